Context: an optimization exercise on an open-source flow, tuned for small area. The choices shown serve that exercise and are no tape-out recipe. At most, simulation tests tie the RTL to the original design; equivalence was not proved. Runs are listed by start time; runs that overlapped did not see each other's results, and the first one shown may already differ from the original design. Some runs may be left out. An edit can pass the tests and still lose a function that they never use. For runs 3, 7, 17, 21 and 23, only the layout was checked, not whether the RTL still works. The clock port is modelled as an ideal driver; clocking choices that lean on that would not hold on a real chip. No activity file was given, so power comes from the tool's default toggle rates.

===== run.sh =====
#!/bin/bash
# synth_recipe.tcl (not shown) runs the flow's synth.tcl, then flattens the netlist and writes it again
# the make line also repeats each setting of config.mk as NAME=value (left out here)
make -C /OpenROAD-flow-scripts/flow DESIGN_CONFIG=/design/flow/config.mk WORK_HOME=/design/flow/orfs CLKGATE_MAP_FILE= SYNTH_SCRIPT=/design/flow/synth_recipe.tcl finish

===== config.mk =====
export PLATFORM = sky130hd
export DESIGN_NAME = Allocator
export DESIGN_NICKNAME = Allocator
export VERILOG_FILES = /design/flow/design.v
export SDC_FILE = /design/flow/constraint.sdc
export NUM_CORES = 4
export LEC_CHECK = 0
export CAP_MARGIN = 20
export CORE_MARGIN = 2
export CORE_UTILIZATION = 40
export SLEW_MARGIN = 20

===== constraint.sdc =====
create_clock -name core_clock -period 5.0 [get_ports {clk_11MHz}]
set_input_delay 1.0000 -clock core_clock [delete_from_list [all_inputs] [get_ports {clk_11MHz}]]
set_output_delay 1.0000 -clock core_clock [all_outputs]
set_load 0.01 [all_outputs]

===== design.v =====
`timescale 1ns / 1ps
module Allocator
	#(parameter MODEL_ADDR_WIDTH=10, MODEL_DATA_WIDTH=18, MODEL_LOC_SIZE=1024,
					WEIGHT_ADDR_WIDTH=11, WEIGHT_DATA_WIDTH=9, WEIGHT_LOC_SIZE=2048,
					TENSOR_ADDR_WIDTH=9, TENSOR_DATA_WIDTH=36, TENSOR_LOC_SIZE=512)
	(input clk_11MHz, input resetn,
	output reg [7:0] N,
	output reg [7:0] M,
	output reg mm_ena,
	output reg mm_wea,
	output reg [MODEL_ADDR_WIDTH-1:0] mm_addra,
	output reg [MODEL_DATA_WIDTH-1:0] mm_dla,
	output wm_ena_0, wm_ena_1, wm_ena_2, wm_ena_3, wm_ena_4, wm_ena_5, wm_ena_6, wm_ena_7,
	output wm_wea_0, wm_wea_1, wm_wea_2, wm_wea_3, wm_wea_4, wm_wea_5, wm_wea_6, wm_wea_7,
	output [WEIGHT_ADDR_WIDTH-1:0] wm_addra_0,
	output [WEIGHT_ADDR_WIDTH-1:0] wm_addra_1,
	output [WEIGHT_ADDR_WIDTH-1:0] wm_addra_2,
	output [WEIGHT_ADDR_WIDTH-1:0] wm_addra_3,
	output [WEIGHT_ADDR_WIDTH-1:0] wm_addra_4,
	output [WEIGHT_ADDR_WIDTH-1:0] wm_addra_5,
	output [WEIGHT_ADDR_WIDTH-1:0] wm_addra_6,
	output [WEIGHT_ADDR_WIDTH-1:0] wm_addra_7,
	output [WEIGHT_DATA_WIDTH-1:0] wm_dla_0,
	output [WEIGHT_DATA_WIDTH-1:0] wm_dla_1,
	output [WEIGHT_DATA_WIDTH-1:0] wm_dla_2,
	output [WEIGHT_DATA_WIDTH-1:0] wm_dla_3,
	output [WEIGHT_DATA_WIDTH-1:0] wm_dla_4,
	output [WEIGHT_DATA_WIDTH-1:0] wm_dla_5,
	output [WEIGHT_DATA_WIDTH-1:0] wm_dla_6,
	output [WEIGHT_DATA_WIDTH-1:0] wm_dla_7,
	output reg tm_ena, tm_wea,
	output reg [TENSOR_ADDR_WIDTH-1:0] tm_addra,
	output [TENSOR_DATA_WIDTH-1:0] tm_dla,
	input [7:0] RxData,
	input valid,
	output reg start_sig,
	output reg [3:0] StateLED
	);
	parameter	IMG_SIZE=10'd784;
	parameter 	Waiting=4'h0,
					FType=4'h1,
					Nnum=4'h2,
					S1=4'h3,
					S2=4'h4,
					WN=4'h5,
					Mnum=4'h6,
					MS1=4'h7,
					MS2=4'h8,
					ReadW=4'h9,
					ReadS=4'hA,
					ReadImage=4'hB,
					Last=4'hC,
					Error=4'hD;
	reg wm_ena[7:0];
	reg wm_wea[7:0];
	reg [WEIGHT_ADDR_WIDTH-1:0] wm_addra[7:0];
	reg [WEIGHT_DATA_WIDTH-1:0] wm_dla[7:0];
	assign wm_ena_0=wm_ena[0];  
	assign wm_ena_1=wm_ena[1];
	assign wm_ena_2=wm_ena[2];
	assign wm_ena_3=wm_ena[3];
	assign wm_ena_4=wm_ena[4];
	assign wm_ena_5=wm_ena[5];
	assign wm_ena_6=wm_ena[6];
	assign wm_ena_7=wm_ena[7];
	assign wm_wea_0=wm_wea[0];  
	assign wm_wea_1=wm_wea[1];
	assign wm_wea_2=wm_wea[2];
	assign wm_wea_3=wm_wea[3];
	assign wm_wea_4=wm_wea[4];
	assign wm_wea_5=wm_wea[5];
	assign wm_wea_6=wm_wea[6];
	assign wm_wea_7=wm_wea[7];
	assign wm_addra_0=wm_addra[0];  
	assign wm_addra_1=wm_addra[1];
	assign wm_addra_2=wm_addra[2];
	assign wm_addra_3=wm_addra[3];
	assign wm_addra_4=wm_addra[4];
	assign wm_addra_5=wm_addra[5];
	assign wm_addra_6=wm_addra[6];
	assign wm_addra_7=wm_addra[7];
	assign wm_dla_0=wm_dla[0];  
	assign wm_dla_1=wm_dla[1];
	assign wm_dla_2=wm_dla[2];
	assign wm_dla_3=wm_dla[3];
	assign wm_dla_4=wm_dla[4];
	assign wm_dla_5=wm_dla[5];
	assign wm_dla_6=wm_dla[6];
	assign wm_dla_7=wm_dla[7];
	reg [3:0] state;
	reg [3:0] next_state;
	reg [0:0] ncnt;
	reg [15:0] i;
	reg [15:0] cnt;
	reg [15:0] line;
	reg [15:0] acline;
	reg [15:0] L;
	reg [15:0] COL;
	reg [15:0] ROW;
	reg [7:0] buffer;
	reg [31:0] img_buffer;
	integer iter;
	assign tm_dla=img_buffer;
	always @(posedge clk_11MHz)
	begin
		if(~resetn)
		begin
			N<=0; M<=0; ROW<=0; COL<=0; 
			mm_ena<=0; mm_wea<=0; buffer<=0;
			mm_addra<=0; mm_dla<=0;
			for(iter=0;iter<8;iter=iter+1)
			begin
				wm_ena[iter]<=0; wm_wea[iter]<=0;
				wm_addra[iter]<=0; wm_dla[iter]<=0;
			end
			tm_ena<=0; tm_wea<=0;
			tm_addra<=0;
			img_buffer<=0;
		end
		else if(valid)
		begin
			case(state)
			Nnum:
			begin
				N<=RxData;
			end
			S1:
			begin
				if(ncnt==0)
				begin
					mm_ena<=0; mm_wea<=0;
					buffer<=RxData;
				end
				else
				begin
					mm_ena<=1; mm_wea<=1;
					mm_addra<=i*4; mm_dla<={1'b0, 1'b0, buffer, RxData};
				end
			end
			S2:
			begin
				if(ncnt==0)
				begin
					mm_ena<=0; mm_wea<=0;
					buffer<=RxData;
				end
				else
				begin
					mm_ena<=1; mm_wea<=1;
					mm_addra<=i*4+1; mm_dla<={1'b0, 1'b0, buffer, RxData};
				end
			end
			WN:
			begin
				if(ncnt==0)
				begin
					mm_ena<=0; mm_wea<=0;
					buffer<=RxData;
				end
				else
				begin
					mm_ena<=1; mm_wea<=1;
					mm_addra<=i*4+2; mm_dla<={1'b0, 1'b0, buffer, RxData};
				end
			end
			Mnum:
			begin
				M<=RxData;
			end
			MS1:
			begin
				if(ncnt==0) begin buffer<=RxData; end
				else begin ROW<={buffer, RxData}; end
			end
			MS2:
			begin
				if(ncnt==0) begin buffer<=RxData; end
				else begin COL<={buffer, RxData}; end
			end
			ReadW:
			begin
				for(iter=0;iter<8;iter=iter+1)
				begin
					if(iter==L[2:0]) begin
						wm_ena[iter]<=1; wm_wea[iter]<=1;
						wm_addra[iter]<=acline[WEIGHT_ADDR_WIDTH-1:0]; wm_dla[iter]<={1'b0, RxData};
					end
					else begin
						wm_ena[iter]<=0; wm_wea[iter]<=0;
					end
				end
			end
			ReadImage:
			begin
				tm_ena<=(i[1:0]==3)?(1):(0); tm_wea<=(i[1:0]==3)?(1):(0); tm_addra<=i/4;
				img_buffer<={RxData[7:0], img_buffer[31:8]};
			end
			Last:
			begin
				mm_ena<=0; mm_wea<=0;
				for(iter=0;iter<8;iter=iter+1)
				begin
					wm_ena[iter]<=0; wm_wea[iter]<=0;
				end
				tm_ena<=0; tm_wea<=0;
			end
			default:
			begin
				mm_ena<=0; mm_wea<=0;
				end
			endcase
		end
		else
		begin
			mm_ena<=0; mm_wea<=0;
			for(iter=0;iter<8;iter=iter+1)
			begin
				wm_ena[iter]<=0; wm_wea[iter]<=0;
			end
			tm_ena<=0; tm_wea<=0;
		end
	end
	always @(posedge clk_11MHz)
	begin
		if(~resetn)
		begin
			cnt <= 0; ncnt <= 0;
			L<=0;
			line<=0; acline<=0;
			start_sig<=0;
		end
		else if(valid)
		begin
			case(state)
			Waiting:
			begin
				cnt <= 0; ncnt <= 0;
				start_sig <= 0;
			end
			FType:
			begin
				cnt <= (RxData==8'h03)?(IMG_SIZE-1):(0); ncnt <= 0;
				i<=0;
				end
			Nnum:
			begin
				cnt <= RxData-1; ncnt <= 0;
				i<=0;
			end
			S1:
			begin
				cnt <= cnt; ncnt <= (ncnt==0)?(1):(0);
			end
			S2:
			begin
				cnt <= cnt; ncnt <= (ncnt==0)?(1):(0);
			end
			WN:
			begin
				cnt <= (ncnt==1 && cnt>0)?(cnt-1):(cnt);
				ncnt <= (ncnt==0)?(1):(0);
				i<=(ncnt==1 && cnt>0)?(i+1):(i);
			end
			Mnum:
			begin
				cnt <= RxData-1; ncnt <= 0;
				i<=0;
				acline <= 0;
			end
			MS1:
			begin
				cnt <= cnt; ncnt <= (ncnt==0)?(1):(0);
			end
			MS2:
			begin
				cnt <= cnt; ncnt <= (ncnt==0)?(1):(0);
				L <= 0;
				line <= 0;
			end
			ReadW:
			begin
				cnt <= (L==COL-1 && line==ROW-1 && cnt>0)?(cnt-1):(cnt);
				ncnt <= 0;
				L <= (L==COL-1)?(0):(L+1);
				line <= (L==COL-1)?(line+1):(line);
				acline <= (L[2:0]==3'h7 || L==COL-1)?(acline+1):(acline);
			end
			ReadImage:
			begin
				cnt <= cnt-1; ncnt <= 0;
				i<=i+1;
				start_sig <= (cnt==0)?(1):(0);
			end
			Last:
			begin
				cnt <= 0; ncnt <= 0;
				start_sig<=0;
			end
			default:
			begin
				cnt <= cnt; ncnt <= ncnt;
				start_sig<=0;
			end
			endcase
		end
		else
		begin
			cnt <= cnt; ncnt <= ncnt;
			start_sig <= 0;
		end
	end
	always @(*) begin
		case(state)
		Waiting: next_state = (RxData==8'hFF) ? (FType) : (Waiting);
		FType: next_state = (RxData==8'h01) ? (Nnum) : ((RxData==8'h02) ? (Mnum) : ((RxData==8'h03) ? (ReadImage) : (Error)));
		Nnum: next_state = S1;
		S1: next_state = (ncnt==0)?(S1):(S2);
		S2: next_state = (ncnt==0)?(S2):(WN);
		WN: next_state = (ncnt==0)?(WN):((cnt>0) ? (S1) : (Last));
		Mnum: next_state = MS1;
		MS1: next_state = (ncnt==0)?(MS1):(MS2);
		MS2: next_state = (ncnt==0)?(MS2):(ReadW);
		ReadW: next_state = (L!=COL-1 || line!=ROW-1)?(ReadW):((cnt>0)?(MS1):(Last));
		ReadImage: next_state = (cnt>0) ? (ReadImage) : (Last);
		Last: next_state = (RxData==8'hFF) ? (Waiting) : (Error);
		default: next_state = Waiting;
		endcase
	end
	always @(posedge clk_11MHz) begin
		if(~resetn) begin state <= Waiting; end
		else if(valid) begin state <= next_state; end
		else begin state <= state; end
	end
	reg [2:0] instage;
	always @(posedge clk_11MHz) begin
		if(~resetn) begin instage<=0; StateLED <= 0; end
		else if(valid) begin
			case(state)
			FType: begin
				instage<=(next_state==Nnum)?(1):((next_state==Mnum)?(2):((next_state==ReadImage)?(3):(0)));
				StateLED[3]<=0;
			end
			Nnum: StateLED[0]<=1;
			Mnum: StateLED[1]<=1;
			ReadImage: StateLED[2]<=1;
			Last: begin
					StateLED[3]<=(next_state!=Error && instage==3)?(1):(StateLED[3]);
					StateLED[2]<=(next_state!=Error && instage==3)?(0):(StateLED[2]);
					StateLED[1]<=(next_state!=Error && instage==2)?(0):(StateLED[1]);
					StateLED[0]<=(next_state!=Error && instage==1)?(0):(StateLED[0]);
			end
			endcase
		end
	end
endmodule

==> summary.txt, run 1 <==
WL met3=~4300 µm; outcome=finished clean; Slew Viols, Final=0; CP Data Required Time=~5400 ps; PwrDens=308.6 mW/mm²; met2 wire len=between 20000 and 30000 µm; synthesis-to-layout area growth=25.22%; Root Driver=clkbuf_16; Top FF cell, synth=dfxtp_1; drt drc=0; Critical path buffers and inverters=1; CTS H-tree lvls=2; Crit. End Element=flop; family with the most delay on the worst path=simple AND/OR/NAND/NOR gates; Fin Setup TNS=0 ps; number of synthesized flops with an enable pin=11; number of global-route vias before repair=between 10000 and 15000; largest net degree at the start of global routing=approximately 180; CP max FO=15; Clock Sinks=367; Clk Latency, worst-skew pair=about 560 ps; minimum clock period=about 3700 ps; layout cells sized above 1=about 5.7%; Hold Fails Final Rpt=0; slowest stage delay, CP=about 620 ps; startpoint types=flop; Setup Viol. Count Final=0; ANT cells=0; gr usage total=about a quarter; PortBufs=between 200 and 300; DRT Pass-1 Iters=5; Max-cap violations=0; Power, Total=~6300 µW; sequential share of the synthesized area=a little under half; slowest CP cell=or4b_1; dpl hpwl=37290 µm; Std-Cell Core Area=around 0.041 mm²; YS warnings=5; gr ovfl total=0; TritonCTS clock tree=built; Nets=around 2300; Critical Setup Path Class=flop to flop; Tcrit/Tclk final=about three quarters; RSZ-0062 raised after global routing=no; non-filler cells, final=2834; Avg Inst Size Synth=between 7 and 8 µm²; Initial DRC Count=1273; Post-CTS Setup Bufs=0; Unique masters post-synth=81; Inst Count DP=between 2000 and 3000; Worst-Margin Slew=about 1100 ps; VDD IR-drop max=~270 µV; CP cell instances=inv_1 -> ha_1 -> or4b_1 -> nor4_1 -> o22ai_1 -> nor4_1 -> o2111a_1 -> nand4_1 -> a21boi_0 -> o22ai_1; Die Area=approximately 0.043 mm²; die width=206.3 µm; Post-Route WL=~56000 µm; Initial Util=40.28%; top sig layer=met4; Synth Register Bits=~370; Cells after Synth=around 2100; Die Y=206.3 µm; post-synthesis async set-or-reset flop share=0%; M1 WL=between 20000 and 25000 µm; CTS resizes=0; routability cong.=~0.90; Rows=74; Setup Skew=about 13 ps; crit path DAT=slightly above 4000 ps; IO Count=285; antenna violations before repair=1; CTS Buf Count=41; antenna-violating nets left=0; CTS clock-pin slew for the worst setup and hold paths=about 60 ps; Hold Crit Class=flop to flop; number of hold buffers added after cts=0; standby leakage power=around 0.007 µW; area of the mapped netlist=~0.016 mm²; Worst slew margin=27.50%; detailed-route via count=between 15000 and 20000; Via density=approximately 5.5; drt wl/cell=between 15 and 20 µm; CTS Buffer Depth=3; fmax=around 270 MHz; global-route wire length before repair=between 80000 and 90000 µm
## cell families (layout without fill, tap and decap cells)
kind of cell	Yosys count	in the layout	synth area share [%]
simple gates	938	938	25.19
compound gates	481	481	17.31
flops	367	367	45.54
buf+inv	215	394	5.548
xor+xnor	62	62	3.317
mux	30	30	1.849
fa+ha+maj	16	16	1.223
other cells	1	14	0.02290
## layout by cell type (no fill, tap or decap), types with 20 or more instances in the layout
cell type and n:
a21oi_1 318, nor2_1 104, nand3_1 51, clkbuf_16 41, nor3_1 38, dfxtp_1 356, buf_4 26, clkdlybuf4s50_1 269
or3_1 20, o21ai_0 35, xnor2_1 35, xor2_1 27, and3_1 22, mux2i_1 28, inv_1 28, nand2_1 594
## where the power goes
group          internal (µW)  switching [µW]
clock network           1720            1230
registers               2960            40.9
logic                    115             261
total                   4790            1540
## per-layer routing
layer  GRT usage [%]  vias up
met3           6.465      104
met1           33.34     7481
met4           9.949        0
met5               0        -
li1                -     7500
met2           40.09      507
## registers in the layout, summed over array words and instances, names as in the netlist, 9 cells and up
| register | cells |
|---|---|
| L | 16 |
| acline | 11 |
| tm_addra | 9 |
| cnt | 16 |
| line | 16 |
| wm_dla | 64 |
| i | 11 |
| COL | 16 |
| ROW | 16 |
| mm_dla | 16 |
| img_buffer | 32 |
| wm_addra | 88 |
| mm_addra | 10 |
## worst paths after layout
path	start	endpoint	slack, ps	cells past startpoint
worst min register to register	wm_dla[7][6]	wm_dla[7][6]	450	2
worst min-delay path	wm_dla[7][6]	wm_dla[7][6]	450	2
worst max-delay path	ROW[0]	cnt[11]	1310	10
worst max register to register	ROW[0]	cnt[11]	1310	10
## per-stage QoR
stage / hold slack [ps] / area (µm²) / setup WS (ps) / utilization, %
6_report: 453.9 / 20500 / 1314 / 50.44
5_1_grt: 470.2 / 20500 / 1022 / 50.44
4_1_cts: 453.9 / 20500 / 1336 / 50.43
3_5_place_dp: 447.3 / 19210 / 1188 / 47.26
3_3_place_gp: 441.8 / 19210 / 1205 / 47.25
2_1_floorplan: 440.9 / 16420 / 1766 / -
## cells in the mapped netlist (9+ instances only)
library cell	n	area share, %
nand3_1	51	1.6
xor2_1	27	1.4
and2_1	10	0.38
and3_1	22	0.84
nand2_1	595	14
xnor2_1	35	1.9
clkbuf_1	145	3.3
buf_4	25	1.1
a21oi_1	319	9.8
o31ai_1	11	0.50
nor3_1	40	1.2
mux2i_1	28	1.7
or4_1	17	0.78
o22ai_1	13	0.50
o21ai_0	36	1.1
or2_2	10	0.38
ha_1	16	1.2
edfxtp_1	11	2.0
inv_1	29	0.66
a31oi_1	11	0.42
nor2_1	104	2.4
o21a_1	13	0.60
nand4_1	12	0.46
dfxtp_1	356	44
nor4_1	14	0.53
buf_1	9	0.21
or3_1	20	0.76
## worst register-to-register path, stage by stage (launching register included)
cell	delay (ps)
dfxtp_1	370
inv_1	80
ha_1	290
or4b_1	620
nor4_1	370
o22ai_1	130
nor4_1	230
o2111a_1	360
nand4_1	590
a21boi_0	400
o22ai_1	100
## cell type report
cell class	count	area, µm²
clock buffers	58	1200
repair buffers	296	2893
inverters	30	120.1
clock inverters	10	88.84
multi-input cells	1541	8078
well taps	532	665.6
fillers	3889	20140
flip-flops and latches	367	7457
==> inputs of run 2 (changes only) <==
==> design.v (replaced) <==
`timescale 1ns / 1ps
module Allocator
	#(parameter MODEL_ADDR_WIDTH=10, MODEL_DATA_WIDTH=18, MODEL_LOC_SIZE=1024,
					WEIGHT_ADDR_WIDTH=11, WEIGHT_DATA_WIDTH=9, WEIGHT_LOC_SIZE=2048,
					TENSOR_ADDR_WIDTH=9, TENSOR_DATA_WIDTH=36, TENSOR_LOC_SIZE=512)
	(input clk_11MHz, input resetn,
	output reg [7:0] N,
	output reg [7:0] M,
	output reg mm_ena,
	output mm_wea,
	output [MODEL_ADDR_WIDTH-1:0] mm_addra,
	output [MODEL_DATA_WIDTH-1:0] mm_dla,
	output wm_ena_0, wm_ena_1, wm_ena_2, wm_ena_3, wm_ena_4, wm_ena_5, wm_ena_6, wm_ena_7,
	output wm_wea_0, wm_wea_1, wm_wea_2, wm_wea_3, wm_wea_4, wm_wea_5, wm_wea_6, wm_wea_7,
	output [WEIGHT_ADDR_WIDTH-1:0] wm_addra_0,
	output [WEIGHT_ADDR_WIDTH-1:0] wm_addra_1,
	output [WEIGHT_ADDR_WIDTH-1:0] wm_addra_2,
	output [WEIGHT_ADDR_WIDTH-1:0] wm_addra_3,
	output [WEIGHT_ADDR_WIDTH-1:0] wm_addra_4,
	output [WEIGHT_ADDR_WIDTH-1:0] wm_addra_5,
	output [WEIGHT_ADDR_WIDTH-1:0] wm_addra_6,
	output [WEIGHT_ADDR_WIDTH-1:0] wm_addra_7,
	output [WEIGHT_DATA_WIDTH-1:0] wm_dla_0,
	output [WEIGHT_DATA_WIDTH-1:0] wm_dla_1,
	output [WEIGHT_DATA_WIDTH-1:0] wm_dla_2,
	output [WEIGHT_DATA_WIDTH-1:0] wm_dla_3,
	output [WEIGHT_DATA_WIDTH-1:0] wm_dla_4,
	output [WEIGHT_DATA_WIDTH-1:0] wm_dla_5,
	output [WEIGHT_DATA_WIDTH-1:0] wm_dla_6,
	output [WEIGHT_DATA_WIDTH-1:0] wm_dla_7,
	output reg tm_ena,
	output tm_wea,
	output [TENSOR_ADDR_WIDTH-1:0] tm_addra,
	output [TENSOR_DATA_WIDTH-1:0] tm_dla,
	input [7:0] RxData,
	input valid,
	output reg start_sig,
	output reg [3:0] StateLED
	);
	localparam [4:0]
		Waiting = 5'd0,  FType = 5'd1,  Nnum = 5'd2,  Error = 5'd3,
		S1a  = 5'd8,  S1b  = 5'd9,  S2a  = 5'd10, S2b  = 5'd11,
		WNa  = 5'd12, WNb  = 5'd13, LastM = 5'd14,
		Mnum = 5'd16, ReadW = 5'd17, LastW = 5'd18,
		MS1a = 5'd20, MS1b = 5'd21, MS2a = 5'd22, MS2b = 5'd23,
		ReadImage = 5'd24, LastI = 5'd25;
	reg [4:0] state, next_state;
	reg [15:0] C;        
	reg [7:0]  D;        
	reg [23:0] img;      
	reg [15:0] L;        
	reg [15:0] rowcnt;   
	reg [10:0] acline;   
	reg [2:0]  lane;     
	reg        we;       
	wire ms    = (state[4:2] == 3'b101);
	wire [15:0] Cinc = C + 16'd1;
	wire [16:0] Linc = {1'b0, L} + 17'd1;
	wire [15:0] COL  = {img[15:8], img[23:16]};
	wire rowend  = (Linc == {1'b0, COL});
	wire lastrow = (rowcnt == 16'd1);
	wire mend    = (&C);
	wire nend    = (Cinc == {8'd0, N});
	wire iend    = (C[9:0] == 10'd782);
	assign mm_wea = mm_ena;
	assign mm_addra = {C[7:0], state == S1a || state == LastM, state == WNa};
	assign mm_dla = {2'b00, img[23:16], D};
	wire [7:0] wsel = {8{we}} & (8'd1 << lane);
	assign {wm_ena_7, wm_ena_6, wm_ena_5, wm_ena_4, wm_ena_3, wm_ena_2, wm_ena_1, wm_ena_0} = wsel;
	assign {wm_wea_7, wm_wea_6, wm_wea_5, wm_wea_4, wm_wea_3, wm_wea_2, wm_wea_1, wm_wea_0} = wsel;
	assign wm_addra_0 = acline; assign wm_addra_1 = acline;
	assign wm_addra_2 = acline; assign wm_addra_3 = acline;
	assign wm_addra_4 = acline; assign wm_addra_5 = acline;
	assign wm_addra_6 = acline; assign wm_addra_7 = acline;
	assign wm_dla_0 = {1'b0, D}; assign wm_dla_1 = {1'b0, D};
	assign wm_dla_2 = {1'b0, D}; assign wm_dla_3 = {1'b0, D};
	assign wm_dla_4 = {1'b0, D}; assign wm_dla_5 = {1'b0, D};
	assign wm_dla_6 = {1'b0, D}; assign wm_dla_7 = {1'b0, D};
	assign tm_wea = tm_ena;
	assign tm_addra = {1'b0, C[9:2]};
	assign tm_dla = {4'b0000, D, img};
	always @(*) begin
		case (state)
		Waiting:   next_state = (RxData == 8'hFF) ? FType : Waiting;
		FType:     next_state = (RxData == 8'h01) ? Nnum : (RxData == 8'h02) ? Mnum :
		                        (RxData == 8'h03) ? ReadImage : Error;
		Nnum:      next_state = S1a;
		S1a:       next_state = S1b;
		S1b:       next_state = S2a;
		S2a:       next_state = S2b;
		S2b:       next_state = WNa;
		WNa:       next_state = WNb;
		WNb:       next_state = nend ? LastM : S1a;
		Mnum:      next_state = MS1a;
		MS1a:      next_state = MS1b;
		MS1b:      next_state = MS2a;
		MS2a:      next_state = MS2b;
		MS2b:      next_state = ReadW;
		ReadW:     next_state = (rowend && lastrow) ? (mend ? LastW : MS1a) : ReadW;
		ReadImage: next_state = iend ? LastI : ReadImage;
		LastM, LastW, LastI: next_state = (RxData == 8'hFF) ? Waiting : Error;
		default:   next_state = Waiting;
		endcase
	end
	always @(posedge clk_11MHz) begin
		if (~resetn) begin
			state <= Waiting;
			N <= 0; M <= 0; StateLED <= 0;
			mm_ena <= 0; we <= 0; tm_ena <= 0; start_sig <= 0;
		end else begin
			mm_ena <= valid && (state == S1b || state == S2b || state == WNb);
			we <= valid && (state == ReadW || (we && ms));
			tm_ena <= valid && state == ReadImage && C[1:0] == 2'd2;
			start_sig <= valid && state == ReadImage && iend;
			if (valid) begin
				state <= next_state;
				case (state)
				FType: StateLED[3] <= 0;
				Nnum: begin N <= RxData; StateLED[0] <= 1; end
				Mnum: begin M <= RxData; StateLED[1] <= 1; end
				ReadImage: StateLED[2] <= 1;
				LastM: if (RxData == 8'hFF) StateLED[0] <= 0;
				LastW: if (RxData == 8'hFF) StateLED[1] <= 0;
				LastI: if (RxData == 8'hFF) begin StateLED[2] <= 0; StateLED[3] <= 1; end
				default: ;
				endcase
			end
		end
	end
	always @(posedge clk_11MHz) begin
		if (state == ReadW) lane <= L[2:0];
		if (valid) begin
			if (!ms) D <= RxData;
			if (state != ReadW) img <= {ms ? RxData : D, img[23:8]};
			case (state)
			FType: C <= 16'hFFFF;
			Mnum: begin
				C[7:0] <= ~RxData;
				L <= 0;
				acline <= 11'h7FF;
			end
			S1a, MS1a, ReadImage: C <= Cinc;
			MS2b: rowcnt <= {img[7:0], img[15:8]};
			ReadW: begin
				L <= rowend ? 16'd0 : Linc[15:0];
				acline <= acline + {10'd0, L[2:0] == 3'd0};
				if (rowend && rowcnt != 16'd0) rowcnt <= rowcnt - 16'd1;
			end
			default: ;
			endcase
		end
	end
endmodule
--- a/config.mk
+++ b/config.mk
@@ -5,7 +5,8 @@
 export SDC_FILE = /design/flow/constraint.sdc
 export NUM_CORES = 4
 export LEC_CHECK = 0
+export ABC_AREA = 1
 export CAP_MARGIN = 20
 export CORE_MARGIN = 2
-export CORE_UTILIZATION = 40
+export CORE_UTILIZATION = 70
 export SLEW_MARGIN = 20
==> summary.txt, run 2 <==
startpoint types=flop; hold path endpoint=StateLED[0]; crit path DAT=about 3600 ps; cell mode on critical path=inv_2; Rows=39; Slew Viols, Final=0; Hold Crit Start=StateLED[0]; detailed-route via count=about 7100; Max-cap violations=0; Die Area=about 0.013 mm²; VDD IR-drop max=roughly 290 µV; post-synthesis async set-or-reset flop share=0%; CP cell instances=inv_2 -> nor3_2 -> inv_2 -> o21ai_1 -> inv_1 -> o21ai_0; gr usage total=33.72%; antenna violations before repair=0; gr ovfl total=0; drt wl/cell=roughly 17 µm; Cells after Synth=1010; Die Y=112.4 µm; YS warnings=1; minimum clock period=3541 ps; DRT Pass-1 Iters=7; Setup Skew=between 7 and 8 ps; most frequent cells in the layout=clkdlybuf4s50_1 (269), nand2_1 (213), inv_1 (98); worst r2r dst=C[11]; CTS H-tree lvls=4; CTS Buffer Depth=2; Via density=5.654; area of the mapped netlist=0.008230 mm²; commonest non-fill, non-tap cell in the layout=clkdlybuf4s50_1; Worst Hold Path Cells=2; Hold Fails Final Rpt=0; Std-Cell Core Area=around 0.011 mm²; Fin Setup TNS=0 ps; drt drc=0; slowest stage delay, CP=just over 900 ps; reg-to-reg startpoint=state[4]; CTS Buf Count=17; outcome=finished clean; flop-to-flop setup slack=1460 ps; Post-CTS Setup Bufs=0; Crit. End Element=flop; IO Count=285; cell with the most instances after synthesis=nand2_1; Root Driver=clkbuf_16; number of global-route vias before repair=between 6000 and 7000; largest net degree at the start of global routing=36; Tcrit/Tclk final=a little over 70%; standby leakage power=just over 0.004 µW; CP max FO=18; slowest CP cell=o21ai_0; Avg Inst Size Synth=8.149 µm²; ANT cells=0; Post-Route WL=21670 µm; Critical Setup Path Class=flop to flop; Clock Sinks=~120; antenna-violating nets left=0; max reg flops=24; Initial DRC Count=around 850; fmax=around 280 MHz; sequential share of the synthesized area=41.35%; Worst Reg2Reg Path Length in Cells=6; top post-synthesis cells by area=edfxtp_1 (34%), buf_4 (18%), nand2_1 (9.7%); number of synthesized flops with an enable pin=94; TritonCTS clock tree=built; largest area contributor in the netlist=edfxtp_1; PortBufs=269; PwrDens=~260 mW/mm²; Top FF cell, synth=edfxtp_1; Unique masters post-synth=47; number of hold buffers added after cts=0; Worst-Margin Slew=roughly 1100 ps; Synth top cells by count=nand2_1 (213), buf_4 (199), inv_1 (98); RSZ-0062 raised after global routing=no; most flop-heavy register=img; Synth Register Bits=about 120; routability cong.=0.9923; Power, Total=approximately 2600 µW; Nets=1122; global-route wire length before repair=33580 µm; CTS resizes=0; CP Data Required Time=slightly above 5000 ps; die width=around 110 µm; Synth top area share=about a third; synthesis-to-layout area growth=23.97%; CTS clock-pin slew for the worst setup and hold paths=roughly 60 ps; Clk Latency, worst-skew pair=430 ps; layout cells sized above 1=7.079%; Initial Util=a little under three quarters; Hold Crit Class=flop to flop; dpl hpwl=~15000 µm; Setup Viol. Count Final=0; Worst slew margin=between 20% and 30%
==> run 2: cell count changes in the layout (fill, tap and decap cells not counted), moves of 24 or more <==
cell	before	now
inv_1	28	98
xnor2_1	35	10
edfxtp_1	11	94
nor2_1	104	71
clkbuf_16	41	17
nand2_1	594	213
buf_4	26	2
mux2i_1	28	0
dfxtp_1	356	29
nor3_1	38	12
a21oi_1	318	37
==> run 2: cells by family (layout without fill, tap and decap cells) <==
group	count (synthesis)	count (layout)	synth area share [%]
compound gates	113	113	7.677
simple gates	425	425	23.40
other cells	1	15	0.04556
buf+inv	317	409	23.69
xor+xnor	23	23	2.630
flops	123	123	41.35
fa+ha+maj	8	8	1.216
==> run 2: through the flow <==
step / setup slack, ps / utilization (%) / cells / instance area [µm²] / hold slack [ps]
5_1_grt: 1213 / 88.98 / 1259 / 10200 / 507.2
3_5_place_dp: 1546 / 83.97 / 1227 / 9629 / 467.6
2_1_floorplan: 1879 / - / 1024 / 8283 / 456.8
3_3_place_gp: 1706 / 83.97 / 1227 / 9629 / 467.3
6_report: 1459 / 88.98 / 1259 / 10200 / 490.9
4_1_cts: 1520 / 88.93 / 1259 / 10200 / 485.3
==> run 2: layout make-up <==
| class | instances | area (µm²) |
|---|---|---|
| clock buffers | 17 | 425.4 |
| clock inverters | 15 | 142.6 |
| fillers | 539 | 1264 |
| inverters | 106 | 400.4 |
| multi-input cells | 584 | 2945 |
| flip-flops and latches | 123 | 3403 |
| well taps | 143 | 178.9 |
| repair buffers | 271 | 2708 |
==> run 2: power breakdown <==
group,internal (µW),leakage (µW),switching [µW]
Combinational,146,0.00272,120
Clock,691,0.000269,496
Sequential,1130,0.00109,41.6
Total,1960,0.00407,658
==> run 2: how the worst max path moves through the flow <==
stage	cells past startpoint	from	end	slack (ps)
3_3_place_gp	6	state[4]	C[10]	1710
4_1_cts	6	state[4]	C[11]	1520
3_5_place_dp	6	state[4]	C[10]	1550
6_report	6	state[4]	C[11]	1460
2_1_floorplan	11	L[0]	rowcnt[0]	1880
5_1_grt	6	state[4]	C[11]	1210
==> run 2: critical path: cells and delay by family (launching register included) <==
kind                   cells  cell delay (ps)
buffers and inverters      3              680
flip-flops                 1              420
AND/OR/NAND/NOR            1              330
AO/OA/AOI/OAI              2             1720
==> run 2: per-layer routing <==
layer / track usage [%] / part of all wire, %
met5: 0 / 0
met4: 14.39 / 3.5
met2: 56.99 / 50
met1: 40.75 / 36
met3: 9.287 / 9.8
==> inputs of run 3 (changes only) <==
--- a/design.v
+++ b/design.v
@@ -129,6 +129,7 @@
 	end
 	always @(posedge clk_11MHz) begin
 		if (state == ReadW) lane <= L[2:0];
+		if (valid || state != ReadW) L <= (state == ReadW && !rowend) ? Linc[15:0] : 16'd0;
 		if (valid) begin
 			if (!ms) D <= RxData;
 			if (state != ReadW) img <= {ms ? RxData : D, img[23:8]};
@@ -136,13 +137,11 @@
 			FType: C <= 16'hFFFF;
 			Mnum: begin
 				C[7:0] <= ~RxData;
-				L <= 0;
 				acline <= 11'h7FF;
 			end
 			S1a, MS1a, ReadImage: C <= Cinc;
 			MS2b: rowcnt <= {img[7:0], img[15:8]};
 			ReadW: begin
-				L <= rowend ? 16'd0 : Linc[15:0];
 				acline <= acline + {10'd0, L[2:0] == 3'd0};
 				if (rowend && rowcnt != 16'd0) rowcnt <= rowcnt - 16'd1;
 			end
==> flow/run.sh (new file) <==
#!/bin/bash
# Standard layout, with each port's buffer the smallest buffer cell.
export BUFFER_PORTS_ARGS="-buffer_cell sky130_fd_sc_hd__buf_1"
bash standard.sh > standard_flow.log 2>&1
==> standard.sh (new file) <==
#!/bin/bash
# synth_recipe.tcl (not shown) runs the flow's synth.tcl, then flattens the netlist and writes it again
# the make line also repeats each setting of config.mk as NAME=value (left out here)
make -C /OpenROAD-flow-scripts/flow DESIGN_CONFIG=/design/flow/config.mk WORK_HOME=/design/flow/orfs CLKGATE_MAP_FILE= SYNTH_SCRIPT=/design/flow/synth_recipe.tcl "${@:-finish}"
--- a/config.mk
+++ b/config.mk
@@ -9,4 +9,5 @@
 export CAP_MARGIN = 20
 export CORE_MARGIN = 2
 export CORE_UTILIZATION = 70
+export CTS_BUF_LIST = sky130_fd_sc_hd__clkbuf_4
 export SLEW_MARGIN = 20
removed: run.sh
==> summary.txt, run 3 <==
outcome=finished clean; CTS H-tree lvls=4; RSZ-0062 raised after global routing=no; Setup Skew=17.82 ps; Cells after Synth=about 1000; drt drc=0; number of synthesized flops with an enable pin=between 90 and 100; Worst Hold Path Cells=2; gr ovfl total=0; CTS resizes=0; drt wl/cell=roughly 15 µm; Setup Viol. Count Final=0; largest net degree at the start of global routing=29; Worst Reg2Reg Path Length in Cells=12; final instance area=0.008137 mm²; dpl hpwl=around 14000 µm; layout cells sized above 1=just over 5%; CTS Buf Count=17; CP Data Required Time=roughly 4000 ps; Hold Crit Start=N[5]; Std-Cell Core Area=~0.011 mm²; CP max FO=6; DRT Pass-1 Iters=5; routability cong.=just under 0.9; non-filler cells, final=1255; ANT cells=0; post-synthesis async set-or-reset flop share=0%; WHS=between 400 and 500 ps; area of the mapped netlist=about 0.008 mm²; PortBufs=about 270; Synth top cells by count=nand2_1 (211), buf_4 (199), inv_1 (100); placed inst area=approximately 0.008 mm²; synthesis-to-layout area growth=0.5411%; die width=approximately 110 µm; Root Driver=clkbuf_4; IO Count=285; Initial Util=71.18%; fmax=about 320 MHz; Final WS setup=1916 ps; largest area contributor in the netlist=edfxtp_1; hold path endpoint=N[5]; Clk Latency, worst-skew pair=about 540 ps; flop-to-flop setup slack=2250 ps; standby leakage power=0.003133 µW; commonest non-fill, non-tap cell in the layout=buf_1; gr usage total=around 29%; YS warnings=1; Slew Viols, Final=0; Via density=5.230; worst r2r dst=rowcnt[10]; Worst-Margin Slew=974.1 ps; CTS clock-pin slew for the worst setup and hold paths=roughly 110 ps; number of global-route vias before repair=between 5000 and 6000; PwrDens=~250 mW/mm²; startpoint types=flop; Initial DRC Count=563; Worst slew margin=a little over a third; detailed-route via count=between 6000 and 7000; top post-synthesis cells by area=edfxtp_1 (35%), buf_4 (18%), nand2_1 (9.8%); crit path DAT=2080 ps; sequential share of the synthesized area=42.05%; TritonCTS clock tree=built; most frequent cells in the layout=buf_1 (269), nand2_1 (211), inv_1 (100); Critical Setup Path Class=flop to primary output; Post-Route WL=18330 µm; pre-CTS setup slack=about 1900 ps; antenna violations before repair=0; most flop-heavy register=img; antenna-violating nets left=0; Fin Setup TNS=0 ps; Inst Count DP=1223; Nets=1118; CTS Buffer Depth=2; minimum clock period=just over 3000 ps; Clock Sinks=123; Post-CTS Setup Bufs=0; Synth Register Bits=around 120; global-route wire length before repair=28460 µm; Rows=39; Hold Fails Final Rpt=0; Die Area=roughly 0.012 mm²; Top FF cell, synth=edfxtp_1; Max-cap violations=0; Synth top area share=34.88%; Crit. End Element=primary output; Tcrit/Tclk final=roughly three fifths; VDD IR-drop max=around 220 µV; max reg flops=24; Hold Crit Class=flop to flop; number of hold buffers added after cts=0; cell with the most instances after synthesis=nand2_1; Unique masters post-synth=42; reg-to-reg startpoint=L[0]; Avg Inst Size Synth=around 8 µm²; Die Y=between 100 and 150 µm
==> run 3: cell types whose count changed in the layout (fill, tap and decap cells not counted), sizes merged, moves of 3 or more <==
cell	delta
inv	-4
nand3b	-3
clkbuf	+4
nor3	+3
a31oi	+5
nand2	-7
buf	+269
clkinvlp	-3
bufinv	+3
clkdlybuf4s50	-269
nor2	+3
==> run 3: critical path, cell delays in order, from the launching register on <==
cell and delay [ps]:
dfxtp_1 470, nand2_1 160, nor2_1 280, inv_1 140
o21ai_0 310, buf_1 190
==> run 3: kinds of logic (layout without fill, tap and decap cells) <==
kind of cell | after synthesis | count (layout) | synth area share [%]
flip-flops | 123 | 123 | 42.05
other | 1 | 15 | 0.04634
adder cells (fa/ha/maj) | 8 | 8 | 1.237
XOR/XNOR | 21 | 21 | 2.458
buffers and inverters | 316 | 410 | 24.00
AO/OA/AOI/OAI | 113 | 113 | 7.669
AND/OR/NAND/NOR | 422 | 422 | 22.54
==> run 3: cell type report <==
cell class                 instances  area, µm²
clock buffer                      21      157.7
clock inverter                    11      152.6
fill                             966       3233
inverter                         107      401.6
multi-input combinational        579       2818
sequential                       123       3403
tap                              143      178.9
timing repair buffer             271       1025
==> run 3: per-stage QoR <==
stage | utilization [%] | total power (µW)
floorplan | - | 1264
global route | 71.56 | 2068
global placement | 68.79 | 1266
finish | 71.56 | 2009
detailed placement | 68.79 | 1267
CTS | 71.52 | 2017
==> run 3: routing by layer <==
| layer | vias to the layer above | wire length (µm) | GRT usage, % |
|---|---|---|---|
| met5 | - | 0 | 0 |
| met4 | 0 | 331 | 9.136 |
| met3 | 20 | 1219 | 5.661 |
| met2 | 294 | 8989 | 48.29 |
| met1 | 2978 | 7788 | 39.07 |
| li1 | 3272 | - | - |
==> run 3: worst max-delay path by stage <==
stage | endpoint | startpoint | cells past startpoint | slack, ps
5_1_grt | mm_addra[1] | state[3] | 5 | 1810
2_1_floorplan | rowcnt[0] | L[0] | 13 | 1840
4_1_cts | mm_addra[1] | state[3] | 5 | 1970
3_5_place_dp | img[3] | valid | 3 | 1910
6_report | mm_addra[1] | state[3] | 5 | 1920
3_3_place_gp | img[3] | valid | 3 | 1910
==> run 3: report_power, final <==
part	internal, µW	switching (µW)	total, µW
logic	31.8	80.3	112
clock network	411	354	765
registers	1110	23.5	1130
total	1550	458	2010
==> inputs of run 4 (changes only) <==
==> design.v (replaced) <==
`timescale 1ns / 1ps
module Allocator
	#(parameter MODEL_ADDR_WIDTH=10, MODEL_DATA_WIDTH=18, MODEL_LOC_SIZE=1024,
					WEIGHT_ADDR_WIDTH=11, WEIGHT_DATA_WIDTH=9, WEIGHT_LOC_SIZE=2048,
					TENSOR_ADDR_WIDTH=9, TENSOR_DATA_WIDTH=36, TENSOR_LOC_SIZE=512)
	(input clk_11MHz, input resetn,
	output reg [7:0] N,
	output reg [7:0] M,
	output reg mm_ena,
	output mm_wea,
	output [MODEL_ADDR_WIDTH-1:0] mm_addra,
	output [MODEL_DATA_WIDTH-1:0] mm_dla,
	output wm_ena_0, wm_ena_1, wm_ena_2, wm_ena_3, wm_ena_4, wm_ena_5, wm_ena_6, wm_ena_7,
	output wm_wea_0, wm_wea_1, wm_wea_2, wm_wea_3, wm_wea_4, wm_wea_5, wm_wea_6, wm_wea_7,
	output [WEIGHT_ADDR_WIDTH-1:0] wm_addra_0,
	output [WEIGHT_ADDR_WIDTH-1:0] wm_addra_1,
	output [WEIGHT_ADDR_WIDTH-1:0] wm_addra_2,
	output [WEIGHT_ADDR_WIDTH-1:0] wm_addra_3,
	output [WEIGHT_ADDR_WIDTH-1:0] wm_addra_4,
	output [WEIGHT_ADDR_WIDTH-1:0] wm_addra_5,
	output [WEIGHT_ADDR_WIDTH-1:0] wm_addra_6,
	output [WEIGHT_ADDR_WIDTH-1:0] wm_addra_7,
	output [WEIGHT_DATA_WIDTH-1:0] wm_dla_0,
	output [WEIGHT_DATA_WIDTH-1:0] wm_dla_1,
	output [WEIGHT_DATA_WIDTH-1:0] wm_dla_2,
	output [WEIGHT_DATA_WIDTH-1:0] wm_dla_3,
	output [WEIGHT_DATA_WIDTH-1:0] wm_dla_4,
	output [WEIGHT_DATA_WIDTH-1:0] wm_dla_5,
	output [WEIGHT_DATA_WIDTH-1:0] wm_dla_6,
	output [WEIGHT_DATA_WIDTH-1:0] wm_dla_7,
	output reg tm_ena,
	output tm_wea,
	output [TENSOR_ADDR_WIDTH-1:0] tm_addra,
	output [TENSOR_DATA_WIDTH-1:0] tm_dla,
	input [7:0] RxData,
	input valid,
	output reg start_sig,
	output reg [3:0] StateLED
	);
	reg [1:0] t;
	reg [2:0] p;
	reg [15:0] C;        
	reg [7:0]  D;        
	reg [23:0] img;      
	reg [15:0] L;        
	reg [15:0] rowcnt;   
	reg [10:0] acline;   
	reg [2:0]  lane;     
	reg        we;       
	wire ctrl   = (t == 2'b00);
	wire model  = (t == 2'b01);
	wire wgt    = (t == 2'b10);
	wire image  = (t == 2'b11);
	wire plast  = (p == 3'd7);
	wire FF     = (RxData == 8'hFF);
	wire Waiting = ctrl & ~p[0] & ~p[1];
	wire FType   = ctrl & p[0];
	wire Nnum    = model & (p == 3'd0);
	wire Mnum    = wgt & (p == 3'd0);
	wire MS2b    = wgt & (p == 3'd4);
	wire ReadW   = wgt & (p == 3'd5);
	wire ReadImg = image & ~p[1];
	function [16:0] inc16(input [15:0] x);
		integer k;
		reg c;
		begin
			c = 1'b1;
			for (k = 0; k < 16; k = k + 1) begin
				inc16[k] = x[k] ^ c;
				c = c & x[k];
			end
			inc16[16] = c;
		end
	endfunction
	function [15:0] dec16(input [15:0] x);
		integer k;
		reg b;
		begin
			b = 1'b1;
			for (k = 0; k < 16; k = k + 1) begin
				dec16[k] = x[k] ^ b;
				b = b & ~x[k];
			end
		end
	endfunction
	function [10:0] inc11(input [10:0] x, input ci);
		integer k;
		reg c;
		begin
			c = ci;
			for (k = 0; k < 11; k = k + 1) begin
				inc11[k] = x[k] ^ c;
				c = c & x[k];
			end
		end
	endfunction
	wire [16:0] Cinc17 = inc16(C);
	wire [15:0] Cinc = Cinc17[15:0];
	wire [16:0] Linc = inc16(L);
	wire [15:0] COL  = {img[15:8], img[23:16]};
	wire rowend  = (Linc == {1'b0, COL});
	wire lastrow = (rowcnt == 16'd1);
	wire mend    = (&C);
	wire nend    = (Cinc == {8'd0, N});
	wire iend    = (C[9:0] == 10'd782);
	assign mm_wea = mm_ena;
	assign mm_addra = {C[7:0], ~(p[2] ^ p[1]), p[2] & ~p[1]};
	assign mm_dla = {2'b00, img[23:16], D};
	wire [7:0] wsel = {8{we}} & (8'd1 << lane);
	assign {wm_ena_7, wm_ena_6, wm_ena_5, wm_ena_4, wm_ena_3, wm_ena_2, wm_ena_1, wm_ena_0} = wsel;
	assign {wm_wea_7, wm_wea_6, wm_wea_5, wm_wea_4, wm_wea_3, wm_wea_2, wm_wea_1, wm_wea_0} = wsel;
	assign wm_addra_0 = acline; assign wm_addra_1 = acline;
	assign wm_addra_2 = acline; assign wm_addra_3 = acline;
	assign wm_addra_4 = acline; assign wm_addra_5 = acline;
	assign wm_addra_6 = acline; assign wm_addra_7 = acline;
	assign wm_dla_0 = {1'b0, D}; assign wm_dla_1 = {1'b0, D};
	assign wm_dla_2 = {1'b0, D}; assign wm_dla_3 = {1'b0, D};
	assign wm_dla_4 = {1'b0, D}; assign wm_dla_5 = {1'b0, D};
	assign wm_dla_6 = {1'b0, D}; assign wm_dla_7 = {1'b0, D};
	assign tm_wea = tm_ena;
	assign tm_addra = {1'b0, C[9:2]};
	assign tm_dla = {4'b0000, D, img};
	reg [1:0] nt;
	reg [2:0] np;
	always @(*) begin
		nt = t; np = p + 3'd1;
		if (plast) begin
			nt = 2'b00; np = FF ? 3'd0 : 3'd2;
		end else case (t)
		2'b00: begin
			if (p[1]) np = 3'd0;
			else if (p[0]) begin
				if (RxData == 8'h01) begin nt = 2'b01; np = 3'd0; end
				else if (RxData == 8'h02) begin nt = 2'b10; np = 3'd0; end
				else if (RxData == 8'h03) begin nt = 2'b11; np = 3'd1; end
				else np = 3'd2;
			end else np = FF ? 3'd1 : 3'd0;
		end
		2'b01: if (p == 3'd6) np = nend ? 3'd7 : 3'd1;
		2'b10: if (p == 3'd5) np = (rowend && lastrow) ? (mend ? 3'd7 : 3'd1) : 3'd5;
		2'b11: np = iend ? 3'd7 : 3'd1;
		endcase
	end
	always @(posedge clk_11MHz) begin
		if (~resetn) begin
			t <= 2'b00; p <= 3'd0;
			N <= 0; M <= 0; StateLED <= 0;
			mm_ena <= 0; we <= 0; tm_ena <= 0; start_sig <= 0;
		end else begin
			mm_ena <= valid && model && !p[0] && p != 3'd0;
			we <= valid && (ReadW || (we && !plast));
			tm_ena <= valid && ReadImg && C[1:0] == 2'd2;
			start_sig <= valid && ReadImg && iend;
			if (valid) begin
				t <= nt; p <= np;
				if (Nnum) N <= RxData;
				if (Mnum) M <= RxData;
				if (FType) StateLED[3] <= 0;
				if (image && plast && FF) StateLED[3] <= 1;
				if (model) StateLED[0] <= !(plast && FF);
				if (wgt) StateLED[1] <= !(plast && FF);
				if (image) StateLED[2] <= !(plast && FF);
			end
		end
	end
	always @(posedge clk_11MHz) begin
		if (ReadW) lane <= L[2:0];
		if (valid || !ReadW) L <= (ReadW && !rowend) ? Linc[15:0] : 16'd0;
		if (valid) begin
			if (ReadW || !we) D <= RxData;
			if (!ReadW) img <= {wgt ? RxData : D, img[23:8]};
			if (FType) C <= 16'hFFFF;
			else if (Mnum) C[7:0] <= ~RxData;
			else if (p == 3'd1 && !ctrl) C <= Cinc;
			if (Mnum) acline <= 11'h7FF;
			else if (ReadW) acline <= inc11(acline, L[2:0] == 3'd0);
			if (MS2b) rowcnt <= {img[7:0], img[15:8]};
			else if (ReadW && rowend && rowcnt != 16'd0) rowcnt <= dec16(rowcnt);
		end
	end
endmodule
==> summary.txt, run 4 <==
Critical Setup Path Class=flop to flop; top post-synthesis cells by area=edfxtp_1 (36%), buf_4 (19%), ha_1 (9.9%); area of the mapped netlist=between 0.007 and 0.008 mm²; Avg Inst Size Synth=9.147 µm²; clock power share=between 30% and 40%; DRT Pass-1 Iters=5; cell-internal power=1542 µW; Slew Viols, Final=0; pre-CTS setup slack=240.4 ps; Inst Count DP=1071; largest area contributor in the netlist=edfxtp_1; Die Area=between 0.01 and 0.015 mm²; mux cell area share after synthesis=0%; Final WS setup=approximately 300 ps; CTS Buf Count=17; crit path DAT=slightly below 5000 ps; IO Count=285; minimum clock period=between 4000 and 5000 ps; VDD IR-drop max=approximately 230 µV; Post-Route WL=about 16000 µm; fmax=between 200 and 250 MHz; CP Data Required Time=between 5000 and 6000 ps; largest family of logic cells by synthesized area=buffers and inverters; Synth Register Bits=roughly 120; Std-Cell Core Area=0.01089 mm²; Setup Viol. Count Final=0; PortBufs=~270; CP cell instances=ha_1 -> ha_1 -> ha_1 -> ha_1 -> ha_1 -> ha_1 -> ha_1 -> ha_1 -> ha_1 -> ha_1 -> ha_1 -> ha_1 -> ha_1 -> ha_1 -> ha_1 -> inv_1 -> nor2_1 -> nor2_1 -> nand3_1 -> nor2_1 -> and2_2 -> nand4_1 -> a21oi_1 -> buf_6; cell with the most instances after synthesis=buf_4; Via density=5.100; startpoint types=flop; Simple-Gate Fraction of Synth Area=approximately 15%; drt drc=0; standby leakage power=approximately 0.0033 µW; Die Y=109.8 µm; sequential share of the synthesized area=a little over two fifths; YS warnings=1; Initial DRC Count=~320; antenna-violating nets left=0; Initial Util=between 70% and 80%; Max-cap violations=0; antenna violations before repair=0; CTS Buffer Depth=2; slowest stage delay, CP=around 440 ps; gr ovfl total=0; Tcrit/Tclk final=93.91%; Seq pwr share=between 50% and 60%; Worst-Margin Slew=816.5 ps; PwrDens=around 260 mW/mm²; sw frac=between 20% and 30%; detailed-route via count=about 5600; Clk Latency, worst-skew pair=between 500 and 600 ps; CTS H-tree lvls=4; Root Driver=clkbuf_4; post-synthesis async set-or-reset flop share=0%; outcome=finished clean; slowest CP cell=edfxtp_1; Worst slew margin=between 40 and 50%; largest net degree at the start of global routing=34; Hold Crit Class=flop to flop; layout cells sized above 1=7.484%; combinational share of power=6.4%; drt wl/cell=14.78 µm; max reg flops=24; adder-cell area share of the yosys netlist=9.896%; Rows=38; CP max FO=16; Nets=1024; gr usage total=between 20 and 30%; ANT cells=0; cell mode on critical path=ha_1; Power, Total=between 2000 and 2500 µW; die width=approximately 110 µm; Unique masters post-synth=37; Top FF cell, synth=edfxtp_1; TritonCTS clock tree=built; flip-flop and latch area=roughly 0.0034 mm²; Cells after Synth=857; number of global-route vias before repair=just under 5000; routability cong.=a little over 0.9; commonest non-fill, non-tap cell in the layout=buf_1; number of synthesized flops with an enable pin=94; Clock Sinks=roughly 120; dpl hpwl=around 13000 µm; global-route wire length before repair=24510 µm; Fillers=~850; Synth Area in XOR/XNOR=under 10%; most flop-heavy register=img; Crit. End Element=flop; post-synthesis compound-gate area fraction=around 5.9%; Hold Fails Final Rpt=0; Net Sw Power=between 400 and 500 µW; CTS clock-pin slew for the worst setup and hold paths=around 100 ps; Synth top cells by count=buf_4 (199), nand2_1 (111), edfxtp_1 (94); synthesis-to-layout area growth=-0.04794%; non-filler cells, final=1102; multi-input logic area=0.002554 mm²; Synth top area share=a little over a third; Setup Skew=17.32 ps; most frequent cells in the layout=buf_1 (269), nand2_1 (111), edfxtp_1 (94)
run 4: cell types whose count changed in the layout (fill, tap and decap cells not counted), sizes merged, moves of 4 or more:
cell	change
o21ai	-21
nor3	-12
nand2	-97
o211ai	-7
a31oi	-4
ha	+54
xor2	-9
nand4	-11
or2	+10
nand3	-46
nor2	+4
a21oi	+10
inv	-9
run 4: timing repair:
item | CTS | global route
hold buffers | 0 | 0
buffers inserted | 0 | 1
setup endpoints to repair | 0 | 16
gates resized for setup | 0 | 1
run 4: layout make-up:
type                            count  share of cell area (%)
Clock buffer                       19                   1.821
Clock inverter                     11                   1.948
Inverter                           97                   4.647
Multi-Input combinational cell    439                   32.59
Sequential cell                   123                   43.44
Tap cell                          140                   2.236
Timing Repair Buffer              273                   13.32
run 4: logic make-up (layout without fill, tap and decap cells):
family                   count (synthesis)  after routing
buffers and inverters                  309            400
AND/OR/NAND/NOR                        264            264
flip-flops                             123            123
AO/OA/AOI/OAI                           87             87
adder cells (fa/ha/maj)                 62             62
XOR/XNOR                                11             11
other                                    1             15
run 4: layer usage:
metal  GRT usage [%]  vias up  share of wire [%]
met5               0        -                  0
met4           12.66        0                3.1
met3           5.691       32                6.2
met2           47.41      232                 51
met1           32.38     2605                 40
li1                -     2751                  -
run 4: path summary, 6_finish.rpt:
kind,startpoint,to,slack [ps],cells past startpoint
setup / recovery,L[0],rowcnt[2],300,24
hold / removal,L[1],lane[1],500,0
setup reg to reg,L[0],rowcnt[2],300,24
hold reg to reg,L[1],lane[1],500,0
run 4: power groups by stage:
| stage | Sequential [µW] | Clock, µW | Combinational, µW |
|---|---|---|---|
| finish | 1140 | 753 | 130 |
| global route | 1140 | 805 | 142 |
| CTS | 1140 | 759 | 131 |
| detailed placement | 1160 | 0 | 131 |
| global placement | 1160 | 0 | 130 |
| floorplan | 1160 | 0 | 134 |
run 4: metrics by stage:
stage	area [µm²]	util, %	setup TNS [ps]	hold slack (ps)
5_1_grt	7835	71.96	-6.545	517.6
4_1_cts	7824	71.86	0	497.0
3_5_place_dp	7528	69.15	0	478.9
2_1_floorplan	7891	-	0	454.3
3_3_place_gp	7528	69.15	0	464.6
6_report	7835	71.96	0	501.5
run 4: worst max-delay path, delay by kind of cell, from the launching register on:
kind                       cells  cell delay, ps
adders and majority gates     15            2850
and+or+nand+nor                6             640
DFF                            1             440
buffers and inverters          2             330
AOI/OAI and AO/OA              1             170
==> inputs of run 5 (changes only) <==
==> flow/run.sh (replaced) <==
#!/bin/bash
# Standard layout, with each port's buffer the smallest buffer cell and a
# clock tree of small buffers without dummy loads.
export BUFFER_PORTS_ARGS="-buffer_cell sky130_fd_sc_hd__buf_1"
export CTS_ARGS="-sink_clustering_enable -repair_clock_nets -buf_list sky130_fd_sc_hd__clkbuf_4 -dont_use_dummy_load"
bash standard.sh > standard_flow.log 2>&1
==> summary.txt, run 5 <==
Std-Cell Core Area=0.01089 mm²; Initial DRC Count=313; Max-cap violations=0; cell mode on critical path=ha_1; DRT Pass-1 Iters=5; gr ovfl total=0; number of hold buffers added after cts=0; Synth top area share=a little over a third; Worst-Margin Slew=about 810 ps; drt wl/cell=about 15 µm; top sig layer=met4; slowest stage delay, CP=between 400 and 500 ps; post-synthesis async set-or-reset flop share=0%; most flop-heavy register=img; Slew Viols, Final=0; most frequent cells in the layout=buf_1 (269), nand2_1 (111), edfxtp_1 (94); top post-synthesis cells by area=edfxtp_1 (36%), buf_4 (19%), ha_1 (9.9%); Avg Inst Size Synth=slightly above 9 µm²; flop-to-flop setup slack=approximately 300 ps; number of global-route vias before repair=slightly below 5000; VDD IR-drop max=approximately 180 µV; startpoint types=flop; synthesis-to-layout area growth=-2.187%; IO Count=approximately 290; outcome=finished clean; slowest CP cell=edfxtp_1; Die Y=between 100 and 150 µm; CTS clock-pin slew for the worst setup and hold paths=80 ps; global-route wire length before repair=about 24000 µm; sequential share of the synthesized area=a little over two fifths; Crit. End Element=flop; Initial Util=71.99%; dpl hpwl=12980 µm; drt drc=0; WL met3=1036 µm; Post-Route WL=between 15000 and 20000 µm; PwrDens=~220 mW/mm²; Setup Skew=34.12 ps; YS warnings=1; fmax=213.1 MHz; antenna violations before repair=0; antenna-violating nets left=0; Top FF cell, synth=edfxtp_1; CTS Buffer Depth=2; largest area contributor in the netlist=edfxtp_1; Rows=38; ANT cells=0; max reg flops=24; routability cong.=around 0.93; Nets=between 1000 and 1500; Worst slew margin=45.62%; CTS H-tree lvls=4; Hold Fails Final Rpt=0; pre-CTS setup slack=approximately 240 ps; Root Driver=clkbuf_4; Synth Register Bits=123; placed inst area=0.007528 mm²; Synth top cells by count=buf_4 (199), nand2_1 (111), edfxtp_1 (94); CTS Buf Count=17; Final WS setup=around 310 ps; Via density=5.175; Clock Sinks=123; Unique masters post-synth=37; Setup Viol. Count Final=0; Power, Total=1724 µW; CP cell instances=ha_1 -> ha_1 -> ha_1 -> ha_1 -> ha_1 -> ha_1 -> ha_1 -> ha_1 -> ha_1 -> ha_1 -> ha_1 -> ha_1 -> ha_1 -> ha_1 -> ha_1 -> inv_1 -> nor2_1 -> nor2_1 -> nand3_1 -> nor2_1 -> and2_2 -> nand4_1 -> a21oi_1 -> buf_6; CP max FO=16; cell with the most instances after synthesis=buf_4; area of the mapped netlist=between 0.007 and 0.008 mm²; Critical Setup Path Class=flop to flop; CP Data Required Time=~5200 ps; Clk Latency, worst-skew pair=520 ps; final instance area=around 0.0077 mm²; standby leakage power=0.003195 µW; M1 WL=between 6000 and 7000 µm; crit path DAT=approximately 4900 ps; Hold Crit Class=flop to flop; layout cells sized above 1=between 6 and 7%; met2 wire len=between 8000 and 9000 µm; detailed-route via count=approximately 5600; Tcrit/Tclk final=93.87%; Cells after Synth=roughly 860; minimum clock period=about 4700 ps; Critical path buffers and inverters=2; Die Area=about 0.012 mm²; PortBufs=269; largest net degree at the start of global routing=34; family with the most delay on the worst path=adder cells; gr usage total=27.02%; number of synthesized flops with an enable pin=94; commonest non-fill, non-tap cell in the layout=buf_1; TritonCTS clock tree=built; die width=around 110 µm
run 5: cell counts after synthesis:
No cell type changed its count.
run 5: layout make-up:
cell class | count | area [µm²]
sequential | 123 | 3403
inverter | 97 | 364.1
clock buffer | 17 | 127.6
tap | 140 | 175.2
timing repair buffer | 273 | 1044
fill | 870 | 3221
multi-input combinational | 439 | 2554
run 5: logic make-up (layout without fill, tap and decap cells):
logic type,Yosys count,after routing,synth area share [%]
fa+ha+maj,62,62,9.896
buf+inv,309,387,24.71
compound gates,87,87,5.890
xor+xnor,11,11,1.229
other cells,1,15,0.04784
simple gates,264,264,14.81
flops,123,123,43.42
run 5: path summary, 6_finish.rpt:
path              from  depth (start not counted)   endpoint
hold reg to reg   L[1]                          0    lane[1]
setup reg to reg  L[0]                         24  rowcnt[2]
hold / removal    L[1]                          0    lane[1]
setup / recovery  L[0]                         24  rowcnt[2]
run 5: through the flow:
stage               setup TNS (ps)  hold slack, ps  utilization, %  std cells
finish                           0           493.0           70.42       1089
global placement                 0           464.6           69.15       1071
detailed placement               0           478.9           69.15       1071
floorplan                        0           454.3               -        871
global route                -41.87           522.3           70.42       1089
CTS                              0           494.8           70.32       1088
run 5: power by group:
group	internal [µW]	switching (µW)
clock	155	301
sequential	1110	28.7
combinational	36.6	93.4
run 5: repair_timing:
| action | in CTS | in global routing |
|---|---|---|
| resized for setup | 0 | 1 |
| setup buffers | 0 | 1 |
| endpoints found under the setup margin | 0 | 16 |
| endpoints found under the hold margin | 0 | 0 |
run 5: routing by layer:
metal	up-vias	global-route usage, %
met3	33	6.224
li1	2742	-
met5	-	0
met1	2613	32.26
met4	0	11.57
met2	248	46.58
==> inputs of run 6 (changes only) <==
==> flow/run.sh (replaced) <==
#!/bin/bash
# Standard layout, with each port's buffer the smallest buffer cell and a
# clock tree of few larger buffers without dummy loads.
export BUFFER_PORTS_ARGS="-buffer_cell sky130_fd_sc_hd__buf_1"
export CTS_ARGS="-sink_clustering_enable -repair_clock_nets -buf_list sky130_fd_sc_hd__clkbuf_8 -dont_use_dummy_load -sink_clustering_size 40 -sink_clustering_max_diameter 150"
bash standard.sh > standard_flow.log 2>&1
==> summary.txt, run 6 <==
global-route wire length before repair=~25000 µm; Hold Fails Final Rpt=0; Clk Latency, worst-skew pair=approximately 440 ps; Std-Cell Core Area=about 0.011 mm²; CTS Buffer Depth=2; max reg flops=24; Die Area=roughly 0.012 mm²; top post-synthesis cells by area=edfxtp_1 (36%), buf_4 (19%), ha_1 (9.9%); Initial DRC Count=about 310; VDD IR-drop max=159.4 µV; PwrDens=around 240 mW/mm²; IO Count=between 200 and 300; Synth top cells by count=buf_4 (199), nand2_1 (111), edfxtp_1 (94); ANT cells=0; largest area contributor in the netlist=edfxtp_1; Die Y=around 110 µm; outcome=finished clean; Final Util=a little over 70%; Tcrit/Tclk final=94.02%; detailed-route via count=around 5600; YS warnings=1; Avg Inst Size Synth=9.147 µm²; layout cells sized above 1=6.428%; Synth top area share=36.01%; Worst slew margin=between 40% and 50%; Post-Route WL=between 15000 and 20000 µm; slowest stage delay, CP=roughly 440 ps; most flop-heavy register=img; pre-CTS setup slack=around 240 ps; fmax=212.7 MHz; startpoint types=flop; Max-cap violations=0; CTS clock-pin slew for the worst setup and hold paths=about 60 ps; gr ovfl total=0; cell with the most instances after synthesis=buf_4; Crit. End Element=flop; CTS Buf Count=17; gr usage total=between 20 and 30%; crit path DAT=~4800 ps; Top FF cell, synth=edfxtp_1; antenna-violating nets left=0; largest net degree at the start of global routing=34; Root Driver=clkbuf_8; Synth Register Bits=about 120; Setup Skew=roughly 23 ps; Via density=about 5.2; WHS=just under 500 ps; drt drc=0; antenna violations before repair=0; dpl hpwl=12980 µm; minimum clock period=roughly 4700 ps; post-synthesis async set-or-reset flop share=0%; sequential share of the synthesized area=a little over two fifths; Rows=38; Clock Sinks=123; PortBufs=around 270; DRT Pass-1 Iters=5; routability cong.=approximately 0.93; Nets=approximately 1000; CTS H-tree lvls=4; RSZ-0062 raised after global routing=no; slowest CP cell=edfxtp_1; Cells after Synth=approximately 860; CP cell instances=ha_1 -> ha_1 -> ha_1 -> ha_1 -> ha_1 -> ha_1 -> ha_1 -> ha_1 -> ha_1 -> ha_1 -> ha_1 -> ha_1 -> ha_1 -> ha_1 -> ha_1 -> inv_1 -> nor2_1 -> nor2_1 -> nand3_1 -> nor2_1 -> and2_2 -> nand4_1 -> a21oi_1 -> buf_6; die width=109.8 µm; Fin Setup TNS=0 ps; CP Data Required Time=5130 ps; synthesis-to-layout area growth=-0.8300%; number of synthesized flops with an enable pin=94; standby leakage power=around 0.0032 µW; CP max FO=16; commonest non-fill, non-tap cell in the layout=buf_1; TritonCTS clock tree=built; Hold Crit Class=flop to flop; Slew Viols, Final=0; Unique masters post-synth=37; drt wl/cell=14.96 µm; Final WS setup=298.9 ps; number of global-route vias before repair=slightly below 5000; Setup Viol. Count Final=0; area of the mapped netlist=about 0.008 mm²; Critical Setup Path Class=flop to flop; Initial Util=71.99%; cell mode on critical path=ha_1; most frequent cells in the layout=buf_1 (269), nand2_1 (111), edfxtp_1 (94); Worst-Margin Slew=798.3 ps
[run 6: changes by cell type in the layout (fill, tap and decap cells not counted)]
cell      previous run  this run
clkbuf_4            17         0
clkbuf_8             0        17
[run 6: power breakdown]
group | internal [µW] | total, µW | switching, µW
combinational | 36.6 | 130 | 93.4
clock | 298 | 624 | 326
sequential | 1110 | 1140 | 28.5
total | 1450 | 1890 | 448
[run 6: routing by layer]
layer | share of wire (%) | up-vias | track usage (%)
met2 | 51 | 268 | 47.55
met5 | 0 | - | 0
met1 | 39 | 2609 | 32.34
met4 | 3.2 | 0 | 13.11
li1 | - | 2733 | -
met3 | 6.5 | 37 | 4.979
[run 6: path summary, 6_finish.rpt]
kind	startpoint	endpoint	slack, ps	cells after the start
max	L[0]	rowcnt[2]	300	24
min	L[1]	lane[1]	490	0
max reg2reg	L[0]	rowcnt[2]	300	24
min reg2reg	L[1]	lane[1]	490	0
[run 6: metrics by stage]
step | instances | instance area, µm² | power, µW
2_1_floorplan | 871 | 7891 | 1297
3_3_place_gp | 1071 | 7528 | 1291
3_5_place_dp | 1071 | 7528 | 1293
4_1_cts | 1088 | 7762 | 1904
5_1_grt | 1089 | 7774 | 1960
6_report | 1089 | 7774 | 1895
[run 6: timing repair]
action                     CTS  global route
hold buffers                 0             0
resized for setup            0             1
buffers inserted             0             1
setup endpoints to repair    0            16
[run 6: cell type report]
type | instances | area (µm²)
sequential | 123 | 3403
fill | 857 | 3114
clock buffer | 17 | 234.0
timing repair buffer | 273 | 1044
tap | 140 | 175.2
multi-input combinational | 439 | 2554
inverter | 97 | 364.1
[run 6: kinds of logic after synthesis]
| family | Yosys count | share of synthesized area (%) |
|---|---|---|
| buf+inv | 309 | 24.71 |
| simple gates | 264 | 14.81 |
| flops | 123 | 43.42 |
| compound gates | 87 | 5.890 |
| fa+ha+maj | 62 | 9.896 |
| xor+xnor | 11 | 1.229 |
| other cells | 1 | 0.04784 |
[run 6: critical path: cells and delay by family (launching register included)]
family                     cells  cell delay, ps
AOI/OAI and AO/OA              1             170
adders and majority gates     15            2840
buffers and inverters          2             320
DFF                            1             440
and+or+nand+nor                6             650
==> inputs of run 7 (changes only) <==
--- a/design.v
+++ b/design.v
@@ -39,7 +39,7 @@
 	);
 	reg [1:0] t;
 	reg [2:0] p;
-	reg [15:0] C;        
+	reg [9:0]  C;        
 	reg [7:0]  D;        
 	reg [23:0] img;      
 	reg [15:0] L;        
@@ -57,7 +57,6 @@
 	wire FType   = ctrl & p[0];
 	wire Nnum    = model & (p == 3'd0);
 	wire Mnum    = wgt & (p == 3'd0);
-	wire MS2b    = wgt & (p == 3'd4);
 	wire ReadW   = wgt & (p == 3'd5);
 	wire ReadImg = image & ~p[1];
 	function [16:0] inc16(input [15:0] x);
@@ -94,14 +93,15 @@
 			end
 		end
 	endfunction
-	wire [16:0] Cinc17 = inc16(C);
-	wire [15:0] Cinc = Cinc17[15:0];
+	wire [16:0] Cinc17 = inc16({6'd0, C});
+	wire [9:0]  Cinc = Cinc17[9:0];
+	wire [16:0] Hinc17 = inc16({8'd0, img[7:0]});
+	wire [7:0]  Hinc = Hinc17[7:0];
 	wire [16:0] Linc = inc16(L);
 	wire [15:0] COL  = {img[15:8], img[23:16]};
 	wire rowend  = (Linc == {1'b0, COL});
 	wire lastrow = (rowcnt == 16'd1);
-	wire mend    = (&C);
-	wire nend    = (Cinc == {8'd0, N});
+	wire mend    = (&C[7:0]) & (&img[7:0]);
 	wire iend    = (C[9:0] == 10'd782);
 	assign mm_wea = mm_ena;
 	assign mm_addra = {C[7:0], ~(p[2] ^ p[1]), p[2] & ~p[1]};
@@ -136,7 +136,7 @@
 				else np = 3'd2;
 			end else np = FF ? 3'd1 : 3'd0;
 		end
-		2'b01: if (p == 3'd6) np = nend ? 3'd7 : 3'd1;
+		2'b01: if (p == 3'd6) np = lastrow ? 3'd7 : 3'd1;
 		2'b10: if (p == 3'd5) np = (rowend && lastrow) ? (mend ? 3'd7 : 3'd1) : 3'd5;
 		2'b11: np = iend ? 3'd7 : 3'd1;
 		endcase
@@ -168,14 +168,20 @@
 		if (valid || !ReadW) L <= (ReadW && !rowend) ? Linc[15:0] : 16'd0;
 		if (valid) begin
 			if (ReadW || !we) D <= RxData;
-			if (!ReadW) img <= {wgt ? RxData : D, img[23:8]};
-			if (FType) C <= 16'hFFFF;
+			if (!ReadW) img[23:8] <= {wgt ? RxData : D, img[23:16]};
+			if (wgt) begin
+				if (Mnum) img[7:0] <= 8'hFF;
+				else if (p == 3'd1 && (&C[7:0])) img[7:0] <= Hinc;
+			end else img[7:0] <= img[15:8];
+			if (FType) C <= 10'h3FF;
 			else if (Mnum) C[7:0] <= ~RxData;
 			else if (p == 3'd1 && !ctrl) C <= Cinc;
 			if (Mnum) acline <= 11'h7FF;
 			else if (ReadW) acline <= inc11(acline, L[2:0] == 3'd0);
-			if (MS2b) rowcnt <= {img[7:0], img[15:8]};
-			else if (ReadW && rowend && rowcnt != 16'd0) rowcnt <= dec16(rowcnt);
+			if (wgt && p == 3'd1) rowcnt[15:8] <= RxData;
+			else if (Nnum) rowcnt <= {8'd0, RxData};
+			else if (wgt && p == 3'd2) rowcnt[7:0] <= RxData;
+			else if ((ReadW && rowend && rowcnt != 16'd0) || (model && p == 3'd6)) rowcnt <= dec16(rowcnt);
 		end
 	end
 endmodule
==> flow/run.sh (replaced) <==
#!/bin/bash
# Standard layout, with each port's buffer the smallest buffer cell and a
# clock tree of small buffers without dummy loads.
export BUFFER_PORTS_ARGS="-buffer_cell sky130_fd_sc_hd__buf_1"
export CTS_ARGS="-sink_clustering_enable -repair_clock_nets -buf_list {sky130_fd_sc_hd__clkbuf_1 sky130_fd_sc_hd__clkbuf_2 sky130_fd_sc_hd__clkbuf_4} -dont_use_dummy_load"
bash standard.sh > standard_flow.log 2>&1
==> summary.txt, run 7 <==
crit path from=L[0]; CTS Buf Count=17; multi-input logic area=about 0.0025 mm²; largest area contributor in the netlist=edfxtp_1; post-synthesis async set-or-reset flop share=0%; Clk Latency, worst-skew pair=about 520 ps; die width=roughly 110 µm; CTS Buffer Depth=2; CTS H-tree lvls=4; cell mode on critical path=ha_1; detailed-route via count=~5400; minimum clock period=4720 ps; standby leakage power=roughly 0.0031 µW; most flop-heavy register=img; most frequent cells in the layout=buf_1 (269), nand2_1 (105), edfxtp_1 (88); gr ovfl total=0; reg-to-reg startpoint=L[0]; ANT cells=0; area of the mapped netlist=0.007500 mm²; Die Area=around 0.012 mm²; Power, Total=1678 µW; Hold Fails Final Rpt=0; routability cong.=between 0.9 and 1; gr usage total=about 28%; Post-Route WL=around 16000 µm; Std-Cell Core Area=0.01037 mm²; Worst-Margin Slew=a little over 800 ps; final instance area=0.007426 mm²; VDD IR-drop max=154.6 µV; placed inst area=0.007263 mm²; global-route wire length before repair=approximately 24000 µm; cell with the most instances after synthesis=buf_4; Nets=990; flip-flop and latch area=approximately 0.0032 mm²; largest registers=img (24), L (16), rowcnt (16); outcome=finished clean; Critical Setup Path Class=flop to flop; Avg Inst Size Synth=slightly above 9 µm²; dpl hpwl=about 13000 µm; Setup Skew=between 30 and 40 ps; pre-CTS setup slack=93.01 ps; Rows=37; Worst Reg2Reg Path Length in Cells=25; Final WS setup=between 200 and 300 ps; Final Util=between 70% and 80%; sequential share of the synthesized area=between 40 and 50%; Unique masters post-synth=38; IO Count=between 200 and 300; Synth top area share=between 30% and 40%; TritonCTS clock tree=built; number of global-route vias before repair=approximately 4800; Worst slew margin=45.32%; layout cells sized above 1=about 6.6%; fmax=211.9 MHz; CP max FO=8; YS warnings=1; drt drc=0; slowest CP cell=edfxtp_1; Hold Crit Class=flop to flop; DRT Pass-1 Iters=5; flop-to-flop setup slack=around 280 ps; Via density=approximately 5.2; commonest non-fill, non-tap cell in the layout=buf_1; Tcrit/Tclk final=between 90% and 100%; largest net degree at the start of global routing=24; Slew Viols, Final=0; max reg flops=24; slowest stage delay, CP=about 440 ps; Root Driver=clkbuf_4; CP Data Required Time=5210 ps; synthesis-to-layout area growth=-0.9843%; antenna violations before repair=0; crit path capture=rowcnt[7]; Initial DRC Count=between 300 and 400; Max-cap violations=0; Fillers=between 800 and 900; startpoint types=flop; Initial Util=72.32%; Fin Setup TNS=0 ps; Synth Register Bits=around 120; drt wl/cell=15.29 µm; Setup Viol. Count Final=0; top post-synthesis cells by area=edfxtp_1 (35%), buf_4 (19%), ha_1 (10%); PortBufs=between 200 and 300; Clock Sinks=~120; antenna-violating nets left=0; PwrDens=around 230 mW/mm²; crit path DAT=~4900 ps; number of hold buffers added after cts=0; Crit. End Element=flop; number of synthesized flops with an enable pin=approximately 90; Synth top cells by count=buf_4 (190), nand2_1 (105), edfxtp_1 (88), inv_1 (88); Cells after Synth=813; worst r2r dst=rowcnt[7]; Top FF cell, synth=edfxtp_1; Die Y=~110 µm; CTS clock-pin slew for the worst setup and hold paths=around 80 ps
## run 7: cell count changes after synthesis, moves of 4 or more
cell	before	now
o211ai_1	3	7
a21oi_1	47	30
nand2_1	111	105
o21ai_0	29	44
edfxtp_1	94	88
buf_4	199	190
nor2_2	11	3
inv_1	92	88
nor2_1	89	62
o22ai_1	0	15
## run 7: power breakdown
part           internal (µW)  switching, µW  leakage, µW
sequential              1060           28.5      0.00110
combinational           42.9            106      0.00193
clock                    155            290    0.0000782
total                   1250            424      0.00311
## run 7: worst max-delay path, delay by kind of cell (launching register included)
| kind | cells | cell delay, ps |
|---|---|---|
| flip-flops | 1 | 440 |
| AND/OR/NAND/NOR | 8 | 860 |
| buffers and inverters | 1 | 140 |
| adder cells (fa/ha/maj) | 15 | 2840 |
| AO/OA/AOI/OAI | 1 | 140 |
## run 7: cell families (layout without fill, tap and decap cells)
| family | after synthesis | after routing | share of synthesized area [%] |
|---|---|---|---|
| other cells | 1 | 15 | 0.05000 |
| flops | 117 | 117 | 42.98 |
| fa+ha+maj | 62 | 62 | 10.34 |
| xor+xnor | 7 | 7 | 0.8175 |
| simple gates | 218 | 218 | 12.76 |
| compound gates | 110 | 110 | 8.358 |
| buf+inv | 298 | 386 | 24.69 |
## run 7: stage by stage
step	instances	hold slack (ps)
3_3_place_gp	1032	461.9
6_report	1051	490.2
5_1_grt	1051	525.3
4_1_cts	1049	488.4
3_5_place_dp	1032	468.6
2_1_floorplan	827	454.3
## run 7: worst min-delay path by stage
stage / start / to / slack (ps) / cells past startpoint
floorplan: L[1] / lane[1] / 450 / 0
global placement: L[1] / lane[1] / 460 / 0
detailed placement: L[1] / lane[1] / 470 / 0
CTS: L[1] / lane[1] / 490 / 0
global route: L[1] / lane[1] / 530 / 0
finish: L[1] / lane[1] / 490 / 0
## run 7: layout make-up
type                    instances  share of cell area, %
inverters                      94                  4.819
flip-flops and latches        117                  43.40
repair buffers                275                  14.20
multi-input cells             412                  33.56
well taps                     136                  2.291
clock buffers                  17                  1.719
## run 7: what timing repair did
item                                    in CTS  in global routing
resized for setup                            0                  8
endpoints found under the setup margin       0                 16
setup buffers                                0                  2
## run 7: layer usage
layer	global-route usage [%]	share of wire [%]
met4	9.249	2.0
met5	0	0
met2	45.28	50
met3	6.295	7.0
met1	36.14	41
==> inputs of run 8 (changes only) <==
--- a/design.v
+++ b/design.v
@@ -43,7 +43,7 @@
 	reg [7:0]  D;        
 	reg [23:0] img;      
 	reg [15:0] L;        
-	reg [15:0] rowcnt;   
+	reg [15:0] nrow;     
 	reg [10:0] acline;   
 	reg [2:0]  lane;     
 	reg        we;       
@@ -71,17 +71,6 @@
 			inc16[16] = c;
 		end
 	endfunction
-	function [15:0] dec16(input [15:0] x);
-		integer k;
-		reg b;
-		begin
-			b = 1'b1;
-			for (k = 0; k < 16; k = k + 1) begin
-				dec16[k] = x[k] ^ b;
-				b = b & ~x[k];
-			end
-		end
-	endfunction
 	function [10:0] inc11(input [10:0] x, input ci);
 		integer k;
 		reg c;
@@ -97,10 +86,12 @@
 	wire [9:0]  Cinc = Cinc17[9:0];
 	wire [16:0] Hinc17 = inc16({8'd0, img[7:0]});
 	wire [7:0]  Hinc = Hinc17[7:0];
+	wire [16:0] Rinc17 = inc16(nrow);
+	wire [15:0] Rinc = Rinc17[15:0];
 	wire [16:0] Linc = inc16(L);
 	wire [15:0] COL  = {img[15:8], img[23:16]};
 	wire rowend  = (Linc == {1'b0, COL});
-	wire lastrow = (rowcnt == 16'd1);
+	wire lastrow = (nrow == 16'hFFFE);
 	wire mend    = (&C[7:0]) & (&img[7:0]);
 	wire iend    = (C[9:0] == 10'd782);
 	assign mm_wea = mm_ena;
@@ -178,10 +169,10 @@
 			else if (p == 3'd1 && !ctrl) C <= Cinc;
 			if (Mnum) acline <= 11'h7FF;
 			else if (ReadW) acline <= inc11(acline, L[2:0] == 3'd0);
-			if (wgt && p == 3'd1) rowcnt[15:8] <= RxData;
-			else if (Nnum) rowcnt <= {8'd0, RxData};
-			else if (wgt && p == 3'd2) rowcnt[7:0] <= RxData;
-			else if ((ReadW && rowend && rowcnt != 16'd0) || (model && p == 3'd6)) rowcnt <= dec16(rowcnt);
+			if (wgt && p == 3'd1) nrow[15:8] <= ~RxData;
+			else if (Nnum) nrow <= {8'hFF, ~RxData};
+			else if (wgt && p == 3'd2) nrow[7:0] <= ~RxData;
+			else if ((ReadW && rowend && !(&nrow)) || (model && p == 3'd6)) nrow <= Rinc;
 		end
 	end
 endmodule
==> flow/run.sh (replaced) <==
#!/bin/bash
# Standard layout, with each port's buffer the smallest buffer cell and a
# clock tree of small buffers without dummy loads.
export BUFFER_PORTS_ARGS="-buffer_cell sky130_fd_sc_hd__buf_1"
export CTS_ARGS="-sink_clustering_enable -repair_clock_nets -buf_list sky130_fd_sc_hd__clkbuf_4 -dont_use_dummy_load"
bash standard.sh > standard_flow.log 2>&1
==> summary.txt, run 8 <==
area of the mapped netlist=approximately 0.0075 mm²; most frequent cells in the layout=buf_1 (269), nand2_1 (99), edfxtp_1 (88); gr ovfl total=0; most flop-heavy register=img; dpl hpwl=about 13000 µm; Root Driver=clkbuf_4; PortBufs=about 270; Synth top cells by count=buf_4 (191), nand2_1 (99), edfxtp_1 (88); Fillers=between 800 and 900; multi-input logic area=approximately 0.0025 mm²; Clk Latency, worst-skew pair=roughly 520 ps; gr usage total=roughly 28%; drt drc=0; largest net degree at the start of global routing=24; Slew Viols, Final=0; IO Count=~290; global-route wire length before repair=between 20000 and 25000 µm; placed inst area=between 0.007 and 0.008 mm²; routability cong.=0.8933; Setup Viol. Count Final=0; flop-to-flop setup slack=roughly 260 ps; antenna-violating nets left=0; layout cells sized above 1=7.229%; Worst Reg2Reg Path Length in Cells=22; fmax=roughly 210 MHz; CP Data Required Time=5240 ps; CP cell instances=ha_1 -> ha_1 -> ha_1 -> ha_1 -> ha_1 -> ha_1 -> ha_1 -> ha_1 -> ha_1 -> ha_1 -> ha_1 -> ha_1 -> ha_1 -> ha_1 -> ha_1 -> inv_1 -> a21oi_1 -> nand3b_1 -> nor2_1 -> nand3_1 -> nand2_1 -> nor2_1; met2 wire len=8221 µm; number of global-route vias before repair=between 4000 and 5000; Die Y=around 110 µm; Hold Crit Class=flop to flop; number of synthesized flops with an enable pin=about 90; CP max FO=16; crit path DAT=~5000 ps; minimum clock period=~4700 ps; standby leakage power=around 0.0031 µW; post-synthesis async set-or-reset flop share=0%; hold path endpoint=StateLED[3]; die width=about 110 µm; CTS H-tree lvls=4; CTS Buffer Depth=2; reg-to-reg startpoint=L[0]; Critical Setup Path Class=flop to flop; Initial Util=72.36%; largest registers=img (24), L (16), nrow (16); Cells after Synth=813; Fin Setup TNS=0 ps; slowest CP cell=edfxtp_1; commonest non-fill, non-tap cell in the layout=buf_1; slowest stage delay, CP=around 460 ps; Hold Fails Final Rpt=0; CTS clock-pin slew for the worst setup and hold paths=around 90 ps; Post-Route WL=between 15000 and 20000 µm; top sig layer=met4; VDD IR-drop max=approximately 160 µV; TritonCTS clock tree=built; Setup Skew=between 30 and 40 ps; final instance area=0.007390 mm²; worst r2r dst=L[4]; top post-synthesis cells by area=edfxtp_1 (35%), buf_4 (19%), ha_1 (10%); Nets=just under 1000; PwrDens=~230 mW/mm²; YS warnings=1; DRT Pass-1 Iters=5; ANT cells=0; cell with the most instances after synthesis=buf_4; Worst slew margin=53.30%; Crit. End Element=flop; Synth Register Bits=117; synthesis-to-layout area growth=-1.517%; Worst-Margin Slew=698.8 ps; Rows=37; Worst Hold Path Cells=2; startpoint types=flop; Initial DRC Count=approximately 250; Max-cap violations=0; M1 WL=~6300 µm; drt wl/cell=15.47 µm; detailed-route via count=about 5400; largest area contributor in the netlist=edfxtp_1; Avg Inst Size Synth=a little over 9 µm²; max reg flops=24; outcome=finished clean; antenna violations before repair=0; sequential share of the synthesized area=a little over two fifths; Unique masters post-synth=37; Via density=roughly 5.2; RSZ-0062 raised after global routing=no; cell mode on critical path=ha_1; Die Area=0.01156 mm²; Std-Cell Core Area=roughly 0.010 mm²; flip-flop and latch area=approximately 0.0032 mm²; Tcrit/Tclk final=approximately 95%; CTS Buf Count=17; Synth top area share=35.22%; Top FF cell, synth=edfxtp_1; Clock Sinks=117; Hold Crit Start=StateLED[3]; WL met3=1306 µm; Post-CTS Setup Bufs=0
==> run 8: metrics by stage <==
stage	setup WS, ps	power, µW	util, %	cells	hold slack [ps]
after floorplan	716.7	1252	-	827	454.3
after global placement	423.0	1253	70.03	1032	462.9
after detailed placement	244.8	1255	70.03	1032	477.3
after CTS	211.9	1694	71.26	1049	492.9
after global routing	6.072	1747	71.26	1049	493.6
final	260.8	1680	71.26	1049	489.7
==> run 8: layer usage <==
metal,up-vias,track usage (%)
met5,-,0
met4,0,9.799
met3,28,6.053
met2,268,46.32
met1,2477,35.15
li1,2655,-
==> run 8: layout make-up <==
cell class | instances | area share, %
sequential | 117 | 43.62
inverter | 80 | 4.098
clock buffer | 17 | 1.727
tap | 136 | 2.303
multi-input combinational | 428 | 34.39
timing repair buffer | 271 | 13.87
==> run 8: what timing repair did <==
item	in CTS	in global routing
endpoints found under the setup margin	0	16
hold buffers	0	0
resized for setup	0	2
==> run 8: worst max path at each step <==
stage               start  endpoint  slack (ps)  cells after the start
global route         L[0]      L[4]           6                     22
global placement     L[0]   nrow[8]         420                     23
CTS                  L[0]  nrow[12]         210                     23
finish               L[0]      L[4]         260                     22
floorplan            L[0]  nrow[10]         720                     23
detailed placement   L[0]  nrow[11]         240                     23
==> run 8: worst max-delay path: cells and delay by family, from the launching register on <==
kind            cells  cell delay (ps)
compound gates      1              140
fa+ha+maj          15             2900
buf+inv             1               60
flops               1              460
simple gates        5              930
==> run 8: cell families (layout without fill, tap and decap cells) <==
kind of cell    Yosys count  after routing  share of synthesized area [%]
buf+inv                 282            368                          23.88
simple gates            242            242                          14.51
flops                   117            117                          42.95
compound gates          100            100                          7.220
fa+ha+maj                62             62                          10.34
xor+xnor                  9              9                          1.051
other cells               1             15                        0.04998
==> run 8: power by group <==
part,internal (µW),switching [µW]
logic,42.6,107
clock network,155,292
registers,1060,27.4
total,1250,427
==> inputs of run 9 (changes only) <==
==> flow/run.sh (replaced) <==
#!/bin/bash
# The standard layout (standard.sh) with three changes:
#  - synthesis maps the logic with ABC's area mapper (flow/abc_area_map.script)
#    and without Yosys's half/full-adder extraction; registers, the synth
#    options and the flatten/rename steps are the standard flow's own (synth_recipe.tcl)
#  - each port's buffer is the smallest buffer cell
#  - the clock tree uses clkbuf_4 and no dummy loads
set -euo pipefail
here=$PWD
export AREA_ABC_SCRIPT=$here/flow/abc_area_map.script
{
  cat <<'TCL'
# use the area script for the technology mapping call of synth.tcl
proc abc {args} {
  set i [lsearch -exact $args -script]
  if {$i >= 0} { lset args [expr {$i + 1}] $::env(AREA_ABC_SCRIPT) }
  yosys abc {*}$args
}
TCL
  cat synth_recipe.tcl
} > area_synth.tcl
sed -e "s#SYNTH_SCRIPT=[^ ]*#SYNTH_SCRIPT=$here/area_synth.tcl ADDER_MAP_FILE=#" standard.sh > area_standard.sh
grep -q "SYNTH_SCRIPT=$here/area_synth.tcl" area_standard.sh
export BUFFER_PORTS_ARGS="-buffer_cell sky130_fd_sc_hd__buf_1"
export CTS_ARGS="-sink_clustering_enable -repair_clock_nets -buf_list sky130_fd_sc_hd__clkbuf_4 -dont_use_dummy_load"
bash area_standard.sh > standard_flow.log 2>&1
==> flow/abc_area_map.script (new file) <==
strash
balance
rewrite
refactor
balance
rewrite
rewrite -z
balance
refactor -z
rewrite -z
balance
dch -f
amap
topo
==> summary.txt, run 9 <==
outcome=finished clean; sequential share of the synthesized area=between 40% and 50%; Fillers=between 700 and 800; worst r2r dst=p[2]; Clock Sinks=117; Crit. End Element=flop; Clk Latency, worst-skew pair=510 ps; global-route wire length before repair=24260 µm; synthesis-to-layout area growth=1.021%; Fin Setup TNS=0 ps; crit path DAT=~4800 ps; gr usage total=a little under a third; number of global-route vias before repair=between 4000 and 5000; area of the mapped netlist=a little under 0.007 mm²; die width=about 100 µm; reg-to-reg startpoint=L[1]; max reg flops=24; standby leakage power=around 0.0024 µW; crit path from=L[1]; VDD IR-drop max=165.7 µV; Final WS setup=roughly 590 ps; dpl hpwl=~12000 µm; Net Sw Power=roughly 390 µW; PwrDens=between 200 and 250 mW/mm²; flop-to-flop setup slack=~590 ps; drt wl/cell=about 16 µm; Via density=about 5.5; layout cells sized above 1=~4.2%; drt drc=0; clock power share=approximately 27%; Worst Hold Path Cells=2; CTS clock-pin slew for the worst setup and hold paths=~90 ps; Cells after Synth=between 700 and 800; detailed-route via count=between 5000 and 6000; number of synthesized flops with an enable pin=88; cell-internal power=1236 µW; flip-flop and latch area=between 0.003 and 0.004 mm²; antenna-violating nets left=0; routability cong.=around 0.93; Final Util=a little under three quarters; CP Data Required Time=approximately 5400 ps; Die Area=between 0.01 and 0.015 mm²; CP max FO=4; most frequent cells in the layout=buf_1 (269), nor2_1 (122), edfxtp_1 (88); CTS Buf Count=17; crit path capture=p[2]; CTS H-tree lvls=4; combinational share of power=between 6 and 7%; Tcrit/Tclk final=between 80 and 90%; Top FF cell, synth=edfxtp_1; Unique masters post-synth=37; cell with the most instances after synthesis=buf_4; multi-input logic area=between 0.002 and 0.0025 mm²; Hold Fails Final Rpt=0; startpoint types=flop; Worst Reg2Reg Path Length in Cells=22; Critical Setup Path Class=flop to flop; placed inst area=between 0.006 and 0.007 mm²; Setup Skew=37.27 ps; top post-synthesis cells by area=edfxtp_1 (38%), buf_4 (21%), dfxtp_1 (8.5%); Worst-Margin Slew=1036 ps; ANT cells=0; Slew Viols, Final=0; CTS Buffer Depth=2; Initial DRC Count=between 300 and 400; largest net degree at the start of global routing=25; Hold Crit Class=flop to flop; DRT Pass-1 Iters=6; commonest non-fill, non-tap cell in the layout=buf_1; Avg Inst Size Synth=between 8 and 9 µm²; final instance area=roughly 0.007 mm²; gr ovfl total=0; RSZ-0062 raised after global routing=no; post-synthesis async set-or-reset flop share=0%; TritonCTS clock tree=built; largest area contributor in the netlist=edfxtp_1; Max-cap violations=0; sw frac=roughly a quarter; Die Y=103.0 µm; Nets=between 900 and 1000; minimum clock period=4405 ps; most flop-heavy register=img; Synth top area share=between 30% and 40%; fmax=approximately 230 MHz; IO Count=285; Worst slew margin=30.69%; Std-Cell Core Area=slightly below 0.01 mm²; largest registers=img (24), L (16), nrow (16); Setup Viol. Count Final=0; Synth top cells by count=buf_4 (188), nor2_1 (122), edfxtp_1 (88); pre-CTS setup slack=553.9 ps; YS warnings=1; Seq pwr share=approximately 66%; Rows=36; Synth Register Bits=between 100 and 150; PortBufs=around 270; Root Driver=clkbuf_4; Post-Route WL=16210 µm; Initial Util=71.21%; antenna violations before repair=0
-- run 9: layer usage --
metal / global-route usage (%) / vias up / routed length (µm)
met4: 11.34 / 0 / 397
met3: 6.102 / 35 / 1263
met5: 0 / - / 0
met1: 38.64 / 2593 / 6452
met2: 51.50 / 308 / 8094
li1: - / 2718 / -
-- run 9: layout make-up --
type / instances / area share, %
Clock buffer: 17 / 1.840
Inverter: 57 / 3.086
Multi-Input combinational cell: 422 / 30.22
Sequential cell: 117 / 46.48
Tap cell: 133 / 2.400
Timing Repair Buffer: 282 / 15.97
-- run 9: cells by family (layout without fill, tap and decap cells) --
logic type	Yosys count	count (layout)	synth area share, %
AND/OR/NAND/NOR	246	246	15.33
buffers and inverters	245	356	23.68
AO/OA/AOI/OAI	161	161	13.98
flip-flops	117	117	46.96
other	1	15	0.05463
-- run 9: timing repair --
action	4_1_cts	5_1_grt
endpoints found under the hold margin	0	0
hold buffers	0	0
gates resized for setup	0	10
setup buffers	0	4
endpoints found under the setup margin	0	18
-- run 9: worst max-delay path, cell delays in order (launching register included) --
cell and delay [ps]:
edfxtp_1 430, buf_4 160, o21ai_1 240, o21ai_0 160, a2111oi_1 330, o211ai_1 140, a2111oi_0 380, o211ai_1 150
a211oi_1 200, o211ai_1 120, a211oi_1 180, o211a_1 170, o211ai_1 80, nor2_1 90, o211a_1 150, o211ai_1 80
nor2_1 100, o211ai_1 200, nor4_2 310, nor3_1 90, o311ai_1 310, o21a_1 170, nor2_1 30
-- run 9: worst min-delay path by stage --
stage               slack [ps]        start           to
detailed placement         490         L[1]      lane[1]
global placement           480         L[1]      lane[1]
CTS                        520         L[1]      lane[1]
finish                     520  StateLED[0]  StateLED[0]
floorplan                  470         L[2]      lane[2]
global route               520  StateLED[0]  StateLED[0]
-- run 9: power by group through the flow --
stage          logic, µW  clock network, µW  registers [µW]
2_1_floorplan        103                  0            1100
3_3_place_gp         109                  0            1090
3_5_place_dp         109                  0            1100
4_1_cts              110                447            1070
5_1_grt              124                483            1080
6_report             110                441            1070
-- run 9: per-stage QoR --
| stage | hold WS, ps | total power, µW | instances |
|---|---|---|---|
| 3_3_place_gp | 478.0 | 1203 | 1007 |
| 2_1_floorplan | 468.7 | 1199 | 784 |
| 4_1_cts | 516.9 | 1630 | 1024 |
| 3_5_place_dp | 494.9 | 1205 | 1007 |
| 5_1_grt | 522.9 | 1683 | 1028 |
| 6_report | 515.0 | 1625 | 1028 |
==> inputs of run 10 (changes only) <==
--- a/design.v
+++ b/design.v
@@ -43,9 +43,9 @@
 	reg [7:0]  D;        
 	reg [23:0] img;      
 	reg [15:0] L;        
-	reg [15:0] nrow;     
+	reg        rowdone;  
+	reg [15:0] rowcnt;   
 	reg [10:0] acline;   
-	reg [2:0]  lane;     
 	reg        we;       
 	wire ctrl   = (t == 2'b00);
 	wire model  = (t == 2'b01);
@@ -71,6 +71,17 @@
 			inc16[16] = c;
 		end
 	endfunction
+	function [15:0] dec16(input [15:0] x);
+		integer k;
+		reg b;
+		begin
+			b = 1'b1;
+			for (k = 0; k < 16; k = k + 1) begin
+				dec16[k] = x[k] ^ b;
+				b = b & ~x[k];
+			end
+		end
+	endfunction
 	function [10:0] inc11(input [10:0] x, input ci);
 		integer k;
 		reg c;
@@ -86,17 +97,17 @@
 	wire [9:0]  Cinc = Cinc17[9:0];
 	wire [16:0] Hinc17 = inc16({8'd0, img[7:0]});
 	wire [7:0]  Hinc = Hinc17[7:0];
-	wire [16:0] Rinc17 = inc16(nrow);
-	wire [15:0] Rinc = Rinc17[15:0];
 	wire [16:0] Linc = inc16(L);
+	wire [16:0] Lnext = rowdone ? 17'd1 : Linc;    
 	wire [15:0] COL  = {img[15:8], img[23:16]};
-	wire rowend  = (Linc == {1'b0, COL});
-	wire lastrow = (nrow == 16'hFFFE);
+	wire rowend  = (Lnext == {1'b0, COL});
+	wire lastrow = (rowcnt == 16'd1);
 	wire mend    = (&C[7:0]) & (&img[7:0]);
 	wire iend    = (C[9:0] == 10'd782);
 	assign mm_wea = mm_ena;
 	assign mm_addra = {C[7:0], ~(p[2] ^ p[1]), p[2] & ~p[1]};
 	assign mm_dla = {2'b00, img[23:16], D};
+	wire [2:0] lane = L[2:0] - 3'd1;
 	wire [7:0] wsel = {8{we}} & (8'd1 << lane);
 	assign {wm_ena_7, wm_ena_6, wm_ena_5, wm_ena_4, wm_ena_3, wm_ena_2, wm_ena_1, wm_ena_0} = wsel;
 	assign {wm_wea_7, wm_wea_6, wm_wea_5, wm_wea_4, wm_wea_3, wm_wea_2, wm_wea_1, wm_wea_0} = wsel;
@@ -155,8 +166,6 @@
 		end
 	end
 	always @(posedge clk_11MHz) begin
-		if (ReadW) lane <= L[2:0];
-		if (valid || !ReadW) L <= (ReadW && !rowend) ? Linc[15:0] : 16'd0;
 		if (valid) begin
 			if (ReadW || !we) D <= RxData;
 			if (!ReadW) img[23:8] <= {wgt ? RxData : D, img[23:16]};
@@ -168,11 +177,13 @@
 			else if (Mnum) C[7:0] <= ~RxData;
 			else if (p == 3'd1 && !ctrl) C <= Cinc;
 			if (Mnum) acline <= 11'h7FF;
-			else if (ReadW) acline <= inc11(acline, L[2:0] == 3'd0);
-			if (wgt && p == 3'd1) nrow[15:8] <= ~RxData;
-			else if (Nnum) nrow <= {8'hFF, ~RxData};
-			else if (wgt && p == 3'd2) nrow[7:0] <= ~RxData;
-			else if ((ReadW && rowend && !(&nrow)) || (model && p == 3'd6)) nrow <= Rinc;
+			else if (ReadW) acline <= inc11(acline, rowdone || L[2:0] == 3'd0);
+			if (ReadW) L <= Lnext[15:0];
+			rowdone <= !ReadW || rowend;
+			if (wgt && p == 3'd1) rowcnt[15:8] <= RxData;
+			else if (Nnum) rowcnt <= {8'd0, RxData};
+			else if (wgt && p == 3'd2) rowcnt[7:0] <= RxData;
+			else if ((ReadW && rowend && rowcnt != 16'd0) || (model && p == 3'd6)) rowcnt <= dec16(rowcnt);
 		end
 	end
 endmodule
==> summary.txt, run 10 <==
Hold Fails Final Rpt=0; drt drc=0; multi-input logic area=between 0.002 and 0.0025 mm²; pre-CTS setup slack=76.67 ps; antenna violations before repair=0; Final Util=between 70 and 80%; VDD IR-drop max=between 150 and 200 µV; Final WS setup=between 300 and 400 ps; flip-flop and latch area=roughly 0.0032 mm²; gr usage total=between 30 and 40%; CP max FO=4; Net Sw Power=approximately 400 µW; Setup Viol. Count Final=0; Cells after Synth=between 700 and 800; Fillers=roughly 770; largest net degree at the start of global routing=25; dpl hpwl=about 12000 µm; layout cells sized above 1=about 3.8%; number of synthesized flops with an enable pin=86; combinational share of power=between 7 and 8%; Initial Util=roughly 73%; crit path DAT=a little over 5000 ps; Nets=roughly 900; IO Count=about 290; Synth top area share=around two fifths; PortBufs=269; placed inst area=between 0.006 and 0.007 mm²; outcome=finished clean; minimum clock period=approximately 4600 ps; Tcrit/Tclk final=92.28%; cell with the most instances after synthesis=buf_4; CTS Buffer Depth=2; Synth Register Bits=around 120; most flop-heavy register=img; sw frac=between 20% and 30%; Clk Latency, worst-skew pair=510 ps; Die Area=0.01050 mm²; detailed-route via count=about 5500; most frequent cells in the layout=buf_1 (269), nor2_1 (113), edfxtp_1 (86); Std-Cell Core Area=0.009328 mm²; Fin Setup TNS=0 ps; Rows=35; Critical Setup Path Class=flop to flop; commonest non-fill, non-tap cell in the layout=buf_1; top post-synthesis cells by area=edfxtp_1 (38%), buf_4 (21%), dfxtp_1 (8.6%); final instance area=just under 0.007 mm²; Hold Crit Class=flop to flop; post-synthesis async set-or-reset flop share=0%; Worst slew margin=27.65%; Synth top cells by count=buf_4 (188), nor2_1 (115), edfxtp_1 (86); PwrDens=roughly 240 mW/mm²; Max-cap violations=0; sequential share of the synthesized area=between 40% and 50%; die width=102.5 µm; Die Y=slightly above 100 µm; Initial DRC Count=between 400 and 500; largest registers=img (24), L (16), rowcnt (16); Post-CTS Setup Bufs=0; Post-Route WL=16360 µm; CTS clock-pin slew for the worst setup and hold paths=about 110 ps; routability cong.=~0.92; Setup Skew=38.49 ps; clock power share=approximately 28%; startpoint types=flop; ANT cells=0; standby leakage power=between 0.002 and 0.0025 µW; Avg Inst Size Synth=9.049 µm²; DRT Pass-1 Iters=5; CP Data Required Time=roughly 5400 ps; Clock Sinks=115; YS warnings=1; Worst-Margin Slew=1085 ps; number of hold buffers added after cts=0; max reg flops=24; number of global-route vias before repair=about 4900; Unique masters post-synth=42; Seq pwr share=65.1%; largest area contributor in the netlist=edfxtp_1; antenna-violating nets left=0; Via density=about 5.5; Slew Viols, Final=0; global-route wire length before repair=roughly 24000 µm; drt wl/cell=16.37 µm; Top FF cell, synth=edfxtp_1; fmax=216.7 MHz; CTS Buf Count=17; Crit. End Element=flop; Root Driver=clkbuf_4; CTS H-tree lvls=4; cell-internal power=1222 µW; WHS=between 500 and 600 ps; area of the mapped netlist=roughly 0.0068 mm²; gr ovfl total=0; synthesis-to-layout area growth=0.4057%; TritonCTS clock tree=built
==> run 10: cell types whose count changed after synthesis, sizes merged, moves of 3 or more <==
cell	change
o31ai	+4
a211oi	-5
o21ai	-14
a31oi	+4
nand2	-29
nor2	-7
or4	+7
nand4	-3
o211ai	-4
o22ai	+7
a21oi	+17
and3	+5
==> run 10: area by class of cell <==
type	instances	share of cell area, %
Tap cell	129	2.369
Timing Repair Buffer	277	15.70
Multi-Input combinational cell	404	30.50
Clock buffer	17	1.873
Inverter	57	3.140
Sequential cell	115	46.42
==> run 10: timing repair <==
| action | CTS | global route |
|---|---|---|
| resized for setup | 1 | 10 |
| setup endpoints to repair | 1 | 18 |
| pin swaps | 0 | 1 |
| endpoints found under the hold margin | 0 | 0 |
==> run 10: cell families (layout without fill, tap and decap cells) <==
kind of cell,count (synthesis),in the layout,synth area share (%)
AOI/OAI and AO/OA,167,167,14.47
xor gates and xnor gates,1,1,0.1291
buffers and inverters,245,351,23.95
DFF,115,115,46.61
other,1,15,0.05526
and+or+nand+nor,221,221,14.79
==> run 10: worst paths after layout <==
kind	from	endpoint	slack, ps	cells past startpoint
setup reg to reg	L[0]	p[1]	390	19
hold / removal	img[19]	img[11]	530	0
setup / recovery	L[0]	p[1]	390	19
hold reg to reg	img[19]	img[11]	530	0
==> run 10: stage by stage <==
stage | std cells | power (µW)
5_1_grt | 999 | 1674
3_3_place_gp | 982 | 1192
3_5_place_dp | 982 | 1195
2_1_floorplan | 764 | 1185
6_report | 999 | 1624
4_1_cts | 999 | 1625
==> run 10: layer usage <==
layer / track usage [%] / vias to the layer above / part of all wire, %
li1: - / 2657 / -
met1: 41.31 / 2556 / 42
met2: 47.61 / 288 / 48
met3: 7.045 / 24 / 8.4
met4: 11.49 / 0 / 1.7
met5: 0 / - / 0
==> run 10: power by group through the flow <==
stage	combinational, µW	sequential [µW]	clock (µW)
2_1_floorplan	106	1080	0
3_3_place_gp	115	1080	0
3_5_place_dp	116	1080	0
4_1_cts	116	1060	452
5_1_grt	128	1060	485
6_report	117	1060	449
==> run 10: worst max-delay path, cell delays in order (launching register included) <==
cell and delay (ps):
edfxtp_1 460, clkinv_1 100, nor2_2 50, and3_1 210, and2_0 200, and2_1 200, and2_0 180, nor3_1 310
a21oi_1 120, or4_1 420, or4_1 540, a2111oi_2 280, o2111ai_1 170, nor3_2 190, clkinv_1 140, o31a_1 310
o311ai_1 270, o311ai_0 150, o21a_1 130, nor2_1 70
==> inputs of run 11 (changes only) <==
--- a/flow/run.sh
+++ b/flow/run.sh
@@ -22,5 +22,5 @@
 sed -e "s#SYNTH_SCRIPT=[^ ]*#SYNTH_SCRIPT=$here/area_synth.tcl ADDER_MAP_FILE=#" standard.sh > area_standard.sh
 grep -q "SYNTH_SCRIPT=$here/area_synth.tcl" area_standard.sh
 export BUFFER_PORTS_ARGS="-buffer_cell sky130_fd_sc_hd__buf_1"
-export CTS_ARGS="-sink_clustering_enable -repair_clock_nets -buf_list sky130_fd_sc_hd__clkbuf_4 -dont_use_dummy_load"
+export CTS_ARGS="-repair_clock_nets -buf_list sky130_fd_sc_hd__clkbuf_4 -dont_use_dummy_load"
 bash area_standard.sh > standard_flow.log 2>&1
==> summary.txt, run 11 <==
outcome=finished clean; Net Sw Power=401.9 µW; Clock Sinks=around 120; Std-Cell Core Area=approximately 0.0093 mm²; antenna violations before repair=0; Die Y=roughly 100 µm; non-filler cells, final=999; top post-synthesis cells by area=edfxtp_1 (38%), buf_4 (21%), dfxtp_1 (8.6%); Post-Route WL=approximately 16000 µm; YS warnings=1; Max-cap violations=0; worst r2r dst=p[1]; Inst Count DP=slightly below 1000; Final WS setup=386.0 ps; Avg Inst Size Synth=about 9.0 µm²; gr usage total=around 30%; sw frac=between 20 and 25%; CTS H-tree lvls=4; max reg flops=24; PwrDens=between 200 and 250 mW/mm²; most frequent cells in the layout=buf_1 (269), nor2_1 (113), edfxtp_1 (86); WHS=529.6 ps; Hold Fails Final Rpt=0; Hold Crit Start=img[19]; startpoint types=flop; gr ovfl total=0; Worst Reg2Reg Path Length in Cells=19; Root Driver=clkbuf_4; Crit. End Element=flop; Power, Total=between 1500 and 2000 µW; fmax=216.7 MHz; CTS Buffer Depth=2; Via density=~5.5; Tcrit/Tclk final=between 90% and 100%; number of global-route vias before repair=roughly 4900; IO Count=about 290; Die Area=roughly 0.010 mm²; Initial Util=just over 70%; global-route wire length before repair=between 20000 and 25000 µm; Initial DRC Count=437; largest area contributor in the netlist=edfxtp_1; largest registers=img (24), L (16), rowcnt (16); post-synthesis async set-or-reset flop share=0%; die width=just over 100 µm; crit path from=L[0]; Setup Skew=around 38 ps; most flop-heavy register=img; slowest stage delay, CP=roughly 540 ps; multi-input logic area=~0.0021 mm²; clock power share=between 20 and 30%; PortBufs=269; Synth top area share=38.05%; reg-to-reg startpoint=L[0]; ANT cells=0; Worst Hold Path Cells=0; DRT Pass-1 Iters=5; hold path endpoint=img[11]; Slew Viols, Final=0; CTS clock-pin slew for the worst setup and hold paths=about 110 ps; Post-CTS Setup Bufs=0; Unique masters post-synth=between 40 and 50; area of the mapped netlist=0.006787 mm²; cell with the most instances after synthesis=buf_4; crit path DAT=about 5000 ps; largest net degree at the start of global routing=25; commonest non-fill, non-tap cell in the layout=buf_1; combinational share of power=a little over 7%; Synth top cells by count=buf_4 (188), nor2_1 (115), edfxtp_1 (86); Nets=883; layout cells sized above 1=~3.8%; routability cong.=between 0.9 and 1; Worst-Margin Slew=roughly 1100 ps; Fillers=roughly 770; Top FF cell, synth=edfxtp_1; number of synthesized flops with an enable pin=86; Critical path buffers and inverters=2; Rows=35; dpl hpwl=around 12000 µm; Worst slew margin=27.65%; family with the most delay on the worst path=simple AND/OR/NAND/NOR gates; Seq pwr share=65.1%; drt drc=0; Hold Crit Class=flop to flop; CTS Buf Count=17; slowest CP cell=or4_1; Clk Latency, worst-skew pair=510 ps; synthesis-to-layout area growth=0.4057%; drt wl/cell=16.37 µm; CP cell instances=clkinv_1 -> nor2_2 -> and3_1 -> and2_0 -> and2_1 -> and2_0 -> nor3_1 -> a21oi_1 -> or4_1 -> or4_1 -> a2111oi_2 -> o2111ai_1 -> nor3_2 -> clkinv_1 -> o31a_1 -> o311ai_1 -> o311ai_0 -> o21a_1 -> nor2_1; detailed-route via count=between 5000 and 6000; standby leakage power=between 0.002 and 0.0025 µW; antenna-violating nets left=0; pre-CTS setup slack=76.67 ps; VDD IR-drop max=between 150 and 200 µV; Cells after Synth=750; CP Data Required Time=5420 ps; Setup Viol. Count Final=0; flip-flop and latch area=0.003163 mm²; cell-internal power=1222 µW; Synth Register Bits=approximately 120; Critical Setup Path Class=flop to flop; sequential share of the synthesized area=between 40% and 50%; number of hold buffers added after cts=0; minimum clock period=approximately 4600 ps; TritonCTS clock tree=built; flop-to-flop setup slack=~390 ps; CP max FO=4
## run 11: cell counts after synthesis
No cell type changed its count.
## run 11: worst max-delay path by stage
stage,endpoint,depth (start not counted)
finish,p[1],19
global route,p[1],22
CTS,p[1],19
detailed placement,p[1],19
global placement,p[1],17
floorplan,rowcnt[0],15
## run 11: kinds of logic (layout without fill, tap and decap cells)
group	count (synthesis)	after routing	synth area share, %
buffers and inverters	245	351	23.95
and+or+nand+nor	221	221	14.79
xor gates and xnor gates	1	1	0.1291
other	1	15	0.05526
AOI/OAI and AO/OA	167	167	14.47
DFF	115	115	46.61
## run 11: power by group through the flow
| stage | logic (µW) | clock network [µW] | registers [µW] |
|---|---|---|---|
| 2_1_floorplan | 106 | 0 | 1080 |
| 4_1_cts | 116 | 452 | 1060 |
| 3_5_place_dp | 116 | 0 | 1080 |
| 3_3_place_gp | 115 | 0 | 1080 |
| 6_report | 117 | 449 | 1060 |
| 5_1_grt | 128 | 485 | 1060 |
## run 11: area by class of cell
cell class                 instances  area share (%)
clock buffer                      17           1.873
inverter                          57           3.140
multi-input combinational        404           30.50
timing repair buffer             277           15.70
sequential                       115           46.42
tap                              129           2.369
## run 11: stage by stage
| stage | util [%] | area [µm²] | TNS, ps |
|---|---|---|---|
| floorplan | - | 6839 | 0 |
| global placement | 71.39 | 6659 | 0 |
| detailed placement | 71.39 | 6659 | 0 |
| CTS | 72.81 | 6792 | 0 |
| global route | 73.05 | 6814 | -1.691 |
| finish | 73.05 | 6814 | 0 |
## run 11: timing repair
action | 4_1_cts | 5_1_grt
endpoints found under the setup margin | 1 | 18
pin swaps | 0 | 1
gates resized for setup | 1 | 10
## run 11: routing by layer
layer  share of wire [%]  up-vias  track usage [%]
met2                  48      288            47.61
met3                 8.4       24            7.045
met1                  42     2556            41.31
met4                 1.7        0            11.49
li1                    -     2657                -
met5                   0        -                0
==> inputs of run 12 (changes only) <==
--- a/design.v
+++ b/design.v
@@ -28,13 +28,13 @@
 	output [WEIGHT_DATA_WIDTH-1:0] wm_dla_5,
 	output [WEIGHT_DATA_WIDTH-1:0] wm_dla_6,
 	output [WEIGHT_DATA_WIDTH-1:0] wm_dla_7,
-	output reg tm_ena,
+	output tm_ena,
 	output tm_wea,
 	output [TENSOR_ADDR_WIDTH-1:0] tm_addra,
 	output [TENSOR_DATA_WIDTH-1:0] tm_dla,
 	input [7:0] RxData,
 	input valid,
-	output reg start_sig,
+	output start_sig,
 	output reg [3:0] StateLED
 	);
 	reg [1:0] t;
@@ -47,6 +47,7 @@
 	reg [15:0] rowcnt;   
 	reg [10:0] acline;   
 	reg        we;       
+	reg        lv;       
 	wire ctrl   = (t == 2'b00);
 	wire model  = (t == 2'b01);
 	wire wgt    = (t == 2'b10);
@@ -119,7 +120,9 @@
 	assign wm_dla_2 = {1'b0, D}; assign wm_dla_3 = {1'b0, D};
 	assign wm_dla_4 = {1'b0, D}; assign wm_dla_5 = {1'b0, D};
 	assign wm_dla_6 = {1'b0, D}; assign wm_dla_7 = {1'b0, D};
+	assign tm_ena = lv & image & C[1] & C[0] & ~(C[9] & C[8] & C[4]);
 	assign tm_wea = tm_ena;
+	assign start_sig = lv & image & p[1];
 	assign tm_addra = {1'b0, C[9:2]};
 	assign tm_dla = {4'b0000, D, img};
 	reg [1:0] nt;
@@ -147,12 +150,10 @@
 		if (~resetn) begin
 			t <= 2'b00; p <= 3'd0;
 			N <= 0; M <= 0; StateLED <= 0;
-			mm_ena <= 0; we <= 0; tm_ena <= 0; start_sig <= 0;
+			mm_ena <= 0; we <= 0;
 		end else begin
 			mm_ena <= valid && model && !p[0] && p != 3'd0;
 			we <= valid && (ReadW || (we && !plast));
-			tm_ena <= valid && ReadImg && C[1:0] == 2'd2;
-			start_sig <= valid && ReadImg && iend;
 			if (valid) begin
 				t <= nt; p <= np;
 				if (Nnum) N <= RxData;
@@ -166,6 +167,7 @@
 		end
 	end
 	always @(posedge clk_11MHz) begin
+		lv <= valid;
 		if (valid) begin
 			if (ReadW || !we) D <= RxData;
 			if (!ReadW) img[23:8] <= {wgt ? RxData : D, img[23:16]};
--- a/flow/run.sh
+++ b/flow/run.sh
@@ -22,5 +22,5 @@
 sed -e "s#SYNTH_SCRIPT=[^ ]*#SYNTH_SCRIPT=$here/area_synth.tcl ADDER_MAP_FILE=#" standard.sh > area_standard.sh
 grep -q "SYNTH_SCRIPT=$here/area_synth.tcl" area_standard.sh
 export BUFFER_PORTS_ARGS="-buffer_cell sky130_fd_sc_hd__buf_1"
-export CTS_ARGS="-repair_clock_nets -buf_list sky130_fd_sc_hd__clkbuf_4 -dont_use_dummy_load"
+export CTS_ARGS="-sink_clustering_enable -repair_clock_nets -buf_list sky130_fd_sc_hd__clkbuf_4 -dont_use_dummy_load"
 bash area_standard.sh > standard_flow.log 2>&1
==> summary.txt, run 12 <==
max reg flops=24; crit path DAT=between 5000 and 6000 ps; fmax=around 220 MHz; PwrDens=237.3 mW/mm²; CP Data Required Time=approximately 5400 ps; Clock Sinks=around 110; synthesis-to-layout area growth=0.7598%; Die Area=about 0.010 mm²; global-route wire length before repair=23600 µm; drt drc=0; Cells after Synth=about 750; gr ovfl total=0; outcome=finished clean; placed inst area=about 0.0066 mm²; Setup Viol. Count Final=0; routability cong.=around 0.95; die width=about 100 µm; area of the mapped netlist=0.006751 mm²; non-filler cells, final=1003; Critical Setup Path Class=flop to flop; Crit. End Element=flop; antenna violations before repair=0; Worst slew margin=a little over a quarter; most flop-heavy register=img; Hold Crit Class=flop to flop; YS warnings=1; Root Driver=clkbuf_4; most frequent cells in the layout=buf_1 (269), nor2_1 (123), edfxtp_1 (86); Top FF cell, synth=edfxtp_1; detailed-route via count=5527; gr usage total=~30%; Tcrit/Tclk final=around 92%; largest net degree at the start of global routing=22; CTS Buffer Depth=2; Synth top area share=a little under two fifths; Initial DRC Count=378; flip-flop and latch area=between 0.003 and 0.004 mm²; Hold Fails Final Rpt=0; Clk Latency, worst-skew pair=520 ps; number of global-route vias before repair=between 4000 and 5000; VDD IR-drop max=about 180 µV; Die Y=~100 µm; CP max FO=4; Via density=roughly 5.5; number of synthesized flops with an enable pin=86; Std-Cell Core Area=0.009284 mm²; PortBufs=between 200 and 300; CTS H-tree lvls=4; post-synthesis async set-or-reset flop share=0%; standby leakage power=between 0.002 and 0.0025 µW; layout cells sized above 1=4.119%; Setup Skew=~48 ps; IO Count=~290; Initial Util=a little over 70%; Inst Count DP=984; startpoint types=flop; Slew Viols, Final=0; Post-Route WL=between 15000 and 20000 µm; Nets=887; Worst-Margin Slew=around 1100 ps; drt wl/cell=16.01 µm; sequential share of the synthesized area=a little under half; Synth Register Bits=between 100 and 150; CTS Buf Count=17; minimum clock period=about 4600 ps; dpl hpwl=roughly 12000 µm; WHS=509.8 ps; top post-synthesis cells by area=edfxtp_1 (38%), buf_4 (21%), dfxtp_1 (8.3%); largest registers=img (24), L (16), rowcnt (16); Rows=35; pre-CTS setup slack=between 200 and 250 ps; final instance area=just under 0.007 mm²; Max-cap violations=0; Unique masters post-synth=between 40 and 50; Avg Inst Size Synth=8.990 µm²; CTS clock-pin slew for the worst setup and hold paths=around 100 ps; cell with the most instances after synthesis=buf_4; Fillers=747; Synth top cells by count=buf_4 (188), nor2_1 (124), edfxtp_1 (86); commonest non-fill, non-tap cell in the layout=buf_1; antenna-violating nets left=0; multi-input logic area=roughly 0.0021 mm²; largest area contributor in the netlist=edfxtp_1; DRT Pass-1 Iters=6; ANT cells=0; TritonCTS clock tree=built; Final WS setup=398.8 ps
## run 12: cell types whose count changed after synthesis, sizes merged, moves of 3 or more
cell / change
nor2: +9
o32ai: -4
o22ai: +6
nand2: -4
a21oi: +4
and2: +4
a211oi: +3
nor3: -3
nand3: +3
nor4: -3
clkinv: -3
## run 12: path summary, 6_finish.rpt
kind / endpoint / slack [ps] / from / cells after the start
hold reg to reg: M[4] / 510 / M[4] / 2
hold / removal: M[4] / 510 / M[4] / 2
setup / recovery: p[1] / 400 / L[0] / 22
setup reg to reg: p[1] / 400 / L[0] / 22
## run 12: per-stage QoR
step	utilization [%]	power (µW)	TNS, ps
CTS	72.80	1620	0
detailed placement	71.43	1193	0
floorplan	-	1181	0
global route	73.27	1669	-45.78
finish	73.27	1615	0
global placement	71.43	1190	0
## run 12: cell type report
cell class                 instances  share of cell area, %
clock buffer                      17                  1.876
inverter                          54                  2.980
multi-input combinational        409                  30.51
sequential                       114                  46.20
tap                              129                  2.373
timing repair buffer             280                  16.06
## run 12: critical path, cell delays in order, from the launching register on
cell and delay, ps:
edfxtp_1 410, clkinv_1 110, nor2_2 150, clkinv_1 150, nor2_1 200, nor2_1 90
nor3_2 180, a21oi_1 90, or4_1 420, or4_1 510, nor3_1 200, o221ai_1 160
a2111oi_2 310, o2111ai_1 160, nor2_1 100, nor2b_2 160, clkinv_1 100, o31a_1 300
nor3_1 150, a211oi_1 80, a311oi_1 300, a21oi_1 70, nor2_1 90
## run 12: cell families (layout without fill, tap and decap cells)
kind of cell    after synthesis  count (layout)  share of synthesized area [%]
simple gates                225             225                          15.07
flops                       114             114                          46.55
buf+inv                     242             351                          23.91
other cells                   1              15                        0.05554
compound gates              168             168                          14.29
xor+xnor                      1               1                         0.1297
## run 12: what timing repair did
| action | CTS | global route |
|---|---|---|
| gates resized for setup | 0 | 11 |
| hold buffers | 0 | 0 |
| setup buffers | 0 | 2 |
| setup endpoints to repair | 0 | 18 |
## run 12: power by group
part	internal [µW]	switching, µW
clock network	155	287
registers	1030	24.3
logic	33.6	87.5
## run 12: routing by layer
metal,wire length [µm],track usage [%],vias to the layer above
met4,395,10.67,0
met3,1255,6.703,35
li1,-,-,2651
met5,0,0,-
met2,8161,49.29,288
met1,6241,38.38,2553
==> inputs of run 13 (changes only) <==
--- a/flow/run.sh
+++ b/flow/run.sh
@@ -4,7 +4,8 @@
 #    and without Yosys's half/full-adder extraction; registers, the synth
 #    options and the flatten/rename steps are the standard flow's own (synth_recipe.tcl)
 #  - each port's buffer is the smallest buffer cell
-#  - the clock tree uses clkbuf_4 and no dummy loads
+#  - the clock tree is four clkbuf_16, each driving a quarter of the
+#    flip-flops (flow/clock_tree.tcl, run as ORFS's PRE_CTS_TCL hook)
 set -euo pipefail
 here=$PWD
 export AREA_ABC_SCRIPT=$here/flow/abc_area_map.script
@@ -23,4 +24,5 @@
 grep -q "SYNTH_SCRIPT=$here/area_synth.tcl" area_standard.sh
 export BUFFER_PORTS_ARGS="-buffer_cell sky130_fd_sc_hd__buf_1"
 export CTS_ARGS="-sink_clustering_enable -repair_clock_nets -buf_list sky130_fd_sc_hd__clkbuf_4 -dont_use_dummy_load"
+export PRE_CTS_TCL=$here/flow/clock_tree.tcl
 bash area_standard.sh > standard_flow.log 2>&1
==> flow/clock_tree.tcl (new file) <==
# PRE_CTS_TCL hook: a clock tree built by hand, in place of TritonCTS's.
# The clock port drives CLK_LEAVES (default 4) clock buffers (CLK_LEAF_BUF,
# default clkbuf_16), through a root buffer CLK_ROOT_BUF if one is named
# (default none). Each leaf sits at the centre of a group of flip-flops
# (split by position into equal groups) and drives that group's clock pins.
# The cts step's detailed placement then legalizes the buffers.
proc build_clock_tree {} {
  set nleaf [expr {[info exists ::env(CLK_LEAVES)] ? $::env(CLK_LEAVES) : 4}]
  set master_name [expr {[info exists ::env(CLK_LEAF_BUF)] ? $::env(CLK_LEAF_BUF) : "sky130_fd_sc_hd__clkbuf_16"}]
  set db [ord::get_db]
  set block [ord::get_db_block]
  set master [$db findMaster $master_name]
  set root_name [expr {[info exists ::env(CLK_ROOT_BUF)] ? $::env(CLK_ROOT_BUF) : "none"}]
  set clk_port [sta::get_property [lindex [all_clocks] 0] sources]
  set clk_name [get_full_name $clk_port]
  set clk_net [$block findNet $clk_name]
  set sinks {}
  foreach it [$clk_net getITerms] {
    lappend sinks [list $it {*}[[$it getInst] getLocation]]
  }
  # split into groups of close flip-flops: sort by x, cut into columns,
  # then sort each column by y and cut into rows
  set ncol [expr {$nleaf >= 4 ? 2 : 1}]
  if {$nleaf >= 8} { set ncol [expr {$nleaf / 4}] }
  set nrow [expr {$nleaf / $ncol}]
  set sinks [lsort -integer -index 1 $sinks]
  set n [llength $sinks]
  set groups {}
  for {set c 0} {$c < $ncol} {incr c} {
    set col [lrange $sinks [expr {$c * $n / $ncol}] [expr {($c + 1) * $n / $ncol - 1}]]
    set col [lsort -integer -index 2 $col]
    set m [llength $col]
    for {set r 0} {$r < $nrow} {incr r} {
      lappend groups [lrange $col [expr {$r * $m / $nrow}] [expr {($r + 1) * $m / $nrow - 1}]]
    }
  }
  # root buffer at the centre of all flip-flops (none: the port drives the leaves)
  if {$root_name eq "none"} {
    set root_net $clk_net
  } else {
  set sx 0; set sy 0
  foreach s $sinks { incr sx [lindex $s 1]; incr sy [lindex $s 2] }
  set root [odb::dbInst_create $block [$db findMaster $root_name] "clkroot"]
  set root_net [odb::dbNet_create $block "clknet_root"]
  $root_net setSigType CLOCK
  [$root findITerm A] connect $clk_net
  [$root findITerm X] connect $root_net
  $root setLocation [expr {$sx / $n}] [expr {$sy / $n}]
  $root setPlacementStatus PLACED
  }
  set i 0
  foreach g $groups {
    set sx 0; set sy 0
    foreach s $g { incr sx [lindex $s 1]; incr sy [lindex $s 2] }
    set cx [expr {$sx / [llength $g]}]
    set cy [expr {$sy / [llength $g]}]
    set inst [odb::dbInst_create $block $master "clkleaf_$i"]
    set net [odb::dbNet_create $block "clknet_leaf_$i"]
    $net setSigType CLOCK
    [$inst findITerm A] connect $root_net
    [$inst findITerm X] connect $net
    foreach s $g {
      set it [lindex $s 0]
      $it disconnect
      $it connect $net
    }
    $inst setLocation $cx $cy
    $inst setPlacementStatus PLACED
    incr i
  }
  puts "build_clock_tree: [llength $groups] leaf buffers ($master_name) for $n clock pins"
}
build_clock_tree
# the tree is complete: keep clock_tree_synthesis from adding to it
set skip {}
foreach n [[ord::get_db_block] getNets] { if {[$n getSigType] eq "CLOCK"} { lappend skip [$n getName] } }
set_cts_config -skip_nets $skip
puts "clock nets left to clock_tree_synthesis: none ([llength $skip] skipped)"
==> summary.txt, run 13 <==
sequential share of the synthesized area=between 40% and 50%; commonest non-fill, non-tap cell in the layout=buf_1; routability cong.=~0.95; antenna violations before repair=0; Top FF cell, synth=edfxtp_1; most flop-heavy register=img; flop-to-flop setup slack=430 ps; VDD IR-drop max=roughly 260 µV; cell with the most instances after synthesis=buf_4; YS warnings=1; gr usage total=27.99%; CP Data Required Time=just over 5000 ps; startpoint types=flop; Die Area=roughly 0.010 mm²; met3 Track Usage GR=3.283%; Worst-Margin Slew=roughly 1100 ps; Worst slew margin=between 20% and 30%; reg-to-reg startpoint=L[0]; standby leakage power=between 0.002 and 0.0025 µW; Unique masters post-synth=between 40 and 50; Slew Viols, Final=0; antenna-violating nets left=0; met2 Track Usage GR=a little under half; Power, Total=around 1600 µW; grt met1 use=about two fifths; outcome=finished clean; Synth Register Bits=about 110; crit path capture=p[1]; most frequent cells in the layout=buf_1 (269), nor2_1 (123), edfxtp_1 (86); detailed-route via count=about 5500; Initial DRC Count=481; Avg Inst Size Synth=around 9 µm²; placed inst area=between 0.006 and 0.007 mm²; DRT Pass-1 Iters=5; worst r2r dst=p[1]; largest registers=img (24), L (16), rowcnt (16); Top Usage Layer GRT=met2; Worst Reg2Reg Path Length in Cells=22; number of synthesized flops with an enable pin=86; Initial Util=72.72%; Hold Crit Class=flop to flop; max reg flops=24; Setup Viol. Count Final=0; Tcrit/Tclk final=between 90% and 100%; largest net degree at the start of global routing=30; Synth top cells by count=buf_4 (188), nor2_1 (124), edfxtp_1 (86); Rows=35; WHS=between 500 and 600 ps; Cells after Synth=between 700 and 800; dpl hpwl=12080 µm; fmax=between 200 and 250 MHz; Std-Cell Core Area=between 0.009 and 0.01 mm²; global-route wire length before repair=approximately 23000 µm; ANT cells=0; Via density=~5.5; Die Y=approximately 100 µm; PwrDens=228.9 mW/mm²; crit path DAT=roughly 4700 ps; crit path from=L[0]; top post-synthesis cells by area=edfxtp_1 (38%), buf_4 (21%), dfxtp_1 (8.3%); gr ovfl total=0; Synth top area share=38.25%; IO Count=285; CP max FO=4; number of global-route vias before repair=approximately 4600; drt wl/cell=between 15 and 20 µm; Setup Skew=a little under 10 ps; layout cells sized above 1=about 2.7%; synthesis-to-layout area growth=0.3521%; largest area contributor in the netlist=edfxtp_1; Clk Latency, worst-skew pair=170 ps; final instance area=slightly below 0.007 mm²; post-synthesis async set-or-reset flop share=0%; Nets=between 800 and 900; Hold Fails Final Rpt=0; die width=just over 100 µm; minimum clock period=4570 ps; Max-cap violations=0; Critical Setup Path Class=flop to flop; CTS clock-pin slew for the worst setup and hold paths=around 110 ps; area of the mapped netlist=between 0.006 and 0.007 mm²; Crit. End Element=flop; PortBufs=269; drt drc=0; Post-Route WL=15810 µm
-- run 13: worst max-delay path, cell delays in order (launching register included) --
cell,delay [ps]
edfxtp_1,410
clkinv_1,110
nor2_2,150
clkinv_1,150
nor2_1,210
nor2_1,90
nor3_2,180
a21oi_1,90
or4_1,420
or4_1,510
nor3_1,210
o221ai_1,160
a2111oi_2,310
o2111ai_1,160
nor2_1,100
nor2b_2,160
clkinv_1,110
o31a_1,300
nor3_1,150
a211oi_1,80
a311oi_1,290
a21oi_1,70
nor2_1,90
-- run 13: metal layers --
| metal | wire [µm] | vias up |
|---|---|---|
| li1 | - | 2642 |
| met1 | 6350 | 2540 |
| met2 | 7885 | 253 |
| met5 | 0 | - |
| met4 | 469 | 0 |
| met3 | 1109 | 32 |
-- run 13: per-stage QoR --
step	utilization (%)	TNS, ps	instances	setup WS [ps]
global route	72.98	-30.33	990	-30.33
CTS	72.51	0	988	217.2
global placement	71.43	0	984	550.2
floorplan	-	0	765	857.3
detailed placement	71.43	0	984	228.5
finish	72.98	0	990	429.9
-- run 13: timing repair --
item | CTS | global route
hold buffers | 0 | 0
buffers inserted | 0 | 2
setup endpoints to repair | 0 | 18
gates resized for setup | 0 | 11
-- run 13: area by class of cell --
| cell class | instances | area, µm² |
|---|---|---|
| Buffer | 4 | 100.1 |
| Fill cell | 739 | 2509 |
| Inverter | 54 | 202.7 |
| Multi-Input combinational cell | 409 | 2076 |
| Sequential cell | 114 | 3143 |
| Tap cell | 129 | 161.4 |
| Timing Repair Buffer | 280 | 1092 |
-- run 13: worst min path at each step --
stage / start / end / slack (ps) / cells past startpoint
floorplan: M[4] / M[4] / 510 / 2
global placement: M[4] / M[4] / 480 / 2
detailed placement: M[4] / M[4] / 490 / 2
CTS: M[4] / M[4] / 500 / 2
global route: M[4] / M[4] / 520 / 2
finish: M[4] / M[4] / 510 / 2
-- run 13: cells by family after synthesis --
family	after synthesis	share of synthesized area (%)
flip-flops	114	46.55
other	1	0.05554
AND/OR/NAND/NOR	225	15.07
buffers and inverters	242	23.91
XOR/XNOR	1	0.1297
AO/OA/AOI/OAI	168	14.29
-- run 13: where the power goes --
group          switching (µW)  total, µW  internal [µW]  leakage (µW)
Clock                     230        379            149     0.0000493
Combinational            87.3        121           33.6       0.00117
Sequential               24.3       1050           1030       0.00103
==> inputs of run 14 (changes only) <==
--- a/design.v
+++ b/design.v
@@ -39,7 +39,7 @@
 	);
 	reg [1:0] t;
 	reg [2:0] p;
-	reg [9:0]  C;        
+	reg [7:0]  C;        
 	reg [7:0]  D;        
 	reg [23:0] img;      
 	reg [15:0] L;        
@@ -94,8 +94,9 @@
 			end
 		end
 	endfunction
-	wire [16:0] Cinc17 = inc16({6'd0, C});
-	wire [9:0]  Cinc = Cinc17[9:0];
+	wire [16:0] Cinc17 = inc16({8'd0, C});
+	wire [7:0]  Cinc = Cinc17[7:0];
+	wire [9:0]  ibyte = {acline[1:0], C};    
 	wire [16:0] Hinc17 = inc16({8'd0, img[7:0]});
 	wire [7:0]  Hinc = Hinc17[7:0];
 	wire [16:0] Linc = inc16(L);
@@ -104,7 +105,7 @@
 	wire rowend  = (Lnext == {1'b0, COL});
 	wire lastrow = (rowcnt == 16'd1);
 	wire mend    = (&C[7:0]) & (&img[7:0]);
-	wire iend    = (C[9:0] == 10'd782);
+	wire iend    = (ibyte == 10'd782);
 	assign mm_wea = mm_ena;
 	assign mm_addra = {C[7:0], ~(p[2] ^ p[1]), p[2] & ~p[1]};
 	assign mm_dla = {2'b00, img[23:16], D};
@@ -120,10 +121,10 @@
 	assign wm_dla_2 = {1'b0, D}; assign wm_dla_3 = {1'b0, D};
 	assign wm_dla_4 = {1'b0, D}; assign wm_dla_5 = {1'b0, D};
 	assign wm_dla_6 = {1'b0, D}; assign wm_dla_7 = {1'b0, D};
-	assign tm_ena = lv & image & C[1] & C[0] & ~(C[9] & C[8] & C[4]);
+	assign tm_ena = lv & image & ibyte[1] & ibyte[0] & ~(ibyte[9] & ibyte[8] & ibyte[4]);
 	assign tm_wea = tm_ena;
 	assign start_sig = lv & image & p[1];
-	assign tm_addra = {1'b0, C[9:2]};
+	assign tm_addra = {1'b0, ibyte[9:2]};
 	assign tm_dla = {4'b0000, D, img};
 	reg [1:0] nt;
 	reg [2:0] np;
@@ -175,11 +176,12 @@
 				if (Mnum) img[7:0] <= 8'hFF;
 				else if (p == 3'd1 && (&C[7:0])) img[7:0] <= Hinc;
 			end else img[7:0] <= img[15:8];
-			if (FType) C <= 10'h3FF;
-			else if (Mnum) C[7:0] <= ~RxData;
+			if (FType) C <= 8'hFF;
+			else if (Mnum) C <= ~RxData;
 			else if (p == 3'd1 && !ctrl) C <= Cinc;
-			if (Mnum) acline <= 11'h7FF;
+			if (FType) acline <= 11'h7FF;
 			else if (ReadW) acline <= inc11(acline, rowdone || L[2:0] == 3'd0);
+			else if (ReadImg && (&C)) acline <= inc11(acline, 1'b1);
 			if (ReadW) L <= Lnext[15:0];
 			rowdone <= !ReadW || rowend;
 			if (wgt && p == 3'd1) rowcnt[15:8] <= RxData;
==> summary.txt, run 14 <==
outcome=finished clean; RSZ-0062 raised after global routing=no; Slew Viols, Final=0; CP max FO=4; YS warnings=1; Post-Route WL=between 15000 and 20000 µm; Setup Viol. Count Final=0; area of the mapped netlist=0.006706 mm²; Synth Area in XOR/XNOR=less than 1%; Clk Latency, worst-skew pair=170 ps; standby leakage power=roughly 0.0023 µW; largest family of logic cells by synthesized area=buffers and inverters; gr usage total=a little over a quarter; dpl hpwl=about 12000 µm; drt wl/cell=approximately 16 µm; antenna-violating nets left=0; commonest non-fill, non-tap cell in the layout=buf_1; sw frac=between 20% and 30%; Rows=35; cell with the most instances after synthesis=buf_4; drt drc=0; CTS clock-pin slew for the worst setup and hold paths=110 ps; Top FF cell, synth=edfxtp_1; adder-cell area share of the yosys netlist=0%; layout cells sized above 1=roughly 2.8%; Worst-Margin Slew=slightly above 1000 ps; post-synthesis async set-or-reset flop share=0%; Synth top area share=between 30% and 40%; Hold Crit Class=flop to flop; Setup Skew=9.921 ps; PwrDens=between 200 and 250 mW/mm²; sequential share of the synthesized area=a little under half; number of hold buffers added after cts=0; cell-internal power=~1200 µW; fmax=214.9 MHz; combinational share of power=a little under 8%; Crit. End Element=flop; Max-cap violations=0; max reg flops=24; DRT Pass-1 Iters=6; detailed-route via count=5418; Synth Register Bits=~110; die width=101.9 µm; gr ovfl total=0; post-synthesis compound-gate area fraction=between 10% and 20%; Unique masters post-synth=41; slowest stage delay, CP=~530 ps; VDD IR-drop max=between 200 and 300 µV; Synth top cells by count=buf_4 (190), nor2_1 (129), edfxtp_1 (84); Fin Setup TNS=0 ps; minimum clock period=between 4000 and 5000 ps; Critical Setup Path Class=flop to flop; startpoint types=flop; synthesis-to-layout area growth=0.3732%; clock power share=about a quarter; slowest CP cell=or4_1; Net Sw Power=around 340 µW; mux cell area share after synthesis=0%; Nets=873; CP cell instances=clkinv_1 -> nor2_2 -> inv_2 -> nor2_2 -> nor2_1 -> nor3_2 -> a21oi_1 -> or4_1 -> or4_1 -> or4_1 -> a2111oi_1 -> o2111ai_1 -> a2111oi_2 -> buf_4 -> nand2_1 -> a311oi_1 -> o21a_1 -> nor3_1 -> o2111ai_1 -> o21a_1 -> nor2_1; Worst slew margin=between 30% and 40%; largest area contributor in the netlist=edfxtp_1; Die Area=0.01038 mm²; cell mode on critical path=or4_1; Avg Inst Size Synth=about 9.0 µm²; Seq pwr share=between 60% and 70%; Die Y=around 100 µm; number of global-route vias before repair=~4500; ANT cells=0; Via density=roughly 5.5; Final WS setup=346.2 ps; IO Count=between 200 and 300; Hold Fails Final Rpt=0; global-route wire length before repair=about 23000 µm; PortBufs=269; largest registers=img (24), L (16), rowcnt (16); antenna violations before repair=0; Std-Cell Core Area=between 0.009 and 0.01 mm²; routability cong.=about 0.94; top post-synthesis cells by area=edfxtp_1 (38%), buf_4 (21%), dfxtp_1 (8.4%); Simple-Gate Fraction of Synth Area=around 17%; CP Data Required Time=about 5100 ps; Final Util=72.51%; Initial Util=between 70 and 80%; most flop-heavy register=img; Tcrit/Tclk final=around 93%; Cells after Synth=around 750; pre-CTS setup slack=~67 ps; number of synthesized flops with an enable pin=84; most frequent cells in the layout=buf_1 (269), nor2_1 (127), edfxtp_1 (84); largest net degree at the start of global routing=29; crit path DAT=4710 ps; Initial DRC Count=342
run 14: layout make-up:
cell class	instances	area [µm²]
inverters	50	187.7
repair buffers	283	1115
plain buffers	4	100.1
multi-input cells	411	2085
flip-flops and latches	112	3083
well taps	129	161.4
fillers	802	2552
run 14: cell families after synthesis:
family                    count (synthesis)
DFF                                     112
AOI/OAI and AO/OA                       144
buffers and inverters                   240
other                                     1
xor gates and xnor gates                  1
and+or+nand+nor                         251
run 14: metrics by stage:
stage / total power (µW) / instance area, µm² / hold WS (ps) / std cells
after global placement: 1170 / 6594 / 482.3 / 983
after global routing: 1572 / 6731 / 548.2 / 989
after floorplan: 1161 / 6759 / 511.8 / 763
after CTS: 1451 / 6694 / 492.3 / 987
after detailed placement: 1172 / 6594 / 494.8 / 983
final: 1532 / 6731 / 508.3 / 989
run 14: path summary, 6_finish.rpt:
check	endpoint	from	cells past startpoint	slack, ps
worst max register to register	p[2]	L[0]	21	350
worst max-delay path	p[2]	L[0]	21	350
worst min-delay path	M[4]	M[4]	2	510
worst min register to register	M[4]	M[4]	2	510
run 14: power by group through the flow:
stage | sequential, µW | clock (µW) | combinational (µW)
floorplan | 1050 | 0 | 108
global placement | 1050 | 0 | 117
detailed placement | 1050 | 0 | 118
CTS | 1050 | 279 | 119
global route | 1040 | 406 | 131
finish | 1030 | 380 | 119
run 14: layer usage:
metal | part of all wire (%) | track usage [%] | vias to the layer above
met5 | 0 | 0 | -
met4 | 2.7 | 7.385 | 0
met3 | 7.6 | 2.462 | 35
met2 | 49 | 45.14 | 282
met1 | 40 | 39.05 | 2467
li1 | - | - | 2634
run 14: repair_timing:
action                                 in CTS  in global routing
setup buffers                               0                  2
setup endpoints to repair                   0                 18
gates resized for setup                     0                  8
endpoints found under the hold margin       0                  0
run 14: worst max-delay path: cells and delay by family (launching register included):
family	cells	cell delay, ps
buffers and inverters	3	370
flip-flops	1	390
AO/OA/AOI/OAI	8	1650
AND/OR/NAND/NOR	10	2120
==> inputs of run 15 (changes only) <==
--- a/flow/run.sh
+++ b/flow/run.sh
@@ -4,7 +4,7 @@
 #    and without Yosys's half/full-adder extraction; registers, the synth
 #    options and the flatten/rename steps are the standard flow's own (synth_recipe.tcl)
 #  - each port's buffer is the smallest buffer cell
-#  - the clock tree is four clkbuf_16, each driving a quarter of the
+#  - the clock tree is four buf_12, each driving a quarter of the
 #    flip-flops (flow/clock_tree.tcl, run as ORFS's PRE_CTS_TCL hook)
 set -euo pipefail
 here=$PWD
--- a/flow/clock_tree.tcl
+++ b/flow/clock_tree.tcl
@@ -1,12 +1,12 @@
 # PRE_CTS_TCL hook: a clock tree built by hand, in place of TritonCTS's.
 # The clock port drives CLK_LEAVES (default 4) clock buffers (CLK_LEAF_BUF,
-# default clkbuf_16), through a root buffer CLK_ROOT_BUF if one is named
+# default buf_12), through a root buffer CLK_ROOT_BUF if one is named
 # (default none). Each leaf sits at the centre of a group of flip-flops
 # (split by position into equal groups) and drives that group's clock pins.
 # The cts step's detailed placement then legalizes the buffers.
 proc build_clock_tree {} {
   set nleaf [expr {[info exists ::env(CLK_LEAVES)] ? $::env(CLK_LEAVES) : 4}]
-  set master_name [expr {[info exists ::env(CLK_LEAF_BUF)] ? $::env(CLK_LEAF_BUF) : "sky130_fd_sc_hd__clkbuf_16"}]
+  set master_name [expr {[info exists ::env(CLK_LEAF_BUF)] ? $::env(CLK_LEAF_BUF) : "sky130_fd_sc_hd__buf_12"}]
   set db [ord::get_db]
   set block [ord::get_db_block]
   set master [$db findMaster $master_name]
==> summary.txt, run 15 <==
hold path endpoint=M[4]; final instance area=between 0.006 and 0.007 mm²; combinational share of power=under 10%; Worst-Margin Slew=just over 1000 ps; Top FF cell, synth=edfxtp_1; Final WS setup=345.4 ps; Fillers=~800; Post-Route WL=15580 µm; Synth top cells by count=buf_4 (190), nor2_1 (129), edfxtp_1 (84); crit path DAT=4690 ps; Setup Viol. Count Final=0; Std-Cell Core Area=about 0.0093 mm²; ANT cells=0; max reg flops=24; antenna-violating nets left=0; YS warnings=1; number of global-route vias before repair=around 4500; Worst Hold Path Cells=2; routability cong.=about 0.94; Critical Setup Path Class=flop to flop; largest area contributor in the netlist=edfxtp_1; Hold Crit Start=M[4]; VDD IR-drop max=between 200 and 300 µV; largest net degree at the start of global routing=29; dpl hpwl=about 12000 µm; top post-synthesis cells by area=edfxtp_1 (38%), buf_4 (21%), dfxtp_1 (8.4%); Hold Fails Final Rpt=0; cell-internal power=around 1200 µW; largest registers=img (24), L (16), rowcnt (16); Die Area=around 0.010 mm²; sw frac=~22%; Via density=approximately 5.5; PortBufs=269; antenna violations before repair=0; detailed-route via count=between 5000 and 6000; fmax=214.8 MHz; cell with the most instances after synthesis=buf_4; Hold Crit Class=flop to flop; Net Sw Power=between 300 and 400 µW; CTS clock-pin slew for the worst setup and hold paths=around 110 ps; drt wl/cell=about 16 µm; Worst slew margin=30.88%; Unique masters post-synth=between 40 and 50; Slew Viols, Final=0; synthesis-to-layout area growth=0.07467%; Fin Setup TNS=0 ps; Synth Register Bits=approximately 110; Seq pwr share=between 60 and 70%; Max-cap violations=0; minimum clock period=about 4700 ps; Cells after Synth=roughly 750; worst r2r dst=p[2]; layout cells sized above 1=2.791%; RSZ-0062 raised after global routing=no; Synth top area share=37.61%; gr ovfl total=0; drt drc=0; placed inst area=~0.0066 mm²; startpoint types=flop; standby leakage power=approximately 0.0023 µW; gr usage total=between 20% and 30%; die width=just over 100 µm; Clk Latency, worst-skew pair=roughly 140 ps; Worst Reg2Reg Path Length in Cells=21; CP Data Required Time=5030 ps; clock power share=between 20% and 30%; Setup Skew=approximately 6.5 ps; Nets=around 870; PwrDens=approximately 220 mW/mm²; reg-to-reg startpoint=L[0]; Initial DRC Count=about 370; commonest non-fill, non-tap cell in the layout=buf_1; pre-CTS setup slack=67.00 ps; area of the mapped netlist=between 0.006 and 0.007 mm²; Tcrit/Tclk final=about 93%; number of synthesized flops with an enable pin=84; global-route wire length before repair=between 20000 and 25000 µm; outcome=finished clean; number of hold buffers added after cts=0; flop-to-flop setup slack=350 ps; IO Count=285; Initial Util=between 70% and 80%; most frequent cells in the layout=buf_1 (269), nor2_1 (127), edfxtp_1 (84); post-synthesis async set-or-reset flop share=0%; most flop-heavy register=img; sequential share of the synthesized area=around 46%; Crit. End Element=flop; DRT Pass-1 Iters=8; Rows=35; Avg Inst Size Synth=8.954 µm²; Die Y=101.9 µm; CP max FO=4
## run 15: changes by cell type in the layout (fill, tap and decap cells not counted), sizes merged
cell,previous run,this run
clkbuf,4,0
buf,283,287
## run 15: worst max-delay path: stages, from the launching register on
cell	delay, ps
edfxtp_1	400
clkinv_1	130
nor2_2	160
inv_2	80
nor2_2	140
nor2_1	70
nor3_2	170
a21oi_1	90
or4_1	400
or4_1	530
or4_1	510
a2111oi_1	330
o2111ai_1	200
a2111oi_2	300
buf_4	170
nand2_1	60
a311oi_1	220
o21a_1	150
nor3_1	40
o2111ai_1	190
o21a_1	160
nor2_1	40
## run 15: layout make-up
type / count / area [µm²] / share of cell area [%]
Inverter: 50 / 187.7 / 2.796
Timing Repair Buffer: 283 / 1115 / 16.61
Multi-Input combinational cell: 411 / 2085 / 31.06
Tap cell: 129 / 161.4 / 2.405
Sequential cell: 112 / 3083 / 45.94
Buffer: 4 / 80.08 / 1.193
## run 15: worst max path at each step
stage | startpoint | to | slack, ps | cells after the start
detailed placement | L[0] | p[2] | 70 | 21
global placement | L[0] | p[2] | 200 | 21
global route | L[0] | rowcnt[14] | 20 | 19
CTS | L[0] | p[2] | 40 | 21
finish | L[0] | p[2] | 350 | 21
floorplan | L[1] | rowcnt[0] | 310 | 15
## run 15: cells by family (layout without fill, tap and decap cells)
kind of cell              count (synthesis)  after routing  synth area share, %
AOI/OAI and AO/OA                       144            144                12.84
other                                     1             15              0.05592
xor gates and xnor gates                  1              1               0.1306
DFF                                     112            112                45.97
buffers and inverters                   240            337                24.07
and+or+nand+nor                         251            251                16.94
## run 15: routing by layer
layer / GRT usage, % / part of all wire, % / routed length (µm)
met1: 38.97 / 40 / 6309
met2: 45.14 / 49 / 7640
met3: 2.462 / 7.6 / 1182
met4: 7.282 / 2.9 / 447
met5: 0 / 0 / 0
## run 15: power groups by stage
stage	Sequential [µW]	Combinational, µW	Clock, µW
3_5_place_dp	1050	118	0
6_report	1030	119	358
3_3_place_gp	1050	117	0
4_1_cts	1050	119	264
5_1_grt	1040	131	387
2_1_floorplan	1050	108	0
## run 15: stage by stage
stage	std cells	hold slack, ps	power (µW)	util, %
after floorplan	763	511.8	1161	-
after global placement	983	482.3	1170	71.02
after detailed placement	983	494.8	1172	71.02
after CTS	987	492.3	1436	71.89
after global routing	989	548.9	1553	72.29
final	989	509.5	1509	72.29
## run 15: timing repair
item	in CTS	in global routing
resized for setup	0	8
setup endpoints to repair	0	18
setup buffers	0	2
==> inputs of run 16 (changes only) <==
--- a/design.v
+++ b/design.v
@@ -107,7 +107,7 @@
 	wire mend    = (&C[7:0]) & (&img[7:0]);
 	wire iend    = (ibyte == 10'd782);
 	assign mm_wea = mm_ena;
-	assign mm_addra = {C[7:0], ~(p[2] ^ p[1]), p[2] & ~p[1]};
+	assign mm_addra = {acline[7:0], ~(p[2] ^ p[1]), p[2] & ~p[1]};
 	assign mm_dla = {2'b00, img[23:16], D};
 	wire [2:0] lane = L[2:0] - 3'd1;
 	wire [7:0] wsel = {8{we}} & (8'd1 << lane);
@@ -142,7 +142,7 @@
 				else np = 3'd2;
 			end else np = FF ? 3'd1 : 3'd0;
 		end
-		2'b01: if (p == 3'd6) np = lastrow ? 3'd7 : 3'd1;
+		2'b01: if (p == 3'd6) np = mend ? 3'd7 : 3'd1;
 		2'b10: if (p == 3'd5) np = (rowend && lastrow) ? (mend ? 3'd7 : 3'd1) : 3'd5;
 		2'b11: np = iend ? 3'd7 : 3'd1;
 		endcase
@@ -172,22 +172,21 @@
 		if (valid) begin
 			if (ReadW || !we) D <= RxData;
 			if (!ReadW) img[23:8] <= {wgt ? RxData : D, img[23:16]};
-			if (wgt) begin
-				if (Mnum) img[7:0] <= 8'hFF;
+			if (wgt || model) begin
+				if (p == 3'd0) img[7:0] <= 8'hFF;
 				else if (p == 3'd1 && (&C[7:0])) img[7:0] <= Hinc;
 			end else img[7:0] <= img[15:8];
 			if (FType) C <= 8'hFF;
-			else if (Mnum) C <= ~RxData;
+			else if (Nnum || Mnum) C <= ~RxData;
 			else if (p == 3'd1 && !ctrl) C <= Cinc;
 			if (FType) acline <= 11'h7FF;
 			else if (ReadW) acline <= inc11(acline, rowdone || L[2:0] == 3'd0);
-			else if (ReadImg && (&C)) acline <= inc11(acline, 1'b1);
+			else if ((ReadImg && (&C)) || (model && p == 3'd1)) acline <= inc11(acline, 1'b1);
 			if (ReadW) L <= Lnext[15:0];
 			rowdone <= !ReadW || rowend;
 			if (wgt && p == 3'd1) rowcnt[15:8] <= RxData;
-			else if (Nnum) rowcnt <= {8'd0, RxData};
 			else if (wgt && p == 3'd2) rowcnt[7:0] <= RxData;
-			else if ((ReadW && rowend && rowcnt != 16'd0) || (model && p == 3'd6)) rowcnt <= dec16(rowcnt);
+			else if (ReadW && rowend && rowcnt != 16'd0) rowcnt <= dec16(rowcnt);
 		end
 	end
 endmodule
==> summary.txt, run 16 <==
Worst slew margin=a little under a third; startpoint types=flop; Slew Viols, Final=0; reg-to-reg startpoint=L[1]; crit path capture=p[2]; crit path DAT=~4800 ps; largest net degree at the start of global routing=29; Die Area=0.01044 mm²; Worst-Margin Slew=just over 1000 ps; die width=between 100 and 150 µm; fmax=between 200 and 250 MHz; Post-Route WL=~17000 µm; Unique masters post-synth=42; antenna violations before repair=0; Setup Skew=roughly 11 ps; Synth Register Bits=112; layout cells sized above 1=3.321%; standby leakage power=0.002250 µW; VDD IR-drop max=between 200 and 250 µV; cell with the most instances after synthesis=buf_4; drt wl/cell=approximately 17 µm; Tcrit/Tclk final=a little over nine tenths; Final WS setup=between 200 and 250 ps; minimum clock period=4751 ps; top post-synthesis cells by area=edfxtp_1 (37%), buf_4 (22%), dfxtp_1 (8.3%); Crit. End Element=flop; stages on the worst setup path=18; sequential share of the synthesized area=a little under half; Nets=856; gr ovfl total=0; Setup Viol. Count Final=0; slowest stage delay, CP=between 500 and 600 ps; Hold Crit Class=flop to flop; routability cong.=around 0.94; Initial DRC Count=slightly below 400; Hold Fails Final Rpt=0; Initial Util=72.70%; antenna-violating nets left=0; gr usage total=29.08%; crit path from=L[1]; Die Y=102.2 µm; Cells after Synth=between 700 and 800; Synth top area share=37.37%; PortBufs=around 270; pre-CTS setup slack=-40.35 ps; dpl hpwl=about 13000 µm; detailed-route via count=5491; Via density=5.649; max reg flops=24; CP cell instances=buf_4 -> nor2_2 -> nor3_1 -> or2_0 -> a211o_1 -> or4_1 -> or4_1 -> a2111o_1 -> a2111o_1 -> nor3_2 -> inv_2 -> or4b_4 -> nor3_2 -> nor2_1 -> o221a_1 -> o2111ai_1 -> o21a_1 -> nor2_1; Std-Cell Core Area=0.009284 mm²; YS warnings=1; CP max FO=4; slowest CP cell=or4b_4; number of global-route vias before repair=about 4600; Avg Inst Size Synth=9.083 µm²; CP Data Required Time=5040 ps; Worst Reg2Reg Path Length in Cells=18; Synth top cells by count=buf_4 (198), nor2_1 (113), edfxtp_1 (84); global-route wire length before repair=around 24000 µm; outcome=finished clean; Critical Setup Path Class=flop to flop; most frequent cells in the layout=buf_1 (269), nor2_1 (110), edfxtp_1 (84); largest area contributor in the netlist=edfxtp_1; IO Count=~290; PwrDens=approximately 230 mW/mm²; largest registers=img (24), L (16), rowcnt (16); Critical path buffers and inverters=2; synthesis-to-layout area growth=-0.6489%; Top FF cell, synth=edfxtp_1; drt drc=0; area of the mapped netlist=0.006749 mm²; commonest non-fill, non-tap cell in the layout=buf_1; Clk Latency, worst-skew pair=150 ps; WHS=slightly above 500 ps; ANT cells=0; worst r2r dst=p[2]; number of hold buffers added after cts=0; Max-cap violations=0; family with the most delay on the worst path=simple AND/OR/NAND/NOR gates; CTS clock-pin slew for the worst setup and hold paths=120 ps; number of synthesized flops with an enable pin=between 80 and 90; most flop-heavy register=img; post-synthesis async set-or-reset flop share=0%; DRT Pass-1 Iters=5; Rows=35; flop-to-flop setup slack=250 ps
run 16: cell types whose count changed in the layout (fill, tap and decap cells not counted), sizes merged, moves of 4 or more:
cell and delta:
a2111oi -4, o21ai +8, clkinv -6, nor2 -16, o22ai -10, o32ai +5
run 16: per-layer routing:
layer,global-route usage [%],part of all wire [%]
met1,39.30,39
met4,6.667,2.1
met2,51.06,50
met3,2.941,8.9
met5,0,0
run 16: cells by family (layout without fill, tap and decap cells):
| group | after synthesis | after routing | synth area share, % |
|---|---|---|---|
| compound gates | 145 | 145 | 13.16 |
| xor+xnor | 2 | 2 | 0.2596 |
| buf+inv | 245 | 331 | 24.64 |
| flops | 112 | 112 | 45.68 |
| other cells | 1 | 15 | 0.05556 |
| simple gates | 238 | 238 | 16.20 |
run 16: worst min-delay path by stage:
stage                startpoint     endpoint  slack, ps  cells after the start
floorplan                  p[0]       mm_ena        490                      1
global placement    StateLED[3]  StateLED[3]        480                      2
detailed placement  StateLED[3]  StateLED[3]        480                      2
CTS                 StateLED[3]  StateLED[3]        480                      2
global route        StateLED[3]  StateLED[3]        540                      2
finish              StateLED[3]  StateLED[3]        510                      2
run 16: worst min-delay path: stages (launching register included):
cell     delay, ps
dfxtp_1        350
a21oi_1         60
nor2_1          70
run 16: area by class of cell:
| cell class | count | area (µm²) |
|---|---|---|
| Fill cell | 733 | 2579 |
| Tap cell | 129 | 161.4 |
| Buffer | 4 | 80.08 |
| Inverter | 47 | 178.9 |
| Multi-Input combinational cell | 400 | 2110 |
| Sequential cell | 112 | 3083 |
| Timing Repair Buffer | 280 | 1092 |
run 16: power by group:
part | internal, µW | total [µW] | leakage (µW) | switching [µW]
Combinational | 32.9 | 118 | 0.00120 | 85.1
Sequential | 1010 | 1030 | 0.00101 | 25.6
Clock | 131 | 365 | 0.0000376 | 234
run 16: timing repair:
item	CTS	global route
setup buffers	0	1
gates resized for setup	4	13
pin swaps	0	3
endpoints found under the setup margin	1	2
run 16: per-stage QoR:
stage / instance area, µm² / cells / setup TNS, ps / util (%) / total power, µW
2_1_floorplan: 6802 / 757 / 0 / - / 1161
3_3_place_gp: 6561 / 967 / 0 / 70.67 / 1169
3_5_place_dp: 6561 / 967 / -40.35 / 70.67 / 1172
4_1_cts: 6655 / 971 / 0 / 71.68 / 1436
5_1_grt: 6705 / 972 / -3.685 / 72.22 / 1557
6_report: 6705 / 972 / 0 / 72.22 / 1517
==> inputs of run 17 (changes only) <==
--- a/design.v
+++ b/design.v
@@ -43,7 +43,7 @@
 	reg [7:0]  D;        
 	reg [23:0] img;      
 	reg [15:0] L;        
-	reg        rowdone;  
+	reg [2:0]  lane;     
 	reg [15:0] rowcnt;   
 	reg [10:0] acline;   
 	reg        we;       
@@ -100,16 +100,14 @@
 	wire [16:0] Hinc17 = inc16({8'd0, img[7:0]});
 	wire [7:0]  Hinc = Hinc17[7:0];
 	wire [16:0] Linc = inc16(L);
-	wire [16:0] Lnext = rowdone ? 17'd1 : Linc;    
 	wire [15:0] COL  = {img[15:8], img[23:16]};
-	wire rowend  = (Lnext == {1'b0, COL});
+	wire rowend  = (Linc == {1'b0, COL});
 	wire lastrow = (rowcnt == 16'd1);
 	wire mend    = (&C[7:0]) & (&img[7:0]);
 	wire iend    = (ibyte == 10'd782);
 	assign mm_wea = mm_ena;
 	assign mm_addra = {acline[7:0], ~(p[2] ^ p[1]), p[2] & ~p[1]};
 	assign mm_dla = {2'b00, img[23:16], D};
-	wire [2:0] lane = L[2:0] - 3'd1;
 	wire [7:0] wsel = {8{we}} & (8'd1 << lane);
 	assign {wm_ena_7, wm_ena_6, wm_ena_5, wm_ena_4, wm_ena_3, wm_ena_2, wm_ena_1, wm_ena_0} = wsel;
 	assign {wm_wea_7, wm_wea_6, wm_wea_5, wm_wea_4, wm_wea_3, wm_wea_2, wm_wea_1, wm_wea_0} = wsel;
@@ -169,6 +167,8 @@
 	end
 	always @(posedge clk_11MHz) begin
 		lv <= valid;
+		if (ReadW) lane <= L[2:0];
+		if (valid || !ReadW) L <= (ReadW && !rowend) ? Linc[15:0] : 16'd0;
 		if (valid) begin
 			if (ReadW || !we) D <= RxData;
 			if (!ReadW) img[23:8] <= {wgt ? RxData : D, img[23:16]};
@@ -180,10 +180,8 @@
 			else if (Nnum || Mnum) C <= ~RxData;
 			else if (p == 3'd1 && !ctrl) C <= Cinc;
 			if (FType) acline <= 11'h7FF;
-			else if (ReadW) acline <= inc11(acline, rowdone || L[2:0] == 3'd0);
+			else if (ReadW) acline <= inc11(acline, L[2:0] == 3'd0);
 			else if ((ReadImg && (&C)) || (model && p == 3'd1)) acline <= inc11(acline, 1'b1);
-			if (ReadW) L <= Lnext[15:0];
-			rowdone <= !ReadW || rowend;
 			if (wgt && p == 3'd1) rowcnt[15:8] <= RxData;
 			else if (wgt && p == 3'd2) rowcnt[7:0] <= RxData;
 			else if (ReadW && rowend && rowcnt != 16'd0) rowcnt <= dec16(rowcnt);
--- a/flow/run.sh
+++ b/flow/run.sh
@@ -1,5 +1,5 @@
 #!/bin/bash
-# The standard layout (standard.sh) with three changes:
+# The standard layout (standard.sh) with these changes:
 #  - synthesis maps the logic with ABC's area mapper (flow/abc_area_map.script)
 #    and without Yosys's half/full-adder extraction; registers, the synth
 #    options and the flatten/rename steps are the standard flow's own (synth_recipe.tcl)
@@ -25,4 +25,5 @@
 export BUFFER_PORTS_ARGS="-buffer_cell sky130_fd_sc_hd__buf_1"
 export CTS_ARGS="-sink_clustering_enable -repair_clock_nets -buf_list sky130_fd_sc_hd__clkbuf_4 -dont_use_dummy_load"
 export PRE_CTS_TCL=$here/flow/clock_tree.tcl
+export PRE_GLOBAL_PLACE_TCL=$here/flow/remove_buffers.tcl
 bash area_standard.sh > standard_flow.log 2>&1
==> flow/remove_buffers.tcl (new file) <==
# PRE_GLOBAL_PLACE_TCL hook: with GPL_TIMING_DRIVEN 0, global_place.tcl does
# not remove synthesis's buffers itself, so remove them here, before the
# ports get their buffers.
remove_buffers
--- a/config.mk
+++ b/config.mk
@@ -10,4 +10,5 @@
 export CORE_MARGIN = 2
 export CORE_UTILIZATION = 70
 export CTS_BUF_LIST = sky130_fd_sc_hd__clkbuf_4
+export GPL_TIMING_DRIVEN = 0
 export SLEW_MARGIN = 20
==> summary.txt, run 17 <==
most frequent cells in the layout=buf_1 (269), nor2_1 (97), edfxtp_1 (86); Crit. End Element=flop; Nets=around 870; CP Data Required Time=a little under 5000 ps; commonest non-fill, non-tap cell in the layout=buf_1; non-filler cells, final=989; Tcrit/Tclk final=around nine tenths; Clk Latency, worst-skew pair=around 150 ps; combinational share of power=7.4%; post-synthesis async set-or-reset flop share=0%; IO Count=~290; pre-CTS setup slack=between 90 and 100 ps; Std-Cell Core Area=approximately 0.0096 mm²; post-synthesis compound-gate area fraction=between 10 and 15%; drt drc=0; Seq pwr share=68.8%; number of global-route vias before repair=4376; Simple-Gate Fraction of Synth Area=14.57%; multi-input logic area=roughly 0.0021 mm²; outcome=finished clean; Post-Route WL=15550 µm; die width=about 100 µm; Cells after Synth=roughly 760; number of synthesized flops with an enable pin=86; Critical Setup Path Class=flop to flop; YS warnings=1; fmax=approximately 230 MHz; sequential share of the synthesized area=between 40% and 50%; slowest stage delay, CP=between 400 and 500 ps; largest registers=img (24), L (16), rowcnt (16); Synth Register Bits=about 110; Hold Crit Class=flop to flop; largest family of logic cells by synthesized area=buffers and inverters; CP max FO=8; Hold Fails Final Rpt=0; Rows=36; PortBufs=~270; Avg Inst Size Synth=8.947 µm²; standby leakage power=~0.0022 µW; Fin Setup TNS=0 ps; CTS clock-pin slew for the worst setup and hold paths=~110 ps; area of the mapped netlist=between 0.006 and 0.007 mm²; antenna-violating nets left=0; mux cell area share after synthesis=0%; Synth top area share=37.78%; largest net degree at the start of global routing=30; startpoint types=flop; cell mode on critical path=o211ai_1; Die Y=a little over 100 µm; sw frac=22.14%; VDD IR-drop max=~280 µV; Max-cap violations=0; global-route wire length before repair=between 20000 and 25000 µm; most flop-heavy register=img; cell-internal power=1187 µW; Setup Skew=8.907 ps; flip-flop and latch area=~0.0031 mm²; ANT cells=0; Worst-Margin Slew=between 800 and 900 ps; drt wl/cell=approximately 16 µm; PwrDens=around 230 mW/mm²; Initial DRC Count=between 200 and 300; detailed-route via count=between 5000 and 6000; layout cells sized above 1=under 10%; cell with the most instances after synthesis=buf_4; antenna violations before repair=0; largest area contributor in the netlist=edfxtp_1; number of hold buffers added after cts=0; Inst Count DP=just under 1000; adder-cell area share of the yosys netlist=0%; routability cong.=0.9065; Unique masters post-synth=37; Fillers=786; slowest CP cell=edfxtp_1; Die Area=0.01057 mm²; Top FF cell, synth=edfxtp_1; CP cell instances=nand2_1 -> o21ai_0 -> nand2_1 -> o21ai_0 -> a2111oi_2 -> o211ai_1 -> a2111oi_2 -> o211ai_1 -> a211oi_2 -> o211ai_1 -> a211oi_1 -> o211a_1 -> o211ai_1 -> a211oi_1 -> nand2_1 -> a211oi_1 -> o211ai_1 -> nor3_1 -> nor2_1 -> nor2_4; Worst slew margin=between 30% and 40%; gr ovfl total=0; Net Sw Power=337.5 µW; crit path DAT=4260 ps; gr usage total=a little over a quarter; Final WS setup=approximately 570 ps; Slew Viols, Final=0; RSZ-0062 raised after global routing=no; clock power share=around a quarter; Setup Viol. Count Final=0; Synth Area in XOR/XNOR=0%; top post-synthesis cells by area=edfxtp_1 (38%), buf_4 (22%), dfxtp_1 (8.2%); Synth top cells by count=buf_4 (198), nor2_1 (101), edfxtp_1 (86); max reg flops=24; Initial Util=approximately 71%; DRT Pass-1 Iters=5; minimum clock period=around 4400 ps; Via density=5.475; synthesis-to-layout area growth=-1.593%; dpl hpwl=11730 µm
==> run 17: cell families after synthesis <==
family | count (synthesis)
AND/OR/NAND/NOR | 226
AO/OA/AOI/OAI | 163
buffers and inverters | 260
flip-flops | 114
other | 1
==> run 17: stage by stage <==
step	utilization, %	hold WS (ps)	total power (µW)	cell area [µm²]
after floorplan	-	461.1	1176	6888
after global placement	68.24	498.3	1179	6578
after detailed placement	68.32	496.4	1181	6585
after CTS	69.15	496.4	1448	6665
after global routing	69.78	524.1	1570	6726
final	69.78	512.8	1524	6726
==> run 17: power groups by stage <==
stage	sequential [µW]	combinational, µW	clock [µW]
after floorplan	1070	105	0
after global placement	1070	109	0
after detailed placement	1070	110	0
after CTS	1070	111	266
after global routing	1050	125	393
final	1050	112	363
==> run 17: cell type report <==
| cell class | count | share of cell area [%] |
|---|---|---|
| inverters | 62 | 3.460 |
| multi-input cells | 404 | 30.80 |
| plain buffers | 4 | 1.190 |
| flip-flops and latches | 114 | 46.73 |
| repair buffers | 272 | 15.35 |
| well taps | 133 | 2.474 |
==> run 17: worst paths after layout <==
path / slack, ps / endpoint / start / depth (start not counted)
setup reg to reg: 570 / rowcnt[9] / L[0] / 20
hold / removal: 510 / StateLED[1] / StateLED[1] / 2
hold reg to reg: 510 / StateLED[1] / StateLED[1] / 2
setup / recovery: 570 / rowcnt[9] / L[0] / 20
==> run 17: timing repair <==
item / CTS / global route
setup endpoints to repair: 0 / 34
gates resized for setup: 0 / 11
buffers inserted: 0 / 3
==> run 17: layer usage <==
layer / wire length, µm / up-vias / GRT usage (%) / part of all wire, %
met3: 1090 / 32 / 2.576 / 7.0
met2: 7785 / 274 / 46.46 / 50
met1: 6296 / 2475 / 34.96 / 40
li1: - / 2634 / - / -
met5: 0 / - / 0 / 0
met4: 382 / 0 / 6.883 / 2.5
==> run 17: critical path: cells and delay by family (launching register included) <==
kind | cells | cell delay (ps)
and+or+nand+nor | 6 | 1070
AOI/OAI and AO/OA | 14 | 2580
DFF | 1 | 460
==> inputs of run 18 (changes only) <==
--- a/design.v
+++ b/design.v
@@ -43,7 +43,7 @@
 	reg [7:0]  D;        
 	reg [23:0] img;      
 	reg [15:0] L;        
-	reg [2:0]  lane;     
+	reg        rowdone;  
 	reg [15:0] rowcnt;   
 	reg [10:0] acline;   
 	reg        we;       
@@ -100,14 +100,16 @@
 	wire [16:0] Hinc17 = inc16({8'd0, img[7:0]});
 	wire [7:0]  Hinc = Hinc17[7:0];
 	wire [16:0] Linc = inc16(L);
+	wire [16:0] Lnext = rowdone ? 17'd1 : Linc;    
 	wire [15:0] COL  = {img[15:8], img[23:16]};
-	wire rowend  = (Linc == {1'b0, COL});
+	wire rowend  = (Lnext == {1'b0, COL});
 	wire lastrow = (rowcnt == 16'd1);
 	wire mend    = (&C[7:0]) & (&img[7:0]);
 	wire iend    = (ibyte == 10'd782);
 	assign mm_wea = mm_ena;
 	assign mm_addra = {acline[7:0], ~(p[2] ^ p[1]), p[2] & ~p[1]};
 	assign mm_dla = {2'b00, img[23:16], D};
+	wire [2:0] lane = L[2:0] - 3'd1;
 	wire [7:0] wsel = {8{we}} & (8'd1 << lane);
 	assign {wm_ena_7, wm_ena_6, wm_ena_5, wm_ena_4, wm_ena_3, wm_ena_2, wm_ena_1, wm_ena_0} = wsel;
 	assign {wm_wea_7, wm_wea_6, wm_wea_5, wm_wea_4, wm_wea_3, wm_wea_2, wm_wea_1, wm_wea_0} = wsel;
@@ -167,8 +169,6 @@
 	end
 	always @(posedge clk_11MHz) begin
 		lv <= valid;
-		if (ReadW) lane <= L[2:0];
-		if (valid || !ReadW) L <= (ReadW && !rowend) ? Linc[15:0] : 16'd0;
 		if (valid) begin
 			if (ReadW || !we) D <= RxData;
 			if (!ReadW) img[23:8] <= {wgt ? RxData : D, img[23:16]};
@@ -180,8 +180,10 @@
 			else if (Nnum || Mnum) C <= ~RxData;
 			else if (p == 3'd1 && !ctrl) C <= Cinc;
 			if (FType) acline <= 11'h7FF;
-			else if (ReadW) acline <= inc11(acline, L[2:0] == 3'd0);
+			else if (ReadW) acline <= inc11(acline, rowdone || L[2:0] == 3'd0);
 			else if ((ReadImg && (&C)) || (model && p == 3'd1)) acline <= inc11(acline, 1'b1);
+			if (ReadW) L <= Lnext[15:0];
+			rowdone <= !ReadW || rowend;
 			if (wgt && p == 3'd1) rowcnt[15:8] <= RxData;
 			else if (wgt && p == 3'd2) rowcnt[7:0] <= RxData;
 			else if (ReadW && rowend && rowcnt != 16'd0) rowcnt <= dec16(rowcnt);
==> summary.txt, run 18 <==
crit path DAT=around 4900 ps; reg-to-reg startpoint=L[0]; sequential share of the synthesized area=45.68%; hold path endpoint=StateLED[1]; worst r2r dst=p[2]; synthesis-to-layout area growth=-1.020%; minimum clock period=just under 5000 ps; most frequent cells in the layout=buf_1 (269), nor2_1 (108), edfxtp_1 (84); startpoint types=flop; Unique masters post-synth=42; Worst Hold Path Cells=2; flop-to-flop setup slack=about 180 ps; Worst Reg2Reg Path Length in Cells=21; Critical Setup Path Class=flop to flop; Worst-Margin Slew=between 900 and 1000 ps; Cells after Synth=743; area of the mapped netlist=0.006749 mm²; Die Area=between 0.01 and 0.015 mm²; largest area contributor in the netlist=edfxtp_1; PwrDens=around 230 mW/mm²; outcome=finished clean; Fillers=just over 700; YS warnings=1; VDD IR-drop max=about 190 µV; Die Y=between 100 and 150 µm; largest net degree at the start of global routing=29; Synth top cells by count=buf_4 (198), nor2_1 (113), edfxtp_1 (84); antenna-violating nets left=0; Initial DRC Count=367; Setup Viol. Count Final=0; largest registers=img (24), L (16), rowcnt (16); Nets=849; max reg flops=24; standby leakage power=between 0.002 and 0.0025 µW; dpl hpwl=12010 µm; pre-CTS setup slack=-254.8 ps; CP max FO=4; post-synthesis async set-or-reset flop share=0%; multi-input logic area=~0.0021 mm²; Hold Fails Final Rpt=0; WHS=~500 ps; global-route wire length before repair=about 23000 µm; Crit. End Element=flop; drt drc=0; Post-Route WL=roughly 16000 µm; Setup Skew=about 6.5 ps; Inst Count DP=~960; ANT cells=0; Tcrit/Tclk final=between 90% and 100%; number of global-route vias before repair=about 4500; commonest non-fill, non-tap cell in the layout=buf_1; antenna violations before repair=0; top post-synthesis cells by area=edfxtp_1 (37%), buf_4 (22%), dfxtp_1 (8.3%); Synth top area share=approximately 37%; Final WS setup=roughly 180 ps; gr ovfl total=0; Top FF cell, synth=edfxtp_1; Std-Cell Core Area=0.009284 mm²; Via density=5.677; PortBufs=about 270; gr usage total=around 28%; cell with the most instances after synthesis=buf_4; Worst slew margin=between 30% and 40%; Max-cap violations=0; Hold Crit Class=flop to flop; Avg Inst Size Synth=between 9 and 10 µm²; IO Count=about 290; Synth Register Bits=about 110; detailed-route via count=about 5500; Hold Crit Start=StateLED[1]; Rows=35; drt wl/cell=16.66 µm; non-filler cells, final=slightly below 1000; Clk Latency, worst-skew pair=about 140 ps; Initial Util=72.70%; most flop-heavy register=img; DRT Pass-1 Iters=6; die width=~100 µm; CP Data Required Time=5040 ps; Fin Setup TNS=0 ps; layout cells sized above 1=slightly above 3%; flip-flop and latch area=0.003083 mm²; CTS clock-pin slew for the worst setup and hold paths=approximately 110 ps; number of synthesized flops with an enable pin=84; Slew Viols, Final=0; routability cong.=0.9522; fmax=207.7 MHz
## run 18: cell types whose count changed after synthesis, sizes merged, moves of 3 or more
cell / delta
a2111oi: -3
a21oi: +4
a32oi: +3
and3: +13
clkinv: -15
nand2: -17
nor2: +12
o211ai: -5
o21a: -3
o21ai: -19
## run 18: area by class of cell
cell class                      instances  share of cell area [%]
Timing Repair Buffer                  273                   15.56
Buffer                                  4                   1.199
Multi-Input combinational cell        400                   31.95
Inverter                               47                   2.716
Sequential cell                       112                   46.15
Tap cell                              129                   2.416
## run 18: cell families (layout without fill, tap and decap cells)
kind of cell | after synthesis | in the layout | share of synthesized area, %
flip-flops | 112 | 112 | 45.68
AO/OA/AOI/OAI | 145 | 145 | 13.16
other | 1 | 15 | 0.05556
buffers and inverters | 245 | 324 | 24.64
AND/OR/NAND/NOR | 238 | 238 | 16.20
XOR/XNOR | 2 | 2 | 0.2596
## run 18: report_power, final
part	switching [µW]	leakage, µW	total [µW]	internal, µW
clock network	233	0.0000376	364	131
registers	25.1	0.00101	1030	1010
logic	83.6	0.00117	116	32.0
## run 18: per-layer routing
metal  global-route usage (%)  wire [µm]  vias up
li1                         -          -     2575
met1                    39.21       6303     2543
met2                    49.85       8130      332
met3                    1.915       1313       28
met4                    5.333        333        0
met5                        0          0        -
## run 18: what timing repair did
action,in CTS,in global routing
pin swaps,1,3
setup endpoints to repair,2,18
buffers inserted,1,3
gates resized for setup,9,10
hold buffers,0,0
## run 18: worst max-delay path by stage
stage,from,endpoint,slack [ps],cells past startpoint
after floorplan,L[1],p[2],340,19
after global placement,L[0],p[2],-250,19
after detailed placement,L[0],p[2],-250,21
after CTS,L[1],p[2],30,20
after global routing,L[0],p[2],-60,21
final,L[0],p[2],180,21
## run 18: through the flow
step	total power (µW)	cell area [µm²]	utilization, %
floorplan	1161	6802	-
finish	1513	6680	71.95
CTS	1434	6611	71.21
detailed placement	1169	6496	69.97
global placement	1167	6486	69.87
global route	1558	6680	71.95
## run 18: worst max-delay path: stages, from the launching register on
cell	delay [ps]
edfxtp_1	440
clkinv_2	120
nor2_4	160
inv_4	70
nor2_4	130
and3_4	210
nor2_1	50
nor3_2	220
a21oi_1	100
or4_1	400
or4_1	530
a2111o_1	360
a2111o_1	360
nor3_2	140
inv_2	80
or4b_4	550
nor3_2	120
nor2_1	70
o221a_1	260
o2111ai_2	170
o21a_1	140
nor2_1	30
==> inputs of run 19 (changes only) <==
--- a/config.mk
+++ b/config.mk
@@ -8,7 +8,7 @@
 export ABC_AREA = 1
 export CAP_MARGIN = 20
 export CORE_MARGIN = 2
-export CORE_UTILIZATION = 70
+export CORE_UTILIZATION = 55
 export CTS_BUF_LIST = sky130_fd_sc_hd__clkbuf_4
 export GPL_TIMING_DRIVEN = 0
 export SLEW_MARGIN = 20
==> summary.txt, run 19 <==
ANT cells=0; commonest non-fill, non-tap cell in the layout=buf_1; Worst Reg2Reg Path Length in Cells=18; outcome=finished clean; standby leakage power=between 0.002 and 0.0025 µW; PwrDens=226.2 mW/mm²; Tcrit/Tclk final=a little over nine tenths; die width=about 110 µm; combinational share of power=roughly 7.6%; dpl hpwl=around 12000 µm; non-filler cells, final=just under 1000; Setup Viol. Count Final=0; multi-input logic area=0.002125 mm²; Clk Latency, worst-skew pair=150 ps; clock power share=between 20% and 30%; Unique masters post-synth=42; VDD IR-drop max=a little over 200 µV; Synth top cells by count=buf_4 (198), nor2_1 (113), edfxtp_1 (84); Final WS setup=around 150 ps; global-route wire length before repair=around 25000 µm; Post-Route WL=around 17000 µm; antenna-violating nets left=0; Fillers=roughly 1100; gr usage total=between 20% and 30%; Seq pwr share=slightly below 70%; cell with the most instances after synthesis=buf_4; crit path from=L[1]; Std-Cell Core Area=between 0.01 and 0.015 mm²; Rows=40; largest area contributor in the netlist=edfxtp_1; CTS clock-pin slew for the worst setup and hold paths=110 ps; Worst Hold Path Cells=2; Critical Setup Path Class=flop to flop; detailed-route via count=around 5300; most frequent cells in the layout=buf_1 (269), nor2_1 (108), edfxtp_1 (84); number of global-route vias before repair=between 4000 and 5000; layout cells sized above 1=under 10%; Cells after Synth=743; Die Area=around 0.013 mm²; antenna violations before repair=0; Hold Fails Final Rpt=0; flop-to-flop setup slack=roughly 150 ps; Synth top area share=a little under two fifths; Avg Inst Size Synth=9.083 µm²; CP Data Required Time=just over 5000 ps; hold path endpoint=StateLED[1]; IO Count=about 290; number of hold buffers added after cts=0; routability cong.=about 0.92; max reg flops=24; Max-cap violations=0; most flop-heavy register=img; pre-CTS setup slack=-288.6 ps; CP max FO=4; sw frac=22.73%; sequential share of the synthesized area=roughly 46%; PortBufs=~270; Top FF cell, synth=edfxtp_1; flip-flop and latch area=0.003083 mm²; Hold Crit Start=StateLED[1]; synthesis-to-layout area growth=-0.7416%; YS warnings=1; crit path DAT=between 4000 and 5000 ps; Setup Skew=9.948 ps; drt drc=0; cell-internal power=1171 µW; top post-synthesis cells by area=edfxtp_1 (37%), buf_4 (22%), dfxtp_1 (8.3%); reg-to-reg startpoint=L[1]; largest net degree at the start of global routing=29; Inst Count DP=976; Die Y=~110 µm; startpoint types=flop; DRT Pass-1 Iters=5; Hold Crit Class=flop to flop; Net Sw Power=between 300 and 400 µW; Slew Viols, Final=0; Worst-Margin Slew=955.2 ps; Initial DRC Count=432; Crit. End Element=flop; Worst slew margin=a little over a third; largest registers=img (24), L (16), rowcnt (16); post-synthesis async set-or-reset flop share=0%; Synth Register Bits=roughly 110; Nets=850; minimum clock period=4847 ps; RSZ-0062 raised after global routing=yes; Initial Util=a little under three fifths; gr ovfl total=0; worst r2r dst=p[2]; fmax=between 200 and 250 MHz; area of the mapped netlist=slightly below 0.007 mm²; number of synthesized flops with an enable pin=84; Via density=5.410; drt wl/cell=between 15 and 20 µm
==> run 19: final cells by class <==
type	count	area share, %
inverters	47	2.690
plain buffers	4	1.195
multi-input cells	400	31.71
flip-flops and latches	112	46.02
repair buffers	274	15.63
well taps	147	2.746
==> run 19: worst max path at each step <==
| stage | end | slack [ps] |
|---|---|---|
| after floorplan | p[2] | 340 |
| after global placement | p[2] | -290 |
| after detailed placement | p[2] | -290 |
| after CTS | p[2] | 8 |
| after global routing | p[2] | -110 |
| final | p[2] | 150 |
==> run 19: metrics by stage <==
stage          hold slack, ps  total power [µW]  cell area (µm²)  utilization (%)  setup TNS (ps)
2_1_floorplan           490.4              1161             6802                -               0
3_3_place_gp            477.6              1171             6509            54.19           -1302
3_5_place_dp            482.9              1172             6526            54.33           -1940
4_1_cts                 484.5              1437             6645            55.32               0
5_1_grt                 535.0              1564             6699            55.77          -107.4
6_report                505.9              1516             6699            55.77               0
==> run 19: repair_timing <==
item,in CTS,in global routing
resized for setup,9,9
endpoints found under the setup margin,18,18
pin swaps,0,4
setup buffers,1,3
==> run 19: per-layer routing <==
metal | wire, µm | up-vias | track usage [%]
li1 | - | 2570 | -
met1 | 7093 | 2471 | 33.20
met2 | 8116 | 254 | 40.20
met3 | 991 | 28 | 1.371
met4 | 397 | 0 | 4.578
met5 | 0 | - | 0
==> run 19: cells by family (layout without fill, tap and decap cells) <==
| family | Yosys count | in the layout | synth area share, % |
|---|---|---|---|
| AOI/OAI and AO/OA | 145 | 145 | 13.16 |
| buffers and inverters | 245 | 325 | 24.64 |
| other | 1 | 15 | 0.05556 |
| DFF | 112 | 112 | 45.68 |
| xor gates and xnor gates | 2 | 2 | 0.2596 |
| and+or+nand+nor | 238 | 238 | 16.20 |
==> run 19: worst max-delay path, cell delays in order (launching register included) <==
cell and delay (ps):
edfxtp_1 450, buf_4 170, nor2_4 140, nor3_1 90
or2_0 220, a211o_1 260, or4_1 550, or4_1 530
a2111o_1 370, a2111o_1 360, nor3_2 150, clkinv_2 130
or4b_4 560, nor3_2 120, nor2_1 50, o221a_1 220
o2111ai_1 170, o21a_1 150, nor2_1 40
==> run 19: power groups by stage <==
stage | sequential, µW | clock [µW] | combinational [µW]
CTS | 1060 | 264 | 116
floorplan | 1050 | 0 | 108
detailed placement | 1060 | 0 | 115
finish | 1030 | 365 | 115
global route | 1040 | 397 | 129
global placement | 1060 | 0 | 115
==> inputs of run 20 (changes only) <==
--- a/config.mk
+++ b/config.mk
@@ -8,7 +8,7 @@
 export ABC_AREA = 1
 export CAP_MARGIN = 20
 export CORE_MARGIN = 2
-export CORE_UTILIZATION = 55
+export CORE_UTILIZATION = 82
 export CTS_BUF_LIST = sky130_fd_sc_hd__clkbuf_4
 export GPL_TIMING_DRIVEN = 0
 export SLEW_MARGIN = 20
==> summary.txt, run 20 <==
outcome=finished clean; adder-cell area share of the yosys netlist=0%; number of global-route vias before repair=4701; Rows=33; max reg flops=24; reg-to-reg startpoint=L[0]; area of the mapped netlist=slightly below 0.007 mm²; fmax=207.5 MHz; largest registers=img (24), L (16), rowcnt (16); Synth top area share=between 30 and 40%; global-route wire length before repair=around 24000 µm; Die Y=94.72 µm; VDD IR-drop max=between 200 and 300 µV; Simple-Gate Fraction of Synth Area=between 10% and 20%; post-synthesis compound-gate area fraction=13.16%; Top FF cell, synth=edfxtp_1; drt drc=0; detailed-route via count=~5600; Cells after Synth=743; Synth Area in XOR/XNOR=less than 1%; antenna-violating nets left=0; drt wl/cell=17.70 µm; CP max FO=4; Worst slew margin=between 30% and 40%; Final Util=between 80% and 90%; Max-cap violations=0; placed inst area=0.006466 mm²; most flop-heavy register=img; Slew Viols, Final=0; number of synthesized flops with an enable pin=84; Nets=around 850; Synth Register Bits=112; Worst Reg2Reg Path Length in Cells=20; flop-to-flop setup slack=approximately 180 ps; sequential share of the synthesized area=a little under half; Initial Util=83.40%; Clk Latency, worst-skew pair=140 ps; DRT Pass-1 Iters=6; IO Count=approximately 290; CP Data Required Time=about 5000 ps; Via density=5.978; Avg Inst Size Synth=9.083 µm²; layout cells sized above 1=~3.6%; die width=about 95 µm; commonest non-fill, non-tap cell in the layout=buf_1; crit path capture=p[2]; most frequent cells in the layout=buf_1 (269), nor2_1 (108), edfxtp_1 (84); largest family of logic cells by synthesized area=buffers and inverters; Worst-Margin Slew=~900 ps; Setup Viol. Count Final=0; ANT cells=0; final instance area=0.006683 mm²; YS warnings=1; Die Area=roughly 0.0090 mm²; worst r2r dst=p[2]; dpl hpwl=~13000 µm; crit path from=L[0]; crit path DAT=4850 ps; top post-synthesis cells by area=edfxtp_1 (37%), buf_4 (22%), dfxtp_1 (8.3%); Fin Setup TNS=0 ps; gr usage total=between 30% and 40%; RSZ-0062 raised after global routing=no; antenna violations before repair=0; Initial DRC Count=around 470; Std-Cell Core Area=around 0.0081 mm²; Synth top cells by count=buf_4 (198), nor2_1 (113), edfxtp_1 (84); Inst Count DP=about 930; post-synthesis async set-or-reset flop share=0%; routability cong.=about 0.97; mux cell area share after synthesis=0%; PwrDens=approximately 230 mW/mm²; Hold Fails Final Rpt=0; Tcrit/Tclk final=96.40%; startpoint types=flop; non-filler cells, final=roughly 940; Post-Route WL=roughly 17000 µm; synthesis-to-layout area growth=-0.9826%; cell with the most instances after synthesis=buf_4; Hold Crit Class=flop to flop; largest net degree at the start of global routing=29; Unique masters post-synth=42; CTS clock-pin slew for the worst setup and hold paths=110 ps; Critical Setup Path Class=flop to flop; gr ovfl total=0; standby leakage power=0.002226 µW; PortBufs=269; minimum clock period=between 4000 and 5000 ps; largest area contributor in the netlist=edfxtp_1; Setup Skew=approximately 7.9 ps; Crit. End Element=flop
==> run 20: critical path, cell delays in order (launching register included) <==
cell	delay, ps
edfxtp_1	440
clkinv_2	120
nor2_4	170
inv_4	70
nor2_4	150
a211oi_4	60
xor2_1	150
a211o_1	260
or4_1	520
or4_1	510
a2111o_1	310
a2111o_1	360
nor3_2	130
inv_2	80
or4b_4	580
nor3_4	120
nor2_1	60
o221a_1	260
o2111ai_2	180
o21a_1	140
nor2_1	30
==> run 20: repair_timing <==
item / CTS / global route
gates resized for setup: 8 / 12
pin swaps: 1 / 8
endpoints found under the setup margin: 18 / 18
hold buffers: 0 / 0
gates cloned: 0 / 0
buffers inserted: 3 / 4
==> run 20: area by class of cell <==
cell class                 instances  area (µm²)
sequential                       112        3083
tap                              105       131.4
buffer                             4       80.08
fill                             503        1410
timing repair buffer             276        1062
multi-input combinational        400        2146
inverter                          47       180.2
==> run 20: worst min path at each step <==
stage                start          end  slack [ps]  cells past startpoint
6_report       StateLED[3]  StateLED[3]         500                      2
3_3_place_gp   StateLED[3]  StateLED[3]         470                      2
2_1_floorplan         p[0]       mm_ena         490                      1
4_1_cts        StateLED[3]  StateLED[3]         480                      2
5_1_grt        StateLED[3]  StateLED[3]         530                      2
3_5_place_dp   StateLED[3]  StateLED[3]         480                      2
==> run 20: cell families after synthesis <==
group / count (synthesis)
other cells: 1
compound gates: 145
buf+inv: 245
flops: 112
xor+xnor: 2
simple gates: 238
==> run 20: metrics by stage <==
stage	setup slack [ps]	power (µW)	hold slack [ps]
floorplan	341.0	1161	490.4
global placement	-202.7	1165	473.8
detailed placement	-312.9	1168	478.8
CTS	13.99	1432	479.8
global route	14.60	1543	533.9
finish	180.2	1504	503.4
==> run 20: routing by layer <==
metal / vias up / track usage (%) / wire (µm)
li1: 2578 / - / -
met1: 2594 / 44.74 / 5855
met2: 405 / 58.75 / 8339
met3: 66 / 4.310 / 1811
met4: 0 / 12.56 / 702
met5: - / 0 / 0
==> run 20: report_power, final <==
group          switching [µW]  internal (µW)  leakage [µW]  total [µW]
logic                    84.7           31.9       0.00118         117
registers                25.2           1010       0.00101        1030
clock network             224            131     0.0000376         354
==> inputs of run 21 (changes only) <==
--- a/design.v
+++ b/design.v
@@ -43,7 +43,7 @@
 	reg [7:0]  D;        
 	reg [23:0] img;      
 	reg [15:0] L;        
-	reg        rowdone;  
+	reg [2:0]  lanep;    
 	reg [15:0] rowcnt;   
 	reg [10:0] acline;   
 	reg        we;       
@@ -100,16 +100,15 @@
 	wire [16:0] Hinc17 = inc16({8'd0, img[7:0]});
 	wire [7:0]  Hinc = Hinc17[7:0];
 	wire [16:0] Linc = inc16(L);
-	wire [16:0] Lnext = rowdone ? 17'd1 : Linc;    
 	wire [15:0] COL  = {img[15:8], img[23:16]};
-	wire rowend  = (Lnext == {1'b0, COL});
+	wire rowend  = (L == COL) && (COL != 16'd0);
 	wire lastrow = (rowcnt == 16'd1);
 	wire mend    = (&C[7:0]) & (&img[7:0]);
 	wire iend    = (ibyte == 10'd782);
 	assign mm_wea = mm_ena;
 	assign mm_addra = {acline[7:0], ~(p[2] ^ p[1]), p[2] & ~p[1]};
 	assign mm_dla = {2'b00, img[23:16], D};
-	wire [2:0] lane = L[2:0] - 3'd1;
+	wire [2:0] lane = lanep - 3'd1;
 	wire [7:0] wsel = {8{we}} & (8'd1 << lane);
 	assign {wm_ena_7, wm_ena_6, wm_ena_5, wm_ena_4, wm_ena_3, wm_ena_2, wm_ena_1, wm_ena_0} = wsel;
 	assign {wm_wea_7, wm_wea_6, wm_wea_5, wm_wea_4, wm_wea_3, wm_wea_2, wm_wea_1, wm_wea_0} = wsel;
@@ -169,6 +168,8 @@
 	end
 	always @(posedge clk_11MHz) begin
 		lv <= valid;
+		if (ReadW) lanep <= L[2:0];
+		if (valid || !ReadW) L <= (ReadW && !rowend) ? Linc[15:0] : 16'd1;
 		if (valid) begin
 			if (ReadW || !we) D <= RxData;
 			if (!ReadW) img[23:8] <= {wgt ? RxData : D, img[23:16]};
@@ -180,10 +181,8 @@
 			else if (Nnum || Mnum) C <= ~RxData;
 			else if (p == 3'd1 && !ctrl) C <= Cinc;
 			if (FType) acline <= 11'h7FF;
-			else if (ReadW) acline <= inc11(acline, rowdone || L[2:0] == 3'd0);
+			else if (ReadW) acline <= inc11(acline, L[2:0] == 3'd1);
 			else if ((ReadImg && (&C)) || (model && p == 3'd1)) acline <= inc11(acline, 1'b1);
-			if (ReadW) L <= Lnext[15:0];
-			rowdone <= !ReadW || rowend;
 			if (wgt && p == 3'd1) rowcnt[15:8] <= RxData;
 			else if (wgt && p == 3'd2) rowcnt[7:0] <= RxData;
 			else if (ReadW && rowend && rowcnt != 16'd0) rowcnt <= dec16(rowcnt);
--- a/config.mk
+++ b/config.mk
@@ -8,7 +8,7 @@
 export ABC_AREA = 1
 export CAP_MARGIN = 20
 export CORE_MARGIN = 2
-export CORE_UTILIZATION = 82
+export CORE_UTILIZATION = 70
 export CTS_BUF_LIST = sky130_fd_sc_hd__clkbuf_4
 export GPL_TIMING_DRIVEN = 0
 export SLEW_MARGIN = 20
==> summary.txt, run 21 <==
cell-internal power=1188 µW; Max-cap violations=0; Post-CTS Setup Bufs=0; drt drc=0; sequential share of the synthesized area=45.85%; Fillers=around 840; antenna violations before repair=0; Nets=roughly 860; Crit. End Element=flop; Synth Register Bits=about 110; layout cells sized above 1=less than 1%; crit path capture=acline[9]; PortBufs=269; worst r2r dst=acline[9]; gr ovfl total=0; Setup Skew=8.063 ps; Critical Setup Path Class=flop to flop; Synth top area share=37.67%; Unique masters post-synth=42; Die Y=approximately 100 µm; sw frac=22.21%; area of the mapped netlist=a little under 0.007 mm²; Worst Reg2Reg Path Length in Cells=14; Worst-Margin Slew=984.4 ps; Die Area=between 0.01 and 0.015 mm²; Fin Setup TNS=0 ps; Power, Total=~1500 µW; crit path DAT=roughly 4300 ps; startpoint types=flop; Slew Viols, Final=0; Setup Viol. Count Final=0; Final WS setup=664.8 ps; CP max FO=27; routability cong.=approximately 0.90; Std-Cell Core Area=roughly 0.0096 mm²; clock power share=23.7%; largest net degree at the start of global routing=30; Worst slew margin=roughly 34%; commonest non-fill, non-tap cell in the layout=buf_1; max reg flops=24; Hold Crit Class=flop to flop; CP Data Required Time=~5000 ps; Post-Route WL=between 15000 and 20000 µm; flop-to-flop setup slack=approximately 660 ps; die width=between 100 and 150 µm; multi-input logic area=0.002064 mm²; Initial DRC Count=about 430; drt wl/cell=about 16 µm; PwrDens=around 230 mW/mm²; minimum clock period=approximately 4300 ps; Net Sw Power=approximately 340 µW; synthesis-to-layout area growth=-2.427%; Top FF cell, synth=edfxtp_1; Rows=36; largest area contributor in the netlist=edfxtp_1; CTS clock-pin slew for the worst setup and hold paths=about 110 ps; pre-CTS setup slack=745.1 ps; detailed-route via count=approximately 5400; IO Count=around 290; flip-flop and latch area=approximately 0.0031 mm²; VDD IR-drop max=around 260 µV; Clk Latency, worst-skew pair=140 ps; most frequent cells in the layout=buf_1 (269), nor2_1 (102), edfxtp_1 (86); outcome=finished clean; top post-synthesis cells by area=edfxtp_1 (38%), buf_4 (22%), dfxtp_1 (8.2%); most flop-heavy register=img; combinational share of power=7.7%; gr usage total=26.57%; global-route wire length before repair=approximately 22000 µm; antenna-violating nets left=0; reg-to-reg startpoint=t[1]; non-filler cells, final=approximately 980; Via density=approximately 5.5; ANT cells=0; Tcrit/Tclk final=between 80% and 90%; Seq pwr share=68.6%; Inst Count DP=979; fmax=approximately 230 MHz; post-synthesis async set-or-reset flop share=0%; YS warnings=1; number of global-route vias before repair=~4400; number of hold buffers added after cts=0; DRT Pass-1 Iters=5; standby leakage power=~0.0022 µW; Initial Util=71.12%; Hold Fails Final Rpt=0; cell with the most instances after synthesis=buf_4; largest registers=img (24), L (16), rowcnt (16); Avg Inst Size Synth=~9 µm²; Synth top cells by count=buf_4 (198), nor2_1 (103), edfxtp_1 (86); Cells after Synth=761; crit path from=t[1]; RSZ-0062 raised after global routing=no; dpl hpwl=approximately 12000 µm; CTS resizes=0; number of synthesized flops with an enable pin=86
[run 21: cell types whose count changed after synthesis, sizes merged, moves of 8 or more]
cell / delta
nand2: +8
o21ai: +11
clkinv: +13
and3: -11
nor2: -10
[run 21: cell type report]
cell class	instances	area share (%)
multi-input cells	403	30.86
flip-flops and latches	114	46.99
plain buffers	4	1.197
well taps	133	2.488
repair buffers	269	15.10
inverters	60	3.367
[run 21: how the worst min path moves through the flow]
stage / cells past startpoint / to / slack [ps] / from
5_1_grt: 0 / lanep[1] / 500 / L[1]
6_report: 0 / lanep[1] / 480 / L[1]
4_1_cts: 0 / lanep[1] / 460 / L[1]
3_5_place_dp: 0 / lanep[1] / 460 / L[1]
2_1_floorplan: 0 / lanep[1] / 430 / L[1]
3_3_place_gp: 0 / lanep[1] / 450 / L[1]
[run 21: power groups by stage]
| stage | logic (µW) | registers [µW] | clock network, µW |
|---|---|---|---|
| 2_1_floorplan | 108 | 1070 | 0 |
| 3_3_place_gp | 116 | 1070 | 0 |
| 3_5_place_dp | 117 | 1070 | 0 |
| 4_1_cts | 117 | 1070 | 266 |
| 5_1_grt | 132 | 1050 | 396 |
| 6_report | 117 | 1050 | 362 |
[run 21: cell families (layout without fill, tap and decap cells)]
family / after synthesis / after routing / synth area share, %
buf+inv: 258 / 333 / 24.97
simple gates: 227 / 227 / 15.02
compound gates: 158 / 158 / 13.73
flops: 114 / 114 / 45.85
xor+xnor: 3 / 3 / 0.3834
other cells: 1 / 15 / 0.05470
[run 21: per-stage QoR]
| step | cell area (µm²) | hold slack [ps] | util, % |
|---|---|---|---|
| final | 6689 | 485.0 | 69.39 |
| after global routing | 6689 | 495.9 | 69.39 |
| after CTS | 6685 | 464.6 | 69.35 |
| after detailed placement | 6605 | 463.0 | 68.52 |
| after global placement | 6598 | 445.3 | 68.45 |
| after floorplan | 6908 | 434.9 | - |
[run 21: layer usage]
metal / routed length (µm) / vias to the layer above / track usage (%)
met5: 0 / - / 0
met4: 351 / 0 / 5.769
met3: 996 / 23 / 1.695
met2: 7518 / 236 / 43.86
met1: 6466 / 2492 / 39.12
li1: - / 2629 / -
[run 21: critical path, cell delays in order, from the launching register on]
cell,delay [ps]
dfxtp_1,420
clkinv_1,110
nor2_1,250
clkinv_1,660
nor2_1,800
clkinv_1,290
a31oi_1,360
nor2b_1,120
and3_1,210
and3_1,200
and3_1,220
and3_1,210
nand2_1,120
clkinv_1,70
o21ai_0,150
==> inputs of run 22 (changes only) <==
--- a/design.v
+++ b/design.v
@@ -43,7 +43,7 @@
 	reg [7:0]  D;        
 	reg [23:0] img;      
 	reg [15:0] L;        
-	reg [2:0]  lanep;    
+	reg        rowdone;  
 	reg [15:0] rowcnt;   
 	reg [10:0] acline;   
 	reg        we;       
@@ -100,15 +100,16 @@
 	wire [16:0] Hinc17 = inc16({8'd0, img[7:0]});
 	wire [7:0]  Hinc = Hinc17[7:0];
 	wire [16:0] Linc = inc16(L);
+	wire [16:0] Lnext = rowdone ? 17'd1 : Linc;    
 	wire [15:0] COL  = {img[15:8], img[23:16]};
-	wire rowend  = (L == COL) && (COL != 16'd0);
+	wire rowend  = rowdone ? (COL == 16'd1) : (Linc == {1'b0, COL});    
 	wire lastrow = (rowcnt == 16'd1);
 	wire mend    = (&C[7:0]) & (&img[7:0]);
 	wire iend    = (ibyte == 10'd782);
 	assign mm_wea = mm_ena;
 	assign mm_addra = {acline[7:0], ~(p[2] ^ p[1]), p[2] & ~p[1]};
 	assign mm_dla = {2'b00, img[23:16], D};
-	wire [2:0] lane = lanep - 3'd1;
+	wire [2:0] lane = L[2:0] - 3'd1;
 	wire [7:0] wsel = {8{we}} & (8'd1 << lane);
 	assign {wm_ena_7, wm_ena_6, wm_ena_5, wm_ena_4, wm_ena_3, wm_ena_2, wm_ena_1, wm_ena_0} = wsel;
 	assign {wm_wea_7, wm_wea_6, wm_wea_5, wm_wea_4, wm_wea_3, wm_wea_2, wm_wea_1, wm_wea_0} = wsel;
@@ -168,8 +169,6 @@
 	end
 	always @(posedge clk_11MHz) begin
 		lv <= valid;
-		if (ReadW) lanep <= L[2:0];
-		if (valid || !ReadW) L <= (ReadW && !rowend) ? Linc[15:0] : 16'd1;
 		if (valid) begin
 			if (ReadW || !we) D <= RxData;
 			if (!ReadW) img[23:8] <= {wgt ? RxData : D, img[23:16]};
@@ -181,8 +180,10 @@
 			else if (Nnum || Mnum) C <= ~RxData;
 			else if (p == 3'd1 && !ctrl) C <= Cinc;
 			if (FType) acline <= 11'h7FF;
-			else if (ReadW) acline <= inc11(acline, L[2:0] == 3'd1);
+			else if (ReadW) acline <= inc11(acline, rowdone || L[2:0] == 3'd0);
 			else if ((ReadImg && (&C)) || (model && p == 3'd1)) acline <= inc11(acline, 1'b1);
+			if (ReadW) L <= Lnext[15:0];
+			rowdone <= !ReadW || rowend;
 			if (wgt && p == 3'd1) rowcnt[15:8] <= RxData;
 			else if (wgt && p == 3'd2) rowcnt[7:0] <= RxData;
 			else if (ReadW && rowend && rowcnt != 16'd0) rowcnt <= dec16(rowcnt);
==> summary.txt, run 22 <==
outcome=finished clean; max reg flops=24; PwrDens=226.6 mW/mm²; Rows=35; Hold Crit Class=flop to flop; global-route wire length before repair=~22000 µm; Fin Setup TNS=0 ps; antenna-violating nets left=0; Net Sw Power=approximately 330 µW; cell with the most instances after synthesis=buf_4; Worst slew margin=37.48%; most flop-heavy register=img; Post-Route WL=~15000 µm; Top FF cell, synth=edfxtp_1; Crit. End Element=flop; detailed-route via count=approximately 5300; slowest stage delay, CP=around 580 ps; Die Y=102.4 µm; drt wl/cell=~16 µm; Via density=around 5.5; IO Count=~290; Max-cap violations=0; family with the most delay on the worst path=simple AND/OR/NAND/NOR gates; gr usage total=about a quarter; VDD IR-drop max=about 280 µV; CP max FO=8; Initial Util=roughly 73%; Tcrit/Tclk final=between 90% and 100%; area of the mapped netlist=~0.0068 mm²; placed inst area=between 0.006 and 0.007 mm²; antenna violations before repair=0; Critical Setup Path Class=flop to flop; layout cells sized above 1=under 10%; Initial DRC Count=290; minimum clock period=~4800 ps; combinational share of power=just under 8%; largest registers=img (24), L (16), rowcnt (16); Nets=~860; Unique masters post-synth=40; Synth top cells by count=buf_4 (198), nor2_1 (120), edfxtp_1 (84); top post-synthesis cells by area=edfxtp_1 (37%), buf_4 (22%), dfxtp_1 (8.3%); clock power share=23.7%; Setup Viol. Count Final=0; Avg Inst Size Synth=between 8 and 9 µm²; startpoint types=flop; largest net degree at the start of global routing=29; Clk Latency, worst-skew pair=approximately 150 ps; gr ovfl total=0; commonest non-fill, non-tap cell in the layout=buf_1; Synth Register Bits=112; die width=between 100 and 150 µm; final instance area=approximately 0.0066 mm²; CP Data Required Time=roughly 4800 ps; Hold Fails Final Rpt=0; Setup Skew=roughly 12 ps; Slew Viols, Final=0; Seq pwr share=between 60% and 70%; synthesis-to-layout area growth=-1.866%; standby leakage power=about 0.0022 µW; Worst-Margin Slew=937.8 ps; fmax=approximately 210 MHz; sw frac=22.22%; number of synthesized flops with an enable pin=84; routability cong.=about 0.9; CP cell instances=clkinv_1 -> nor2_2 -> inv_2 -> nor2_2 -> nor2_1 -> nor3_2 -> a21oi_1 -> or4_1 -> or4_1 -> or4_1 -> a2111oi_2 -> o21ai_1 -> nor3_1 -> nor4b_1 -> nor2_1 -> nor2_2; Std-Cell Core Area=approximately 0.0093 mm²; DRT Pass-1 Iters=5; number of hold buffers added after cts=0; slowest CP cell=or4_1; cell-internal power=~1200 µW; crit path DAT=about 4600 ps; post-synthesis async set-or-reset flop share=0%; Synth top area share=between 30% and 40%; PortBufs=269; YS warnings=1; ANT cells=0; number of global-route vias before repair=between 4000 and 5000; Post-CTS Setup Bufs=0; CTS clock-pin slew for the worst setup and hold paths=110 ps; most frequent cells in the layout=buf_1 (269), nor2_1 (114), edfxtp_1 (84); largest area contributor in the netlist=edfxtp_1; Cells after Synth=~750; drt drc=0; dpl hpwl=between 10000 and 15000 µm; Die Area=~0.010 mm²; sequential share of the synthesized area=45.52%; Critical path buffers and inverters=2
run 22: cell count changes in the layout (fill, tap and decap cells not counted), sizes merged, moves of 7 or more:
cell	delta
and3	+10
clkinv	-11
o21ai	-8
nor2	+17
nand2	-11
a211oi	-7
run 22: worst paths after layout:
kind                     from           to  slack (ps)  cells past startpoint
setup / recovery         L[1]   rowcnt[15]         210                     16
hold / removal    StateLED[2]  StateLED[2]         530                      2
setup reg to reg         L[1]   rowcnt[15]         210                     16
hold reg to reg   StateLED[2]  StateLED[2]         530                      2
run 22: area by class of cell:
cell class                      instances  area (µm²)
Multi-Input combinational cell        408        2113
Sequential cell                       112        3083
Timing Repair Buffer                  270        1021
Tap cell                              129       161.4
Inverter                               50       187.7
Buffer                                  4       80.08
Fill cell                             763        2681
run 22: cells by family after synthesis:
| group | share of synthesized area, % |
|---|---|
| xor gates and xnor gates | 0.1293 |
| DFF | 45.52 |
| buffers and inverters | 24.72 |
| and+or+nand+nor | 16.63 |
| AOI/OAI and AO/OA | 12.95 |
| other | 0.05537 |
run 22: worst register-to-register path: cells and delay by family, from the launching register on:
kind,cells,cell delay (ps)
flip-flops,1,410
AND/OR/NAND/NOR,11,3320
buffers and inverters,2,200
AO/OA/AOI/OAI,3,530
run 22: per-layer routing:
layer	wire (µm)	part of all wire (%)	GRT usage, %
met3	1056	6.9	1.984
met2	7536	49	45.04
met4	259	1.7	4.410
met1	6372	42	37.99
met5	0	0	0
run 22: timing repair:
item | in CTS | in global routing
resized for setup | 3 | 9
gates cloned | 0 | 0
setup endpoints to repair | 16 | 18
run 22: power groups by stage:
stage	Clock, µW	Combinational (µW)	Sequential (µW)
after floorplan	0	109	1050
after global placement	0	115	1050
after detailed placement	0	118	1050
after CTS	264	118	1050
after global routing	390	131	1030
final	357	118	1030
run 22: per-stage QoR:
step / setup WS [ps] / utilization, % / total power, µW / instances / hold slack, ps
after floorplan: 644.9 / - / 1161 / 768 / 524.9
after global placement: -136.6 / 69.79 / 1166 / 968 / 505.3
final: 207.1 / 71.25 / 1506 / 973 / 528.1
after CTS: 24.55 / 71.00 / 1434 / 973 / 511.7
after detailed placement: -203.7 / 70.03 / 1170 / 969 / 504.2
after global routing: -27.32 / 71.25 / 1555 / 973 / 546.0
==> inputs of run 23 (changes only) <==
--- a/design.v
+++ b/design.v
@@ -96,7 +96,7 @@
 	endfunction
 	wire [16:0] Cinc17 = inc16({8'd0, C});
 	wire [7:0]  Cinc = Cinc17[7:0];
-	wire [9:0]  ibyte = {acline[1:0], C};    
+	wire [9:0]  ibyte = acline[9:0];         
 	wire [16:0] Hinc17 = inc16({8'd0, img[7:0]});
 	wire [7:0]  Hinc = Hinc17[7:0];
 	wire [16:0] Linc = inc16(L);
@@ -176,12 +176,11 @@
 				if (p == 3'd0) img[7:0] <= 8'hFF;
 				else if (p == 3'd1 && (&C[7:0])) img[7:0] <= Hinc;
 			end else img[7:0] <= img[15:8];
-			if (FType) C <= 8'hFF;
-			else if (Nnum || Mnum) C <= ~RxData;
-			else if (p == 3'd1 && !ctrl) C <= Cinc;
+			if (Nnum || Mnum) C <= ~RxData;
+			else if (p == 3'd1 && (model || wgt)) C <= Cinc;
 			if (FType) acline <= 11'h7FF;
 			else if (ReadW) acline <= inc11(acline, rowdone || L[2:0] == 3'd0);
-			else if ((ReadImg && (&C)) || (model && p == 3'd1)) acline <= inc11(acline, 1'b1);
+			else if (ReadImg || (model && p == 3'd1)) acline <= inc11(acline, 1'b1);
 			if (ReadW) L <= Lnext[15:0];
 			rowdone <= !ReadW || rowend;
 			if (wgt && p == 3'd1) rowcnt[15:8] <= RxData;
==> summary.txt, run 23 <==
VDD IR-drop max=approximately 230 µV; Hold Crit Class=flop to flop; PwrDens=between 200 and 250 mW/mm²; flop-to-flop setup slack=80 ps; hold path endpoint=StateLED[3]; Crit. End Element=flop; Initial DRC Count=around 360; detailed-route via count=between 5000 and 6000; WHS=approximately 500 ps; CP Data Required Time=5040 ps; ANT cells=0; Worst Reg2Reg Path Length in Cells=20; Cells after Synth=752; Fillers=between 700 and 800; most frequent cells in the layout=buf_1 (269), nor2_1 (110), edfxtp_1 (84); Via density=between 5 and 6; Critical Setup Path Class=flop to flop; Std-Cell Core Area=slightly above 0.009 mm²; pre-CTS setup slack=-538.0 ps; standby leakage power=between 0.002 and 0.0025 µW; reg-to-reg startpoint=L[0]; largest net degree at the start of global routing=29; gr ovfl total=0; largest area contributor in the netlist=edfxtp_1; Rows=35; Initial Util=72.60%; Max-cap violations=0; crit path DAT=about 5000 ps; outcome=finished clean; Clk Latency, worst-skew pair=140 ps; Top FF cell, synth=edfxtp_1; Hold Fails Final Rpt=0; IO Count=roughly 290; routability cong.=roughly 0.92; die width=about 100 µm; placed inst area=0.006514 mm²; commonest non-fill, non-tap cell in the layout=buf_1; CTS clock-pin slew for the worst setup and hold paths=110 ps; sequential share of the synthesized area=45.53%; RSZ-0062 raised after global routing=yes; Setup Viol. Count Final=0; drt drc=0; YS warnings=1; area of the mapped netlist=~0.0068 mm²; gr usage total=27.57%; global-route wire length before repair=between 20000 and 25000 µm; top post-synthesis cells by area=edfxtp_1 (37%), buf_4 (22%), dfxtp_1 (8.3%); Setup Skew=9.307 ps; worst r2r dst=p[2]; Worst Hold Path Cells=2; Synth top cells by count=buf_4 (198), nor2_1 (118), edfxtp_1 (84); max reg flops=24; Tcrit/Tclk final=between 90% and 100%; final instance area=0.006797 mm²; post-synthesis async set-or-reset flop share=0%; synthesis-to-layout area growth=0.3696%; CP max FO=3; Unique masters post-synth=36; Die Area=around 0.010 mm²; Nets=~860; Die Y=102.4 µm; antenna-violating nets left=0; Hold Crit Start=StateLED[3]; crit path from=L[0]; Worst slew margin=39.93%; number of synthesized flops with an enable pin=84; dpl hpwl=roughly 12000 µm; startpoint types=flop; DRT Pass-1 Iters=5; drt wl/cell=about 16 µm; minimum clock period=around 4900 ps; Worst-Margin Slew=897.7 ps; flip-flop and latch area=slightly above 0.003 mm²; layout cells sized above 1=about 4.8%; Slew Viols, Final=0; Synth Register Bits=112; antenna violations before repair=0; number of global-route vias before repair=between 4000 and 5000; cell with the most instances after synthesis=buf_4; multi-input logic area=between 0.002 and 0.0025 mm²; Final WS setup=75.42 ps; Synth top area share=between 30% and 40%; Post-Route WL=15430 µm; fmax=around 200 MHz; largest registers=img (24), L (16), rowcnt (16); PortBufs=about 270; Avg Inst Size Synth=9.005 µm²; most flop-heavy register=img
## run 23: worst max path at each step
stage / end / slack [ps] / cells past startpoint
2_1_floorplan: p[2] / 180 / 20
3_3_place_gp: p[2] / -450 / 20
3_5_place_dp: p[2] / -540 / 20
4_1_cts: p[2] / 100 / 20
5_1_grt: p[2] / -80 / 20
6_report: p[2] / 80 / 20
## run 23: metrics by stage
step / cells / util [%] / TNS (ps) / total power, µW
after floorplan: 766 / - / 0 / 1160
after global placement: 966 / 69.78 / -6793 / 1165
after detailed placement: 966 / 69.83 / -8510 / 1167
after CTS: 976 / 71.86 / 0 / 1433
after global routing: 978 / 72.86 / -76.60 / 1547
final: 978 / 72.86 / 0 / 1503
## run 23: routing by layer
layer / global-route usage [%] / wire, µm / up-vias
li1: - / - / 2620
met1: 38.81 / 6141 / 2564
met2: 46.76 / 7765 / 290
met3: 2.189 / 1247 / 15
met4: 7.077 / 280 / 0
met5: 0 / 0 / -
## run 23: logic make-up (layout without fill, tap and decap cells)
| group | after synthesis | after routing | synth area share, % |
|---|---|---|---|
| buf+inv | 251 | 334 | 24.89 |
| other cells | 1 | 15 | 0.05538 |
| compound gates | 148 | 148 | 13.32 |
| simple gates | 240 | 240 | 16.20 |
| flops | 112 | 112 | 45.53 |
## run 23: cell type report
class / instances / area share [%]
inverter: 53 / 3.038
timing repair buffer: 277 / 15.74
buffer: 4 / 1.178
tap: 129 / 2.375
multi-input combinational: 403 / 32.31
sequential: 112 / 45.36
## run 23: worst max-delay path, cell delays in order, from the launching register on
cell       delay (ps)
edfxtp_1          390
clkinv_2          100
nor2_4            120
inv_4              60
nor2_4            110
nor2_1             80
nor3_4            220
a21oi_1            90
or4_1             490
or4_4             430
or4_4             560
a2111oi_4         200
o21ai_1           110
or4_4             560
or4_4             550
nor3_2            130
nor2_1             60
o221a_1           210
o2111ai_1         180
o21a_1            140
nor2_1             40
## run 23: repair_timing
action / CTS / global route
setup endpoints to repair: 18 / 19
pin swaps: 4 / 13
resized for setup: 16 / 19
buffers inserted: 6 / 2
hold buffers: 0 / 0
## run 23: where the power goes
part | internal [µW] | switching [µW] | total [µW]
sequential | 1010 | 22.6 | 1030
clock | 131 | 224 | 355
combinational | 32.0 | 85.0 | 117
total | 1170 | 332 | 1500
==> inputs of run 24 (changes only) <==
--- a/design.v
+++ b/design.v
@@ -96,7 +96,7 @@
 	endfunction
 	wire [16:0] Cinc17 = inc16({8'd0, C});
 	wire [7:0]  Cinc = Cinc17[7:0];
-	wire [9:0]  ibyte = acline[9:0];         
+	wire [9:0]  ibyte = {acline[1:0], C};    
 	wire [16:0] Hinc17 = inc16({8'd0, img[7:0]});
 	wire [7:0]  Hinc = Hinc17[7:0];
 	wire [16:0] Linc = inc16(L);
@@ -176,11 +176,12 @@
 				if (p == 3'd0) img[7:0] <= 8'hFF;
 				else if (p == 3'd1 && (&C[7:0])) img[7:0] <= Hinc;
 			end else img[7:0] <= img[15:8];
-			if (Nnum || Mnum) C <= ~RxData;
-			else if (p == 3'd1 && (model || wgt)) C <= Cinc;
+			if (FType) C <= 8'hFF;
+			else if (Nnum || Mnum) C <= ~RxData;
+			else if (p == 3'd1 && !ctrl) C <= Cinc;
 			if (FType) acline <= 11'h7FF;
 			else if (ReadW) acline <= inc11(acline, rowdone || L[2:0] == 3'd0);
-			else if (ReadImg || (model && p == 3'd1)) acline <= inc11(acline, 1'b1);
+			else if ((ReadImg && (&C)) || (model && p == 3'd1)) acline <= inc11(acline, 1'b1);
 			if (ReadW) L <= Lnext[15:0];
 			rowdone <= !ReadW || rowend;
 			if (wgt && p == 3'd1) rowcnt[15:8] <= RxData;
--- a/flow/run.sh
+++ b/flow/run.sh
@@ -6,6 +6,8 @@
 #  - each port's buffer is the smallest buffer cell
 #  - the clock tree is four buf_12, each driving a quarter of the
 #    flip-flops (flow/clock_tree.tcl, run as ORFS's PRE_CTS_TCL hook)
+#  - the outputs that are constant share synthesis's one tie cell
+#    (SKIP_REPAIR_TIE_FANOUT) instead of getting a tie cell each
 set -euo pipefail
 here=$PWD
 export AREA_ABC_SCRIPT=$here/flow/abc_area_map.script
@@ -26,4 +28,5 @@
 export CTS_ARGS="-sink_clustering_enable -repair_clock_nets -buf_list sky130_fd_sc_hd__clkbuf_4 -dont_use_dummy_load"
 export PRE_CTS_TCL=$here/flow/clock_tree.tcl
 export PRE_GLOBAL_PLACE_TCL=$here/flow/remove_buffers.tcl
+export SKIP_REPAIR_TIE_FANOUT=1
 bash area_standard.sh > standard_flow.log 2>&1
==> summary.txt, run 24 <==
Worst Hold Path Cells=2; YS warnings=1; Cells after Synth=754; CTS clock-pin slew for the worst setup and hold paths=around 110 ps; Initial DRC Count=about 360; drt drc=0; crit path DAT=4750 ps; antenna-violating nets left=0; Unique masters post-synth=40; CP cell instances=clkinv_1 -> nor2_2 -> inv_2 -> nor2_2 -> nor2_1 -> nor3_2 -> a21oi_1 -> or4_1 -> or4_1 -> or4_1 -> a2111oi_2 -> o21ai_1 -> or4_1 -> nor2_2 -> nor2_1 -> nor4_1 -> nor4_1 -> nor2_1 -> a22oi_1 -> nor2_1; CP max FO=4; CP Data Required Time=just over 5000 ps; standby leakage power=around 0.0021 µW; final instance area=between 0.006 and 0.007 mm²; Hold Fails Final Rpt=0; largest net degree at the start of global routing=29; cell with the most instances after synthesis=buf_4; dpl hpwl=around 12000 µm; Critical path buffers and inverters=2; top sig layer=met4; Clk Latency, worst-skew pair=140 ps; Hold Crit Start=StateLED[2]; Die Area=about 0.010 mm²; Post-Route WL=roughly 15000 µm; number of synthesized flops with an enable pin=84; sequential share of the synthesized area=45.52%; Slew Viols, Final=0; number of global-route vias before repair=between 4000 and 5000; Setup Viol. Count Final=0; WL met3=roughly 1100 µm; Tcrit/Tclk final=93.44%; Top FF cell, synth=edfxtp_1; Crit. End Element=flop; family with the most delay on the worst path=simple AND/OR/NAND/NOR gates; IO Count=approximately 290; post-synthesis async set-or-reset flop share=0%; routability cong.=about 0.9; Hold Crit Class=flop to flop; Setup Skew=7.030 ps; minimum clock period=4672 ps; Die Y=102.4 µm; Final Util=a little under three quarters; drt wl/cell=approximately 16 µm; met2 wire len=between 7000 and 8000 µm; ANT cells=0; M1 WL=approximately 6300 µm; global-route wire length before repair=22070 µm; hold path endpoint=StateLED[2]; Worst Reg2Reg Path Length in Cells=20; Via density=approximately 5.5; Std-Cell Core Area=a little over 0.009 mm²; most flop-heavy register=img; Fillers=around 770; antenna violations before repair=0; largest area contributor in the netlist=edfxtp_1; Synth top area share=37.24%; Synth top cells by count=buf_4 (198), nor2_1 (120), edfxtp_1 (84); gr ovfl total=0; outcome=finished clean; Fin Setup TNS=0 ps; Worst slew margin=approximately 36%; Max-cap violations=0; placed inst area=roughly 0.0065 mm²; worst r2r dst=p[1]; Worst-Margin Slew=about 960 ps; slowest CP cell=or4_1; PwrDens=between 200 and 250 mW/mm²; number of hold buffers added after cts=0; RSZ-0062 raised after global routing=no; Synth Register Bits=112; DRT Pass-1 Iters=5; Avg Inst Size Synth=8.982 µm²; area of the mapped netlist=around 0.0068 mm²; Rows=35; Critical Setup Path Class=flop to flop; reg-to-reg startpoint=L[0]; gr usage total=approximately a quarter; Initial Util=between 70% and 80%; startpoint types=flop; top post-synthesis cells by area=edfxtp_1 (37%), buf_4 (22%), dfxtp_1 (8.3%); layout cells sized above 1=2.284%; largest registers=img (24), L (16), rowcnt (16); die width=102.4 µm; Nets=around 850; max reg flops=24; fmax=214.0 MHz; synthesis-to-layout area growth=-2.235%; slowest stage delay, CP=570 ps; commonest non-fill, non-tap cell in the layout=buf_1; VDD IR-drop max=about 270 µV; most frequent cells in the layout=buf_1 (269), nor2_1 (113), edfxtp_1 (84); flop-to-flop setup slack=about 330 ps; detailed-route via count=roughly 5300; PortBufs=between 200 and 300
## run 24: layout make-up
class                      instances  area, µm²  share of cell area, %
sequential                       112       3083                  46.56
tap                              129      161.4                  2.438
inverter                          50      187.7                  2.834
buffer                             4      80.08                  1.209
multi-input combinational        394       2064                  31.18
timing repair buffer             272       1045                  15.78
## run 24: routing by layer
metal / up-vias / global-route usage [%]
li1: 2583 / -
met3: 25 / 2.531
met2: 245 / 44.28
met4: 0 / 5.436
met1: 2414 / 37.74
met5: - / 0
## run 24: per-stage QoR
stage               worst slack (ps)  total power [µW]  cells  hold slack [ps]
detailed placement            -255.1              1169    955            515.0
CTS                            31.11              1433    959            519.2
finish                         327.8              1504    961            539.3
global route                   13.26              1550    961            575.7
global placement              -166.0              1165    954            504.4
floorplan                      644.9              1161    754            524.9
## run 24: logic make-up (layout without fill, tap and decap cells)
kind of cell	count (synthesis)	count (layout)	share of synthesized area (%)
AO/OA/AOI/OAI	147	147	12.95
XOR/XNOR	1	1	0.1293
buffers and inverters	248	326	24.72
flip-flops	112	112	45.52
other	1	1	0.05537
AND/OR/NAND/NOR	245	245	16.63
## run 24: how the worst max path moves through the flow
stage / start / endpoint / slack [ps] / depth (start not counted)
2_1_floorplan: L[1] / rowcnt[0] / 640 / 16
3_3_place_gp: L[0] / rowcnt[2] / -170 / 16
3_5_place_dp: L[0] / rowcnt[3] / -260 / 16
4_1_cts: L[0] / p[1] / 30 / 18
5_1_grt: L[0] / p[1] / 10 / 20
6_report: L[0] / p[1] / 330 / 20
## run 24: report_power, final
| group | switching, µW | internal [µW] | leakage [µW] | total (µW) |
|---|---|---|---|---|
| clock | 226 | 131 | 0.0000376 | 357 |
| combinational | 86.6 | 31.7 | 0.00110 | 118 |
| sequential | 20.8 | 1010 | 0.00101 | 1030 |
| total | 334 | 1170 | 0.00214 | 1500 |
## run 24: timing repair
item                                    4_1_cts  5_1_grt
endpoints found under the setup margin       17       18
resized for setup                             5        8
gates cloned                                  0        0
setup buffers                                 0        2
## run 24: worst register-to-register path, cell delays in order, from the launching register on
cell and delay [ps]:
edfxtp_1 410, clkinv_1 130, nor2_2 170, inv_2 80
nor2_2 140, nor2_1 70, nor3_2 210, a21oi_1 90
or4_1 410, or4_1 530, or4_1 540, a2111oi_2 310
o21ai_1 160, or4_1 570, nor2_2 150, nor2_1 50
nor4_1 190, nor4_1 100, nor2_1 100, a22oi_1 90
nor2_1 110

[separate check: timing with driven ports]
Ports are ideal in the flow. The routed layouts listed here were re-timed in OpenROAD.
Step 1: set_driving_cell puts a clkbuf_16 on clk_11MHz and a buf_2 on each other input, an assumption about the parent block.
Step 2 also shifts input and output timing later by t, the mid clock arrival at the registers, as if the neighbouring blocks saw the same clock.
Slacks: ideal / step 1 / step 2; pairs: ideal / step 1.
run	t, ns	slack for setup (ns)	pins driven straight from the clock port
run 1	0.609	1.314 / 1.314 / 1.137	1
run 2	0.467	1.459 / 1.459 / 1.459	1
run 3	0.567	1.916 / 1.880 / 1.973	1
run 4	0.555	0.305 / 0.305 / 0.305	1
run 5	0.534	0.306 / 0.306 / 0.306	1
run 6	0.457	0.299 / 0.299 / 0.299	1
run 7	0.532	0.280 / 0.280 / 0.280	1
run 8	0.538	0.261 / 0.261 / 0.261	1
run 9	0.526	0.595 / 0.595 / 0.595	1
run 10	0.522	0.386 / 0.386 / 0.386	1
run 11	0.522	0.386 / 0.386 / 0.386	1
run 12	0.528	0.399 / 0.399 / 0.399	1
run 13	0.251	0.430 / 0.430 / 0.430	4
run 14	0.245	0.346 / 0.346 / 0.346	4
run 15	0.227	0.345 / 0.345 / 0.345	4
run 16	0.230	0.249 / 0.249 / 0.249	4
run 17	0.233	0.572 / 0.573 / 0.573	4
run 18	0.229	0.184 / 0.184 / 0.184	4
run 19	0.228	0.153 / 0.153 / 0.153	4
run 20	0.229	0.180 / 0.180 / 0.180	4
run 21	0.226	0.665 / 0.665 / 0.665	4
run 22	0.225	0.207 / 0.207 / 0.207	4
run 23	0.230	0.075 / 0.075 / 0.075	4
run 24	0.226	0.328 / 0.328 / 0.328	4
After both steps every run listed still meets setup and hold. For run 1, which loses most, drivers alone change the setup slack by 0.000 ns; drivers and shift together by -0.177 ns.
